Context: an optimization exercise on an open-source flow, tuned for small area. The choices shown serve that exercise and are no tape-out recipe.
The RTL was checked by simulation tests, not by an equivalence proof against the original design.
Runs are listed by start time; runs that overlapped did not see each other's results, and the first one shown may already differ from the original design.
The series may have gaps, and a smaller design here may also do less where the tests do not look.
No activity file was given, so power comes from the tool's default toggle rates.

**flow/run.sh**
```bash
#!/bin/bash
# synth_recipe.tcl (not shown) runs the flow's synth.tcl, then flattens the netlist and writes it again
# the make line also repeats each setting of config.mk as NAME=value (left out here)
make -C /OpenROAD-flow-scripts/flow DESIGN_CONFIG=/design/flow/config.mk WORK_HOME=/design/flow/orfs CLKGATE_MAP_FILE= SYNTH_SCRIPT=/design/flow/synth_recipe.tcl finish
```
**flow/config.mk**
```make
export PLATFORM = sky130hd
export DESIGN_NAME = pid_control
export DESIGN_NICKNAME = pid_control
export VERILOG_FILES = /design/flow/design.v
export SDC_FILE = /design/flow/constraint.sdc
export NUM_CORES = 4
export LEC_CHECK = 0
export CAP_MARGIN = 20
export CORE_MARGIN = 2
export CORE_UTILIZATION = 40
export SLEW_MARGIN = 20
```
**flow/constraint.sdc**
```tcl
create_clock -name core_clock -period 8.0 [get_ports {clk}]
set_input_delay 1.6000 -clock core_clock [delete_from_list [all_inputs] [get_ports {clk}]]
set_output_delay 1.6000 -clock core_clock [all_outputs]
set_load 0.01 [all_outputs]
```
**flow/design.v**
```verilog
module pid #(
  parameter integer b0 = 922,
  parameter integer b1 = 922,
  parameter integer b2 = 922
) (
  input                      clk    ,
  input                      reset  ,
  input  logic signed [15:0] refer  ,
  input  logic signed [15:0] data   ,
  input                      enable ,
  output logic signed [15:0] control
);
  logic signed [31:0] error     ;
  logic signed [31:0] prev_error;
  logic signed [31:0] prev_int  ;
  logic signed [31:0] P, I, D;
  assign P = error                ;
  assign I = (error + prev_int)   ;
  assign D = (error - prev_error) ;
  assign control = (P * b0 + I * b1 + D * b2) >>> 10;
  always_ff @(posedge clk or posedge reset)
    begin
      if (reset)
        begin
          error      <= '0;
          prev_error <= '0;
          prev_int   <= '0;
        end
      else
        begin
          if (enable)
            begin
              error      <= refer - data;
              prev_error <= error;
              prev_int   <= (I<0)?0:I;							
            end
        end
    end
endmodule
module pid_control #(
  parameter SENSOR_ADDR = 16'hDEAD,
  parameter PWM_ADDR    = 16'hDEAD,
  parameter INIT_REFER  = 0       ,
  parameter PWM_WIDTH   = 16      ,
  parameter TEMP_WIDTH  = 16
) (
  input                         clk               ,
  input                         reset             ,
  output logic [TEMP_WIDTH-1:0] temp_address      ,
  output logic                  temp_read         ,
  input        [          31:0] temp_readdata     ,
  input                         temp_readdatavalid,
  input                         temp_waitrequest  ,
  output logic [ PWM_WIDTH-1:0] pwm_address       ,
  output logic                  pwm_write         ,
  output logic [          31:0] pwm_writedata     ,
  input                         pwm_waitrequest   ,
  input        [           1:0] csr_address       ,
  input                         csr_write         ,
  input        [          31:0] csr_writedata     ,
  input                         csr_read          ,
  output logic [          31:0] csr_readdata
);
  enum logic [3:0] {
    TEMP_IDLE,
    TEMP_RESET,
    TEMP_READ,
    TEMP_CALC,
    TEMP_READ_PID,
    TEMP_WRITE_PID,
    TEMP_FINISH
  } temp_state;
  logic signed [15:0] readed_temp;
  logic               enable_pid ;
  logic signed [15:0] pid_wire   ;
  logic signed [15:0] pid_data   ;
  logic signed [15:0] refer      ;
  always_ff @(posedge clk or posedge reset)
    begin
      if (reset)
        begin
          refer        <= INIT_REFER;
          csr_readdata <= '0;
        end
      else
        begin
          if (csr_write)
            case (csr_address)
              2'h0 : refer <= csr_writedata;
            endcase
          else if (csr_read)
            case (csr_address)
              2'h0 : csr_readdata <= {{24{refer[7]}}, refer};
              2'h1 : csr_readdata <= readed_temp;
            endcase
          else
            begin
              csr_readdata <= '0;
            end
        end
    end
  always_ff @(posedge clk or posedge reset)
    begin
      if (reset)
        begin
          temp_state    <= TEMP_RESET;
          readed_temp   <= '0;
          temp_read     <= '0;
          temp_address  <= '0;
          enable_pid    <= '0;
          pid_data      <= '0;
          pwm_address   <= '0;
          pwm_write     <= '0;
          pwm_writedata <= '0;
        end
      else
        begin
          pid_data <= pid_wire;
          case (temp_state)
            TEMP_IDLE :
              begin
                temp_address <= SENSOR_ADDR;
                temp_read    <= 1'b1;
                enable_pid   <= '0;
                if (~temp_waitrequest)
                  temp_state <= TEMP_READ;
              end
            TEMP_READ :
              begin
                temp_read    <= 1'b0;
                temp_address <= '0;
                if (temp_readdatavalid)
                  begin
                    readed_temp <= temp_readdata;
                    temp_state  <= TEMP_CALC;
                  end
              end
            TEMP_CALC :
              begin
                enable_pid <= 1'b1;
                temp_state <= TEMP_READ_PID;
              end
            TEMP_READ_PID :
              begin
                enable_pid <= '0;
                temp_state <= TEMP_WRITE_PID;
              end
            TEMP_WRITE_PID :
              begin
                pwm_address   <= PWM_ADDR;
                pwm_write     <= 1'b1;
                pwm_writedata <= (pid_data < 0) ? 0 : (pid_data > 4095) ? 4095 : pid_data;
                temp_state    <= TEMP_FINISH;
              end
            TEMP_FINISH :
              begin
                if (!pwm_waitrequest)
                  begin
                    pwm_address   <= '0;
                    pwm_writedata <= '0;
                    pwm_write     <= '0;
                    temp_state    <= TEMP_IDLE;
                  end
              end
            default : temp_state <= TEMP_IDLE;
          endcase
        end
    end
  pid #(
    .b0(922),   
    .b1(0  ),   
    .b2(512)    
  ) pid_inst (
    .clk    (clk        ),
    .reset  (reset      ),
    .refer  (refer      ),
    .data   (readed_temp),
    .enable (enable_pid ),
    .control(pid_wire   )
  );
endmodule
```
==> qor.yml, run 1 <==
finalCritPeriodShare_pct: 83.7
yosysTopAreaCell: "dfrtp_1"
htree_levels: 4
dieWidth_um: 164
routed_wl_mm: 20.6
ctsLongestPathBuffers: 2
hold_buffers: 0
dieHeight_um: 164
ys.flop_type: "dfrtp_1"
ys_seq_area_share_pct: 29.3
layout_commonest_cell: "inv_1"
ant_nets: 0
rsz0062_at_grt: "false"
placementRows: 58
clock_sinks: 120
core_area_mm2: 0.0252
post_cts_buffers: 0
final.setup.tns_ns: 0
antenna_cells: 0
finalSetupViolations: 0
tritoncts: "yes"
async_flop_share_pct: 100
path_cells: "ha_1 > inv_1 > fa_1 > fa_1 > fa_1 > fa_1 > inv_1 > ha_1 > a21oi_1 > o21ai_1 > o31ai_1 > o211ai_2 > o31ai_4 > nand2b_1 > a21oi_1 > xnor2_1 > ha_1 > a21oi_1 > nor2_1 > nor2_1 > o2111ai_1 > a21oi_2 > xnor2_1 > xnor3_1"
drive_above_1_share_pct: 6.35
start_util_pct: 40.7
max_cap_violations: 0
cp-end-kind: "register"
cp_common_cell: "fa_1"
drv_slew: 0
crit_family: "adder cells"
layout_min_cycle_time_ns: 6.70
hold_viol: 0
yosys-top-cells-area: "dfrtp_1 (29%), ha_1 (14%), fa_1 (12%), inv_1 (6.9%), buf_4 (4.7%)"
crit_path_start_kind: "register"
first_global_vias: 7392
wire_per_inst_um: 13.2
synth_top_area_share_pct: 29.1
antenna_found_initial: 0
synthCells: 1141
grt_use_total_pct: 16.3
hpwl_mm: 16.3
cp_max_fo: 7
viasPerCell: 4.75
drt_iter0_markers: 292
final.setup_skew_ns: 0.0120
criticalPathCategory: "register to register"
synth_seq_cells: 120
grt_max_degree: 68
grt_pass1_wl_mm: 35.3
cts_buffers: 17
worstPathArrival_ns: 6.98
yosysWarningCount: 2
rrSetupSlack_ns: 1.30
firstDrtPassIters: 4
die_area_mm2: 0.0269
nNetsFinal: 1461
hold_path_class: "register to register"
syn_area_mm2: 0.0102
clockRootBuffer: "clkbuf_16"
clock_latency_ns: 0.42
crit_buf_inv: 2
gp_congestion: 0.801
cpMaxStageDelayCell: "fa_1"
crit_required_ns: 8.28
critical_path.max_stage_delay_ns: 0.55
fmax_mhz: 149
worst_pin_slew_ns: 0.873
area_growth_syn_to_layout_pct: 17.2
dr_total_vias: 7393
layout_common_cells: "inv_1 (187), dfrtp_1 (119), ha_1 (113)"
num_io_pins: 171
drt_drc_violations_left: 0
syn_area_per_cell_um2: 8.98
outcome: "finished clean"
yosysUniqueCellTypes: 64
max-slew-margin-rel_pct: 41.8
clk_pin_slew_ns: 0.05
fin_util_pct: 47.7
port_buffers: 111
synth_edf_count: 0
overflow: 0
cts.repair.resized: 0
## cell families after synthesis
group | after synthesis | share of synthesized area [%]
simple gates | 285 | 12.8
xor+xnor | 47 | 4.22
buf+inv | 275 | 12.4
other cells | 1 | 0.0366
fa+ha+maj | 173 | 25.5
flops | 120 | 29.3
compound gates | 217 | 13.2
mux | 23 | 2.48
## layer usage
metal	vias up	track usage, %	part of all wire [%]
met5	-	0	0
met4	0	3.99	1.1
met3	19	3.41	3.5
met2	129	27.3	48
met1	3434	21.6	48
li1	3811	-	-
## cell usage after synthesis (15+ instances only)
cell,count
a21oi_1,50
buf_4,64
clkbuf_1,23
dfrtp_1,119
fa_1,60
ha_1,113
inv_1,188
mux2_2,19
nand2_1,107
nand3_1,17
nor2_1,76
nor3_1,24
o21ai_0,84
or3_1,15
xnor2_1,33
## cell type report
type                            count  area [µm²]
Inverter                          188         708
Timing Repair Buffer              116        1150
Sequential cell                   120        3000
Fill cell                        2404       13200
Tap cell                          330         413
Multi-Input combinational cell    772        6080
Clock buffer                       19         443
Clock inverter                     13         219
## flip-flops by register name (all words and copies together) (netlist names)
register / cells
csr_readdata: 17
enable_pid: 1
pid_data: 16
pid_inst.error: 17
pid_inst.prev_error: 17
pwm_address: 1
pwm_writedata: 15
readed_temp: 16
refer: 16
temp_address: 1
temp_state: 3
## worst register-to-register path, cell delays in order (launching register included)
cell and delay [ns]:
dfrtp_1 0.49, ha_1 0.38, inv_1 0.06, fa_1 0.49, fa_1 0.55, fa_1 0.44, fa_1 0.51, inv_1 0.04
ha_1 0.35, a21oi_1 0.19, o21ai_1 0.10, o31ai_1 0.24, o211ai_2 0.21, o31ai_4 0.27, nand2b_1 0.12, a21oi_1 0.20
xnor2_1 0.18, ha_1 0.33, a21oi_1 0.17, nor2_1 0.05, nor2_1 0.25, o2111ai_1 0.21, a21oi_2 0.20, xnor2_1 0.13
xnor3_1 0.41
## through the flow
stage / instance area [µm²] / hold WS, ns / std cells / worst slack [ns]
floorplan: 10300 / 0.485 / 1167 / 1.87
global placement: 11300 / 0.462 / 1526 / 1.36
detailed placement: 11300 / 0.471 / 1526 / 1.27
CTS: 12000 / 0.483 / 1558 / 1.24
global route: 12000 / 0.503 / 1558 / 0.703
finish: 12000 / 0.472 / 1558 / 1.30
## worst paths after layout
path / depth (start not counted) / from / endpoint
worst max-delay path: 24 / pid_inst.error[2]$_DFFE_PP0P_ / pid_data[15]$_DFF_PP0_
worst min-delay path: 2 / pwm_writedata[11]$_DFFE_PP0P_ / pwm_writedata[11]$_DFFE_PP0P_
worst max register to register: 24 / pid_inst.error[2]$_DFFE_PP0P_ / pid_data[15]$_DFF_PP0_
worst min register to register: 2 / pwm_writedata[11]$_DFFE_PP0P_ / pwm_writedata[11]$_DFFE_PP0P_
max in group asynchronous: 3 / reset / readed_temp[10]$_DFFE_PP0P_
min in group asynchronous: 2 / reset / enable_pid$_DFFE_PP0P_
Power of run 1 is left out: the tool's default activity adds up to more than one toggle a clock period on the data nets, which glitch-free logic cannot reach.
==> run 2, diff against run 1 <==
==> flow/design.v (replaced) <==
module pid (
  input                      clk    ,
  input                      reset  ,
  input  logic signed [15:0] refer  ,
  input  logic signed [15:0] data   ,
  input                      enable ,
  output logic        [11:0] pend
);
  logic signed [16:0] error;      
  logic        [15:0] ctl;
  wire n1 = refer[0] ^ ~data[0] ^ 1'b1;
  wire n2 = (refer[0] & ~data[0]) | (refer[0] & 1'b1) | (~data[0] & 1'b1);
  wire n3 = refer[1] ^ ~data[1] ^ n2;
  wire n4 = (refer[1] & ~data[1]) | (refer[1] & n2) | (~data[1] & n2);
  wire n5 = refer[2] ^ ~data[2] ^ n4;
  wire n6 = (refer[2] & ~data[2]) | (refer[2] & n4) | (~data[2] & n4);
  wire n7 = refer[3] ^ ~data[3] ^ n6;
  wire n8 = (refer[3] & ~data[3]) | (refer[3] & n6) | (~data[3] & n6);
  wire n9 = refer[4] ^ ~data[4] ^ n8;
  wire n10 = (refer[4] & ~data[4]) | (refer[4] & n8) | (~data[4] & n8);
  wire n11 = refer[5] ^ ~data[5] ^ n10;
  wire n12 = (refer[5] & ~data[5]) | (refer[5] & n10) | (~data[5] & n10);
  wire n13 = refer[6] ^ ~data[6] ^ n12;
  wire n14 = (refer[6] & ~data[6]) | (refer[6] & n12) | (~data[6] & n12);
  wire n15 = refer[7] ^ ~data[7] ^ n14;
  wire n16 = (refer[7] & ~data[7]) | (refer[7] & n14) | (~data[7] & n14);
  wire n17 = refer[8] ^ ~data[8] ^ n16;
  wire n18 = (refer[8] & ~data[8]) | (refer[8] & n16) | (~data[8] & n16);
  wire n19 = refer[9] ^ ~data[9] ^ n18;
  wire n20 = (refer[9] & ~data[9]) | (refer[9] & n18) | (~data[9] & n18);
  wire n21 = refer[10] ^ ~data[10] ^ n20;
  wire n22 = (refer[10] & ~data[10]) | (refer[10] & n20) | (~data[10] & n20);
  wire n23 = refer[11] ^ ~data[11] ^ n22;
  wire n24 = (refer[11] & ~data[11]) | (refer[11] & n22) | (~data[11] & n22);
  wire n25 = refer[12] ^ ~data[12] ^ n24;
  wire n26 = (refer[12] & ~data[12]) | (refer[12] & n24) | (~data[12] & n24);
  wire n27 = refer[13] ^ ~data[13] ^ n26;
  wire n28 = (refer[13] & ~data[13]) | (refer[13] & n26) | (~data[13] & n26);
  wire n29 = refer[14] ^ ~data[14] ^ n28;
  wire n30 = (refer[14] & ~data[14]) | (refer[14] & n28) | (~data[14] & n28);
  wire n31 = refer[15] ^ ~data[15] ^ n30;
  wire n32 = (refer[15] & ~data[15]) | (refer[15] & n30) | (~data[15] & n30);
  wire n33 = refer[15] ^ ~data[15] ^ n32;
  wire n34 = (refer[15] & ~data[15]) | (refer[15] & n32) | (~data[15] & n32);
  wire [16:0] e_new = {n33, n31, n29, n27, n25, n23, n21, n19, n17, n15, n13, n11, n9, n7, n5, n3, n1};
  wire n35 = e_new[8] ^ e_new[6];
  wire n36 = e_new[8] & e_new[6];
  wire n37 = e_new[9] ^ e_new[7] ^ e_new[6];
  wire n38 = (e_new[9] & e_new[7]) | (e_new[9] & e_new[6]) | (e_new[7] & e_new[6]);
  wire n39 = e_new[10] ^ e_new[8] ^ e_new[7];
  wire n40 = (e_new[10] & e_new[8]) | (e_new[10] & e_new[7]) | (e_new[8] & e_new[7]);
  wire n41 = e_new[11] ^ e_new[9] ^ e_new[8];
  wire n42 = (e_new[11] & e_new[9]) | (e_new[11] & e_new[8]) | (e_new[9] & e_new[8]);
  wire n43 = e_new[12] ^ e_new[10] ^ e_new[9];
  wire n44 = (e_new[12] & e_new[10]) | (e_new[12] & e_new[9]) | (e_new[10] & e_new[9]);
  wire n45 = e_new[13] ^ e_new[11] ^ e_new[10];
  wire n46 = (e_new[13] & e_new[11]) | (e_new[13] & e_new[10]) | (e_new[11] & e_new[10]);
  wire n47 = e_new[14] ^ e_new[12] ^ e_new[11];
  wire n48 = (e_new[14] & e_new[12]) | (e_new[14] & e_new[11]) | (e_new[12] & e_new[11]);
  wire n49 = e_new[15] ^ e_new[13] ^ e_new[12];
  wire n50 = (e_new[15] & e_new[13]) | (e_new[15] & e_new[12]) | (e_new[13] & e_new[12]);
  wire n51 = ~e_new[16] ^ e_new[14] ^ e_new[13];
  wire n52 = (~e_new[16] & e_new[14]) | (~e_new[16] & e_new[13]) | (e_new[14] & e_new[13]);
  wire n53 = e_new[10] ^ e_new[9];
  wire n54 = e_new[10] & e_new[9];
  wire n55 = e_new[15] ^ e_new[14] ^ e_new[11];
  wire n56 = (e_new[15] & e_new[14]) | (e_new[15] & e_new[11]) | (e_new[14] & e_new[11]);
  wire n57 = e_new[10] ^ e_new[8];
  wire n58 = e_new[10] & e_new[8];
  wire n59 = ~e_new[16] ^ e_new[15] ^ e_new[12];
  wire n60 = (~e_new[16] & e_new[15]) | (~e_new[16] & e_new[12]) | (e_new[15] & e_new[12]);
  wire n61 = e_new[7] ^ e_new[5];
  wire n62 = e_new[7] & e_new[5];
  wire n63 = e_new[5] ^ e_new[2] ^ e_new[1];
  wire n64 = (e_new[5] & e_new[2]) | (e_new[5] & e_new[1]) | (e_new[2] & e_new[1]);
  wire n65 = ~error[0] ^ 1'b1;
  wire n66 = ~error[0] & 1'b1;
  wire n67 = e_new[3] ^ e_new[2] ^ e_new[0];
  wire n68 = (e_new[3] & e_new[2]) | (e_new[3] & e_new[0]) | (e_new[2] & e_new[0]);
  wire n69 = ~error[1] ^ n36 ^ n37;
  wire n70 = (~error[1] & n36) | (~error[1] & n37) | (n36 & n37);
  wire n71 = e_new[4] ^ e_new[3] ^ e_new[1];
  wire n72 = (e_new[4] & e_new[3]) | (e_new[4] & e_new[1]) | (e_new[3] & e_new[1]);
  wire n73 = ~error[2] ^ n38 ^ n39;
  wire n74 = (~error[2] & n38) | (~error[2] & n39) | (n38 & n39);
  wire n75 = e_new[5] ^ e_new[4] ^ e_new[2];
  wire n76 = (e_new[5] & e_new[4]) | (e_new[5] & e_new[2]) | (e_new[4] & e_new[2]);
  wire n77 = ~error[3] ^ n40 ^ n41;
  wire n78 = (~error[3] & n40) | (~error[3] & n41) | (n40 & n41);
  wire n79 = e_new[6] ^ e_new[5] ^ e_new[3];
  wire n80 = (e_new[6] & e_new[5]) | (e_new[6] & e_new[3]) | (e_new[5] & e_new[3]);
  wire n81 = ~error[4] ^ n42 ^ n43;
  wire n82 = (~error[4] & n42) | (~error[4] & n43) | (n42 & n43);
  wire n83 = e_new[7] ^ e_new[6] ^ e_new[4];
  wire n84 = (e_new[7] & e_new[6]) | (e_new[7] & e_new[4]) | (e_new[6] & e_new[4]);
  wire n85 = ~error[5] ^ n44 ^ n45;
  wire n86 = (~error[5] & n44) | (~error[5] & n45) | (n44 & n45);
  wire n87 = e_new[8] ^ e_new[7] ^ e_new[5];
  wire n88 = (e_new[8] & e_new[7]) | (e_new[8] & e_new[5]) | (e_new[7] & e_new[5]);
  wire n89 = ~error[6] ^ n46 ^ n47;
  wire n90 = (~error[6] & n46) | (~error[6] & n47) | (n46 & n47);
  wire n91 = e_new[9] ^ e_new[8] ^ e_new[6];
  wire n92 = (e_new[9] & e_new[8]) | (e_new[9] & e_new[6]) | (e_new[8] & e_new[6]);
  wire n93 = ~error[7] ^ n48 ^ n49;
  wire n94 = (~error[7] & n48) | (~error[7] & n49) | (n48 & n49);
  wire n95 = e_new[7] ^ ~error[8] ^ 1'b1;
  wire n96 = (e_new[7] & ~error[8]) | (e_new[7] & 1'b1) | (~error[8] & 1'b1);
  wire n97 = n50 ^ n51 ^ n53;
  wire n98 = (n50 & n51) | (n50 & n53) | (n51 & n53);
  wire n99 = ~error[9] ^ 1'b1 ^ n52;
  wire n100 = (~error[9] & 1'b1) | (~error[9] & n52) | (1'b1 & n52);
  wire n101 = n54 ^ n55 ^ n57;
  wire n102 = (n54 & n55) | (n54 & n57) | (n55 & n57);
  wire n103 = e_new[11] ^ e_new[9] ^ ~error[10];
  wire n104 = (e_new[11] & e_new[9]) | (e_new[11] & ~error[10]) | (e_new[9] & ~error[10]);
  wire n105 = n56 ^ n58 ^ n59;
  wire n106 = (n56 & n58) | (n56 & n59) | (n58 & n59);
  wire n107 = ~e_new[16] ^ e_new[13] ^ e_new[12];
  wire n108 = (~e_new[16] & e_new[13]) | (~e_new[16] & e_new[12]) | (e_new[13] & e_new[12]);
  wire n109 = e_new[10] ^ ~error[11] ^ n60;
  wire n110 = (e_new[10] & ~error[11]) | (e_new[10] & n60) | (~error[11] & n60);
  wire n111 = e_new[14] ^ e_new[13] ^ e_new[11];
  wire n112 = (e_new[14] & e_new[13]) | (e_new[14] & e_new[11]) | (e_new[13] & e_new[11]);
  wire n113 = ~error[12] ^ 1'b1;
  wire n114 = ~error[12] & 1'b1;
  wire n115 = e_new[15] ^ e_new[14] ^ e_new[12];
  wire n116 = (e_new[15] & e_new[14]) | (e_new[15] & e_new[12]) | (e_new[14] & e_new[12]);
  wire n117 = ~error[13] ^ 1'b1;
  wire n118 = ~error[13] & 1'b1;
  wire n119 = ~e_new[16] ^ e_new[15] ^ e_new[13];
  wire n120 = (~e_new[16] & e_new[15]) | (~e_new[16] & e_new[13]) | (e_new[15] & e_new[13]);
  wire n121 = e_new[6] ^ e_new[4];
  wire n122 = e_new[6] & e_new[4];
  wire n123 = e_new[4] ^ e_new[1] ^ e_new[0];
  wire n124 = (e_new[4] & e_new[1]) | (e_new[4] & e_new[0]) | (e_new[1] & e_new[0]);
  wire n125 = n35 ^ n62 ^ n63;
  wire n126 = (n35 & n62) | (n35 & n63) | (n62 & n63);
  wire n127 = n64 ^ n66 ^ n67;
  wire n128 = (n64 & n66) | (n64 & n67) | (n66 & n67);
  wire n129 = n68 ^ n70 ^ n71;
  wire n130 = (n68 & n70) | (n68 & n71) | (n70 & n71);
  wire n131 = n72 ^ n74 ^ n75;
  wire n132 = (n72 & n74) | (n72 & n75) | (n74 & n75);
  wire n133 = n76 ^ n78 ^ n79;
  wire n134 = (n76 & n78) | (n76 & n79) | (n78 & n79);
  wire n135 = n80 ^ n82 ^ n83;
  wire n136 = (n80 & n82) | (n80 & n83) | (n82 & n83);
  wire n137 = n84 ^ n86 ^ n87;
  wire n138 = (n84 & n86) | (n84 & n87) | (n86 & n87);
  wire n139 = n88 ^ n90 ^ n91;
  wire n140 = (n88 & n90) | (n88 & n91) | (n90 & n91);
  wire n141 = n92 ^ n94 ^ n95;
  wire n142 = (n92 & n94) | (n92 & n95) | (n94 & n95);
  wire n143 = n96 ^ n98 ^ n99;
  wire n144 = (n96 & n98) | (n96 & n99) | (n98 & n99);
  wire n145 = n100 ^ n102 ^ n103;
  wire n146 = (n100 & n102) | (n100 & n103) | (n102 & n103);
  wire n147 = n104 ^ n106 ^ n107;
  wire n148 = (n104 & n106) | (n104 & n107) | (n106 & n107);
  wire n149 = n108 ^ n110 ^ n111;
  wire n150 = (n108 & n110) | (n108 & n111) | (n110 & n111);
  wire n151 = n112 ^ n114 ^ n115;
  wire n152 = (n112 & n114) | (n112 & n115) | (n114 & n115);
  wire n153 = ~error[14] ^ n116 ^ n118;
  wire n154 = (~error[14] & n116) | (~error[14] & n118) | (n116 & n118);
  wire n155 = ~e_new[16] ^ e_new[14] ^ ~error[15];
  wire n156 = (~e_new[16] & e_new[14]) | (~e_new[16] & ~error[15]) | (e_new[14] & ~error[15]);
  wire n157 = e_new[3] ^ e_new[1];
  wire n158 = e_new[3] & e_new[1];
  wire n159 = e_new[4] ^ e_new[2] ^ e_new[1];
  wire n160 = (e_new[4] & e_new[2]) | (e_new[4] & e_new[1]) | (e_new[2] & e_new[1]);
  wire n161 = e_new[5] ^ e_new[3] ^ e_new[2];
  wire n162 = (e_new[5] & e_new[3]) | (e_new[5] & e_new[2]) | (e_new[3] & e_new[2]);
  wire n163 = e_new[3] ^ e_new[0] ^ n121;
  wire n164 = (e_new[3] & e_new[0]) | (e_new[3] & n121) | (e_new[0] & n121);
  wire n165 = n61 ^ n122 ^ n123;
  wire n166 = (n61 & n122) | (n61 & n123) | (n122 & n123);
  wire n167 = n65 ^ n124 ^ n125;
  wire n168 = (n65 & n124) | (n65 & n125) | (n124 & n125);
  wire n169 = n69 ^ n126 ^ n127;
  wire n170 = (n69 & n126) | (n69 & n127) | (n126 & n127);
  wire n171 = n73 ^ n128 ^ n129;
  wire n172 = (n73 & n128) | (n73 & n129) | (n128 & n129);
  wire n173 = n77 ^ n130 ^ n131;
  wire n174 = (n77 & n130) | (n77 & n131) | (n130 & n131);
  wire n175 = n81 ^ n132 ^ n133;
  wire n176 = (n81 & n132) | (n81 & n133) | (n132 & n133);
  wire n177 = n85 ^ n134 ^ n135;
  wire n178 = (n85 & n134) | (n85 & n135) | (n134 & n135);
  wire n179 = n89 ^ n136 ^ n137;
  wire n180 = (n89 & n136) | (n89 & n137) | (n136 & n137);
  wire n181 = n93 ^ n138 ^ n139;
  wire n182 = (n93 & n138) | (n93 & n139) | (n138 & n139);
  wire n183 = n97 ^ n140 ^ n141;
  wire n184 = (n97 & n140) | (n97 & n141) | (n140 & n141);
  wire n185 = n101 ^ n142 ^ n143;
  wire n186 = (n101 & n142) | (n101 & n143) | (n142 & n143);
  wire n187 = n105 ^ n144 ^ n145;
  wire n188 = (n105 & n144) | (n105 & n145) | (n144 & n145);
  wire n189 = n109 ^ n146 ^ n147;
  wire n190 = (n109 & n146) | (n109 & n147) | (n146 & n147);
  wire n191 = n113 ^ n148 ^ n149;
  wire n192 = (n113 & n148) | (n113 & n149) | (n148 & n149);
  wire n193 = n117 ^ n150 ^ n151;
  wire n194 = (n117 & n150) | (n117 & n151) | (n150 & n151);
  wire n195 = n119 ^ n152 ^ n153;
  wire n196 = (n119 & n152) | (n119 & n153) | (n152 & n153);
  wire n197 = n120 ^ n154 ^ n155;
  wire n198 = (n120 & n154) | (n120 & n155) | (n154 & n155);
  wire n199 = e_new[15] ^ error[16] ^ n156;
  wire n200 = (e_new[15] & error[16]) | (e_new[15] & n156) | (error[16] & n156);
  wire n201 = e_new[2] ^ e_new[0];
  wire n202 = e_new[2] & e_new[0];
  wire n203 = e_new[0] ^ n157 ^ n202;
  wire n204 = (e_new[0] & n157) | (e_new[0] & n202) | (n157 & n202);
  wire n205 = n158 ^ n159 ^ n204;
  wire n206 = (n158 & n159) | (n158 & n204) | (n159 & n204);
  wire n207 = n160 ^ n161 ^ n206;
  wire n208 = (n160 & n161) | (n160 & n206) | (n161 & n206);
  wire n209 = n162 ^ n163 ^ n208;
  wire n210 = (n162 & n163) | (n162 & n208) | (n163 & n208);
  wire n211 = n164 ^ n165 ^ n210;
  wire n212 = (n164 & n165) | (n164 & n210) | (n165 & n210);
  wire n213 = n166 ^ n167 ^ n212;
  wire n214 = (n166 & n167) | (n166 & n212) | (n167 & n212);
  wire n215 = n168 ^ n169 ^ n214;
  wire n216 = (n168 & n169) | (n168 & n214) | (n169 & n214);
  wire n217 = n170 ^ n171 ^ n216;
  wire n218 = (n170 & n171) | (n170 & n216) | (n171 & n216);
  wire n219 = n172 ^ n173 ^ n218;
  wire n220 = (n172 & n173) | (n172 & n218) | (n173 & n218);
  wire n221 = n174 ^ n175 ^ n220;
  wire n222 = (n174 & n175) | (n174 & n220) | (n175 & n220);
  wire n223 = n176 ^ n177 ^ n222;
  wire n224 = (n176 & n177) | (n176 & n222) | (n177 & n222);
  wire n225 = n178 ^ n179 ^ n224;
  wire n226 = (n178 & n179) | (n178 & n224) | (n179 & n224);
  wire n227 = n180 ^ n181 ^ n226;
  wire n228 = (n180 & n181) | (n180 & n226) | (n181 & n226);
  wire n229 = n182 ^ n183 ^ n228;
  wire n230 = (n182 & n183) | (n182 & n228) | (n183 & n228);
  wire n231 = n184 ^ n185 ^ n230;
  wire n232 = (n184 & n185) | (n184 & n230) | (n185 & n230);
  wire n233 = n186 ^ n187 ^ n232;
  wire n234 = (n186 & n187) | (n186 & n232) | (n187 & n232);
  wire n235 = n188 ^ n189 ^ n234;
  wire n236 = (n188 & n189) | (n188 & n234) | (n189 & n234);
  wire n237 = n190 ^ n191 ^ n236;
  wire n238 = (n190 & n191) | (n190 & n236) | (n191 & n236);
  wire n239 = n192 ^ n193 ^ n238;
  wire n240 = (n192 & n193) | (n192 & n238) | (n193 & n238);
  wire n241 = n194 ^ n195 ^ n240;
  wire n242 = (n194 & n195) | (n194 & n240) | (n195 & n240);
  wire n243 = n196 ^ n197 ^ n242;
  wire n244 = (n196 & n197) | (n196 & n242) | (n197 & n242);
  wire n245 = n198 ^ n199 ^ n244;
  wire n246 = (n198 & n199) | (n198 & n244) | (n199 & n244);
  assign ctl = {n245, n243, n241, n239, n237, n235, n233, n231, n229, n227, n225, n223, n221, n219, n217, n215};
  always_ff @(posedge clk or posedge reset)
    if (reset)
      begin
        error <= '0;
        pend  <= '0;
      end
    else if (enable)
      begin
        error <= e_new;
        pend  <= ctl[15] ? 12'd0 : (|ctl[14:12]) ? 12'd4095 : ctl[11:0];
      end
endmodule
module pid_control #(
  parameter SENSOR_ADDR = 16'hDEAD,
  parameter PWM_ADDR    = 16'hDEAD,
  parameter INIT_REFER  = 0       ,
  parameter PWM_WIDTH   = 16      ,
  parameter TEMP_WIDTH  = 16
) (
  input                         clk               ,
  input                         reset             ,
  output logic [TEMP_WIDTH-1:0] temp_address      ,
  output logic                  temp_read         ,
  input        [          31:0] temp_readdata     ,
  input                         temp_readdatavalid,
  input                         temp_waitrequest  ,
  output logic [ PWM_WIDTH-1:0] pwm_address       ,
  output logic                  pwm_write         ,
  output logic [          31:0] pwm_writedata     ,
  input                         pwm_waitrequest   ,
  input        [           1:0] csr_address       ,
  input                         csr_write         ,
  input        [          31:0] csr_writedata     ,
  input                         csr_read          ,
  output logic [          31:0] csr_readdata
);
  localparam logic [2:0] S_RESET = 3'd0,
                         S_IDLE  = 3'd1,
                         S_READ  = 3'd2,
                         S_CALC  = 3'd3,
                         S_RPID  = 3'd4,
                         S_WPID  = 3'd5;
  logic        [ 2:0] state;
  logic signed [15:0] readed_temp;
  logic signed [15:0] refer;
  logic        [15:0] rd_lo;
  logic               rd_hi;
  logic        [11:0] pend;
  logic        [11:0] pwm_val;
  wire idle = (state == S_IDLE) & ~pwm_write;
  wire rpid = (state == S_RPID);
  always_ff @(posedge clk or posedge reset)
    if (reset)
      begin
        refer <= INIT_REFER;
        rd_lo <= '0;
        rd_hi <= 1'b0;
      end
    else
      begin
        if (csr_write)
          begin
            if (csr_address == 2'h0)
              refer <= csr_writedata[15:0];
          end
        else if (csr_read)
          begin
            if (csr_address == 2'h0)
              begin
                rd_lo <= refer;
                rd_hi <= refer[7];
              end
            else if (csr_address == 2'h1)
              begin
                rd_lo <= readed_temp;
                rd_hi <= readed_temp[15];
              end
          end
        else
          begin
            rd_lo <= '0;
            rd_hi <= 1'b0;
          end
      end
  assign csr_readdata = {{16{rd_hi}}, rd_lo};
  always_ff @(posedge clk or posedge reset)
    if (reset)
      begin
        state       <= S_RESET;
        readed_temp <= '0;
        temp_read   <= 1'b0;
        pwm_write   <= 1'b0;
      end
    else
      begin
        temp_read <= idle;
        if (pwm_write)
          begin
            if (!pwm_waitrequest)
              pwm_write <= 1'b0;
          end
        else
          case (state)
            S_RESET : state <= S_IDLE;
            S_IDLE  : if (!temp_waitrequest) state <= S_READ;
            S_READ  :
              if (temp_readdatavalid)
                begin
                  readed_temp <= temp_readdata[15:0];
                  state       <= S_CALC;
                end
            S_CALC  : state <= S_RPID;
            S_RPID  : state <= S_WPID;
            default :
              begin
                pwm_write <= 1'b1;
                state     <= S_IDLE;
              end
          endcase
      end
  always_ff @(posedge clk)
    if (rpid)
      pwm_val <= pend;
  assign temp_address  = temp_read ? SENSOR_ADDR : '0;
  assign pwm_address   = pwm_write ? PWM_ADDR : '0;
  assign pwm_writedata = {20'd0, pwm_val & {12{pwm_write}}};
  pid pid_inst (
    .clk    (clk        ),
    .reset  (reset      ),
    .refer  (refer      ),
    .data   (readed_temp),
    .enable (rpid       ),
    .pend   (pend       )
  );
endmodule
==> run 2 against run 1 <==
  * The layout now fails its checks (setup timing)
  * Largest cell class unchanged
  * Routed wire length down 33%
  * Critical path depth up 22
  * Cell count down 39%
  * Worst hold slack worse by 0.00089 ns
  * Sequential share of layout area up 2.9 points
  * Non-clock buffer count up 48
  * Die area down 32%
  * Register-to-register slack worse by 4.5 ns
  * Fmax down 40%
  * First-iteration DRC count down 63%
==> qor.yml, run 2 <==
drt_iter0_markers: 108  # -63%
dieHeight_um: 136  # -17%
final.setup.tns_ns: -37.92  # -37.92 ns
firstDrtPassIters: 4  # unchanged
ant_nets: 0  # unchanged
cp-end-kind: "register"
r2r-start: "refer[0]$_DFFE_PP0P_"
drt_drc_violations_left: 0  # unchanged
rrSetupSlack_ns: -3.18  # -4.48 ns
routed_wl_mm: 13.8  # -33%
num_io_pins: 171  # unchanged
critical_path.max_stage_delay_ns: 0.56  # about the same
core_area_mm2: 0.0171  # -32%
post_cts_buffers: 0  # unchanged
ff2ff_path_depth: 46  # +92%
async_flop_share_pct: 87.4  # -13 points
antenna_cells: 0  # unchanged
nNetsFinal: 896  # -39%
largest_register: "pid_inst.error"
hold_viol: 0  # unchanged
hpwl_mm: 10.9  # -33%
dp_cells: 927  # -39%
layoutNonFillerInstCount: 943  # -39%
holdPathStages: 0  # -2
max_cap_violations: 0  # unchanged
largest_reg_flops: 17
final.setup_skew_ns: 0.0109  # -0.00108 ns
synth_commonest_cells: "inv_1 (112), fa_1 (101), dfrtp_1 (83), buf_4 (69), nand2_1 (46)"
hold_path_class: "register to register"
synthCells: 595  # -48%
cts.repair.resized: 5  # +5
gp_congestion: 0.817  # +2.1%
failed_checks: "setup timing"
clock_latency_ns: 0.36  # -0.06 ns
grt_pass1_wl_mm: 23.2  # -34%
crit_path_start_kind: "register"
yosysUniqueCellTypes: 41  # -36%
crit_required_ns: 8.29  # about the same
finalSetupViolations: 12  # +12
max-slew-margin-rel_pct: 48.2  # +6.4 points
finalCritPeriodShare_pct: 140  # +56 points
worstPathArrival_ns: 11.47  # +4.49 ns
fin_util_pct: 51.0  # +3.3 points
rsz0062_at_grt: "true"
layout_setup_ws_ns: -3.18  # -4.48 ns
grt_use_total_pct: 16.2  # -0.061 points
placementRows: 48  # -17%
yosysWarningCount: 2  # unchanged
criticalPathCategory: "register to register"
cp_common_cell: "fa_2"
ctsLongestPathBuffers: 2  # unchanged
worstReg2RegEnd: "pid_inst.pend[9]$_DFFE_PP0N_"
ys_seq_area_share_pct: 35.1  # +5.8 points
drive_above_1_share_pct: 24.7  # +18 points
antenna_found_initial: 0  # unchanged
wire_per_inst_um: 14.6  # +10%
tritoncts: "yes"
overflow: 0  # unchanged
min_from: "pid_inst.pend[10]$_DFFE_PP0N_"
cpMaxStageDelayCell: "fa_2"
drv_slew: 0  # unchanged
layout_min_cycle_time_ns: 11.18  # +4.48 ns
synthMostInstantiatedCell: "inv_1"
dieWidth_um: 136  # -17%
cts_buffers: 9  # -8
hold_end: "pwm_val[10]$_DFFE_PN_"
viasPerCell: 4.54  # -4.3%
worst_pin_slew_ns: 0.778  # -0.0957 ns
yosys-top-cells-area: "dfrtp_1 (30%), fa_1 (29%), buf_4 (7.5%), inv_1 (6.1%), edfxtp_1 (5.2%)"
area_growth_syn_to_layout_pct: 25.6
ys.flop_type: "dfrtp_1"
syn_area_per_cell_um2: 11.7  # +30%
first_global_vias: 4616  # -38%
synth_top_area_share_pct: 29.9  # +0.85 points
synth_seq_cells: 95  # -21%
cp_max_fo: 12  # +5
yosysTopAreaCell: "dfrtp_1"
detailedPlace.worstSlack_ns: -3.26  # -4.54 ns
layout_commonest_cell: "clkdlybuf4s50_1"
clk_pin_slew_ns: 0.07  # +0.02 ns
synth_edf_count: 12  # +12
hold_buffers: 0  # unchanged
fmax_mhz: 89.5  # -40%
dr_total_vias: 4283  # -42%
start_util_pct: 40.6  # -0.12 points
layout_common_cells: "clkdlybuf4s50_1 (108), inv_1 (91), dfrtp_1 (83)"
port_buffers: 108  # -2.7%
clockRootBuffer: "clkbuf_16"
outcome: "complete, but fails checks"
clock_sinks: 95  # -21%
die_area_mm2: 0.0184  # -32%
grt_max_degree: 84  # +24%
htree_levels: 3  # -1
syn_area_mm2: 0.00694  # -32%
==> run 2: changes by cell type after synthesis, sizes merged, moves of 32 or more <==
cell	change
inv	-75
fa	+41
a21oi	-52
ha	-104
xnor2	-32
nor2	-69
nand2	-61
dfrtp	-36
o21ai	-49
==> run 2: final cells by class <==
class | count | area (µm²)
fill | 1556 | 8390
multi-input combinational | 330 | 3760
sequential | 95 | 2440
timing repair buffer | 164 | 1530
inverter | 113 | 425
tap | 225 | 282
clock buffer | 11 | 253
clock inverter | 5 | 37.5
==> run 2: worst max-delay path by stage <==
stage,start,endpoint,slack [ns],cells after the start
floorplan,refer[0]$_DFFE_PP0P_,pid_inst.pend[11]$_DFFE_PP0N_,-2.90,46
global placement,refer[0]$_DFFE_PP0P_,pid_inst.pend[9]$_DFFE_PP0N_,-3.09,46
detailed placement,refer[0]$_DFFE_PP0P_,pid_inst.pend[9]$_DFFE_PP0N_,-3.26,46
CTS,refer[0]$_DFFE_PP0P_,pid_inst.pend[9]$_DFFE_PP0N_,-3.23,46
global route,refer[0]$_DFFE_PP0P_,pid_inst.pend[9]$_DFFE_PP0N_,-3.51,46
finish,refer[0]$_DFFE_PP0P_,pid_inst.pend[9]$_DFFE_PP0N_,-3.18,46
==> run 2: metal layers <==
metal  GRT usage (%)  part of all wire [%]  vias to the layer above  wire, µm
li1                -                     -                     1990         -
met4            4.34                   1.1                        0       156
met2            26.3                    47                      141      6520
met1            22.0                    45                     2140      6260
met5               0                     0                        -         0
met3            3.89                   6.1                       12       845
==> run 2: critical path, delay by kind of cell (launching register included) <==
kind / cells / cell delay [ns]
multiplexers: 1 / 0.21
XOR/XNOR: 1 / 0.19
flip-flops: 1 / 0.39
AO/OA/AOI/OAI: 1 / 0.18
buffers and inverters: 14 / 0.86
adder cells (fa/ha/maj): 28 / 9.25
AND/OR/NAND/NOR: 1 / 0.04
==> run 2: through the flow <==
| step | hold WS, ns | cell area [µm²] |
|---|---|---|
| after global routing | 0.486 | 8720 |
| final | 0.471 | 8720 |
| after CTS | 0.472 | 8710 |
| after detailed placement | 0.457 | 8400 |
| after floorplan | 0.426 | 7200 |
| after global placement | 0.441 | 8400 |
==> run 2: cells by family (layout without fill, tap and decap cells) <==
| group | after synthesis | count (layout) | share of synthesized area (%) |
|---|---|---|---|
| adder cells (fa/ha/maj) | 110 | 110 | 30.7 |
| other | 1 | 30 | 0.0540 |
| flip-flops | 95 | 95 | 35.1 |
| buffers and inverters | 199 | 293 | 14.9 |
| XOR/XNOR | 3 | 3 | 0.378 |
| AND/OR/NAND/NOR | 78 | 78 | 5.50 |
| AO/OA/AOI/OAI | 66 | 66 | 6.65 |
| multiplexers | 43 | 43 | 6.70 |
Power of run 2 is left out for the same reason.
==> run 3, diff against run 2 <==
==> flow/design.v (replaced) <==
module pid (
  input                      clk    ,
  input                      reset  ,
  input  logic signed [15:0] refer  ,
  input  logic signed [15:0] data   ,
  input                      load   ,
  input                      calc   ,
  output logic        [11:0] pend
);
  logic signed [16:0] error;      
  logic signed [16:0] eprev;      
  logic        [15:0] ctl;
  wire n1 = refer[0] ^ data[0];
  wire n2 = refer[0] | ~data[0];
  wire n3 = refer[1] ^ ~data[1] ^ n2;
  wire n4 = (refer[1] & ~data[1]) | (refer[1] & n2) | (~data[1] & n2);
  wire n5 = refer[2] ^ ~data[2] ^ n4;
  wire n6 = (refer[2] & ~data[2]) | (refer[2] & n4) | (~data[2] & n4);
  wire n7 = refer[3] ^ ~data[3] ^ n6;
  wire n8 = (refer[3] & ~data[3]) | (refer[3] & n6) | (~data[3] & n6);
  wire n9 = refer[4] ^ ~data[4] ^ n8;
  wire n10 = (refer[4] & ~data[4]) | (refer[4] & n8) | (~data[4] & n8);
  wire n11 = refer[5] ^ ~data[5] ^ n10;
  wire n12 = (refer[5] & ~data[5]) | (refer[5] & n10) | (~data[5] & n10);
  wire n13 = refer[6] ^ ~data[6] ^ n12;
  wire n14 = (refer[6] & ~data[6]) | (refer[6] & n12) | (~data[6] & n12);
  wire n15 = refer[7] ^ ~data[7] ^ n14;
  wire n16 = (refer[7] & ~data[7]) | (refer[7] & n14) | (~data[7] & n14);
  wire n17 = refer[8] ^ ~data[8] ^ n16;
  wire n18 = (refer[8] & ~data[8]) | (refer[8] & n16) | (~data[8] & n16);
  wire n19 = refer[9] ^ ~data[9] ^ n18;
  wire n20 = (refer[9] & ~data[9]) | (refer[9] & n18) | (~data[9] & n18);
  wire n21 = refer[10] ^ ~data[10] ^ n20;
  wire n22 = (refer[10] & ~data[10]) | (refer[10] & n20) | (~data[10] & n20);
  wire n23 = refer[11] ^ ~data[11] ^ n22;
  wire n24 = (refer[11] & ~data[11]) | (refer[11] & n22) | (~data[11] & n22);
  wire n25 = refer[12] ^ ~data[12] ^ n24;
  wire n26 = (refer[12] & ~data[12]) | (refer[12] & n24) | (~data[12] & n24);
  wire n27 = refer[13] ^ ~data[13] ^ n26;
  wire n28 = (refer[13] & ~data[13]) | (refer[13] & n26) | (~data[13] & n26);
  wire n29 = refer[14] ^ ~data[14] ^ n28;
  wire n30 = (refer[14] & ~data[14]) | (refer[14] & n28) | (~data[14] & n28);
  wire n31 = refer[15] ^ ~data[15] ^ n30;
  wire n32 = (refer[15] & ~data[15]) | (refer[15] & n30) | (~data[15] & n30);
  wire n33 = refer[15] ^ ~data[15] ^ n32;
  wire n34 = (refer[15] & ~data[15]) | (refer[15] & n32) | (~data[15] & n32);
  wire [16:0] e_new = {n33, n31, n29, n27, n25, n23, n21, n19, n17, n15, n13, n11, n9, n7, n5, n3, n1};
  wire n35 = error[8] ^ error[6];
  wire n36 = error[8] & error[6];
  wire n37 = error[9] ^ error[7] ^ error[6];
  wire n38 = (error[9] & error[7]) | (error[9] & error[6]) | (error[7] & error[6]);
  wire n39 = error[10] ^ error[8] ^ error[7];
  wire n40 = (error[10] & error[8]) | (error[10] & error[7]) | (error[8] & error[7]);
  wire n41 = error[11] ^ error[9] ^ error[8];
  wire n42 = (error[11] & error[9]) | (error[11] & error[8]) | (error[9] & error[8]);
  wire n43 = error[12] ^ error[10] ^ error[9];
  wire n44 = (error[12] & error[10]) | (error[12] & error[9]) | (error[10] & error[9]);
  wire n45 = error[13] ^ error[11] ^ error[10];
  wire n46 = (error[13] & error[11]) | (error[13] & error[10]) | (error[11] & error[10]);
  wire n47 = error[14] ^ error[12] ^ error[11];
  wire n48 = (error[14] & error[12]) | (error[14] & error[11]) | (error[12] & error[11]);
  wire n49 = error[15] ^ error[13] ^ error[12];
  wire n50 = (error[15] & error[13]) | (error[15] & error[12]) | (error[13] & error[12]);
  wire n51 = ~error[16] ^ error[14] ^ error[13];
  wire n52 = (~error[16] & error[14]) | (~error[16] & error[13]) | (error[14] & error[13]);
  wire n53 = error[10] ^ error[9];
  wire n54 = error[10] & error[9];
  wire n55 = error[15] ^ error[14] ^ error[11];
  wire n56 = (error[15] & error[14]) | (error[15] & error[11]) | (error[14] & error[11]);
  wire n57 = error[10] ^ error[8];
  wire n58 = error[10] & error[8];
  wire n59 = ~error[16] ^ error[15] ^ error[12];
  wire n60 = (~error[16] & error[15]) | (~error[16] & error[12]) | (error[15] & error[12]);
  wire n61 = error[7] ^ error[5];
  wire n62 = error[7] & error[5];
  wire n63 = error[5] ^ error[2] ^ error[1];
  wire n64 = (error[5] & error[2]) | (error[5] & error[1]) | (error[2] & error[1]);
  wire n65 = ~eprev[0] ^ 1'b1;
  wire n66 = ~eprev[0] & 1'b1;
  wire n67 = error[3] ^ error[2] ^ error[0];
  wire n68 = (error[3] & error[2]) | (error[3] & error[0]) | (error[2] & error[0]);
  wire n69 = ~eprev[1] ^ n36 ^ n37;
  wire n70 = (~eprev[1] & n36) | (~eprev[1] & n37) | (n36 & n37);
  wire n71 = error[4] ^ error[3] ^ error[1];
  wire n72 = (error[4] & error[3]) | (error[4] & error[1]) | (error[3] & error[1]);
  wire n73 = ~eprev[2] ^ n38 ^ n39;
  wire n74 = (~eprev[2] & n38) | (~eprev[2] & n39) | (n38 & n39);
  wire n75 = error[5] ^ error[4] ^ error[2];
  wire n76 = (error[5] & error[4]) | (error[5] & error[2]) | (error[4] & error[2]);
  wire n77 = ~eprev[3] ^ n40 ^ n41;
  wire n78 = (~eprev[3] & n40) | (~eprev[3] & n41) | (n40 & n41);
  wire n79 = error[6] ^ error[5] ^ error[3];
  wire n80 = (error[6] & error[5]) | (error[6] & error[3]) | (error[5] & error[3]);
  wire n81 = ~eprev[4] ^ n42 ^ n43;
  wire n82 = (~eprev[4] & n42) | (~eprev[4] & n43) | (n42 & n43);
  wire n83 = error[7] ^ error[6] ^ error[4];
  wire n84 = (error[7] & error[6]) | (error[7] & error[4]) | (error[6] & error[4]);
  wire n85 = ~eprev[5] ^ n44 ^ n45;
  wire n86 = (~eprev[5] & n44) | (~eprev[5] & n45) | (n44 & n45);
  wire n87 = error[8] ^ error[7] ^ error[5];
  wire n88 = (error[8] & error[7]) | (error[8] & error[5]) | (error[7] & error[5]);
  wire n89 = ~eprev[6] ^ n46 ^ n47;
  wire n90 = (~eprev[6] & n46) | (~eprev[6] & n47) | (n46 & n47);
  wire n91 = error[9] ^ error[8] ^ error[6];
  wire n92 = (error[9] & error[8]) | (error[9] & error[6]) | (error[8] & error[6]);
  wire n93 = ~eprev[7] ^ n48 ^ n49;
  wire n94 = (~eprev[7] & n48) | (~eprev[7] & n49) | (n48 & n49);
  wire n95 = error[7] ^ ~eprev[8] ^ 1'b1;
  wire n96 = (error[7] & ~eprev[8]) | (error[7] & 1'b1) | (~eprev[8] & 1'b1);
  wire n97 = n50 ^ n51 ^ n53;
  wire n98 = (n50 & n51) | (n50 & n53) | (n51 & n53);
  wire n99 = ~eprev[9] ^ 1'b1 ^ n52;
  wire n100 = (~eprev[9] & 1'b1) | (~eprev[9] & n52) | (1'b1 & n52);
  wire n101 = n54 ^ n55 ^ n57;
  wire n102 = (n54 & n55) | (n54 & n57) | (n55 & n57);
  wire n103 = error[11] ^ error[9] ^ ~eprev[10];
  wire n104 = (error[11] & error[9]) | (error[11] & ~eprev[10]) | (error[9] & ~eprev[10]);
  wire n105 = n56 ^ n58 ^ n59;
  wire n106 = (n56 & n58) | (n56 & n59) | (n58 & n59);
  wire n107 = ~error[16] ^ error[13] ^ error[12];
  wire n108 = (~error[16] & error[13]) | (~error[16] & error[12]) | (error[13] & error[12]);
  wire n109 = error[10] ^ ~eprev[11] ^ n60;
  wire n110 = (error[10] & ~eprev[11]) | (error[10] & n60) | (~eprev[11] & n60);
  wire n111 = error[14] ^ error[13] ^ error[11];
  wire n112 = (error[14] & error[13]) | (error[14] & error[11]) | (error[13] & error[11]);
  wire n113 = ~eprev[12] ^ 1'b1;
  wire n114 = ~eprev[12] & 1'b1;
  wire n115 = error[15] ^ error[14] ^ error[12];
  wire n116 = (error[15] & error[14]) | (error[15] & error[12]) | (error[14] & error[12]);
  wire n117 = ~eprev[13] ^ 1'b1;
  wire n118 = ~eprev[13] & 1'b1;
  wire n119 = ~error[16] ^ error[15] ^ error[13];
  wire n120 = (~error[16] & error[15]) | (~error[16] & error[13]) | (error[15] & error[13]);
  wire n121 = error[6] ^ error[4];
  wire n122 = error[6] & error[4];
  wire n123 = error[4] ^ error[1] ^ error[0];
  wire n124 = (error[4] & error[1]) | (error[4] & error[0]) | (error[1] & error[0]);
  wire n125 = n35 ^ n62 ^ n63;
  wire n126 = (n35 & n62) | (n35 & n63) | (n62 & n63);
  wire n127 = n64 ^ n66 ^ n67;
  wire n128 = (n64 & n66) | (n64 & n67) | (n66 & n67);
  wire n129 = n68 ^ n70 ^ n71;
  wire n130 = (n68 & n70) | (n68 & n71) | (n70 & n71);
  wire n131 = n72 ^ n74 ^ n75;
  wire n132 = (n72 & n74) | (n72 & n75) | (n74 & n75);
  wire n133 = n76 ^ n78 ^ n79;
  wire n134 = (n76 & n78) | (n76 & n79) | (n78 & n79);
  wire n135 = n80 ^ n82 ^ n83;
  wire n136 = (n80 & n82) | (n80 & n83) | (n82 & n83);
  wire n137 = n84 ^ n86 ^ n87;
  wire n138 = (n84 & n86) | (n84 & n87) | (n86 & n87);
  wire n139 = n88 ^ n90 ^ n91;
  wire n140 = (n88 & n90) | (n88 & n91) | (n90 & n91);
  wire n141 = n92 ^ n94 ^ n95;
  wire n142 = (n92 & n94) | (n92 & n95) | (n94 & n95);
  wire n143 = n96 ^ n98 ^ n99;
  wire n144 = (n96 & n98) | (n96 & n99) | (n98 & n99);
  wire n145 = n100 ^ n102 ^ n103;
  wire n146 = (n100 & n102) | (n100 & n103) | (n102 & n103);
  wire n147 = n104 ^ n106 ^ n107;
  wire n148 = (n104 & n106) | (n104 & n107) | (n106 & n107);
  wire n149 = n108 ^ n110 ^ n111;
  wire n150 = (n108 & n110) | (n108 & n111) | (n110 & n111);
  wire n151 = n112 ^ n114 ^ n115;
  wire n152 = (n112 & n114) | (n112 & n115) | (n114 & n115);
  wire n153 = ~eprev[14] ^ n116 ^ n118;
  wire n154 = (~eprev[14] & n116) | (~eprev[14] & n118) | (n116 & n118);
  wire n155 = ~error[16] ^ error[14] ^ ~eprev[15];
  wire n156 = (~error[16] & error[14]) | (~error[16] & ~eprev[15]) | (error[14] & ~eprev[15]);
  wire n157 = error[3] ^ error[1];
  wire n158 = error[3] & error[1];
  wire n159 = error[4] ^ error[2] ^ error[1];
  wire n160 = (error[4] & error[2]) | (error[4] & error[1]) | (error[2] & error[1]);
  wire n161 = error[5] ^ error[3] ^ error[2];
  wire n162 = (error[5] & error[3]) | (error[5] & error[2]) | (error[3] & error[2]);
  wire n163 = error[3] ^ error[0] ^ n121;
  wire n164 = (error[3] & error[0]) | (error[3] & n121) | (error[0] & n121);
  wire n165 = n61 ^ n122 ^ n123;
  wire n166 = (n61 & n122) | (n61 & n123) | (n122 & n123);
  wire n167 = n65 ^ n124 ^ n125;
  wire n168 = (n65 & n124) | (n65 & n125) | (n124 & n125);
  wire n169 = n69 ^ n126 ^ n127;
  wire n170 = (n69 & n126) | (n69 & n127) | (n126 & n127);
  wire n171 = n73 ^ n128 ^ n129;
  wire n172 = (n73 & n128) | (n73 & n129) | (n128 & n129);
  wire n173 = n77 ^ n130 ^ n131;
  wire n174 = (n77 & n130) | (n77 & n131) | (n130 & n131);
  wire n175 = n81 ^ n132 ^ n133;
  wire n176 = (n81 & n132) | (n81 & n133) | (n132 & n133);
  wire n177 = n85 ^ n134 ^ n135;
  wire n178 = (n85 & n134) | (n85 & n135) | (n134 & n135);
  wire n179 = n89 ^ n136 ^ n137;
  wire n180 = (n89 & n136) | (n89 & n137) | (n136 & n137);
  wire n181 = n93 ^ n138 ^ n139;
  wire n182 = (n93 & n138) | (n93 & n139) | (n138 & n139);
  wire n183 = n97 ^ n140 ^ n141;
  wire n184 = (n97 & n140) | (n97 & n141) | (n140 & n141);
  wire n185 = n101 ^ n142 ^ n143;
  wire n186 = (n101 & n142) | (n101 & n143) | (n142 & n143);
  wire n187 = n105 ^ n144 ^ n145;
  wire n188 = (n105 & n144) | (n105 & n145) | (n144 & n145);
  wire n189 = n109 ^ n146 ^ n147;
  wire n190 = (n109 & n146) | (n109 & n147) | (n146 & n147);
  wire n191 = n113 ^ n148 ^ n149;
  wire n192 = (n113 & n148) | (n113 & n149) | (n148 & n149);
  wire n193 = n117 ^ n150 ^ n151;
  wire n194 = (n117 & n150) | (n117 & n151) | (n150 & n151);
  wire n195 = n119 ^ n152 ^ n153;
  wire n196 = (n119 & n152) | (n119 & n153) | (n152 & n153);
  wire n197 = n120 ^ n154 ^ n155;
  wire n198 = (n120 & n154) | (n120 & n155) | (n154 & n155);
  wire n199 = error[15] ^ eprev[16] ^ n156;
  wire n200 = (error[15] & eprev[16]) | (error[15] & n156) | (eprev[16] & n156);
  wire n201 = error[2] & error[0];
  wire n202 = (error[0] & n157) | (error[0] & n201) | (n157 & n201);
  wire n203 = (n158 & n159) | (n158 & n202) | (n159 & n202);
  wire n204 = (n160 & n161) | (n160 & n203) | (n161 & n203);
  wire n205 = (n162 & n163) | (n162 & n204) | (n163 & n204);
  wire n206 = (n164 & n165) | (n164 & n205) | (n165 & n205);
  wire n207 = (n166 & n167) | (n166 & n206) | (n167 & n206);
  wire n208 = n168 ^ n169;
  wire n209 = n168 & n169;
  wire n210 = n170 ^ n171 ^ n209;
  wire n211 = (n170 & n171) | (n170 & n209) | (n171 & n209);
  wire n212 = n172 ^ n173 ^ n211;
  wire n213 = (n172 & n173) | (n172 & n211) | (n173 & n211);
  wire n214 = n174 ^ n175 ^ n213;
  wire n215 = (n174 & n175) | (n174 & n213) | (n175 & n213);
  wire n216 = n176 ^ n177 ^ n215;
  wire n217 = (n176 & n177) | (n176 & n215) | (n177 & n215);
  wire n218 = n178 ^ n179 ^ n217;
  wire n219 = (n178 & n179) | (n178 & n217) | (n179 & n217);
  wire n220 = n180 ^ n181 ^ n219;
  wire n221 = (n180 & n181) | (n180 & n219) | (n181 & n219);
  wire n222 = n182 ^ n183 ^ n221;
  wire n223 = (n182 & n183) | (n182 & n221) | (n183 & n221);
  wire n224 = n208 ^ n207;
  wire n225 = n207 & n208;
  wire n226 = n210 ^ n225;
  wire n227 = n225 & n210;
  wire n228 = n212 ^ n227;
  wire n229 = n227 & n212;
  wire n230 = n214 ^ n229;
  wire n231 = n229 & n214;
  wire n232 = n216 ^ n231;
  wire n233 = n231 & n216;
  wire n234 = n218 ^ n233;
  wire n235 = n233 & n218;
  wire n236 = n220 ^ n235;
  wire n237 = n235 & n220;
  wire n238 = n222 ^ n237;
  wire n239 = n237 & n222;
  wire n240 = n223 | n239;
  wire n241 = n184 ^ n185;
  wire n242 = n184 & n185;
  wire n243 = n186 ^ n187 ^ n242;
  wire n244 = (n186 & n187) | (n186 & n242) | (n187 & n242);
  wire n245 = n188 ^ n189 ^ n244;
  wire n246 = (n188 & n189) | (n188 & n244) | (n189 & n244);
  wire n247 = n190 ^ n191 ^ n246;
  wire n248 = (n190 & n191) | (n190 & n246) | (n191 & n246);
  wire n249 = n192 ^ n193 ^ n248;
  wire n250 = (n192 & n193) | (n192 & n248) | (n193 & n248);
  wire n251 = n194 ^ n195 ^ n250;
  wire n252 = (n194 & n195) | (n194 & n250) | (n195 & n250);
  wire n253 = n196 ^ n197 ^ n252;
  wire n254 = (n196 & n197) | (n196 & n252) | (n197 & n252);
  wire n255 = n198 ^ n199 ^ n254;
  wire n256 = (n198 & n199) | (n198 & n254) | (n199 & n254);
  wire n257 = n241 ^ n240;
  wire n258 = n240 & n241;
  wire n259 = n243 ^ n258;
  wire n260 = n258 & n243;
  wire n261 = n245 ^ n260;
  wire n262 = n260 & n245;
  wire n263 = n247 ^ n262;
  wire n264 = n262 & n247;
  wire n265 = n249 ^ n264;
  wire n266 = n264 & n249;
  wire n267 = n251 ^ n266;
  wire n268 = n266 & n251;
  wire n269 = n253 ^ n268;
  wire n270 = n268 & n253;
  wire n271 = n255 ^ n270;
  wire n272 = n270 & n255;
  assign ctl = {n271, n269, n267, n265, n263, n261, n259, n257, n238, n236, n234, n232, n230, n228, n226, n224};
  always_ff @(posedge clk or posedge reset)
    if (reset)
      error <= '0;
    else if (load)
      error <= e_new;
  always_ff @(posedge clk)
    if (load)
      eprev <= error;
  always_ff @(posedge clk or posedge reset)
    if (reset)
      pend <= '0;
    else if (calc)
      pend <= ctl[15] ? 12'd0 : (|ctl[14:12]) ? 12'd4095 : ctl[11:0];
endmodule
module pid_control #(
  parameter SENSOR_ADDR = 16'hDEAD,
  parameter PWM_ADDR    = 16'hDEAD,
  parameter INIT_REFER  = 0       ,
  parameter PWM_WIDTH   = 16      ,
  parameter TEMP_WIDTH  = 16
) (
  input                         clk               ,
  input                         reset             ,
  output logic [TEMP_WIDTH-1:0] temp_address      ,
  output logic                  temp_read         ,
  input        [          31:0] temp_readdata     ,
  input                         temp_readdatavalid,
  input                         temp_waitrequest  ,
  output logic [ PWM_WIDTH-1:0] pwm_address       ,
  output logic                  pwm_write         ,
  output logic [          31:0] pwm_writedata     ,
  input                         pwm_waitrequest   ,
  input        [           1:0] csr_address       ,
  input                         csr_write         ,
  input        [          31:0] csr_writedata     ,
  input                         csr_read          ,
  output logic [          31:0] csr_readdata
);
  localparam logic [2:0] S_RESET = 3'd0,
                         S_IDLE  = 3'd1,
                         S_READ  = 3'd2,
                         S_CALC  = 3'd3,
                         S_RPID  = 3'd4,
                         S_WPID  = 3'd5;
  logic        [ 2:0] state;
  logic signed [15:0] readed_temp;
  logic signed [15:0] refer;
  logic        [15:0] rd_lo;
  logic               rd_hi;
  logic        [11:0] pend;
  logic        [11:0] pwm_val;
  wire idle = (state == S_IDLE) & ~pwm_write;
  wire rpid = (state == S_RPID);
  wire wpid = (state == S_WPID) & ~pwm_write;
  always_ff @(posedge clk or posedge reset)
    if (reset)
      begin
        refer <= INIT_REFER;
        rd_lo <= '0;
        rd_hi <= 1'b0;
      end
    else
      begin
        if (csr_write)
          begin
            if (csr_address == 2'h0)
              refer <= csr_writedata[15:0];
          end
        else if (csr_read)
          begin
            if (csr_address == 2'h0)
              begin
                rd_lo <= refer;
                rd_hi <= refer[7];
              end
            else if (csr_address == 2'h1)
              begin
                rd_lo <= readed_temp;
                rd_hi <= readed_temp[15];
              end
          end
        else
          begin
            rd_lo <= '0;
            rd_hi <= 1'b0;
          end
      end
  assign csr_readdata = {{16{rd_hi}}, rd_lo};
  always_ff @(posedge clk or posedge reset)
    if (reset)
      begin
        state       <= S_RESET;
        readed_temp <= '0;
        temp_read   <= 1'b0;
        pwm_write   <= 1'b0;
      end
    else
      begin
        temp_read <= idle;
        if (pwm_write)
          begin
            if (!pwm_waitrequest)
              pwm_write <= 1'b0;
          end
        else
          case (state)
            S_RESET : state <= S_IDLE;
            S_IDLE  : if (!temp_waitrequest) state <= S_READ;
            S_READ  :
              if (temp_readdatavalid)
                begin
                  readed_temp <= temp_readdata[15:0];
                  state       <= S_CALC;
                end
            S_CALC  : state <= S_RPID;
            S_RPID  : state <= S_WPID;
            default :
              begin
                pwm_write <= 1'b1;
                state     <= S_IDLE;
              end
          endcase
      end
  always_ff @(posedge clk)
    if (rpid)
      pwm_val <= pend;
  assign temp_address  = temp_read ? SENSOR_ADDR : '0;
  assign pwm_address   = pwm_write ? PWM_ADDR : '0;
  assign pwm_writedata = {20'd0, pwm_val & {12{pwm_write}}};
  pid pid_inst (
    .clk    (clk        ),
    .reset  (reset      ),
    .refer  (refer      ),
    .data   (readed_temp),
    .load   (rpid       ),
    .calc   (wpid       ),
    .pend   (pend       )
  );
endmodule
==> run 3 against run 2 <==
  * Now clean on timing, DRC and antenna
  * Die area increased by 12%
  * First-iteration DRC count increased by 47%
  * Worst hold slack got worse by 0.018 ns
  * Design area increased by 4.0%
  * Register-to-register slack improved by 3.5 ns
  * Synthesized cell count increased by 17%
  * Sequential share of layout area increased by 4.6 points
  * Global-route usage decreased by 1.4 points
  * Clock skew decreased by 0.0016 ns
  * Critical path depth decreased by 28
==> qor.yml, run 3 <==
finalCritPeriodShare_pct: 96.3  # -43 points
rsz0062_at_grt: "false"
yosysUniqueCellTypes: 36  # -12%
worstReg2RegEnd: "pid_inst.error[16]$_DFFE_PP0N_"
hold_path_class: "register to register"
layout_min_cycle_time_ns: 7.70  # -3.48 ns
antenna_found_initial: 0  # unchanged
antenna_cells: 0  # unchanged
crit_path_start_kind: "register"
ys.flop_type: "dfrtp_1"
synth_edf_count: 29  # +17
post_cts_buffers: 0  # unchanged
path_cells: "ha_1 > fa_1 > fa_1 > fa_1 > fa_1 > fa_2 > fa_1 > fa_1 > fa_2 > fa_1 > fa_1 > fa_1 > fa_2 > fa_2 > fa_1 > fa_1 > nand3_1 > o21ai_0"
cp-end-kind: "register"
clock_sinks: 112  # +18%
final.setup_skew_ns: 0.00934  # -0.00158 ns
ctsLongestPathBuffers: 2  # unchanged
layout_common_cells: "inv_1 (148), clkdlybuf4s50_1 (108), fa_1 (95)"
cpMaxStageDelayCell: "fa_1"
max_cap_violations: 0  # unchanged
firstDrtPassIters: 4  # unchanged
cts_buffers: 9  # unchanged
final.setup.tns_ns: 0  # +37.92 ns
core_area_mm2: 0.0189  # +10%
wire_per_inst_um: 13.7  # -6.5%
routed_wl_mm: 14.1  # +2.5%
cp_common_cell: "fa_1"
gp_congestion: 0.825  # +0.91%
viasPerCell: 4.41  # -2.9%
critPathCapture: "pid_inst.error[16]$_DFFE_PP0N_"
hold_buffers: 0  # unchanged
critical_path.max_stage_delay_ns: 0.47  # -0.09 ns
drive_above_1_share_pct: 6.85  # -18 points
synth_commonest_cells: "inv_1 (150), fa_1 (99), dfrtp_1 (83), buf_4 (69), nand2_1 (67)"
synthCells: 698  # +17%
area_growth_syn_to_layout_pct: 16.7
yosys-top-cells-area: "dfrtp_1 (27%), fa_1 (26%), edfxtp_1 (11%), inv_1 (7.2%), buf_4 (6.7%)"
dr_total_vias: 4559  # +6.4%
rrSetupSlack_ns: 0.30  # +3.48 ns
clockRootBuffer: "clkbuf_16"
htree_levels: 3  # unchanged
placementRows: 50  # +4.2%
ant_nets: 0  # unchanged
syn_area_mm2: 0.00777  # +12%
layout_commonest_cell: "inv_1"
crit_required_ns: 8.21  # -0.08 ns
top_regs: "pid_inst.eprev: 17 flops, pid_inst.error: 17 flops"
overflow: 0  # unchanged
ff2ff_path_depth: 18  # -61%
drt_iter0_markers: 159  # +47%
outcome: "finished clean"
worst_pin_slew_ns: 0.872  # +0.0940 ns
grt_use_total_pct: 14.8  # -1.4 points
finalSetupViolations: 0  # -12
drv_slew: 0  # unchanged
drt_drc_violations_left: 0  # unchanged
tritoncts: "yes"
port_buffers: 108  # unchanged
synthMostInstantiatedCell: "inv_1"
hpwl_mm: 10.9  # -0.19%
num-fill-cells: 1757  # +13%
startpoint: "readed_temp[0]$_DFFE_PP0P_"
dieHeight_um: 143  # +5.6%
fmax_mhz: 130  # +45%
yosysWarningCount: 2  # unchanged
grt_max_degree: 84  # unchanged
async_flop_share_pct: 74.1  # -13 points
start_util_pct: 41.1  # +0.55 points
num_io_pins: 171  # unchanged
worstPathArrival_ns: 7.92  # -3.55 ns
max-slew-margin-rel_pct: 41.8  # -6.4 points
hold_viol: 0  # unchanged
clock_latency_ns: 0.36  # about the same
cp_max_fo: 3  # -9
syn_area_per_cell_um2: 11.1  # -4.6%
ys_seq_area_share_pct: 37.9  # +2.8 points
synth_top_area_share_pct: 26.7  # -3.2 points
yosysTopAreaCell: "dfrtp_1"
criticalPathCategory: "register to register"
die_area_mm2: 0.0206  # +12%
nNetsFinal: 967  # +7.9%
first_global_vias: 4777  # +3.5%
grt_pass1_wl_mm: 23.8  # +2.5%
r2r-start: "readed_temp[0]$_DFFE_PP0P_"
synth_seq_cells: 112  # +18%
dieWidth_um: 143  # +5.6%
clk_pin_slew_ns: 0.08  # about the same
[run 3: changes by cell type in the layout (fill, tap and decap cells not counted), sizes merged, moves of 3 or more]
cell	change
buf	-46
o31ai	+12
o21ai	+12
ha	+17
mux2	-9
edfxtp	+17
xnor2	+3
nand2	+21
nor2	+9
inv	+37
o221a	-12
[run 3: cell type report]
type | instances | area, µm² | share of cell area [%]
Multi-Input combinational cell | 378 | 3790 | 41.8
Clock buffer | 9 | 225 | 2.48
Inverter | 150 | 564 | 6.22
Tap cell | 260 | 325 | 3.59
Timing Repair Buffer | 118 | 1160 | 12.8
Clock inverter | 7 | 53.8 | 0.593
Sequential cell | 112 | 2950 | 32.5
[run 3: repair_timing]
| item | in CTS | in global routing |
|---|---|---|
| pin swaps | 0 | 0 |
| endpoints found under the setup margin | 3 | 8 |
| resized for setup | 2 | 5 |
| hold endpoints to repair | 0 | 0 |
[run 3: kinds of logic after synthesis]
| group | after synthesis | synth area share, % |
|---|---|---|
| flip-flops | 112 | 37.9 |
| multiplexers | 33 | 4.51 |
| AO/OA/AOI/OAI | 77 | 5.59 |
| adder cells (fa/ha/maj) | 126 | 29.8 |
| XOR/XNOR | 5 | 0.564 |
| other | 1 | 0.0483 |
| buffers and inverters | 237 | 15.1 |
| AND/OR/NAND/NOR | 107 | 6.41 |
[run 3: layer usage]
metal  global-route usage, %  part of all wire, %
met4                    4.80                  1.4
met3                    2.27                  4.7
met2                    24.1                   47
met5                       0                    0
met1                    20.6                   47
[run 3: per-stage QoR]
stage	instances	area, µm²	hold WS (ns)	utilization (%)	setup WS (ns)
finish	1034	9070	0.454	48.0	0.298
global route	1034	9070	0.475	48.0	0.0253
CTS	1034	9040	0.457	47.8	0.0491
detailed placement	1018	8750	0.439	46.3	0.0123
global placement	1018	8750	0.433	46.3	0.0187
floorplan	727	7880	0.425	-	0.355
[run 3: worst min path at each step]
| stage | cells after the start | slack [ns] | start | end |
|---|---|---|---|---|
| floorplan | 0 | 0.42 | pid_inst.pend[0]$_DFFE_PP0P_ | pwm_val[0]$_DFFE_PN_ |
| CTS | 0 | 0.46 | pid_inst.pend[9]$_DFFE_PP0P_ | pwm_val[9]$_DFFE_PN_ |
| detailed placement | 0 | 0.44 | pid_inst.pend[9]$_DFFE_PP0P_ | pwm_val[9]$_DFFE_PN_ |
| finish | 0 | 0.45 | pid_inst.pend[9]$_DFFE_PP0P_ | pwm_val[9]$_DFFE_PN_ |
| global route | 0 | 0.47 | pid_inst.pend[7]$_DFFE_PP0P_ | pwm_val[7]$_DFFE_PN_ |
| global placement | 0 | 0.43 | pid_inst.pend[2]$_DFFE_PP0P_ | pwm_val[2]$_DFFE_PN_ |
[run 3: critical path, delay by kind of cell (launching register included)]
family	cells	cell delay [ns]
adder cells (fa/ha/maj)	16	7.01
AND/OR/NAND/NOR	1	0.08
AO/OA/AOI/OAI	1	0.08
flip-flops	1	0.40
Power of run 3 is left out for the same reason.
==> run 4, diff against run 3 <==
==> flow/design.v (replaced) <==
module pid (
  input                      clk    ,
  input                      reset  ,
  input  logic signed [15:0] refer  ,
  input  logic signed [15:0] data   ,
  input                      load   ,    
  input                      init   ,    
  input                      step   ,    
  input                      dbl    ,    
  input                      cin    ,    
  output logic        [11:0] pwm_val
);
  logic signed [16:0] error;      
  logic        [25:0] acc;
  logic        [16:0] eb;
  logic        [17:0] addend;
  logic        [25:0] sum;
  logic        [25:0] acc_init;
  logic        [15:0] ctl;
  assign eb       = {~error[16], error[15:0]};
  assign addend   = dbl ? {eb, 1'b0} : {1'b0, eb};
  logic        [26:0] cy;
  logic        [16:0] e_new;
  logic        [17:0] bc;
  assign cy[0] = cin;
  for (genvar i = 0; i < 26; i++) begin : g_sum
    if (i < 18) begin : g_fa
      assign sum[i]  = acc[i] ^ addend[i] ^ cy[i];
      assign cy[i+1] = (acc[i] & addend[i]) | (acc[i] & cy[i]) | (addend[i] & cy[i]);
    end else begin : g_ha
      assign sum[i]  = acc[i] ^ cy[i];
      assign cy[i+1] = acc[i] & cy[i];
    end
  end
  assign bc[0] = 1'b1;
  for (genvar i = 0; i < 17; i++) begin : g_sub
    localparam int J = (i < 16) ? i : 15;
    assign e_new[i] = refer[J] ^ ~data[J] ^ bc[i];
    assign bc[i+1]  = (refer[J] & ~data[J]) | (refer[J] & bc[i]) | (~data[J] & bc[i]);
  end
  assign acc_init = {~eb[16:7] + 10'd102, ~eb[6:0], 9'h1ff};
  assign ctl      = sum[15:0];
  always_ff @(posedge clk or posedge reset)
    if (reset)
      error <= '0;
    else if (load)
      error <= e_new;
  always_ff @(posedge clk)
    if (init)
      acc <= acc_init;
    else if (step)
      acc <= {2'b00, sum[25:2]};
  always_ff @(posedge clk)
    if (load)
      pwm_val <= ctl[15] ? 12'd0 : (|ctl[14:12]) ? 12'd4095 : ctl[11:0];
endmodule
module pid_control #(
  parameter SENSOR_ADDR = 16'hDEAD,
  parameter PWM_ADDR    = 16'hDEAD,
  parameter INIT_REFER  = 0       ,
  parameter PWM_WIDTH   = 16      ,
  parameter TEMP_WIDTH  = 16
) (
  input                         clk               ,
  input                         reset             ,
  output logic [TEMP_WIDTH-1:0] temp_address      ,
  output logic                  temp_read         ,
  input        [          31:0] temp_readdata     ,
  input                         temp_readdatavalid,
  input                         temp_waitrequest  ,
  output logic [ PWM_WIDTH-1:0] pwm_address       ,
  output logic                  pwm_write         ,
  output logic [          31:0] pwm_writedata     ,
  input                         pwm_waitrequest   ,
  input        [           1:0] csr_address       ,
  input                         csr_write         ,
  input        [          31:0] csr_writedata     ,
  input                         csr_read          ,
  output logic [          31:0] csr_readdata
);
  localparam logic [2:0] S_RESET = 3'd0,
                         S_IDLE  = 3'd1,
                         S_READ  = 3'd2,
                         S_CALC  = 3'd3,
                         S_RPID  = 3'd4,
                         S_WPID  = 3'd5;
  logic        [ 2:0] state;
  logic signed [15:0] readed_temp;
  logic signed [15:0] refer;
  logic        [15:0] rd_lo;
  logic               rd_hi;
  logic        [11:0] pwm_val;
  wire idle = (state == S_IDLE) & ~pwm_write;
  wire rpid = (state == S_RPID);
  wire wpid = (state == S_WPID) & ~pwm_write;
  wire read = (state == S_READ);
  wire calc = (state == S_CALC);
  wire step = wpid | calc | (pwm_write & ~pwm_waitrequest) |
              (idle & ~temp_waitrequest) | (read & temp_readdatavalid);
  always_ff @(posedge clk or posedge reset)
    if (reset)
      begin
        refer <= INIT_REFER;
        rd_lo <= '0;
        rd_hi <= 1'b0;
      end
    else
      begin
        if (csr_write)
          begin
            if (csr_address == 2'h0)
              refer <= csr_writedata[15:0];
          end
        else if (csr_read)
          begin
            if (csr_address == 2'h0)
              begin
                rd_lo <= refer;
                rd_hi <= refer[7];
              end
            else if (csr_address == 2'h1)
              begin
                rd_lo <= readed_temp;
                rd_hi <= readed_temp[15];
              end
          end
        else
          begin
            rd_lo <= '0;
            rd_hi <= 1'b0;
          end
      end
  assign csr_readdata = {{16{rd_hi}}, rd_lo};
  always_ff @(posedge clk or posedge reset)
    if (reset)
      begin
        state       <= S_RESET;
        readed_temp <= '0;
        temp_read   <= 1'b0;
        pwm_write   <= 1'b0;
      end
    else
      begin
        temp_read <= idle;
        if (pwm_write)
          begin
            if (!pwm_waitrequest)
              pwm_write <= 1'b0;
          end
        else
          case (state)
            S_RESET : state <= S_IDLE;
            S_IDLE  : if (!temp_waitrequest) state <= S_READ;
            S_READ  :
              if (temp_readdatavalid)
                begin
                  readed_temp <= temp_readdata[15:0];
                  state       <= S_CALC;
                end
            S_CALC  : state <= S_RPID;
            S_RPID  : state <= S_WPID;
            default :
              begin
                pwm_write <= 1'b1;
                state     <= S_IDLE;
              end
          endcase
      end
  assign temp_address  = temp_read ? SENSOR_ADDR : '0;
  assign pwm_address   = pwm_write ? PWM_ADDR : '0;
  assign pwm_writedata = {20'd0, pwm_val & {12{pwm_write}}};
  pid pid_inst (
    .clk    (clk                       ),
    .reset  (reset                     ),
    .refer  (refer                     ),
    .data   (readed_temp               ),
    .load   (rpid                      ),
    .init   (rpid | (state == S_RESET) ),
    .step   (step                      ),
    .dbl    (wpid | pwm_write | read    ),
    .cin    (wpid                      ),
    .pwm_val(pwm_val                   )
  );
endmodule
==> run 4 against run 3 <==
  * Now fails the layout checks on setup timing
  * Fmax down 6.4%
  * Register-to-register slack worse by 0.52 ns
  * Clock skew down 0.0024 ns
  * Setup slack worse by 0.52 ns
  * Via count down 11%
  * Non-clock buffer count up 11
  * Largest cell class unchanged
==> qor.yml, run 4 <==
yosysUniqueCellTypes: 47  # +31%
wire_per_inst_um: 14.7  # +7.6%
drive_above_1_share_pct: 15.8  # +8.9 points
area_growth_syn_to_layout_pct: 21.9
hold_viol: 0  # unchanged
grt_use_total_pct: 15.5  # +0.66 points
port_buffers: 108  # unchanged
synth_compound_area_share_pct: 11.3  # +5.7 points
yosys.area_share.simple_pct: 8.65  # +2.2 points
gp_congestion: 0.807  # -2.1%
num-fill-cells: 1386  # -21%
final.setup_skew_ns: 0.00694  # -0.00240 ns
cts_buffers: 9  # unchanged
largest_register: "pid_inst.acc"
max_cap_violations: 0  # unchanged
nNetsFinal: 756  # -22%
ys_seq_area_share_pct: 44.9  # +6.9 points
fmax_mhz: 122  # -6.4%
grt_max_degree: 72  # -14%
largest_reg_flops: 26
failed_checks: "setup timing"
synthXorXnorAreaFrac_pct: 1.11  # +0.55 points
first_global_vias: 4022  # -16%
layout_min_cycle_time_ns: 8.23  # +0.525 ns
synth_seq_cells: 109  # -2.7%
antenna_found_initial: 0  # unchanged
placementRows: 45  # -10%
drv_slew: 0  # unchanged
yosys.area_share.adder_pct: 12.3  # -18 points
overflow: 0  # unchanged
clock_latency_ns: 0.35  # about the same
layout_commonest_cell: "clkdlybuf4s50_1"
hpwl_mm: 8.93  # -18%
ant_nets: 0  # unchanged
worst_pin_slew_ns: 0.925  # +0.0532 ns
firstDrtPassIters: 4  # unchanged
num_io_pins: 171  # unchanged
htree_levels: 3  # unchanged
outcome: "complete, but fails checks"
grt_util_met1_pct: 21.4  # +0.72 points
clockRootBuffer: "clkbuf_16"
layout_common_cells: "clkdlybuf4s50_1 (108), dfrtp_1 (70), nand2_1 (52)"
synth_commonest_cells: "dfrtp_1 (71), buf_4 (69), nand2_1 (53), inv_1 (42), fa_1 (33)"
synth_edf_count: 29  # unchanged
dr_total_vias: 4055  # -11%
hold_buffers: 0  # unchanged
antenna_cells: 0  # unchanged
ys.flop_type: "dfrtp_1"
syn_area_per_cell_um2: 11.0  # -0.97%
synthMostInstantiatedCell: "dfrtp_1"
crit_required_ns: 8.19  # -0.02 ns
yosys-mux-area-fraction_pct: 8.51  # +4.0 points
drt_iter0_markers: 196  # +23%
finalSetupViolations: 3  # +3
layout_setup_ws_ns: -0.226  # -0.525 ns
rsz0062_at_grt: "true"
tritoncts: "yes"
max-slew-margin-rel_pct: 38.3  # -3.4 points
grt.met2_usage_pct: 25.4  # +1.3 points
start_util_pct: 41.2  # +0.049 points
hold_path_class: "register to register"
yosysTopAreaCell: "dfrtp_1"
critical_path.max_stage_delay_ns: 0.43  # -0.04 ns
grt_util_met3_pct: 2.44  # +0.17 points
async_flop_share_pct: 65.1  # -9.0 points
yosysWarningCount: 2  # unchanged
cpMaxStageDelayCell: "dfrtp_1"
die_area_mm2: 0.0168  # -18%
cp-end-kind: "register"
cp_max_fo: 3  # unchanged
synthCells: 572  # -18%
clk_pin_slew_ns: 0.08  # about the same
worstPathArrival_ns: 8.42  # +0.50 ns
dieHeight_um: 130  # -9.6%
busiest_layer: "met2"
routed_wl_mm: 12.6  # -11%
synth_top_family_by_area: "buffers and inverters"
final_area_mm2: 0.00769  # -15%
clock_sinks: 109  # -2.7%
yosys-top-cells-area: "dfrtp_1 (28%), edfxtp_1 (14%), fa_1 (10%), buf_4 (8.2%), mux2i_1 (4.8%)"
cp_common_cell: "fa_2"
finalCritPeriodShare_pct: 103  # +6.6 points
syn_area_mm2: 0.00630  # -19%
viasPerCell: 4.73  # +7.3%
grt_pass1_wl_mm: 20.4  # -14%
dieWidth_um: 130  # -9.6%
core_area_mm2: 0.0153  # -19%
placed_cell_area_mm2: 0.00733  # -16%
top_regs: "pid_inst.acc: 26 flops, pid_inst.error: 17 flops"
criticalPathCategory: "register to register"
drt_drc_violations_left: 0  # unchanged
crit_path_start_kind: "register"
ctsLongestPathBuffers: 2  # unchanged
synth_top_area_share_pct: 28.2  # +1.4 points
-- run 4: cell types whose count changed after synthesis, moves of 14 or more --
cell	change
a21oi_1	+30
fa_1	-66
ha_1	-17
inv_1	-108
mux2_1	+20
mux2_2	-15
nand2_1	-14
o21ai_0	-45
o21ai_1	+24
-- run 4: path summary, 6_finish.rpt --
kind	start	to	slack, ns	cells after the start
setup / recovery	state[1]$_DFFE_PP0P_	pid_inst.acc[23]$_DFFE_PP_	-0.23	38
hold / removal	rd_lo[15]$_DFFE_PP0P_	rd_lo[15]$_DFFE_PP0P_	0.49	2
setup reg to reg	state[1]$_DFFE_PP0P_	pid_inst.acc[23]$_DFFE_PP_	-0.23	38
hold reg to reg	rd_lo[15]$_DFFE_PP0P_	rd_lo[15]$_DFFE_PP0P_	0.49	2
max in group asynchronous	reset	pwm_write$_DFF_PP0_	5.53	3
min in group asynchronous	reset	pid_inst.error[2]$_DFFE_PP0N_	1.84	3
-- run 4: per-stage QoR --
stage / util, % / instances / setup TNS, ns / hold WS, ns / setup WS (ns)
after floorplan: - / 601 / -1.43 / 0.474 / -0.443
after global placement: 47.9 / 836 / -0.646 / 0.478 / -0.277
after detailed placement: 47.9 / 836 / -0.901 / 0.479 / -0.338
after CTS: 50.0 / 855 / -0.505 / 0.498 / -0.243
after global routing: 50.2 / 857 / -1.42 / 0.522 / -0.526
final: 50.2 / 857 / -0.454 / 0.491 / -0.226
-- run 4: cell type report --
cell class                 count  area (µm²)  share of cell area [%]
multi-input combinational    350        2920                    38.0
sequential                   109        2830                    36.8
timing repair buffer         129        1240                    16.1
tap                          211         264                    3.43
clock buffer                  10         229                    2.98
inverter                      42         158                    2.05
clock inverter                 6        46.3                   0.602
-- run 4: routing by layer --
metal  share of wire (%)  vias up
met5                   0        -
met4                 1.2        0
met3                 5.0       10
met2                  46      127
met1                  48     1972
li1                    -     1946
-- run 4: worst max-delay path: cells and delay by family, from the launching register on --
family,cells,cell delay [ns]
adders and majority gates,25,6.38
AOI/OAI and AO/OA,2,0.40
buffers and inverters,7,0.37
and+or+nand+nor,3,0.32
xor gates and xnor gates,1,0.13
DFF,1,0.43
-- run 4: cells by family (layout without fill, tap and decap cells) --
group,count (synthesis),in the layout
AOI/OAI and AO/OA,103,103
xor gates and xnor gates,8,8
adders and majority gates,42,42
buffers and inverters,142,187
DFF,109,109
muxes,51,51
other,1,30
and+or+nand+nor,116,116
-- run 4: repair_timing --
action | CTS | global route
buffers inserted | 3 | 2
gates resized for setup | 7 | 3
pin swaps | 1 | 0
gates cloned | 0 | 0
setup endpoints to repair | 5 | 7
Power of run 4 is not shown: the default activity estimate is doubtful for this run.
==> run 5, diff against run 4 <==
--- a/flow/design.v
+++ b/flow/design.v
@@ -19,7 +19,8 @@
   logic        [15:0] ctl;
   assign eb       = {~error[16], error[15:0]};
   assign addend   = dbl ? {eb, 1'b0} : {1'b0, eb};
-  logic        [26:0] cy;
+  logic        [18:0] cy;
+  logic        [25:18] ones;
   logic        [16:0] e_new;
   logic        [17:0] bc;
   assign cy[0] = cin;
@@ -27,10 +28,13 @@
     if (i < 18) begin : g_fa
       assign sum[i]  = acc[i] ^ addend[i] ^ cy[i];
       assign cy[i+1] = (acc[i] & addend[i]) | (acc[i] & cy[i]) | (addend[i] & cy[i]);
-    end else begin : g_ha
-      assign sum[i]  = acc[i] ^ cy[i];
-      assign cy[i+1] = acc[i] & cy[i];
+    end else begin : g_inc
+      assign sum[i]  = acc[i] ^ (cy[18] & ones[i]);
     end
+  end
+  assign ones[18] = 1'b1;
+  for (genvar i = 19; i < 26; i++) begin : g_ones
+    assign ones[i] = ones[i-1] & acc[i-1];
   end
   assign bc[0] = 1'b1;
   for (genvar i = 0; i < 17; i++) begin : g_sub
@@ -40,10 +44,8 @@
   end
   assign acc_init = {~eb[16:7] + 10'd102, ~eb[6:0], 9'h1ff};
   assign ctl      = sum[15:0];
-  always_ff @(posedge clk or posedge reset)
-    if (reset)
-      error <= '0;
-    else if (load)
+  always_ff @(posedge clk)
+    if (init)
       error <= e_new;
   always_ff @(posedge clk)
     if (init)
==> run 5 against run 4 <==
  * Now clean on timing, DRC and antenna
  * Design area fell by 1.0%
  * Sequential cell count did not move
  * Fmax rose by 3.9%
  * Global-route usage fell by 0.28 points
  * First-iteration DRC count fell by 2.0%
  * Utilization fell by 0.33 points
  * Clock skew rose by 0.0018 ns
  * Critical path depth fell by 6
  * Register-to-register slack improved by 0.31 ns
  * Synthesized cell count fell by 3.3%
  * Critical endpoint is now pid_inst.acc[19]$_DFFE_PP_
  * Largest cell class is now registers
==> qor.yml, run 5 <==
core_area_mm2: 0.0153  # -0.37%
grt_use_total_pct: 15.2  # -0.28 points
power-per-cell-area_mw_per_mm2: 462
synth_edf_count: 46  # +59%
nNetsFinal: 738  # -2.4%
crit_path_start_kind: "register"
placementRows: 45  # unchanged
max_cap_violations: 0  # unchanged
yosysUniqueCellTypes: 52  # +11%
cpMaxStageDelayCell: "dfrtp_2"
syn_area_mm2: 0.00626  # -0.69%
cp_max_fo: 5  # +2
yosysTopAreaCell: "edfxtp_1"
synthCells: 553  # -3.3%
drive_above_1_share_pct: 17.0  # +1.2 points
r2r-start: "state[2]$_DFFE_PP0P_"
first_global_vias: 3894  # -3.2%
ctsLongestPathBuffers: 2  # unchanged
grt_max_degree: 55  # -24%
die_area_mm2: 0.0167  # -0.67%
max-slew-margin-rel_pct: 42.7  # +4.3 points
finalSetupViolations: 0  # -3
drv_slew: 0  # unchanged
gp_congestion: 0.818  # +1.3%
synthMostInstantiatedCell: "buf_4"
ant_nets: 0  # unchanged
seq_area_mm2: 0.00291  # +3.0%
routed_wl_mm: 12.2  # -2.9%
dieHeight_um: 129  # -0.34%
drt_drc_violations_left: 0  # unchanged
num_io_pins: 171  # unchanged
cts_buffers: 9  # unchanged
drt_iter0_markers: 192  # -2.0%
critical_path.max_stage_delay_ns: 0.43  # about the same
dieWidth_um: 129  # -0.34%
async_flop_share_pct: 49.5  # -16 points
firstDrtPassIters: 4  # unchanged
outcome: "finished clean"
synth_top_area_share_pct: 22.1  # -6.1 points
htree_levels: 3  # unchanged
hpwl_mm: 8.56  # -4.1%
overflow: 0  # unchanged
wire_per_inst_um: 14.5  # -1.6%
grt_pass1_wl_mm: 19.5  # -4.2%
startpoint: "state[2]$_DFFE_PP0P_"
port_buffers: 108  # unchanged
synth_commonest_cells: "buf_4 (70), inv_1 (61), dfrtp_1 (54), edfxtp_1 (46), nand2_1 (44)"
top_regs: "pid_inst.acc: 26 flops, pid_inst.error: 17 flops"
syn_area_per_cell_um2: 11.3  # +2.7%
clock_sinks: 109  # unchanged
fmax_mhz: 126  # +3.9%
crit_required_ns: 8.08  # -0.11 ns
criticalPathCategory: "register to register"
num-fill-cells: 1395  # +0.65%
rsz0062_at_grt: "true"
yosysWarningCount: 2  # unchanged
layout_min_cycle_time_ns: 7.92  # -0.308 ns
yosys-top-cells-area: "edfxtp_1 (22%), dfrtp_1 (22%), fa_1 (11%), buf_4 (8.4%), mux2i_1 (5.1%)"
area_growth_syn_to_layout_pct: 21.5
ys.flop_type: "dfrtp_1"
synth_seq_cells: 109  # unchanged
hold_viol: 0  # unchanged
hold_path_class: "register to register"
dp_cells: 824  # -1.4%
largest_register: "pid_inst.acc"
ys_seq_area_share_pct: 46.5  # +1.7 points
fin_util_pct: 49.9  # -0.33 points
worstPathArrival_ns: 8.00  # -0.42 ns
start_util_pct: 41.0  # -0.14 points
largest_reg_flops: 26  # unchanged
clk_pin_slew_ns: 0.08  # about the same
finalCritPeriodShare_pct: 99.0  # -3.8 points
min_from: "rd_lo[2]$_DFFE_PP0P_"
final.setup_skew_ns: 0.00872  # +0.00178 ns
layout_common_cells: "clkdlybuf4s50_1 (108), inv_1 (54), dfrtp_1 (53)"
leakagePower_nw: 3.17
rrSetupSlack_ns: 0.08  # +0.31 ns
layoutNonFillerInstCount: 845  # -1.4%
clockRootBuffer: "clkbuf_16"
antenna_cells: 0  # unchanged
antenna_found_initial: 0  # unchanged
viasPerCell: 4.61  # -2.5%
dr_total_vias: 3899  # -3.8%
tritoncts: "yes"
layout_commonest_cell: "clkdlybuf4s50_1"
cp_common_cell: "fa_2"
vdd_ir_drop_max_mv: 0.169
cp-end-kind: "register"
clock_latency_ns: 0.36  # about the same
multiInputGateArea_mm2: 0.00268  # -8.2%
worst_pin_slew_ns: 0.855  # -0.0700 ns
[run 5: cell types whose count changed in the layout (fill, tap and decap cells not counted), moves of 9 or more]
cell / previous run / this run
mux2_1: 20 / 6
mux2_2: 1 / 14
edfxtp_1: 29 / 46
o21ai_1: 24 / 2
a21oi_1: 32 / 15
nand2_1: 52 / 43
dfrtp_1: 70 / 53
o21ai_0: 12 / 37
inv_1: 34 / 54
[run 5: layer usage]
metal  track usage, %  vias up  share of wire [%]
li1                 -     1874                  -
met1             19.8     1905                 45
met2             24.6      108                 48
met3             4.09       12                5.4
met4             5.37        0                1.3
met5                0        -                  0
[run 5: cell type report]
type                       count  share of cell area [%]
clock inverter                 7                   0.756
timing repair buffer         126                    16.2
inverter                      62                    3.06
sequential                   109                    38.3
tap                          211                    3.47
multi-input combinational    321                    35.3
clock buffer                   9                    2.96
[run 5: what timing repair did]
| item | CTS | global route |
|---|---|---|
| buffers inserted | 4 | 1 |
| gates resized for setup | 5 | 28 |
| setup endpoints to repair | 6 | 9 |
| pin swaps | 5 | 26 |
| hold buffers | 0 | 0 |
[run 5: logic make-up (layout without fill, tap and decap cells)]
family,Yosys count,after routing,share of synthesized area [%]
AO/OA/AOI/OAI,88,88,9.37
XOR/XNOR,14,14,1.96
adder cells (fa/ha/maj),36,36,11.2
buffers and inverters,152,204,14.2
flip-flops,109,109,46.5
multiplexers,52,52,8.71
other,1,30,0.0599
AND/OR/NAND/NOR,101,101,8.03
[run 5: worst max-delay path: cells and delay by family (launching register included)]
family / cells / cell delay, ns
AO/OA/AOI/OAI: 2 / 0.33
XOR/XNOR: 1 / 0.11
adder cells (fa/ha/maj): 18 / 5.71
buffers and inverters: 7 / 0.55
flip-flops: 1 / 0.43
AND/OR/NAND/NOR: 4 / 0.50
[run 5: worst paths after layout]
check                                                   to  cells after the start
max in group asynchronous             state[2]$_DFFE_PP0P_                      3
min in group asynchronous              pwm_write$_DFF_PP0_                      3
worst min register to register        rd_lo[2]$_DFFE_PP0P_                      2
worst min-delay path                  rd_lo[2]$_DFFE_PP0P_                      2
worst max register to register  pid_inst.acc[19]$_DFFE_PP_                     32
worst max-delay path            pid_inst.acc[19]$_DFFE_PP_                     32
[run 5: power breakdown]
group	total [mW]	internal, mW	switching (mW)
Combinational	1.93	0.928	1.00
Sequential	1.15	0.960	0.186
Clock	0.438	0.217	0.222
[run 5: through the flow]
| step | worst slack [ns] | hold WS (ns) | power (mW) | cell area (µm²) | TNS [ns] |
|---|---|---|---|---|---|
| 4_1_cts | 0.00106 | 0.495 | 3.49 | 7520 | 0 |
| 5_1_grt | -0.204 | 0.515 | 3.83 | 7610 | -1.27 |
| 3_5_place_dp | -0.0841 | 0.477 | 3.01 | 7190 | -0.294 |
| 3_3_place_gp | -0.0114 | 0.472 | 2.96 | 7190 | -0.0191 |
| 6_report | 0.0814 | 0.489 | 3.51 | 7610 | 0 |
| 2_1_floorplan | 0.0152 | 0.464 | 2.52 | 6410 | 0 |
==> run 6, diff against run 5 <==
==> flow/design.v (replaced) <==
module pid_fa (
  input  a ,
  input  b ,
  input  c ,
  output s ,
  output co
);
  assign s  = a ^ b ^ c;
  assign co = (a & b) | (a & c) | (b & c);
endmodule
module pid_control #(
  parameter SENSOR_ADDR = 16'hDEAD,
  parameter PWM_ADDR    = 16'hDEAD,
  parameter INIT_REFER  = 0       ,
  parameter PWM_WIDTH   = 16      ,
  parameter TEMP_WIDTH  = 16
) (
  input                         clk               ,
  input                         reset             ,
  output logic [TEMP_WIDTH-1:0] temp_address      ,
  output logic                  temp_read         ,
  input        [          31:0] temp_readdata     ,
  input                         temp_readdatavalid,
  input                         temp_waitrequest  ,
  output logic [ PWM_WIDTH-1:0] pwm_address       ,
  output logic                  pwm_write         ,
  output logic [          31:0] pwm_writedata     ,
  input                         pwm_waitrequest   ,
  input        [           1:0] csr_address       ,
  input                         csr_write         ,
  input        [          31:0] csr_writedata     ,
  input                         csr_read          ,
  output logic [          31:0] csr_readdata
);
  localparam logic [2:0] S_RESET = 3'b000,
                         S_IDLE  = 3'b001,
                         S_CALC  = 3'b011,
                         S_RPID  = 3'b010,
                         S_READ  = 3'b101,
                         S_WPID  = 3'b110;
  logic        [ 2:0] state;
  logic signed [15:0] readed_temp;
  logic signed [15:0] refer;
  logic        [15:0] rd_lo;
  logic               rd_hi;
  wire idle   = (state == S_IDLE);
  wire read   = (state == S_READ);
  wire calc   = (state == S_CALC);
  wire rpid   = (state == S_RPID);
  wire wpid   = (state == S_WPID) & ~pwm_write;
  wire finish = pwm_write;
  always_ff @(posedge clk or posedge reset)
    if (reset)
      begin
        refer <= INIT_REFER;
        rd_lo <= '0;
        rd_hi <= 1'b0;
      end
    else
      begin
        if (csr_write)
          begin
            if (csr_address == 2'h0)
              refer <= csr_writedata[15:0];
          end
        else if (csr_read)
          begin
            if (csr_address == 2'h0)
              begin
                rd_lo <= refer;
                rd_hi <= refer[7];
              end
            else if (csr_address == 2'h1)
              begin
                rd_lo <= readed_temp;
                rd_hi <= readed_temp[15];
              end
          end
        else
          begin
            rd_lo <= '0;
            rd_hi <= 1'b0;
          end
      end
  assign csr_readdata = {{16{rd_hi}}, rd_lo};
  always_ff @(posedge clk or posedge reset)
    if (reset)
      begin
        state       <= S_RESET;
        readed_temp <= '0;
        temp_read   <= 1'b0;
        pwm_write   <= 1'b0;
      end
    else
      begin
        temp_read <= idle;
        case (state)
          S_RESET : state <= S_IDLE;
          S_IDLE  : if (!temp_waitrequest) state <= S_READ;
          S_READ  :
            if (temp_readdatavalid)
              begin
                readed_temp <= temp_readdata[15:0];
                state       <= S_CALC;
              end
          S_CALC  : state <= S_RPID;
          S_RPID  : state <= S_WPID;
          default :
            if (!pwm_write)
              pwm_write <= 1'b1;
            else if (!pwm_waitrequest)
              begin
                pwm_write <= 1'b0;
                state     <= S_IDLE;
              end
        endcase
      end
  assign temp_address = temp_read ? SENSOR_ADDR : '0;
  assign pwm_address  = pwm_write ? PWM_ADDR : '0;
  logic signed [16:0] error;      
  logic        [25:0] acc;        
  logic        [11:0] pwm_val;    
  logic        [16:0] e_new;
  logic        [16:0] eb;
  logic        [17:0] addend;
  logic        [25:0] sum;
  logic        [25:0] acc_init;
  logic        [15:0] ctl;
  logic        [18:0] cy;
  logic        [25:18] ones;
  logic        [17:0] bc;
  wire init = rpid | (state == S_RESET);
  wire step = wpid | calc | (finish & ~pwm_waitrequest) |
              (idle & ~temp_waitrequest) | (read & temp_readdatavalid);
  wire dbl  = state[2];
  assign eb     = {~error[16], error[15:0]};
  assign addend = dbl ? {eb, 1'b0} : {1'b0, eb};
  assign cy[0] = wpid;
  for (genvar i = 0; i < 18; i++) begin : g_sum
    pid_fa u_fa (.a(acc[i]), .b(addend[i]), .c(cy[i]), .s(sum[i]), .co(cy[i+1]));
  end
  assign ones[18] = 1'b1;
  for (genvar i = 19; i < 26; i++) begin : g_ones
    assign ones[i] = ones[i-1] & acc[i-1];
  end
  for (genvar i = 18; i < 26; i++) begin : g_inc
    assign sum[i] = acc[i] ^ (cy[18] & ones[i]);
  end
  assign bc[0] = 1'b1;
  for (genvar i = 0; i < 17; i++) begin : g_sub
    localparam int J = (i < 16) ? i : 15;
    pid_fa u_fa (.a(refer[J]), .b(~readed_temp[J]), .c(bc[i]), .s(e_new[i]), .co(bc[i+1]));
  end
  assign acc_init = {~eb[16:7] + 10'd102, ~eb[6:0], 9'h1ff};
  assign ctl      = sum[15:0];
  always_ff @(posedge clk)
    if (init)
      error <= e_new;
  always_ff @(posedge clk)
    if (init)
      acc <= acc_init;
    else if (step)
      acc <= {2'b00, sum[25:2]};
  always_ff @(posedge clk)
    if (rpid)
      pwm_val <= ctl[15] ? 12'd0 : (|ctl[14:12]) ? 12'd4095 : ctl[11:0];
  assign pwm_writedata = {20'd0, pwm_val & {12{pwm_write}}};
endmodule
--- a/flow/config.mk
+++ b/flow/config.mk
@@ -9,3 +9,4 @@
 export CORE_MARGIN = 2
 export CORE_UTILIZATION = 40
 export SLEW_MARGIN = 20
+export SYNTH_HIERARCHICAL = 1
==> run 6 against run 5 <==
  * Still clean on timing, DRC and antenna
  * Clock skew is 0.0030 ns higher
  * Sequential cell count stayed put
  * Utilization hardly changed
  * Worst hold slack worse by 0.0033 ns
==> qor.yml, run 6 <==
outcome: "finished clean"
placementRows: 44  # -2.2%
hold_end: "rd_lo[5]$_DFFE_PP0P_"
grt_max_degree: 55  # unchanged
core_area_mm2: 0.0145  # -4.7%
p_sw_mw: 1.25  # -11%
criticalPathCategory: "register to register"
holdPathStages: 2  # unchanged
largest_register: "acc"
yosys-top-cells-area: "edfxtp_1 (23%), dfrtp_1 (23%), fa_1 (12%), buf_4 (8.7%), mux2_2 (8.7%)"
rsz0062_at_grt: "true"
synth_seq_cells: 109  # unchanged
clockRootBuffer: "clkbuf_16"
layout_common_cells: "clkdlybuf4s50_1 (108), dfrtp_1 (52), mux2_2 (46), edfxtp_1 (46), nor2_1 (36)"
top_regs: "acc: 26 flops, error: 17 flops"
ys.flop_type: "dfrtp_1"
antenna_found_initial: 0  # unchanged
tritoncts: "yes"
p_clk_share_pct: 13.8  # +1.3 points
overflow: 0  # unchanged
num-fill-cells: 1312  # -5.9%
hold_path_class: "register to register"
synth_compound_area_share_pct: 6.38  # -3.0 points
drv_slew: 0  # unchanged
path_cells: "nor2b_4 > fa_2 > fa_2 > fa_2 > fa_2 > fa_2 > fa_2 > fa_2 > fa_2 > fa_2 > fa_2 > fa_2 > fa_2 > fa_2 > fa_2 > fa_2 > fa_2 > fa_2 > fa_2 > buf_4 > ha_1 > xnor2_2 > o21ai_0"
die_area_mm2: 0.0159  # -4.6%
nNetsFinal: 678  # -8.1%
synthCells: 496  # -10%
yosysTopAreaCell: "edfxtp_1"
synthXorXnorAreaFrac_pct: 2.06  # +0.097 points
yosysUniqueCellTypes: 37  # -29%
viasPerCell: 4.78  # +3.7%
layout_commonest_cell: "clkdlybuf4s50_1"
cp_common_cell: "fa_2"
worst_pin_slew_ns: 1.06  # +0.205 ns
start_util_pct: 41.0  # about the same
largest_reg_flops: 26  # unchanged
cp_max_fo: 2  # -3
ctsLongestPathBuffers: 2  # unchanged
synth_edf_count: 46  # unchanged
dieWidth_um: 126  # -2.3%
drive_above_1_share_pct: 17.1  # +0.068 points
routed_wl_mm: 11.6  # -5.3%
wire_per_inst_um: 15.3  # +5.7%
min_from: "rd_lo[5]$_DFFE_PP0P_"
firstDrtPassIters: 5  # +1
max-slew-margin-rel_pct: 29.1  # -14 points
max_cap_violations: 0  # unchanged
num_io_pins: 171  # unchanged
final.setup_skew_ns: 0.0117  # +0.00297 ns
dp_cells: 738  # -10%
worstPathArrival_ns: 7.98  # -0.02 ns
yosys-mux-area-fraction_pct: 11.5  # +2.8 points
ff2ff_path_depth: 23  # -28%
yosysWarningCount: 7  # +5
syn_area_mm2: 0.00597  # -4.7%
drt_drc_violations_left: 0  # unchanged
hold_viol: 0  # unchanged
clk_pin_slew_ns: 0.08  # about the same
first_global_vias: 3724  # -4.4%
r2r-start: "error[0]$_DFFE_PP_"
internal_power_mw: 2.09  # -0.61%
yosys.area_share.adder_pct: 12.2  # +1.0 points
dieHeight_um: 126  # -2.3%
finalSetupViolations: 0  # unchanged
whs_ns: 0.486  # -0.00327 ns
grt_use_total_pct: 15.1  # -0.096 points
power-per-cell-area_mw_per_mm2: 461  # -0.15%
ys_seq_area_share_pct: 48.8  # +2.3 points
startpoint: "error[0]$_DFFE_PP_"
area_growth_syn_to_layout_pct: 21.5  # about the same
crit_path_start_kind: "register"
ant_nets: 0  # unchanged
hpwl_mm: 8.12  # -5.2%
gp_congestion: 0.818  # about the same
swShare_pct: 37.4  # -2.7 points
syn_area_per_cell_um2: 12.0  # +6.2%
grt_pass1_wl_mm: 18.9  # -3.0%
critical_path.max_stage_delay_ns: 0.44  # about the same
cpMaxStageDelayCell: "edfxtp_1"
hold_buffers: 0  # unchanged
cts_buffers: 9  # unchanged
finalCritPeriodShare_pct: 98.5  # -0.50 points
drt_iter0_markers: 154  # -20%
cp-end-kind: "register"
layoutNonFillerInstCount: 757  # -10%
clock_latency_ns: 0.36  # about the same
synth_top_area_share_pct: 23.2  # +1.1 points
leakagePower_nw: 2.87  # -9.2%
synth_top_family_by_area: "adder cells"
yosys.area_share.simple_pct: 7.03  # -1.0 points
p_total_mw: 3.34  # -4.9%
rrSetupSlack_ns: 0.12  # +0.04 ns
seq_power_share_pct: 34.4  # +1.8 points
htree_levels: 3  # unchanged
worstReg2RegEnd: "acc[17]$_DFFE_PP_"
dr_total_vias: 3622  # -7.1%
layout_min_cycle_time_ns: 7.88  # -0.0397 ns
p_comb_share_pct: 51.9  # -3.0 points
synthMostInstantiatedCell: "buf_4"
antenna_cells: 0  # unchanged
synth_commonest_cells: "buf_4 (69), dfrtp_1 (54), edfxtp_1 (46), mux2_2 (46), nor2_1 (36)"
crit_required_ns: 8.10  # +0.02 ns
port_buffers: 108  # unchanged
async_flop_share_pct: 49.5  # unchanged
vdd_ir_drop_max_mv: 0.159  # -6.3%
clock_sinks: 109  # unchanged
fmax_mhz: 127  # +0.50%
==> run 6: cell count changes in the layout (fill, tap and decap cells not counted), moves of 13 or more <==
cell / change
mux2_2: +32
inv_1: -24
nor2_1: +22
nand2_1: -18
mux2i_1: -15
o21ai_0: -13
==> run 6: per-layer routing <==
| metal | track usage [%] | routed length, µm | vias to the layer above |
|---|---|---|---|
| met5 | 0 | 0 | - |
| met4 | 6.92 | 269 | 0 |
| met3 | 2.80 | 557 | 17 |
| met2 | 24.2 | 5300 | 120 |
| met1 | 20.1 | 5460 | 1769 |
| li1 | - | - | 1716 |
==> run 6: worst max-delay path: cells and delay by family (launching register included) <==
family | cells | cell delay [ns]
and+or+nand+nor | 1 | 0.16
AOI/OAI and AO/OA | 1 | 0.09
DFF | 1 | 0.44
buffers and inverters | 1 | 0.15
xor gates and xnor gates | 1 | 0.15
adders and majority gates | 19 | 6.61
==> run 6: kinds of logic (layout without fill, tap and decap cells) <==
| family | after synthesis | after routing |
|---|---|---|
| AND/OR/NAND/NOR | 92 | 92 |
| other | 2 | 31 |
| multiplexers | 63 | 63 |
| flip-flops | 109 | 109 |
| XOR/XNOR | 14 | 14 |
| buffers and inverters | 118 | 166 |
| adder cells (fa/ha/maj) | 37 | 37 |
| AO/OA/AOI/OAI | 61 | 61 |
==> run 6: final cells by class <==
type	instances	area, µm²	share of cell area [%]
Clock buffer	11	243	3.35
Timing Repair Buffer	119	1180	16.2
Tap cell	184	230	3.18
Inverter	31	116	1.61
Clock inverter	5	56.3	0.777
Multi-Input combinational cell	298	2510	34.7
Sequential cell	109	2920	40.2
==> run 6: Yosys stat by module, one instance, submodules excluded <==
module | flops+latches | cells inside | area, µm²
pid_fa | 0 | 1 | 20.0
pid_control | 109 | 461 | 5270
==> run 6: worst max path at each step <==
stage,end,cells past startpoint
6_report,acc[17]$_DFFE_PP_,23
5_1_grt,acc[22]$_DFFE_PP_,23
4_1_cts,acc[22]$_DFFE_PP_,23
3_3_place_gp,acc[23]$_DFFE_PP_,23
3_5_place_dp,acc[22]$_DFFE_PP_,23
2_1_floorplan,acc[23]$_DFFE_PP_,26
==> run 6: what timing repair did <==
item,in CTS,in global routing
setup endpoints to repair,3,6
pin swaps,0,7
hold endpoints to repair,0,0
gates resized for setup,1,8
setup buffers,1,2
==> run 6: metrics by stage <==
step	cell area, µm²	setup WS (ns)	setup TNS [ns]	util [%]
finish	7250	0.121	0	49.9
global route	7250	-0.0403	-0.0704	49.9
CTS	7200	0.0433	0	49.5
detailed placement	6890	0.0256	0	47.4
global placement	6890	0.0906	0	47.4
floorplan	6120	0.0151	0	-
==> run 6: power groups by stage <==
| stage | sequential [mW] | combinational (mW) | clock (mW) |
|---|---|---|---|
| 3_3_place_gp | 1.15 | 1.67 | 0 |
| 5_1_grt | 1.18 | 1.95 | 0.497 |
| 6_report | 1.15 | 1.73 | 0.460 |
| 2_1_floorplan | 1.13 | 1.24 | 0 |
| 3_5_place_dp | 1.16 | 1.70 | 0 |
| 4_1_cts | 1.15 | 1.72 | 0.472 |
==> run 7, diff against run 6 <==
--- a/flow/config.mk
+++ b/flow/config.mk
@@ -8,5 +8,6 @@
 export CAP_MARGIN = 20
 export CORE_MARGIN = 2
 export CORE_UTILIZATION = 40
+export CTS_BUF_LIST = sky130_fd_sc_hd__clkbuf_8
 export SLEW_MARGIN = 20
 export SYNTH_HIERARCHICAL = 1
==> run 7 against run 6 <==
  * Clock power fell by 25%
  * Fmax barely moved
  * Cell count fell by 0.13%
  * Via count fell by 1.0%
  * Design area fell by 1.6%
  * Synthesized cell count did not move
  * Highest routed layer unchanged
==> qor.yml, run 7 <==
ys_seq_area_share_pct: 48.8  # unchanged
whs_ns: 0.493  # +0.00712 ns
synth_seq_cells: 109  # unchanged
synth_top_area_share_pct: 23.2  # unchanged
antenna_found_initial: 0  # unchanged
criticalPathCategory: "register to register"
power-per-cell-area_mw_per_mm2: 451  # -2.1%
seq_power_share_pct: 35.7  # +1.3 points
cp_common_cell: "fa_2"
rrSetupSlack_ns: 0.12  # about the same
async_flop_share_pct: 49.5  # unchanged
layout_common_cells: "clkdlybuf4s50_1 (108), dfrtp_1 (52), mux2_2 (46), edfxtp_1 (46), nor2_1 (36)"
placementRows: 44  # unchanged
internal_power_mw: 1.98  # -5.2%
grt_pass1_wl_mm: 18.8  # -0.44%
swShare_pct: 38.4  # +0.93 points
antenna_cells: 0  # unchanged
finalCritPeriodShare_pct: 98.5  # about the same
synthCells: 496  # unchanged
top_regs: "acc: 26 flops, error: 17 flops"
first_global_vias: 3725  # +0.027%
cp-end-kind: "register"
path_cells: "nor2b_4 > fa_2 > fa_2 > fa_2 > fa_2 > fa_2 > fa_2 > fa_2 > fa_2 > fa_2 > fa_2 > fa_2 > fa_2 > fa_2 > fa_2 > fa_2 > fa_2 > fa_2 > fa_2 > buf_4 > ha_2 > xnor2_2 > o21ai_0"
synth_edf_count: 46  # unchanged
drt_drc_violations_left: 0  # unchanged
r2r-start: "error[0]$_DFFE_PP_"
syn_area_per_cell_um2: 12.0  # unchanged
nNetsFinal: 677  # -0.15%
crit_family: "adder cells"
fin_util_pct: 49.1  # -0.82 points
worst_pin_slew_ns: 1.07  # +0.0138 ns
htree_levels: 3  # unchanged
final.setup_skew_ns: 0.0185  # +0.00680 ns
clock_sinks: 109  # unchanged
crit_buf_inv: 1  # unchanged
p_comb_share_pct: 53.5  # +1.6 points
hold_end: "rd_lo[5]$_DFFE_PP0P_"
die_area_mm2: 0.0159  # unchanged
crit_path_start_kind: "register"
dieWidth_um: 126  # unchanged
p_clk_share_pct: 10.8  # -3.0 points
yosysUniqueCellTypes: 37  # unchanged
detailedPlace.worstSlack_ns: 0.0256  # unchanged
hpwl_mm: 8.12  # unchanged
layout_min_cycle_time_ns: 7.88  # -0.00226 ns
area_growth_syn_to_layout_pct: 19.5
cp_max_fo: 2  # unchanged
hold_buffers: 0  # unchanged
cts_buffers: 9  # unchanged
ff2ff_path_depth: 23  # unchanged
max_cap_violations: 0  # unchanged
final_area_mm2: 0.00713  # -1.6%
hold_path_class: "register to register"
largest_register: "acc"
crit_required_ns: 8.14  # +0.04 ns
dieHeight_um: 126  # unchanged
grt_use_total_pct: 15.0  # -0.094 points
clock_latency_ns: 0.39  # +0.03 ns
drv_slew: 0  # unchanged
outcome: "finished clean"
largest_reg_flops: 26  # unchanged
placed_cell_area_mm2: 0.00689  # unchanged
viasPerCell: 4.74  # -0.89%
worstReg2RegEnd: "acc[17]$_DFFE_PP_"
clockRootBuffer: "clkbuf_8"
cpMaxStageDelayCell: "edfxtp_1"
dr_total_vias: 3585  # -1.0%
synthMostInstantiatedCell: "buf_4"
worstPathArrival_ns: 8.02  # +0.04 ns
drive_above_1_share_pct: 17.1  # +0.030 points
yosysWarningCount: 7  # unchanged
leakagePower_nw: 2.82  # -1.9%
rsz0062_at_grt: "true"
ctsLongestPathBuffers: 2  # unchanged
gp_congestion: 0.818  # unchanged
critical_path.max_stage_delay_ns: 0.45  # about the same
yosysTopAreaCell: "edfxtp_1"
routed_wl_mm: 11.5  # -0.56%
hold_viol: 0  # unchanged
synth_commonest_cells: "buf_4 (69), dfrtp_1 (54), edfxtp_1 (46), mux2_2 (46), nor2_1 (36)"
vdd_ir_drop_max_mv: 0.155  # -2.2%
seq_area_mm2: 0.00292  # unchanged
syn_area_mm2: 0.00597  # unchanged
num_io_pins: 171  # unchanged
layout_setup_ws_ns: 0.123  # +0.00226 ns
overflow: 0  # unchanged
clk_pin_slew_ns: 0.11  # +0.03 ns
num-fill-cells: 1325  # +0.99%
grt_max_degree: 55  # unchanged
p_sw_mw: 1.24  # -1.3%
tritoncts: "yes"
ant_nets: 0  # unchanged
fmax_mhz: 127  # about the same
core_area_mm2: 0.0145  # unchanged
drt_iter0_markers: 144  # -6.5%
port_buffers: 108  # unchanged
holdPathStages: 2  # unchanged
max-slew-margin-rel_pct: 28.2  # -0.93 points
start_util_pct: 41.0  # unchanged
min_from: "rd_lo[5]$_DFFE_PP0P_"
multiInputGateArea_mm2: 0.00251  # about the same
ys.flop_type: "dfrtp_1"
finalSetupViolations: 0  # unchanged
yosys-top-cells-area: "edfxtp_1 (23%), dfrtp_1 (23%), fa_1 (12%), buf_4 (8.7%), mux2_2 (8.7%)"
firstDrtPassIters: 4  # -1
wire_per_inst_um: 15.2  # -0.43%
layout_commonest_cell: "clkdlybuf4s50_1"
==> run 7: cell counts after synthesis <==
Identical to the previous run, type by type.
==> run 7: what timing repair did <==
action / in CTS / in global routing
pin swaps: 0 / 8
gates resized for setup: 1 / 9
buffers inserted: 1 / 1
setup endpoints to repair: 4 / 6
hold endpoints to repair: 0 / 0
==> run 7: worst max path at each step <==
stage | start | to | depth (start not counted)
CTS | error[0]$_DFFE_PP_ | acc[22]$_DFFE_PP_ | 23
finish | error[0]$_DFFE_PP_ | acc[17]$_DFFE_PP_ | 23
detailed placement | error[0]$_DFFE_PP_ | acc[22]$_DFFE_PP_ | 23
floorplan | state[2]$_DFFE_PP0P_ | acc[23]$_DFFE_PP_ | 26
global placement | error[0]$_DFFE_PP_ | acc[23]$_DFFE_PP_ | 23
global route | error[0]$_DFFE_PP_ | acc[22]$_DFFE_PP_ | 23
==> run 7: cell families (layout without fill, tap and decap cells) <==
| kind of cell | count (synthesis) | in the layout | synth area share, % |
|---|---|---|---|
| flip-flops | 109 | 109 | 48.8 |
| adder cells (fa/ha/maj) | 37 | 37 | 12.2 |
| AND/OR/NAND/NOR | 92 | 92 | 7.03 |
| other | 2 | 31 | 0.126 |
| multiplexers | 63 | 63 | 11.5 |
| buffers and inverters | 118 | 165 | 11.9 |
| XOR/XNOR | 14 | 14 | 2.06 |
| AO/OA/AOI/OAI | 61 | 61 | 6.38 |
==> run 7: worst reg2reg max path: stages (launching register included) <==
cell	delay [ns]
edfxtp_1	0.45
nor2b_4	0.16
fa_2	0.36
fa_2	0.35
fa_2	0.35
fa_2	0.35
fa_2	0.35
fa_2	0.34
fa_2	0.34
fa_2	0.35
fa_2	0.35
fa_2	0.35
fa_2	0.35
fa_2	0.34
fa_2	0.35
fa_2	0.34
fa_2	0.34
fa_2	0.36
fa_2	0.41
fa_2	0.42
buf_4	0.15
ha_2	0.18
xnor2_2	0.17
o21ai_0	0.09
==> run 7: routing by layer <==
metal  part of all wire (%)  routed length [µm]  vias up  track usage (%)
met2                     46                5300      112             24.3
met1                     47                5410     1744             19.9
li1                       -                   -     1714                -
met4                    2.0                 225        0             6.53
met5                      0                   0        -                0
met3                    5.1                 583       15             2.80
==> run 7: power by group through the flow <==
stage	registers [mW]	logic [mW]	clock network, mW
finish	1.15	1.72	0.347
global route	1.18	1.93	0.381
CTS	1.15	1.72	0.358
detailed placement	1.16	1.70	0
global placement	1.15	1.67	0
floorplan	1.13	1.24	0
==> run 7: through the flow <==
stage          TNS, ns  std cells  power [mW]
2_1_floorplan        0        525        2.36
3_3_place_gp         0        738        2.82
6_report             0        756        3.22
3_5_place_dp         0        738        2.86
4_1_cts              0        755        3.23
5_1_grt         -0.105        756        3.50
==> run 7: cell type report <==
cell class	count	area share [%]
clock buffer	10	1.93
clock inverter	6	0.842
inverter	31	1.63
multi-input combinational	298	35.3
sequential	109	40.9
tap	184	3.23
timing repair buffer	118	16.2
==> run 7: Yosys stat by module (local to each module, per instance) <==
module	cell area [µm²]	flops+latches	times used	cells
pid_control	5270	109	1	461
pid_fa	20.0	0	35	1
==> run 8, diff against run 7 <==
--- a/flow/design.v
+++ b/flow/design.v
@@ -39,7 +39,8 @@
                          S_READ  = 3'b101,
                          S_WPID  = 3'b110;
   logic        [ 2:0] state;
-  logic signed [15:0] readed_temp;
+  logic        [15:0] temp_n;        
+  wire  signed [15:0] readed_temp = ~temp_n;
   logic signed [15:0] refer;
   logic        [15:0] rd_lo;
   logic               rd_hi;
@@ -87,7 +88,7 @@
     if (reset)
       begin
         state       <= S_RESET;
-        readed_temp <= '0;
+        temp_n      <= '1;
         temp_read   <= 1'b0;
         pwm_write   <= 1'b0;
       end
@@ -100,7 +101,7 @@
           S_READ  :
             if (temp_readdatavalid)
               begin
-                readed_temp <= temp_readdata[15:0];
+                temp_n      <= ~temp_readdata[15:0];
                 state       <= S_CALC;
               end
           S_CALC  : state <= S_RPID;
@@ -149,7 +150,7 @@
   assign bc[0] = 1'b1;
   for (genvar i = 0; i < 17; i++) begin : g_sub
     localparam int J = (i < 16) ? i : 15;
-    pid_fa u_fa (.a(refer[J]), .b(~readed_temp[J]), .c(bc[i]), .s(e_new[i]), .co(bc[i+1]));
+    pid_fa u_fa (.a(refer[J]), .b(temp_n[J]), .c(bc[i]), .s(e_new[i]), .co(bc[i+1]));
   end
   assign acc_init = {~eb[16:7] + 10'd102, ~eb[6:0], 9'h1ff};
   assign ctl      = sum[15:0];
@@ -160,7 +161,7 @@
     if (init)
       acc <= acc_init;
     else if (step)
-      acc <= {2'b00, sum[25:2]};
+      acc[23:0] <= sum[25:2];
   always_ff @(posedge clk)
     if (rpid)
       pwm_val <= ctl[15] ? 12'd0 : (|ctl[14:12]) ? 12'd4095 : ctl[11:0];
==> flow/flow/run.sh (new file) <==
#!/bin/bash
# Layout flow: the standard layout (standard.sh: ORFS synthesis through
# finish, unchanged), except that the buffers ORFS puts on the input and
# output ports are the smallest buffer cell, sky130_fd_sc_hd__buf_1.
# ORFS writes each step's full log under orfs/logs/; the output of
# standard.sh itself goes to standard.log.
set -euo pipefail
export BUFFER_PORTS_ARGS="-buffer_cell sky130_fd_sc_hd__buf_1"
bash standard.sh > standard.log 2>&1
==> flow/standard.sh (new file) <==
#!/bin/bash
# synth_recipe.tcl (not shown) runs the flow's synth.tcl, then flattens the netlist and writes it again
# the make line also repeats each setting of config.mk as NAME=value (left out here)
make -C /OpenROAD-flow-scripts/flow DESIGN_CONFIG=/design/flow/config.mk WORK_HOME=/design/flow/orfs CLKGATE_MAP_FILE= SYNTH_SCRIPT=/design/flow/synth_recipe.tcl "${@:-finish}"
removed: flow/run.sh
==> run 8 against run 7 <==
  * Still clean
  * Clock skew shrank 0.0080 ns
  * Combinational power down 15%
  * Routed wire length fell by 5.4%
  * Synthesized cell count decreased by 0.40%
  * Largest cell class unchanged
  * Non-clock buffer count decreased by 2
  * Clock power shrank about 10%
  * Sequential share of layout area grew 5.8 points
  * Critical endpoint is now acc[21]$_DFFE_PP_
  * Setup slack gained 0.076 ns
  * Area after synthesis shrank 1.8%
  * Register-to-register slack improved by 0.08 ns
  * Global-route usage is 0.85 points lower
  * Largest power group unchanged
  * Design area down 12%
==> qor.yml, run 8 <==
routed_wl_mm: 10.9  # -5.4%
crit_buf_inv: 0  # -1
hold_path_class: "register to register"
critical_path.max_stage_delay_ns: 0.45  # about the same
firstDrtPassIters: 4  # unchanged
final.setup.tns_ns: 0  # unchanged
drive_above_1_share_pct: 16.3  # -0.79 points
async_flop_share_pct: 49.5  # unchanged
dieWidth_um: 125  # -0.90%
synth_edf_count: 46  # unchanged
wire_per_inst_um: 14.6  # -4.2%
ys.flop_type: "edfxtp_1"
start_util_pct: 40.6  # -0.45 points
criticalPathCategory: "register to register"
grt_max_degree: 55  # unchanged
cp_common_cell: "fa_2"
grt_pass1_wl_mm: 17.6  # -6.7%
antenna_cells: 0  # unchanged
first_global_vias: 3470  # -6.8%
cpMaxStageDelayCell: "edfxtp_1"
clockRootBuffer: "clkbuf_8"
ctsLongestPathBuffers: 2  # unchanged
drt_iter0_markers: 181  # +26%
internal_power_mw: 1.75  # -12%
port_buffers: 108  # unchanged
crit_path_start_kind: "register"
swShare_pct: 40.5  # +2.1 points
ys_seq_area_share_pct: 50.1  # +1.3 points
p_sw_mw: 1.19  # -3.7%
p_comb_share_pct: 49.6  # -3.9 points
max_cap_violations: 0  # unchanged
final.setup_skew_ns: 0.0105  # -0.00796 ns
finalSetupViolations: 0  # unchanged
vdd_ir_drop_max_mv: 0.185  # +19%
drt_drc_violations_left: 0  # unchanged
clock_latency_ns: 0.38  # about the same
layout_commonest_cell: "buf_1"
crit_family: "adder cells"
overflow: 0  # unchanged
leakagePower_nw: 2.42  # -14%
finalCritPeriodShare_pct: 97.5  # -0.95 points
crit_required_ns: 8.12  # -0.02 ns
seq_power_share_pct: 39.8  # +4.1 points
layout_setup_ws_ns: 0.199  # +0.0760 ns
tritoncts: "yes"
cp_max_fo: 5  # +3
startpoint: "error[0]$_DFFE_PP_"
yosys.area_share.simple_pct: 7.91  # +0.88 points
top_regs: "acc: 26 flops, error: 17 flops"
clk_pin_slew_ns: 0.10  # about the same
viasPerCell: 4.72  # -0.38%
hold_viol: 0  # unchanged
yosys-mux-area-fraction_pct: 6.11  # -5.4 points
nNetsFinal: 668  # -1.3%
largest_reg_flops: 26  # unchanged
num_io_pins: 171  # unchanged
detailedPlace.worstSlack_ns: 0.126  # +0.101 ns
ant_nets: 0  # unchanged
synth_commonest_cells: "buf_4 (68), edfxtp_1 (46), nand2_1 (40), dfrtp_1 (38), o21ai_0 (37)"
min_from: "state[1]$_DFFE_PP0P_"
yosys.area_share.adder_pct: 12.4  # +0.23 points
worst_pin_slew_ns: 0.970  # -0.104 ns
dieHeight_um: 125  # -0.90%
fmax_mhz: 128  # +0.97%
antenna_found_initial: 0  # unchanged
synth_top_family_by_area: "adder cells"
worstPathArrival_ns: 7.92  # -0.10 ns
synthCells: 494  # -0.40%
yosysUniqueCellTypes: 38  # +2.7%
synth_compound_area_share_pct: 10.1  # +3.7 points
layout_min_cycle_time_ns: 7.80  # -0.0760 ns
layout_common_cells: "buf_1 (108), edfxtp_1 (46), nand2_1 (40)"
synthXorXnorAreaFrac_pct: 2.09  # +0.039 points
area_growth_syn_to_layout_pct: 7.37
cp-end-kind: "register"
hpwl_mm: 7.73  # -4.9%
clock_sinks: 109  # unchanged
placementRows: 44  # unchanged
outcome: "finished clean"
core_area_mm2: 0.0144  # -0.76%
power-per-cell-area_mw_per_mm2: 467  # +3.5%
dr_total_vias: 3529  # -1.6%
gp_congestion: 0.825  # +0.87%
yosysWarningCount: 7  # unchanged
htree_levels: 3  # unchanged
die_area_mm2: 0.0156  # -1.8%
synth_top_area_share_pct: 23.6  # +0.44 points
path_cells: "nor2b_1 > fa_2 > fa_2 > fa_2 > fa_2 > fa_2 > fa_2 > fa_2 > fa_2 > fa_2 > fa_2 > fa_2 > fa_2 > fa_2 > fa_2 > fa_2 > fa_2 > fa_2 > fa_2 > and4_4 > nand3_1 > xor2_1 > o22ai_1"
yosys-top-cells-area: "edfxtp_1 (24%), dfrtp_1 (16%), fa_1 (12%), buf_4 (8.7%), dfstp_2 (7.2%)"
grt_use_total_pct: 14.2  # -0.85 points
drv_slew: 0  # unchanged
syn_area_per_cell_um2: 11.9  # -1.4%
largest_register: "acc"
max-slew-margin-rel_pct: 35.3  # +7.1 points
synthMostInstantiatedCell: "buf_4"
syn_area_mm2: 0.00586  # -1.8%
yosysTopAreaCell: "edfxtp_1"
rsz0062_at_grt: "false"
cts_buffers: 9  # unchanged
p_clk_share_pct: 10.6  # -0.2 points
r2r-start: "error[0]$_DFFE_PP_"
synth_seq_cells: 109  # unchanged
[run 8: power groups by stage]
stage | combinational, mW | sequential [mW] | clock, mW
6_report | 1.46 | 1.17 | 0.312
5_1_grt | 1.66 | 1.20 | 0.340
2_1_floorplan | 1.16 | 1.14 | 0
3_3_place_gp | 1.41 | 1.17 | 0
3_5_place_dp | 1.45 | 1.18 | 0
4_1_cts | 1.46 | 1.17 | 0.325
[run 8: metrics by stage]
stage	instance area (µm²)	cells	total power [mW]	utilization (%)	hold WS [ns]
2_1_floorplan	6020	523	2.30	-	0.478
3_3_place_gp	6080	729	2.58	42.2	0.489
3_5_place_dp	6080	729	2.64	42.2	0.489
4_1_cts	6260	745	2.96	43.4	0.513
5_1_grt	6290	747	3.20	43.6	0.517
6_report	6290	747	2.94	43.6	0.503
[run 8: per-module statistics from Yosys (local to each module, per instance)]
module | times used | cells inside | flip-flops and latches | cell area [µm²]
pid_control | 1 | 459 | 109 | 5150
pid_fa | 35 | 1 | 0 | 20.0
[run 8: cells by family after synthesis]
kind of cell    Yosys count
fa+ha+maj                37
flops                   109
other cells               2
compound gates           91
simple gates            104
mux                      32
buf+inv                 105
xor+xnor                 14
[run 8: final timing paths]
check                                   endpoint  slack (ns)  cells past startpoint
hold reg to reg             state[0]$_DFFE_PP0P_        0.50                      1
hold / removal              state[0]$_DFFE_PP0P_        0.50                      1
max in group asynchronous   state[1]$_DFFE_PP0P_        6.09                      3
setup reg to reg               acc[21]$_DFFE_PP_        0.20                     23
setup / recovery               acc[21]$_DFFE_PP_        0.20                     23
min in group asynchronous  refer[13]$_DFFE_PP0P_        1.37                      3
[run 8: layout make-up]
cell class                 count  area (µm²)
fill                        1390        8140
sequential                   109        2940
clock buffer                  10         138
multi-input combinational    309        2430
clock inverter                 6        40.0
inverter                      13        48.8
tap                          184         230
timing repair buffer         116         465
[run 8: metal layers]
| layer | global-route usage [%] | vias up | part of all wire [%] |
|---|---|---|---|
| met2 | 21.7 | 107 | 46 |
| met1 | 19.8 | 1694 | 47 |
| met5 | 0 | - | 0 |
| met4 | 3.40 | 0 | 0.99 |
| li1 | - | 1720 | - |
| met3 | 4.71 | 8 | 5.7 |
[run 8: what timing repair did]
action                                  4_1_cts  5_1_grt
gates resized for setup                       0        4
hold endpoints to repair                      0        0
hold buffers                                  0        0
endpoints found under the setup margin        0        4
buffers inserted                              0        2
==> run 9, diff against run 8 <==
==> flow/run.sh (new file) <==
#!/bin/bash
# synth_recipe.tcl (not shown) runs the flow's synth.tcl, then flattens the netlist and writes it again
# the make line also repeats each setting of config.mk as NAME=value (left out here)
make -C /OpenROAD-flow-scripts/flow DESIGN_CONFIG=/design/flow/config.mk WORK_HOME=/design/flow/orfs CLKGATE_MAP_FILE= SYNTH_SCRIPT=/design/flow/synth_recipe.tcl finish
removed: flow/flow/run.sh
removed: flow/standard.sh
==> run 9 against run 8 <==
  * Still clean on timing, DRC and antenna
  * Worst hold slack better by 0.0037 ns
  * First-iteration DRC count down 0.55%
  * Design area up 11%
  * Die area unchanged
  * Clock power up 11%
  * Combinational power up about 10%
  * Area after synthesis unchanged
  * Sequential power about the same
  * Setup slack worse by 0.039 ns
  * Critical path type unchanged
==> qor.yml, run 9 <==
yosysTopAreaCell: "edfxtp_1"
dieWidth_um: 125  # unchanged
syn_area_mm2: 0.00586  # unchanged
cp-end-kind: "register"
clockRootBuffer: "clkbuf_8"
drt_drc_violations_left: 0  # unchanged
fmax_mhz: 128  # -0.50%
gp_congestion: 0.795  # -3.6%
synth_top_area_share_pct: 23.6  # unchanged
routed_wl_mm: 11.2  # +3.1%
grt_util_met3_pct: 3.51  # -1.2 points
layout_commonest_cell: "clkdlybuf4s50_1"
clock_latency_ns: 0.39  # about the same
grt_util_met1_pct: 20.0  # +0.19 points
dieHeight_um: 125  # unchanged
yosysWarningCount: 7  # unchanged
largest_register: "acc"
crit_path_start_kind: "register"
antenna_found_initial: 0  # unchanged
criticalPathCategory: "register to register"
ys_seq_area_share_pct: 50.1  # unchanged
seq_power_share_pct: 37.3  # -2.5 points
antenna_cells: 0  # unchanged
area_growth_syn_to_layout_pct: 19.5
hold_buffers: 0  # unchanged
p_sw_mw: 1.20  # +0.66%
dr_total_vias: 3540  # +0.31%
viasPerCell: 4.73  # about the same
tritoncts: "yes"
cts_buffers: 9  # unchanged
busiest_layer: "met2"
worstPathArrival_ns: 7.96  # +0.04 ns
rsz0062_at_grt: "true"
yosysUniqueCellTypes: 38  # unchanged
port_buffers: 108  # unchanged
max_cap_violations: 0  # unchanged
syn_area_per_cell_um2: 11.9  # unchanged
synth_edf_count: 46  # unchanged
drt_iter0_markers: 180  # -0.55%
internal_power_mw: 1.93  # +10%
ctsLongestPathBuffers: 2  # unchanged
crit_required_ns: 8.12  # about the same
power-per-cell-area_mw_per_mm2: 447  # -4.4%
hold_viol: 0  # unchanged
overflow: 0  # unchanged
max-slew-margin-rel_pct: 34.8  # -0.52 points
ys.flop_type: "edfxtp_1"
largest_reg_flops: 26  # unchanged
layout_common_cells: "clkdlybuf4s50_1 (108), edfxtp_1 (46), nand2_1 (40)"
first_global_vias: 3605  # +3.9%
die_area_mm2: 0.0156  # unchanged
nNetsFinal: 670  # +0.30%
synth_commonest_cells: "buf_4 (68), edfxtp_1 (46), nand2_1 (40), dfrtp_1 (38), o21ai_0 (37)"
fin_util_pct: 48.5  # +4.9 points
grt_pass1_wl_mm: 18.3  # +4.0%
layout_setup_ws_ns: 0.160  # -0.0392 ns
num_io_pins: 171  # unchanged
placementRows: 44  # unchanged
detailedPlace.worstSlack_ns: 0.114  # -0.0126 ns
final.setup_skew_ns: 0.0144  # +0.00387 ns
synthMostInstantiatedCell: "buf_4"
drive_above_1_share_pct: 16.8  # +0.47 points
firstDrtPassIters: 4  # unchanged
whs_ns: 0.507  # +0.00374 ns
p_clk_share_pct: 11.1  # +0.5 points
hpwl_mm: 8.05  # +4.1%
top_regs: "acc: 26 flops, error: 17 flops"
start_util_pct: 40.6  # unchanged
htree_levels: 3  # unchanged
drv_slew: 0  # unchanged
wire_per_inst_um: 15.0  # +2.8%
cp_max_fo: 5  # unchanged
layout_min_cycle_time_ns: 7.84  # +0.0392 ns
vdd_ir_drop_max_mv: 0.179  # -3.4%
hold_path_class: "register to register"
finalCritPeriodShare_pct: 98.0  # +0.49 points
outcome: "finished clean"
clock_sinks: 109  # unchanged
grt.met2_usage_pct: 23.7  # +2.0 points
finalSetupViolations: 0  # unchanged
synth_seq_cells: 109  # unchanged
grt_max_degree: 55  # unchanged
swShare_pct: 38.3  # -2.2 points
worst_pin_slew_ns: 0.978  # +0.00784 ns
clk_pin_slew_ns: 0.11  # about the same
p_comb_share_pct: 51.7  # +2.1 points
yosys-top-cells-area: "edfxtp_1 (24%), dfrtp_1 (16%), fa_1 (12%), buf_4 (8.7%), dfstp_2 (7.2%)"
async_flop_share_pct: 49.5  # unchanged
leakagePower_nw: 2.71  # +12%
core_area_mm2: 0.0144  # unchanged
synthCells: 494  # unchanged
grt_use_total_pct: 14.7  # +0.50 points
ant_nets: 0  # unchanged
-- run 9: cell types whose count changed in the layout (fill, tap and decap cells not counted), moves of 2 or more --
cell             delta
buf_1             -108
clkdlybuf4s50_1   +108
inv_1               -3
buf_4               +2
-- run 9: path summary, 6_finish.rpt --
| check | slack [ns] | end | from | depth (start not counted) |
|---|---|---|---|---|
| max | 0.16 | acc[21]$_DFFE_PP_ | error[0]$_DFFE_PP_ | 23 |
| min | 0.51 | temp_n[1]$_DFFE_PP1P_ | temp_n[1]$_DFFE_PP1P_ | 2 |
| max reg2reg | 0.16 | acc[21]$_DFFE_PP_ | error[0]$_DFFE_PP_ | 23 |
| min reg2reg | 0.51 | temp_n[1]$_DFFE_PP1P_ | temp_n[1]$_DFFE_PP1P_ | 2 |
| max in group asynchronous | 5.81 | state[1]$_DFFE_PP0P_ | reset | 3 |
| min in group asynchronous | 1.71 | refer[13]$_DFFE_PP0P_ | reset | 3 |
-- run 9: cell type report --
type,count,area [µm²]
inverters,13,48.8
clock inverters,7,77.6
repair buffers,118,1160
fillers,1325,7430
well taps,184,230
flip-flops and latches,109,2930
clock buffers,9,124
multi-input cells,309,2430
-- run 9: per-stage QoR --
stage | cells | total power [mW] | setup TNS, ns | area [µm²]
after CTS | 747 | 3.14 | 0 | 6970
after detailed placement | 731 | 2.79 | 0 | 6770
after floorplan | 523 | 2.30 | 0 | 6020
after global routing | 749 | 3.40 | -0.00227 | 7000
after global placement | 731 | 2.75 | 0 | 6770
final | 749 | 3.13 | 0 | 7000
-- run 9: modules after synthesis, one instance, submodules excluded --
module / flops+latches / area, µm²
pid_control: 109 / 5150
pid_fa: 0 / 20.0
-- run 9: what timing repair did --
item | in CTS | in global routing
gates resized for setup | 0 | 3
setup buffers | 0 | 2
endpoints found under the setup margin | 0 | 4
-- run 9: cells by family after synthesis --
logic type,Yosys count,share of synthesized area [%]
AOI/OAI and AO/OA,91,10.1
xor gates and xnor gates,14,2.09
adders and majority gates,37,12.4
buffers and inverters,105,11.2
DFF,109,50.1
muxes,32,6.11
other,2,0.128
and+or+nand+nor,104,7.91
-- run 9: routing by layer --
| metal | vias up | share of wire (%) |
|---|---|---|
| met5 | - | 0 |
| met4 | 0 | 1.0 |
| met3 | 10 | 5.3 |
| met2 | 123 | 47 |
| met1 | 1689 | 47 |
| li1 | 1718 | - |
-- run 9: worst max-delay path, stage by stage, from the launching register on --
cell and delay [ns]:
edfxtp_1 0.44, nor2b_1 0.18, fa_2 0.37, fa_2 0.35, fa_2 0.35, fa_2 0.35
fa_2 0.35, fa_2 0.34, fa_2 0.35, fa_2 0.35, fa_2 0.37, fa_2 0.35
fa_2 0.34, fa_2 0.35, fa_2 0.35, fa_2 0.34, fa_2 0.35, fa_2 0.35
fa_2 0.36, fa_2 0.38, and4_4 0.23, nand3_1 0.10, xor2_1 0.17, o22ai_1 0.10
-- run 9: power by group through the flow --
| stage | Sequential (mW) | Clock (mW) | Combinational [mW] |
|---|---|---|---|
| after detailed placement | 1.18 | 0 | 1.61 |
| after global placement | 1.17 | 0 | 1.57 |
| after global routing | 1.20 | 0.378 | 1.82 |
| final | 1.16 | 0.346 | 1.61 |
| after CTS | 1.17 | 0.355 | 1.62 |
| after floorplan | 1.14 | 0 | 1.16 |
==> run 10, diff against run 9 <==
--- a/flow/config.mk
+++ b/flow/config.mk
@@ -9,5 +9,7 @@
 export CORE_MARGIN = 2
 export CORE_UTILIZATION = 40
 export CTS_BUF_LIST = sky130_fd_sc_hd__clkbuf_8
+export CTS_CLUSTER_DIAMETER = 200
+export CTS_CLUSTER_SIZE = 30
 export SLEW_MARGIN = 20
 export SYNTH_HIERARCHICAL = 1
==> run 10 against run 9 <==
  * Still clean on timing, DRC and antenna
  * Sequential share of layout area unchanged
  * Total power unchanged
  * Global-route usage stayed put
  * Area after synthesis did not move
  * Combinational power hardly changed
  * Clock skew did not move
  * Non-clock buffer count unchanged
  * Fmax unchanged
  * Cell count unchanged
  * Clock-buffer cell count stayed put
  * Via count stayed put
  * Clock power about the same
  * Largest cell class unchanged
==> qor.yml, run 10 <==
ys_seq_area_share_pct: 50.1  # unchanged
dieWidth_um: 125  # unchanged
grt_pass1_wl_mm: 18.3  # unchanged
overflow: 0  # unchanged
firstDrtPassIters: 4  # unchanged
syn_area_mm2: 0.00586  # unchanged
crit_path_start_kind: "register"
worstPathArrival_ns: 7.96  # about the same
startpoint: "error[0]$_DFFE_PP_"
drv_slew: 0  # unchanged
largest_reg_flops: 26  # unchanged
critical_path.max_stage_delay_ns: 0.44  # about the same
outcome: "finished clean"
first_global_vias: 3605  # unchanged
ff2ff_path_depth: 23  # unchanged
htree_levels: 3  # unchanged
crit_required_ns: 8.12  # about the same
layoutNonFillerInstCount: 749  # unchanged
layout_common_cells: "clkdlybuf4s50_1 (108), edfxtp_1 (46), nand2_1 (40)"
start_util_pct: 40.6  # unchanged
yosysWarningCount: 7  # unchanged
fmax_mhz: 128  # unchanged
clock_sinks: 109  # unchanged
final_area_mm2: 0.00700  # unchanged
cts_buffers: 9  # unchanged
grt_use_total_pct: 14.7  # unchanged
final.setup_skew_ns: 0.0144  # unchanged
fin_util_pct: 48.5  # unchanged
gp_congestion: 0.795  # unchanged
drive_above_1_share_pct: 16.8  # unchanged
viasPerCell: 4.73  # unchanged
clockRootBuffer: "clkbuf_8"
hold_viol: 0  # unchanged
max-slew-margin-rel_pct: 34.8  # unchanged
min_from: "temp_n[1]$_DFFE_PP1P_"
cp-end-kind: "register"
whs_ns: 0.507  # unchanged
leakagePower_nw: 2.71  # unchanged
power-per-cell-area_mw_per_mm2: 447  # unchanged
synth_seq_cells: 109  # unchanged
synth_top_area_share_pct: 23.6  # unchanged
worst_pin_slew_ns: 0.978  # unchanged
antenna_found_initial: 0  # unchanged
dp_cells: 731  # unchanged
path_depth: 23  # unchanged
dr_wl_met2_mm: 5.23  # unchanged
wire_per_inst_um: 15.0  # unchanged
hpwl_mm: 8.05  # unchanged
cp_max_fo: 5  # unchanged
largest_register: "acc"
clk_pin_slew_ns: 0.11  # about the same
routed_wl_mm: 11.2  # unchanged
core_area_mm2: 0.0144  # unchanged
yosysTopAreaCell: "edfxtp_1"
ys.flop_type: "edfxtp_1"
synthMostInstantiatedCell: "buf_4"
yosys-top-cells-area: "edfxtp_1 (24%), dfrtp_1 (16%), fa_1 (12%), buf_4 (8.7%), dfstp_2 (7.2%)"
yosysUniqueCellTypes: 38  # unchanged
hold_path_class: "register to register"
clock_latency_ns: 0.39  # about the same
layout_setup_ws_ns: 0.160  # unchanged
num_io_pins: 171  # unchanged
wl_met1_mm: 5.30  # unchanged
ant_nets: 0  # unchanged
dieHeight_um: 125  # unchanged
synthCells: 494  # unchanged
drt_drc_violations_left: 0  # unchanged
max_cap_violations: 0  # unchanged
detailedPlace.worstSlack_ns: 0.114  # unchanged
r2r-start: "error[0]$_DFFE_PP_"
syn_area_per_cell_um2: 11.9  # unchanged
ctsLongestPathBuffers: 2  # unchanged
cpMaxStageDelayCell: "edfxtp_1"
finalSetupViolations: 0  # unchanged
crit_family: "adder cells"
synth_commonest_cells: "buf_4 (68), edfxtp_1 (46), nand2_1 (40), dfrtp_1 (38), o21ai_0 (37)"
finalCritPeriodShare_pct: 98.0  # unchanged
die_area_mm2: 0.0156  # unchanged
met3WireLength_um: 600  # unchanged
nNetsFinal: 670  # unchanged
rsz0062_at_grt: "true"
highest_layer: "met4"
port_buffers: 108  # unchanged
path_cells: "nor2b_1 > fa_2 > fa_2 > fa_2 > fa_2 > fa_2 > fa_2 > fa_2 > fa_2 > fa_2 > fa_2 > fa_2 > fa_2 > fa_2 > fa_2 > fa_2 > fa_2 > fa_2 > fa_2 > and4_4 > nand3_1 > xor2_1 > o22ai_1"
crit_buf_inv: 0  # unchanged
vdd_ir_drop_max_mv: 0.179  # unchanged
drt_iter0_markers: 180  # unchanged
antenna_cells: 0  # unchanged
async_flop_share_pct: 49.5  # unchanged
dr_total_vias: 3540  # unchanged
holdPathStages: 2  # unchanged
layout_min_cycle_time_ns: 7.84  # unchanged
synth_edf_count: 46  # unchanged
num-fill-cells: 1325  # unchanged
placed_cell_area_mm2: 0.00677  # unchanged
criticalPathCategory: "register to register"
tritoncts: "yes"
cp_common_cell: "fa_2"
placementRows: 44  # unchanged
top_regs: "acc: 26 flops, error: 17 flops"
area_growth_syn_to_layout_pct: 19.5  # unchanged
layout_commonest_cell: "clkdlybuf4s50_1"
grt_max_degree: 55  # unchanged
[run 10: cell type report]
type	instances	area (µm²)	share of cell area (%)
Clock buffer	9	124	1.77
Clock inverter	7	77.6	1.11
Inverter	13	48.8	0.697
Multi-Input combinational cell	309	2430	34.7
Sequential cell	109	2930	41.9
Tap cell	184	230	3.29
Timing Repair Buffer	118	1160	16.5
[run 10: timing repair]
item,in CTS,in global routing
gates resized for setup,0,3
setup endpoints to repair,0,4
setup buffers,0,2
hold buffers,0,0
[run 10: path summary, 6_finish.rpt]
| check | end | slack [ns] |
|---|---|---|
| min in group asynchronous | refer[13]$_DFFE_PP0P_ | 1.71 |
| max in group asynchronous | state[1]$_DFFE_PP0P_ | 5.81 |
| setup / recovery | acc[21]$_DFFE_PP_ | 0.16 |
| setup reg to reg | acc[21]$_DFFE_PP_ | 0.16 |
| hold reg to reg | temp_n[1]$_DFFE_PP1P_ | 0.51 |
| hold / removal | temp_n[1]$_DFFE_PP1P_ | 0.51 |
[run 10: Yosys stat by module, one instance, submodules excluded]
module	flip-flops and latches	cells	cell area (µm²)	copies in the design
pid_control	109	459	5150	1
pid_fa	0	1	20.0	35
[run 10: report_power, final]
part	internal (mW)	switching, mW	total (mW)
clock network	0.149	0.197	0.346
registers	0.977	0.188	1.16
logic	0.802	0.813	1.61
[run 10: kinds of logic after synthesis]
| kind of cell | count (synthesis) | synth area share (%) |
|---|---|---|
| flops | 109 | 50.1 |
| buf+inv | 105 | 11.2 |
| simple gates | 104 | 7.91 |
| compound gates | 91 | 10.1 |
| fa+ha+maj | 37 | 12.4 |
| mux | 32 | 6.11 |
| xor+xnor | 14 | 2.09 |
| other cells | 2 | 0.128 |
[run 10: worst reg2reg max path: cells and delay by family, from the launching register on]
family,cells,cell delay [ns]
flip-flops,1,0.44
AND/OR/NAND/NOR,3,0.51
XOR/XNOR,1,0.17
adder cells (fa/ha/maj),18,6.36
AO/OA/AOI/OAI,1,0.10
[run 10: stage by stage]
step           power (mW)  setup TNS, ns
3_5_place_dp         2.79              0
4_1_cts              3.14              0
2_1_floorplan        2.30              0
3_3_place_gp         2.75              0
5_1_grt              3.40       -0.00227
6_report             3.13              0
[run 10: layer usage]
layer  global-route usage, %  vias to the layer above
met5                       0                        -
met4                    4.25                        0
met3                    3.51                       10
met2                    23.7                      123
met1                    20.0                     1689
li1                        -                     1718
==> run 11, diff against run 10 <==
==> flow/flow/run.sh (new file) <==
#!/bin/bash
# Layout flow: the standard layout (standard.sh: ORFS synthesis through
# finish, unchanged), except that
#  - the buffers ORFS puts on the input and output ports are the smallest
#    buffer cell, sky130_fd_sc_hd__buf_1;
#  - clock tree synthesis inserts no dummy loads.
# ORFS writes each step's full log under orfs/logs/; the output of
# standard.sh itself goes to standard.log.
set -euo pipefail
export BUFFER_PORTS_ARGS="-buffer_cell sky130_fd_sc_hd__buf_1"
export CTS_ARGS="-sink_clustering_enable -repair_clock_nets -buf_list sky130_fd_sc_hd__clkbuf_8 -dont_use_dummy_load"
bash standard.sh > standard.log 2>&1
==> flow/standard.sh (new file) <==
#!/bin/bash
# synth_recipe.tcl (not shown) runs the flow's synth.tcl, then flattens the netlist and writes it again
# the make line also repeats each setting of config.mk as NAME=value (left out here)
make -C /OpenROAD-flow-scripts/flow DESIGN_CONFIG=/design/flow/config.mk WORK_HOME=/design/flow/orfs CLKGATE_MAP_FILE= SYNTH_SCRIPT=/design/flow/synth_recipe.tcl "${@:-finish}"
--- a/flow/config.mk
+++ b/flow/config.mk
@@ -9,7 +9,5 @@
 export CORE_MARGIN = 2
 export CORE_UTILIZATION = 40
 export CTS_BUF_LIST = sky130_fd_sc_hd__clkbuf_8
-export CTS_CLUSTER_DIAMETER = 200
-export CTS_CLUSTER_SIZE = 30
 export SLEW_MARGIN = 20
 export SYNTH_HIERARCHICAL = 1
removed: flow/run.sh
==> run 11 against run 10 <==
  * Sequential share of layout area up 5.2 points
  * Worst hold slack got worse by 0.0056 ns
  * Global-route usage shrank 0.53 points
  * Synthesized cell count stayed put
  * Critical path type unchanged
  * Die area stayed put
  * Sequential cell count stayed put
  * Combinational power down 9%
  * Largest cell class unchanged
  * Design area down 11%
==> qor.yml, run 11 <==
outcome: "finished clean"
yosysWarningCount: 7  # unchanged
worstReg2RegEnd: "acc[21]$_DFFE_PP_"
layout_min_cycle_time_ns: 7.80  # -0.0408 ns
synthCells: 494  # unchanged
hpwl_mm: 7.73  # -4.0%
whs_ns: 0.501  # -0.00564 ns
clockRootBuffer: "clkbuf_8"
cts_buffers: 9  # unchanged
clock_latency_ns: 0.38  # about the same
layout_commonest_cell: "buf_1"
routed_wl_mm: 10.9  # -3.3%
viasPerCell: 4.78  # +1.2%
drive_above_1_share_pct: 15.8  # -0.99 points
final_area_mm2: 0.00623  # -11%
hold_viol: 0  # unchanged
dr_total_vias: 3540  # unchanged
crit_required_ns: 8.10  # -0.02 ns
nNetsFinal: 668  # -0.30%
max_cap_violations: 0  # unchanged
area_growth_syn_to_layout_pct: 6.45
synth_compound_area_share_pct: 10.1  # unchanged
ant_nets: 0  # unchanged
worstPathArrival_ns: 7.90  # -0.06 ns
htree_levels: 3  # unchanged
grt_pass1_wl_mm: 17.6  # -3.8%
dieWidth_um: 125  # unchanged
power-per-cell-area_mw_per_mm2: 464  # +3.9%
vdd_ir_drop_max_mv: 0.183  # +2.1%
max-slew-margin-rel_pct: 36.3  # +1.5 points
dieHeight_um: 125  # unchanged
hold_path_class: "register to register"
cp_max_fo: 5  # unchanged
fmax_mhz: 128  # +0.52%
antenna_cells: 0  # unchanged
rrSetupSlack_ns: 0.20  # +0.04 ns
ff2ff_path_depth: 23  # unchanged
critPathCapture: "acc[21]$_DFFE_PP_"
first_global_vias: 3444  # -4.5%
yosys-top-cells-area: "edfxtp_1 (24%), dfrtp_1 (16%), fa_1 (12%), buf_4 (8.7%), dfstp_2 (7.2%)"
cpMaxStageDelayCell: "edfxtp_1"
wire_per_inst_um: 14.7  # -2.1%
synth_commonest_cells: "buf_4 (68), edfxtp_1 (46), nand2_1 (40), dfrtp_1 (38), o21ai_0 (37)"
synth_top_family_by_area: "adder cells"
clk_pin_slew_ns: 0.07  # -0.04 ns
syn_area_per_cell_um2: 11.9  # unchanged
largest_register: "acc"
yosysTopAreaCell: "edfxtp_1"
holdPathStages: 1  # -1
criticalPathCategory: "register to register"
synthMostInstantiatedCell: "buf_4"
drv_slew: 0  # unchanged
tritoncts: "yes"
firstDrtPassIters: 4  # unchanged
hold_buffers: 0  # unchanged
drt_iter0_markers: 149  # -17%
yosys.area_share.simple_pct: 7.91  # unchanged
placed_cell_area_mm2: 0.00608  # -10%
grt_max_degree: 55  # unchanged
yosys.area_share.adder_pct: 12.4  # unchanged
worst_pin_slew_ns: 0.955  # -0.0229 ns
drt_drc_violations_left: 0  # unchanged
critical_path.max_stage_delay_ns: 0.45  # about the same
r2r-start: "error[0]$_DFFE_PP_"
cp-end-kind: "register"
leakagePower_nw: 2.38  # -12%
largest_reg_flops: 26  # unchanged
die_area_mm2: 0.0156  # unchanged
yosysUniqueCellTypes: 38  # unchanged
overflow: 0  # unchanged
final.setup.tns_ns: 0  # unchanged
num_io_pins: 171  # unchanged
layout_common_cells: "buf_1 (108), edfxtp_1 (46), nand2_1 (40)"
start_util_pct: 40.6  # unchanged
core_area_mm2: 0.0144  # unchanged
startpoint: "error[0]$_DFFE_PP_"
synth_top_area_share_pct: 23.6  # unchanged
synth_seq_cells: 109  # unchanged
syn_area_mm2: 0.00586  # unchanged
crit_buf_inv: 0  # unchanged
gp_congestion: 0.825  # +3.8%
async_flop_share_pct: 49.5  # unchanged
finalSetupViolations: 0  # unchanged
path_depth: 23  # unchanged
grt_use_total_pct: 14.2  # -0.53 points
port_buffers: 108  # unchanged
synth_edf_count: 46  # unchanged
final.setup_skew_ns: 0.0241  # +0.00972 ns
antenna_found_initial: 0  # unchanged
clock_sinks: 109  # unchanged
ys.flop_type: "edfxtp_1"
path_cells: "nor2b_1 > fa_2 > fa_2 > fa_2 > fa_2 > fa_2 > fa_2 > fa_2 > fa_2 > fa_2 > fa_2 > fa_2 > fa_2 > fa_2 > fa_2 > fa_2 > fa_2 > fa_2 > fa_2 > and4_4 > nand3_1 > xor2_1 > o22ai_1"
placementRows: 44  # unchanged
finalCritPeriodShare_pct: 97.5  # -0.51 points
crit_family: "adder cells"
synthXorXnorAreaFrac_pct: 2.09  # unchanged
ys_seq_area_share_pct: 50.1  # unchanged
crit_path_start_kind: "register"
rsz0062_at_grt: "false"
ctsLongestPathBuffers: 2  # unchanged
yosys-mux-area-fraction_pct: 6.11  # unchanged
top_regs: "acc: 26 flops, error: 17 flops"
cp_common_cell: "fa_2"
==> run 11: stage by stage <==
step           power (mW)  util (%)  std cells  setup slack, ns
4_1_cts              2.91      43.0        738            0.114
3_5_place_dp         2.64      42.2        729            0.126
5_1_grt              3.16      43.2        740           0.0465
2_1_floorplan        2.30         -        523           0.0345
3_3_place_gp         2.58      42.2        729            0.220
6_report             2.89      43.2        740            0.201
==> run 11: kinds of logic (layout without fill, tap and decap cells) <==
family	Yosys count	count (layout)
AOI/OAI and AO/OA	91	91
xor gates and xnor gates	14	14
adders and majority gates	37	37
buffers and inverters	105	138
DFF	109	109
muxes	32	32
other	2	31
and+or+nand+nor	104	104
==> run 11: worst min-delay path by stage <==
stage,startpoint,end,slack [ns]
2_1_floorplan,temp_n[0]$_DFFE_PP1P_,temp_n[0]$_DFFE_PP1P_,0.48
3_3_place_gp,temp_n[10]$_DFFE_PP1P_,temp_n[10]$_DFFE_PP1P_,0.49
3_5_place_dp,rd_lo[15]$_DFFE_PP0P_,rd_lo[15]$_DFFE_PP0P_,0.49
4_1_cts,temp_n[5]$_DFFE_PP1P_,temp_n[5]$_DFFE_PP1P_,0.51
5_1_grt,state[1]$_DFFE_PP0P_,state[0]$_DFFE_PP0P_,0.51
6_report,state[1]$_DFFE_PP0P_,state[0]$_DFFE_PP0P_,0.50
==> run 11: repair_timing <==
item / 4_1_cts / 5_1_grt
gates resized for setup: 0 / 4
setup buffers: 0 / 2
endpoints found under the setup margin: 0 / 4
==> run 11: power breakdown <==
part / internal [mW] / switching, mW
Clock: 0.102 / 0.168
Combinational: 0.645 / 0.810
Sequential: 0.978 / 0.190
Total: 1.72 / 1.17
==> run 11: cell type report <==
| cell class | count | area, µm² |
|---|---|---|
| tap | 184 | 230 |
| multi-input combinational | 309 | 2430 |
| inverter | 13 | 48.8 |
| sequential | 109 | 2940 |
| timing repair buffer | 116 | 465 |
| fill | 1391 | 8190 |
| clock buffer | 9 | 124 |
==> run 11: Yosys stat by module, one instance, submodules excluded <==
| module | cells inside | times used | flops+latches | cell area [µm²] |
|---|---|---|---|---|
| pid_control | 459 | 1 | 109 | 5150 |
| pid_fa | 1 | 35 | 0 | 20.0 |
==> run 11: layer usage <==
metal  vias up  part of all wire, %  track usage, %
met4         0                 0.77            2.94
met3         4                  6.6            4.71
met1      1710                   47            19.8
met2       116                   46            21.8
li1       1710                    -               -
met5         -                    0               0
==> run 12, diff against run 11 <==
==> flow/flow/run.sh (replaced) <==
#!/bin/bash
# Layout flow: the standard layout (standard.sh: ORFS synthesis through
# finish, unchanged), except that the buffers ORFS puts on the input and
# output ports are the smallest buffer cell, sky130_fd_sc_hd__buf_1.
# ORFS writes each step's full log under orfs/logs/; the output of
# standard.sh itself goes to standard.log.
set -euo pipefail
export BUFFER_PORTS_ARGS="-buffer_cell sky130_fd_sc_hd__buf_1"
bash standard.sh > standard.log 2>&1
--- a/flow/config.mk
+++ b/flow/config.mk
@@ -7,7 +7,8 @@
 export LEC_CHECK = 0
 export CAP_MARGIN = 20
 export CORE_MARGIN = 2
-export CORE_UTILIZATION = 40
+export CORE_UTILIZATION = 60
 export CTS_BUF_LIST = sky130_fd_sc_hd__clkbuf_8
+export PLACE_DENSITY = 0.75
 export SLEW_MARGIN = 20
 export SYNTH_HIERARCHICAL = 1
==> run 12 against run 11 <==
  * Sequential cell count unchanged
  * Clock skew down 0.0078 ns
  * Cell count decreased by 5.4%
  * First-iteration DRC count up 7.4%
  * Sequential power hardly changed
  * Still clean
  * Largest cell class unchanged
  * Register-to-register slack better by 0.05 ns
  * Sequential share of layout area fell by 0.30 points
  * Area after synthesis stayed put
==> qor.yml, run 12 <==
outcome: "finished clean"
dieWidth_um: 103  # -18%
synth_seq_cells: 109  # unchanged
layoutNonFillerInstCount: 700  # -5.4%
detailedPlace.worstSlack_ns: 0.138  # +0.0119 ns
antenna_found_initial: 0  # unchanged
placementRows: 36  # -18%
viasPerCell: 5.10  # +6.7%
worstReg2RegEnd: "acc[23]$_DFFE_PP_"
criticalPathCategory: "register to register"
clock_latency_ns: 0.37  # about the same
critical_path.max_stage_delay_ns: 0.45  # about the same
yosysWarningCount: 7  # unchanged
leakagePower_nw: 2.44  # +2.3%
die_area_mm2: 0.0106  # -32%
num_io_pins: 171  # unchanged
min_from: "temp_n[7]$_DFFE_PP1P_"
top_regs: "acc: 26 flops, error: 17 flops"
port_buffers: 108  # unchanged
clockRootBuffer: "clkbuf_8"
ant_nets: 0  # unchanged
nNetsFinal: 672  # +0.60%
syn_area_per_cell_um2: 11.9  # unchanged
async_flop_share_pct: 49.5  # unchanged
rrSetupSlack_ns: 0.25  # +0.05 ns
antenna_cells: 0  # unchanged
clk_pin_slew_ns: 0.10  # +0.03 ns
crit_family: "adder cells"
synth_top_area_share_pct: 23.6  # unchanged
whs_ns: 0.503  # +0.00232 ns
layout_min_cycle_time_ns: 7.75  # -0.0472 ns
power-per-cell-area_mw_per_mm2: 470  # +1.4%
grt_max_degree: 55  # unchanged
hpwl_mm: 7.26  # -6.1%
htree_levels: 3  # unchanged
yosysUniqueCellTypes: 38  # unchanged
yosys-top-cells-area: "edfxtp_1 (24%), dfrtp_1 (16%), fa_1 (12%), buf_4 (8.7%), dfstp_2 (7.2%)"
dr_total_vias: 3573  # +0.93%
drt_drc_violations_left: 0  # unchanged
layout_common_cells: "buf_1 (108), edfxtp_1 (46), nand2_1 (40)"
hold_viol: 0  # unchanged
start_util_pct: 60.7  # +20 points
fmax_mhz: 129  # +0.61%
clock_sinks: 109  # unchanged
crit_required_ns: 8.12  # +0.02 ns
p_total_mw: 2.95  # +2.1%
crit_buf_inv: 0  # unchanged
cts_buffers: 9  # unchanged
max-slew-margin-rel_pct: 38.7  # +2.4 points
first_global_vias: 3331  # -3.3%
worst_pin_slew_ns: 0.919  # -0.0360 ns
hold_path_class: "register to register"
ys.flop_type: "edfxtp_1"
syn_area_mm2: 0.00586  # unchanged
gp_congestion: 0.863  # +4.6%
overflow: 0  # unchanged
cpMaxStageDelayCell: "dfrtp_2"
final.setup_skew_ns: 0.0163  # -0.00778 ns
finalSetupViolations: 0  # unchanged
path_cells: "nand2b_1 > nor3b_1 > fa_2 > fa_2 > fa_2 > fa_2 > fa_2 > fa_2 > fa_2 > fa_2 > fa_2 > fa_2 > fa_2 > fa_2 > fa_2 > fa_2 > fa_2 > fa_2 > fa_2 > fa_2 > and4_4 > nand3_1 > xor2_1 > o22ai_1"
ctsLongestPathBuffers: 2  # unchanged
drt_iter0_markers: 160  # +7.4%
routed_wl_mm: 10.2  # -6.4%
layout_commonest_cell: "buf_1"
tritoncts: "yes"
ff2ff_path_depth: 24  # +4.3%
vdd_ir_drop_max_mv: 0.204  # +11%
r2r-start: "state[1]$_DFFE_PP0P_"
grt_pass1_wl_mm: 16.3  # -7.1%
rsz0062_at_grt: "false"
ys_seq_area_share_pct: 50.1  # unchanged
cp-end-kind: "register"
hold_end: "temp_n[7]$_DFFE_PP1P_"
yosysTopAreaCell: "edfxtp_1"
grt_use_total_pct: 20.3  # +6.2 points
drv_slew: 0  # unchanged
crit_path_start_kind: "register"
synthCells: 494  # unchanged
core_area_mm2: 0.00964  # -33%
dp_cells: 679  # -6.9%
largest_register: "acc"
max_cap_violations: 0  # unchanged
area_growth_syn_to_layout_pct: 7.18
holdPathStages: 2  # +1
wire_per_inst_um: 14.5  # -1.1%
worstPathArrival_ns: 7.87  # -0.03 ns
synthMostInstantiatedCell: "buf_4"
layout_setup_ws_ns: 0.248  # +0.0472 ns
largest_reg_flops: 26  # unchanged
final.setup.tns_ns: 0  # unchanged
synth_edf_count: 46  # unchanged
dieHeight_um: 103  # -18%
finalCritPeriodShare_pct: 96.9  # -0.59 points
cp_common_cell: "fa_2"
firstDrtPassIters: 4  # unchanged
cp_max_fo: 5  # unchanged
drive_above_1_share_pct: 17.5  # +1.6 points
synth_commonest_cells: "buf_4 (68), edfxtp_1 (46), nand2_1 (40), dfrtp_1 (38), o21ai_0 (37)"
-- run 12: cell counts after synthesis --
Identical to the previous run, type by type.
-- run 12: cell families after synthesis --
logic type	after synthesis	synth area share, %
flops	109	50.1
buf+inv	105	11.2
simple gates	104	7.91
compound gates	91	10.1
fa+ha+maj	37	12.4
mux	32	6.11
xor+xnor	14	2.09
other cells	2	0.128
-- run 12: repair_timing --
| item | 4_1_cts | 5_1_grt |
|---|---|---|
| hold buffers | 0 | 0 |
| setup endpoints to repair | 0 | 5 |
| gates resized for setup | 0 | 5 |
| buffers inserted | 0 | 5 |
-- run 12: Yosys stat by module, one instance, submodules excluded --
| module | flip-flops and latches | cell area, µm² | copies in the design |
|---|---|---|---|
| pid_control | 109 | 5150 | 1 |
| pid_fa | 0 | 20.0 | 35 |
-- run 12: metal layers --
layer	global-route usage, %	share of wire, %	vias up	routed length, µm
li1	-	-	1729	-
met1	28.9	45	1728	4610
met2	32.3	48	108	4910
met3	4.95	5.5	8	560
met4	4.76	1.0	0	102
met5	0	0	-	0
-- run 12: worst max path at each step --
| stage | start | to | slack, ns | cells after the start |
|---|---|---|---|---|
| floorplan | state[2]$_DFFE_PP0P_ | acc[21]$_DFFE_PP_ | 0.03 | 27 |
| global placement | state[0]$_DFFE_PP0P_ | acc[23]$_DFFE_PP_ | 0.24 | 24 |
| detailed placement | state[0]$_DFFE_PP0P_ | acc[23]$_DFFE_PP_ | 0.14 | 24 |
| CTS | state[0]$_DFFE_PP0P_ | acc[21]$_DFFE_PP_ | 0.11 | 24 |
| global route | state[1]$_DFFE_PP0P_ | acc[23]$_DFFE_PP_ | 0.03 | 24 |
| finish | state[1]$_DFFE_PP0P_ | acc[23]$_DFFE_PP_ | 0.25 | 24 |
-- run 12: area by class of cell --
| class | instances | area [µm²] |
|---|---|---|
| fill | 769 | 3360 |
| clock inverter | 7 | 75.1 |
| timing repair buffer | 120 | 495 |
| tap | 133 | 166 |
| sequential | 109 | 2940 |
| clock buffer | 9 | 124 |
| inverter | 13 | 48.8 |
| multi-input combinational | 309 | 2430 |
-- run 12: where the power goes --
part           leakage [nW]  switching [mW]  internal (mW)
clock                 0.103           0.188          0.147
combinational          1.18           0.797          0.654
sequential             1.15           0.188          0.978
-- run 12: through the flow --
| step | instance area, µm² | utilization, % |
|---|---|---|
| CTS | 6230 | 64.6 |
| floorplan | 6020 | - |
| global placement | 6030 | 62.5 |
| global route | 6280 | 65.1 |
| detailed placement | 6030 | 62.5 |
| finish | 6280 | 65.1 |
-- run 12: worst reg2reg max path, delay by kind of cell (launching register included) --
| kind | cells | cell delay (ns) |
|---|---|---|
| adder cells (fa/ha/maj) | 18 | 6.32 |
| XOR/XNOR | 1 | 0.15 |
| AO/OA/AOI/OAI | 1 | 0.09 |
| AND/OR/NAND/NOR | 4 | 0.53 |
| flip-flops | 1 | 0.45 |
==> run 13, diff against run 12 <==
==> flow/flow/run.sh (replaced) <==
#!/bin/bash
# Layout flow: the standard layout (standard.sh: ORFS synthesis through
# finish, unchanged), except that
#  - the buffers ORFS puts on the input and output ports are the smallest
#    buffer cell, sky130_fd_sc_hd__buf_1;
#  - clock tree synthesis inserts no dummy loads;
#  - the constant outputs share their tie cell (no per-port tie copies).
# ORFS writes each step's full log under orfs/logs/; the output of
# standard.sh itself goes to standard.log.
set -euo pipefail
export BUFFER_PORTS_ARGS="-buffer_cell sky130_fd_sc_hd__buf_1"
export CTS_ARGS="-sink_clustering_enable -repair_clock_nets -buf_list sky130_fd_sc_hd__clkbuf_8 -dont_use_dummy_load"
export SKIP_REPAIR_TIE_FANOUT=1
bash standard.sh > standard.log 2>&1
--- a/flow/config.mk
+++ b/flow/config.mk
@@ -7,8 +7,7 @@
 export LEC_CHECK = 0
 export CAP_MARGIN = 20
 export CORE_MARGIN = 2
-export CORE_UTILIZATION = 60
+export CORE_UTILIZATION = 40
 export CTS_BUF_LIST = sky130_fd_sc_hd__clkbuf_8
-export PLACE_DENSITY = 0.75
 export SLEW_MARGIN = 20
 export SYNTH_HIERARCHICAL = 1
==> run 13 against run 12 <==
  * Cell count is 1.4% higher
  * Global-route usage decreased by 5.8 points
  * First-iteration DRC count is 9.4% higher
  * Sequential share of layout area is 1.1 points higher
  * Largest cell class unchanged
  * Largest power group unchanged
==> qor.yml, run 13 <==
outcome: "finished clean"
worst_pin_slew_ns: 0.929  # +0.0105 ns
viasPerCell: 4.92  # -3.5%
ys.flop_type: "edfxtp_1"
p_sw_mw: 1.16  # -0.82%
max_cap_violations: 0  # unchanged
async_flop_share_pct: 49.5  # unchanged
cp-end-kind: "register"
core_area_mm2: 0.0144  # +50%
hold_path_class: "register to register"
crit_buf_inv: 0  # unchanged
fin_util_pct: 42.5  # -23 points
drv_slew: 0  # unchanged
max-slew-margin-rel_pct: 38.0  # -0.70 points
syn_area_per_cell_um2: 11.9  # unchanged
grt_use_total_pct: 14.5  # -5.8 points
power-per-cell-area_mw_per_mm2: 471  # +0.26%
yosysWarningCount: 7  # unchanged
layout_commonest_cell: "buf_1"
critical_path.max_stage_delay_ns: 0.47  # +0.02 ns
ctsLongestPathBuffers: 2  # unchanged
clockRootBuffer: "clkbuf_8"
p_comb_share_pct: 50.1  # +0.9 points
p_clk_share_pct: 9.2  # -2.2 points
hpwl_mm: 7.71  # +6.3%
yosysUniqueCellTypes: 38  # unchanged
tritoncts: "yes"
dp_cells: 700  # +3.1%
first_global_vias: 3666  # +10%
syn_area_mm2: 0.00586  # unchanged
finalSetupViolations: 0  # unchanged
layoutNonFillerInstCount: 710  # +1.4%
leakagePower_nw: 2.29  # -6.1%
worstPathArrival_ns: 7.89  # +0.02 ns
cp_common_cell: "fa_2"
synthXorXnorAreaFrac_pct: 2.09  # unchanged
largest_reg_flops: 26  # unchanged
synth_top_area_share_pct: 23.6  # unchanged
port_buffers: 108  # unchanged
drive_above_1_share_pct: 16.5  # -0.92 points
overflow: 0  # unchanged
yosysTopAreaCell: "edfxtp_1"
multiInputGateArea_mm2: 0.00233  # -4.3%
num-fill-cells: 1378  # +79%
ys_seq_area_share_pct: 50.1  # unchanged
layout_min_cycle_time_ns: 7.80  # +0.0467 ns
internal_power_mw: 1.72  # -3.0%
criticalPathCategory: "register to register"
yosys.area_share.simple_pct: 7.91  # unchanged
firstDrtPassIters: 4  # unchanged
drt_iter0_markers: 175  # +9.4%
grt_pass1_wl_mm: 18.3  # +12%
finalCritPeriodShare_pct: 97.5  # +0.58 points
path_cells: "nor2b_4 > fa_2 > fa_2 > fa_2 > fa_2 > fa_2 > fa_2 > fa_2 > fa_2 > fa_2 > fa_2 > fa_2 > fa_2 > fa_2 > fa_2 > fa_2 > fa_2 > fa_2 > fa_2 > and4_4 > nand3_1 > xor2_1 > o22ai_1"
largest_register: "acc"
final.setup.tns_ns: 0  # unchanged
hold_buffers: 0  # unchanged
synthCells: 494  # unchanged
top_regs: "acc: 26 flops, error: 17 flops"
dieHeight_um: 125  # +22%
antenna_cells: 0  # unchanged
clock_sinks: 109  # unchanged
die_area_mm2: 0.0156  # +48%
synth_seq_cells: 109  # unchanged
placementRows: 44  # +22%
ant_nets: 0  # unchanged
crit_required_ns: 8.09  # -0.03 ns
clock_latency_ns: 0.38  # about the same
synthMostInstantiatedCell: "buf_4"
seq_area_mm2: 0.00294  # about the same
start_util_pct: 40.6  # -20 points
seq_power_share_pct: 40.7  # +1.2 points
fmax_mhz: 128  # -0.60%
drt_drc_violations_left: 0  # unchanged
routed_wl_mm: 10.9  # +6.6%
synth_top_family_by_area: "adder cells"
crit_family: "adder cells"
yosys-mux-area-fraction_pct: 6.11  # unchanged
wire_per_inst_um: 15.3  # +5.1%
layout_common_cells: "buf_1 (108), edfxtp_1 (46), nand2_1 (40)"
area_growth_syn_to_layout_pct: 4.59
cts_buffers: 9  # unchanged
cpMaxStageDelayCell: "edfxtp_1"
num_io_pins: 171  # unchanged
rsz0062_at_grt: "false"
nNetsFinal: 638  # -5.1%
gp_congestion: 0.813  # -5.8%
grt_max_degree: 55  # unchanged
dieWidth_um: 125  # +22%
synth_commonest_cells: "buf_4 (68), edfxtp_1 (46), nand2_1 (40), dfrtp_1 (38), o21ai_0 (37)"
hold_viol: 0  # unchanged
yosys-top-cells-area: "edfxtp_1 (24%), dfrtp_1 (16%), fa_1 (12%), buf_4 (8.7%), dfstp_2 (7.2%)"
final.setup_skew_ns: 0.0249  # +0.00854 ns
htree_levels: 3  # unchanged
dr_total_vias: 3496  # -2.2%
synth_edf_count: 46  # unchanged
crit_path_start_kind: "register"
clk_pin_slew_ns: 0.10  # about the same
cp_max_fo: 5  # unchanged
swShare_pct: 40.3  # +0.54 points
yosys.area_share.adder_pct: 12.4  # unchanged
synth_compound_area_share_pct: 10.1  # unchanged
antenna_found_initial: 0  # unchanged
vdd_ir_drop_max_mv: 0.184  # -9.6%
==> run 13: tightest hold or removal path, cell delays in order, from the launching register on <==
cell     delay, ns
dfrtp_1       0.36
nand2_1       0.05
o31ai_1       0.06
==> run 13: stage by stage <==
stage / area, µm² / worst slack [ns] / hold WS, ns / power [mW]
floorplan: 5910 / 0.0345 / 0.478 / 2.30
global route: 6120 / 0.0114 / 0.529 / 3.16
detailed placement: 5980 / 0.124 / 0.473 / 2.62
global placement: 5970 / 0.226 / 0.467 / 2.58
finish: 6120 / 0.201 / 0.499 / 2.89
CTS: 6100 / 0.109 / 0.501 / 2.90
==> run 13: final cells by class <==
type / count / share of cell area (%)
Clock buffer: 9 / 2.02
Multi-Input combinational cell: 280 / 38.0
Tap cell: 184 / 3.76
Inverter: 13 / 0.838
Timing Repair Buffer: 115 / 7.48
Sequential cell: 109 / 47.9
==> run 13: timing repair <==
action	in CTS	in global routing
setup endpoints to repair	0	5
setup buffers	0	1
gates resized for setup	0	6
==> run 13: worst paths after layout <==
path                                        from                    end  slack, ns  cells past startpoint
hold reg to reg            rd_lo[15]$_DFFE_PP0P_  rd_lo[15]$_DFFE_PP0P_       0.50                      2
setup / recovery              error[0]$_DFFE_PP_      acc[23]$_DFFE_PP_       0.20                     23
min in group asynchronous                  reset  rd_lo[15]$_DFFE_PP0P_       1.31                      2
max in group asynchronous                  reset   state[1]$_DFFE_PP0P_       6.17                      2
setup reg to reg              error[0]$_DFFE_PP_      acc[23]$_DFFE_PP_       0.20                     23
hold / removal             rd_lo[15]$_DFFE_PP0P_  rd_lo[15]$_DFFE_PP0P_       0.50                      2
==> run 13: per-module statistics from Yosys (local to each module, per instance) <==
module / flops+latches / cell area [µm²]
pid_control: 109 / 5150
pid_fa: 0 / 20.0
==> run 13: per-layer routing <==
metal  GRT usage, %  share of wire, %  vias to the layer above
met3           4.36               6.9                       16
met1           20.0                46                     1682
met5              0                 0                        -
met4           4.31               1.2                        0
met2           22.4                46                      123
li1               -                 -                     1675
==> run 13: logic make-up after synthesis <==
group                    after synthesis
other                                  2
AND/OR/NAND/NOR                      104
adder cells (fa/ha/maj)               37
XOR/XNOR                              14
multiplexers                          32
buffers and inverters                105
AO/OA/AOI/OAI                         91
flip-flops                           109
==> run 13: power groups by stage <==
stage          clock [mW]  combinational, mW  sequential [mW]
6_report            0.267               1.45             1.17
5_1_grt             0.299               1.65             1.21
4_1_cts             0.277               1.45             1.18
3_5_place_dp            0               1.44             1.19
3_3_place_gp            0               1.41             1.17
2_1_floorplan           0               1.16             1.14

-- what the ideal ports hide --
The results above use ideal ports. As a check the final layouts listed here were re-extracted and re-timed, cells and wires unchanged. Step 1: set_driving_cell puts a clkbuf_16 on clk and a buf_2 on each other input, an assumption about the parent block. Step 2 times the ports against the registers' clock, not the clock port: input delays grow and output delays shrink by t, the midpoint of the rising clock arrivals with the driver on. a / b / c = ideal ports / drivers / drivers and shift; a / b = the first two.
run	t, ns	setup slack, ns	hold slack, ns	worst setup path at the end	cell pins on the clock port's net
run 1	0.460	1.301 / 1.301 / 1.301	0.472 / 0.472 / 0.472	register to register	1
run 2	0.396	-3.179 / -3.179 / -3.179	0.471 / 0.471 / 0.471	register to register	1
run 3	0.397	0.298 / 0.298 / 0.298	0.454 / 0.454 / 0.454	register to register	1
run 4	0.386	-0.226 / -0.226 / -0.226	0.491 / 0.491 / 0.491	register to register	1
run 5	0.398	0.081 / 0.081 / 0.081	0.489 / 0.489 / 0.489	register to register	1
run 6	0.391	0.121 / 0.121 / 0.121	0.486 / 0.486 / 0.486	register to register	1
run 7	0.416	0.123 / 0.123 / 0.123	0.493 / 0.493 / 0.493	register to register	1
run 8	0.411	0.199 / 0.199 / 0.199	0.503 / 0.503 / 0.503	register to register	1
run 9	0.414	0.160 / 0.160 / 0.160	0.507 / 0.507 / 0.507	register to register	1
run 10	0.414	0.160 / 0.160 / 0.160	0.507 / 0.507 / 0.507	register to register	1
run 11	0.406	0.201 / 0.201 / 0.201	0.501 / 0.501 / 0.501	register to register	1
run 12	0.395	0.248 / 0.248 / 0.248	0.503 / 0.503 / 0.503	register to register	1
run 13	0.399	0.201 / 0.201 / 0.201	0.499 / 0.499 / 0.499	register to register	1
